Background: an optimization exercise with open tools, aiming at small area, a short achievable clock period and few clock cycles per item. Do not read the settings as production practice. At most, simulation tests tie the RTL to the original design; equivalence was not proved. The runs stand in the order in which they began. Some may have run side by side, so a run need not build on the results above it, and the first need not be the original design. Some runs may be left out. An edit can pass the tests and still lose a function that they never use. Only the layout flow was run in runs 4, 9, 11, 12, 19 and 21; the RTL was not checked for function there. Power figures rest on the tool's default switching activity, not on a simulated workload.

$ cat flow/design.v
module mux8x3(i0, i1, i2, i3, i4, i5, i6, i7, key, out);
    input [15:0] i0, i1, i2, i3, i4, i5, i6, i7;
	input [2:0] key;
	output reg [15:0] out;
    always @* begin
        case (key)
            3'b000: out = i0;
            3'b001: out = i1;
            3'b010: out = i2;
            3'b011: out = i3;
            3'b100: out = i4;
            3'b101: out = i5;
            3'b110: out = i6;
            3'b111: out = i7;
        endcase
    end
endmodule
module mux4x2(i0, i1, i2, i3, key, out);
    input [15:0] i0, i1, i2, i3;
	input [1:0] key;
	output reg [15:0] out;
    always @* begin
        case (key)
            2'b00: out = i0;
            2'b01: out = i1;
            2'b10: out = i2;
            2'b11: out = i3;
        endcase
    end
endmodule
module registrador(in, enable, reset, out, clock);
	input [15:0] in;
	input enable, reset, clock;
	output reg [15:0] out;
	always @(posedge clock) begin
		if (reset == 1) out <= 16'b0000000000000000;
		else if (enable == 1) out <= in;
	end
endmodule
module bancoReg(in, out, key, w, reset, clock);
    input [15:0] in;
    input [2:0] key;
    input w, reset, clock;
    output [15:0] out;
    wire [15:0] outR0, outR1, outR2, outR3, outR4, outR5, outR6, outR7;
    reg r0e, r1e, r2e, r3e, r4e, r5e, r6e, r7e;
    mux8x3 mOut (.i0(outR0), .i1(outR1), .i2(outR2), .i3(outR3), .i4(outR4), .i5(outR5), .i6(outR6), .i7(outR7), .key(key), .out(out));
    registrador re0 (.in(in), .enable(r0e), .reset(reset), .out(outR0), .clock(clock));
    registrador re1 (.in(in), .enable(r1e), .reset(reset), .out(outR1), .clock(clock));
    registrador re2 (.in(in), .enable(r2e), .reset(reset), .out(outR2), .clock(clock));
    registrador re3 (.in(in), .enable(r3e), .reset(reset), .out(outR3), .clock(clock));
    registrador re4 (.in(in), .enable(r4e), .reset(reset), .out(outR4), .clock(clock));
    registrador re5 (.in(in), .enable(r5e), .reset(reset), .out(outR5), .clock(clock));
    registrador re6 (.in(in), .enable(r6e), .reset(reset), .out(outR6), .clock(clock));
    registrador re7 (.in(in), .enable(r7e), .reset(reset), .out(outR7), .clock(clock));
    always @* begin
        r0e = 0;
        r1e = 0;
        r2e = 0;
        r3e = 0;
        r4e = 0;
        r5e = 0;
        r6e = 0;
        r7e = 0;
        if (w == 1) begin
            case (key)
                3'b000: r0e = 1;
                3'b001: r1e = 1;
                3'b010: r2e = 1;
                3'b011: r3e = 1;
                3'b100: r4e = 1;
                3'b101: r5e = 1;
                3'b110: r6e = 1;
                3'b111: r7e = 1;
            endcase
        end
    end
endmodule
module extensor(in, out);
    input [15:0] in;
    output reg [15:0] out;
    always @* begin
        if (in[9] == 1)
            out = {6'b111111, in[9:0]};
        else out = {6'b000000, in[9:0]};
    end
endmodule
module ula (rA, b, opSelect, rG);
	input [15:0] rA, b;
	input [2:0] opSelect;
	output reg [15:0] rG;
	parameter REP = 3'b111;
	parameter LDI = 3'b101;
	parameter ADD = 3'b000;
	parameter SUB = 3'b001;
	parameter NAN = 3'b010;
	parameter OUT = 3'b100;
	always @* begin
		case (opSelect)
			ADD: rG = rA + b;
			SUB: rG = rA - b;
			NAN: rG = ~(rA & b);
			default: rG = rA;
		endcase
	end
endmodule
module counter (clock, clear, out);
	input clock, clear;
	output reg [1:0] out;
	always @(posedge clock) begin
		if(clear == 1)
			out <= 2'b00;
		else
			out <= out + 1'b1;
	end
endmodule
module pc(clock, reset, enable, jmp, pc);
    input clock, reset, enable;
    input [5:0] jmp;
    output reg [5:0] pc;
    always @(posedge clock) begin
        if (reset == 1) pc <= 6'd0;
        else if (enable == 1) begin
            if (jmp == 0) pc <= pc + 6'd1;
            else pc <= pc + jmp;
        end
    end
endmodule
module processor (clock, reset, instr, pc, bus, bus_valid, exit);
	input clock;
	input reset;             
	input [15:0] instr;      
	output [5:0] pc;         
	output reg [15:0] bus;
	output reg bus_valid;
	output reg exit;
	parameter ADD = 3'b000;  
	parameter SUB = 3'b001;  
	parameter NAN = 3'b010;  
	parameter HLT = 3'b011;  
	parameter OUT = 3'b100;  
	parameter LDI = 3'b101;  
	parameter BNE = 3'b110;  
	parameter REP = 3'b111;  
	wire [15:0] outMulti, outBReg, outRR, outRA, outUla, outEx;
	wire [1:0] outCont;
	wire [2:0] opcode = instr[15:13];
	wire run = ~exit;        
	wire taken = (opcode == BNE) && (outRR == 0);
	reg [5:0] jmp;
	reg [2:0] regSelect;
	reg [1:0] muxSelect;  
	reg w, rRe, rAe, pcE;
	wire clearCont = reset | exit | (outCont == 2'b11);
	bancoReg b1 (.in(outMulti), .out(outBReg), .key(regSelect), .w(w), .reset(reset), .clock(clock));
	extensor ex(.in(instr), .out(outEx));
	mux4x2 m1 (.i0(outBReg), .i1(outRR), .i2(outEx), .i3(16'b0000000000000000), .key(muxSelect), .out(outMulti));
	registrador rR(.in(outUla), .enable(rRe), .reset(1'b0), .out(outRR), .clock(clock));
	registrador rA(.in(outMulti), .enable(rAe), .reset(1'b0), .out(outRA), .clock(clock));
	ula u1 (.rA(outRA), .b(outMulti), .opSelect(opcode), .rG(outUla));
	counter c1 (.clock(clock), .clear(clearCont), .out(outCont));
	pc p1 (.clock(clock), .reset(reset), .enable(pcE), .jmp(jmp), .pc(pc));
	always @* begin
		jmp = 0;
		w = 0;
		rAe = 0;
		rRe = 0;
		pcE = 0;
		muxSelect = 0;
		regSelect = instr[12:10];  
		case (outCont)
			2'b00: begin
			end
			2'b01: begin
				rAe = run;
				if (opcode == REP) regSelect = instr[9:7];
				else if (opcode == LDI) muxSelect = 2'b10;
			end
			2'b10: begin
				rRe = run;
				if (opcode == ADD || opcode == SUB || opcode == NAN) regSelect = instr[9:7];
				else if (opcode == LDI) muxSelect = 2'b10;
			end
			2'b11: begin
				muxSelect = 2'b01;
				pcE = run;
				if (taken) begin
					muxSelect = 2'b10;
					jmp = outMulti[5:0];
				end
				else if (opcode == OUT || opcode == HLT) begin
				end
				else w = run;
			end
		endcase
	end
	always @(posedge clock) begin
		if (reset == 1) begin
			bus <= 16'b0000000000000000;
			bus_valid <= 0;
			exit <= 0;
		end
		else begin
			bus_valid <= 0;
			if (run && outCont == 2'b11 && !taken && opcode == OUT) begin
				bus <= outMulti;
				bus_valid <= 1;
			end
			if (run && outCont == 2'b11 && !taken && opcode == HLT) exit <= 1;
		end
	end
endmodule
$ cat flow/run.sh
#!/bin/bash
# synth_recipe.tcl (not shown) runs the flow's synth.tcl, then flattens the netlist and writes it again
# the make line also repeats each setting of config.mk as NAME=value (left out here)
make -C /OpenROAD-flow-scripts/flow DESIGN_CONFIG=/design/flow/config.mk WORK_HOME=/design/flow/orfs CLKGATE_MAP_FILE= SYNTH_SCRIPT=/design/flow/synth_recipe.tcl finish
$ cat flow/config.mk
export PLATFORM = sky130hd
export DESIGN_NAME = processor
export DESIGN_NICKNAME = processor
export VERILOG_FILES = /design/flow/design.v
export SDC_FILE = /design/flow/constraint.sdc
export NUM_CORES = 4
export LEC_CHECK = 0
export CAP_MARGIN = 20
export CORE_MARGIN = 2
export CORE_UTILIZATION = 40
export SLEW_MARGIN = 20
$ cat flow/constraint.sdc
create_clock -name core_clock -period 7.0 [get_ports {clock}]
set_input_delay 1.4000 -clock core_clock [delete_from_list [all_inputs] [get_ports {clock}]]
set_output_delay 1.4000 -clock core_clock [all_outputs]
set_load 0.01 [all_outputs]
==> impl_results.md, run 1 <==
- Status: finished clean
- DIE HEIGHT: 159 µm
- R2r setup slk: 1.04 ns
- P per Cell Area: 327 nW/µm²
- GR peak layer: met2
- Share of layout cells above drive strength 1: between 15 and 20%
- Worst Reg-to-Reg Cells: 22
- Pre-CTS setup slack: -0.0262 ns
- Initial antenna violation count: 0
- Hold_sp: b1.re3.out[12]$_SDFFE_PP0P_
- Hold Path Class: flop to flop
- Critical Path End Type: flop
- R2R Path End: rR.out[15]$_DFFE_PP_
- DR DRC count: 0
- Worst Tran Pin Value: 1.11 ns
- Placer Congestion: 0.931
- Most used cell, CP: and3_1
- DR iter-0 viols: 861
- Post-DP HPWL: 21400 µm
- DR vias: 8667
- Mean Syn Cell Area: 8.49 µm²
- Area growth syn-to-layout: 20.1%
- Largest net degree at the start of global routing: 101
- Met1 usage: between 30% and 40%
- Nets@finish: 1263
- Initial core utilization: about two fifths
- FF+latch count, synth: 186
- Syn Std Cell Area: 9590 µm²
- Postcts setup bufs: 0
- Clock Latency Late Sink: 0.44 ns
- Filler cells: 2286
- FF+latch area: around 4000 µm²
- Crit path max fanout: 4
- # resized after CTS: 0
- Sw Pwr: 1.40 mW
- Clock sink count: 186
- Max-slew headroom: 26.0%
- Final Hold Fails: 0
- Fin crit share: 94.2%
- Worst-path clk slew: 0.08 ns
- Global route overflow: 0
- TritonCTS clock tree: done
- Power share of the clock group: 25.2%
- N_diodes: 0
- Endpoints failing setup: 0
- Internal: 2.37 mW
- Leak: 4.13 nW
- Hold Path Stages: 2
- Arrival time worst endpoint: 6.77 ns
- Seq pwr share: 31.4%
- Final critical path time including I/O delays and setup: 6.59 ns
- Ys Warns: 9
- Most frequent cells in the layout: 158 x nand2_1, 154 x nor2_1, 154 x dfxtp_1
- Top-Level Pins: 42
- Hold Buf Count CTS: 0
- TritonCTS Buffers: 17
- Area occupied by multi-input gates: 5140 µm²
- Slowest stage delay, CP: 0.54 ns
- Register area share after synthesis: 42.2%
- Critical-path top delay cell: clkdlybuf4s50_1
- Max Clock Freq: approximately 150 MHz
- RSZ-0062 raised after global routing: no
- RR Startpoint: c1.out[0]$_SDFF_PP0_
- WL final: roughly 30000 µm
- Final Max Tran Viols: 0
- Routed Antenna Nets: 0
- 1st-pass router iterations: 5
- Switching share of total power: a little under two fifths
- Post-route setup slack: 0.406 ns
- Root Driver: clkbuf_16
- EDFF count, synth: 32
- Gate power share: 43.4%
- Setup CP Type: primary input to flop
- # rows: between 50 and 60
- M3 GR Usage: 4.08%
- Maximum vdd drop: 165 µV
- Hold Path Sink: b1.re3.out[12]$_SDFFE_PP0P_
- Met2 usage: 39.1%
- Worst Path Required: 7.18 ns
- Input/output buffers: 41
- Synth unique cells: 70
- Total GRT Usage: between 20% and 30%
- Core area: 23500 µm²
- Vias/cell: approximately 5.6
- Synthesized instance count: ~1100
- Ys flop type: dfxtp_1
- First-pass GRT wire length: 47700 µm
- Total power draw: 3.77 mW
- CP Launch Type: primary input
- Syn nets: roughly 1200
- Crit-path cells: clkdlybuf4s50_1, and3_2, mux2_2, nand3_2, buf_12, mux4_2, a22oi_1, o21a_1, and3_1, and4_1, a21oi_1, xnor2_1, ha_1, and3_1, nand3_1, nand2_1, a41oi_1, a211o_1, o21ai_0, xor3_1, or4_1, mux2i_1, a211oi_1
- Die ar.: 25200 µm²
- Post-synth ARST share: 0%
- Clk_skew: around 0.011 ns
- Die Wd: 159 µm
- Clock tree buffer depth: 2
- H-tree Lvls: 4
- Fin util: 49.0%
- Vias in the first global route: 8177
- Drt wl/cell: 19.6 µm
- Leading cell type in the layout, fill and taps excluded: nand2_1
- Max-cap violations: 0
synthesized netlist by cell type (all sizes together) (3+ instances only):
| library cell | count | area (µm²) |
|---|---|---|
| nor2 | 161 | 604 |
| o211ai | 9 | 67.6 |
| o211a | 4 | 40.0 |
| nor3 | 17 | 90.1 |
| nand2b | 5 | 31.3 |
| mux4 | 11 | 248 |
| o21a | 5 | 37.5 |
| edfxtp | 32 | 961 |
| o22a | 7 | 61.3 |
| clkbuf | 68 | 255 |
| inv | 27 | 101 |
| a32oi | 9 | 78.8 |
| and4 | 3 | 26.3 |
| buf | 20 | 108 |
| a21o | 8 | 60.1 |
| nor4 | 8 | 56.3 |
| o21ai | 32 | 160 |
| mux2i | 12 | 120 |
| nor2b | 10 | 62.6 |
| mux2 | 9 | 101 |
| and3 | 14 | 90.1 |
| and2 | 3 | 18.8 |
| a31oi | 10 | 62.6 |
| xor2 | 9 | 78.8 |
| ha | 27 | 338 |
| or3 | 4 | 25.0 |
| a221oi | 5 | 43.8 |
| nand4 | 9 | 56.3 |
| nand3 | 24 | 125 |
| xnor2 | 21 | 184 |
| a211oi | 93 | 698 |
| o21bai | 3 | 22.5 |
| o31ai | 3 | 36.3 |
| a21oi | 91 | 459 |
| o22ai | 5 | 31.3 |
| nand2 | 159 | 599 |
| a22oi | 8 | 60.1 |
| dfxtp | 154 | 3080 |
per-layer routing:
| metal | vias to the layer above | wire length [µm] |
|---|---|---|
| met5 | - | 0 |
| met4 | 0 | 573 |
| met3 | 40 | 1730 |
| met2 | 272 | 14200 |
| met1 | 4111 | 13800 |
| li1 | 4244 | - |
power groups by stage:
| stage | Sequential [mW] | Clock (mW) | Combinational (mW) |
|---|---|---|---|
| detailed placement | 1.21 | 0 | 1.61 |
| floorplan | 1.20 | 0 | 1.01 |
| global route | 1.19 | 1.01 | 1.78 |
| finish | 1.18 | 0.948 | 1.64 |
| CTS | 1.18 | 0.966 | 1.62 |
| global placement | 1.21 | 0 | 1.61 |
state kept, by name (all words and copies together) (netlist names), 2 cells and up:
| register | flops |
|---|---|
| b1.re0.out | 16 |
| b1.re1.out | 16 |
| b1.re2.out | 16 |
| b1.re3.out | 16 |
| b1.re4.out | 16 |
| b1.re5.out | 16 |
| b1.re6.out | 16 |
| b1.re7.out | 16 |
| bus | 16 |
| rA.out | 16 |
| rR.out | 16 |
| p1.pc | 6 |
| c1.out | 2 |
kinds of logic after synthesis:
logic type                 synth area share, %
AOI/OAI and AO/OA                         22.1
xor gates and xnor gates                  2.99
adders and majority gates                 3.94
buffers and inverters                     4.88
DFF                                       42.2
muxes                                     4.89
and+or+nand+nor                           19.0
stage by stage:
stage / hold slack, ns / area (µm²) / cells / setup TNS, ns
floorplan: 0.433 / 9590 / 1130 / 0
global placement: 0.441 / 11000 / 1516 / 0
detailed placement: 0.447 / 11000 / 1516 / -0.0262
CTS: 0.458 / 11500 / 1548 / 0
global route: 0.474 / 11500 / 1548 / 0
finish: 0.458 / 11500 / 1548 / 0
worst max-delay path by stage:
| stage | from | end | slack, ns |
|---|---|---|---|
| global placement | instr[13] | rR.out[15]$_DFFE_PP_ | 0.12 |
| detailed placement | instr[13] | rR.out[15]$_DFFE_PP_ | -0.03 |
| global route | instr[13] | rR.out[15]$_DFFE_PP_ | 0.03 |
| floorplan | instr[13] | rR.out[15]$_DFFE_PP_ | 0.62 |
| finish | instr[15] | rR.out[15]$_DFFE_PP_ | 0.41 |
| CTS | instr[13] | rR.out[15]$_DFFE_PP_ | 0.42 |
final cells by class:
cell class | count | area share [%]
clock inverters | 14 | 1.12
repair buffers | 155 | 11.1
flip-flops and latches | 186 | 35.1
multi-input cells | 828 | 44.6
well taps | 319 | 3.46
inverters | 28 | 0.912
clock buffers | 18 | 3.72
critical path, delay by kind of cell:
kind / cells / cell delay (ns)
compound gates: 7 / 1.16
mux: 3 / 1.09
simple gates: 8 / 1.72
xor+xnor: 2 / 0.40
fa+ha+maj: 1 / 0.30
buf+inv: 2 / 0.68
Testbench counts, summed over its fixed seeds: cycles 175,852, instructions 43,963.
==> run 2, diff against run 1 <==
==> flow/design.v (replaced) <==
module processor (clock, reset, instr, pc, bus, bus_valid, exit);
	input clock;
	input reset;             
	input [15:0] instr;      
	output reg [5:0] pc;     
	output [15:0] bus;
	output bus_valid;
	output exit;
	wire [2:0] op = instr[15:13];
	wire [2:0] a  = instr[12:10];
	wire [2:0] b  = instr[9:7];
	wire [15:0] imm = {{6{instr[9]}}, instr[9:0]};
	wire [5:0] off = instr[5:0];
	reg halted;              
	reg first;               
	wire hold = first & (op == 3'b100);
	wire run = ~halted & ~hold;
	reg [15:0] r0, r1, r2, r3, r4, r5, r6, r7;
	reg [15:0] ra, rb, res;
	always @* begin
		case (a)
			3'd0: ra = r0; 3'd1: ra = r1; 3'd2: ra = r2; 3'd3: ra = r3;
			3'd4: ra = r4; 3'd5: ra = r5; 3'd6: ra = r6; default: ra = r7;
		endcase
		case (b)
			3'd0: rb = r0; 3'd1: rb = r1; 3'd2: rb = r2; 3'd3: rb = r3;
			3'd4: rb = r4; 3'd5: rb = r5; 3'd6: rb = r6; default: rb = r7;
		endcase
		case (op)
			3'b000: res = ra + rb;
			3'b001: res = ra - rb;
			3'b010: res = ~(ra & rb);
			3'b101: res = imm;
			default: res = rb;       
		endcase
	end
	wire wr = run & (op == 3'b000 | op == 3'b001 | op == 3'b010 | op == 3'b101 | op == 3'b111);
	wire [15:0] wd = reset ? 16'd0 : res;
	wire [7:0] we = {8{reset}} | ({8{wr}} & (8'd1 << a));
	always @(posedge clock) begin
		if (we[0]) r0 <= wd;
		if (we[1]) r1 <= wd;
		if (we[2]) r2 <= wd;
		if (we[3]) r3 <= wd;
		if (we[4]) r4 <= wd;
		if (we[5]) r5 <= wd;
		if (we[6]) r6 <= wd;
		if (we[7]) r7 <= wd;
	end
	wire taken = (op == 3'b110) & (ra == 16'd0) & (off != 6'd0);
	always @(posedge clock) begin
		if (reset) begin
			pc <= 6'd0;
			halted <= 1'b0;
		end else if (run) begin
			pc <= pc + (taken ? off : 6'd1);
			if (op == 3'b011) halted <= 1'b1;
		end
	end
	always @(posedge clock) first <= reset;
	assign bus = ra;
	assign bus_valid = run & (op == 3'b100);
	assign exit = halted | (run & (op == 3'b011));
endmodule
==> run 2 against run 1 <==
  * Flip-flop and latch count shrank 50
  * Register-to-register slack gained 1.0 ns
  * Combinational power shrank 54%
  * Total power shrank 29%
  * Largest power group is now registers
==> impl_results.md, run 2 <==
- Status: finished clean
- Final Max Tran Viols: 0 (unchanged)
- Vias/cell: 6.31 (+13%)
- Leak: 3.69 nW (-11%)
- Most common cell in the netlist: edfxtp_1
- Simple-Gate Fraction of Synth Area: 13.7% (-5.3 points)
- DR DRC count: 0 (unchanged)
- Max Clock Freq: 163 MHz (+7.7%)
- Mean Syn Cell Area: 11.3 µm² (+33%)
- Post-route setup slack: 0.875 ns (+0.469 ns)
- Initial core utilization: 40.5% (-0.29 points)
- RSZ-0062 raised after global routing: no
- Drt wl/cell: 24.0 µm (+23%)
- Largest net degree at the start of global routing: 41 (-59%)
- Ys flop type: edfxtp_1
- Vias in the first global route: 6693 (-18%)
- Final critical path time including I/O delays and setup: 6.12 ns (-0.469 ns)
- Worst-path clk slew: 0.06 ns (-0.02 ns)
- TritonCTS Buffers: 17 (unchanged)
- Worst Reg-to-Reg Cells: 18 (-18%)
- CP Launch Type: primary input
- Share of layout cells above drive strength 1: 16.0% (+0.54 points)
- Input/output buffers: 41 (unchanged)
- Sum Neg Setup Slack: 0 ns (unchanged)
- 1st-pass router iterations: 5 (unchanged)
- Top-Level Pins: 42 (unchanged)
- Clock tree buffer depth: 2 (unchanged)
- Worst Path Required: 7.24 ns (+0.06 ns)
- R2r setup slk: 2.09 ns (+1.05 ns)
- DR vias: 6946 (-20%)
- Final Hold Fails: 0 (unchanged)
- Gate power share: 28.3% (-15 points)
- Ys Warns: 1 (-8)
- Placed Area: 9320 µm² (-15%)
- WL final: 26400 µm (-13%)
- Max-cap violations: 0 (unchanged)
- Synthesized instance count: 748 (-34%)
- Register area share after synthesis: 47.5% (+5.4 points)
- Sw Pwr: 0.844 mW (-40%)
- Postcts setup bufs: 0 (unchanged)
- # rows: 53 (-5.4%)
- Syn Std Cell Area: 8420 µm² (-12%)
- P per Cell Area: 269 nW/µm² (-18%)
- Post-synth ARST share: 0% (unchanged)
- Mux cell area share after synthesis: 10.6% (+5.7 points)
- # resized after CTS: 0 (unchanged)
- Clock sink count: 136 (-27%)
- Switching share of total power: 31.7% (-5.5 points)
- Seq pwr share: 40.3% (+8.9 points)
- Leading cell type in the layout, fill and taps excluded: edfxtp_1
- Max-slew headroom: 26.3% (+0.31 points)
- Slowest stage delay, CP: 0.68 ns (+0.14 ns)
- DIE HEIGHT: 149 µm (-6.1%)
- Die Wd: 149 µm (-6.1%)
- Maximum vdd drop: 164 µV (-0.52%)
- N_diodes: 0 (unchanged)
- Die ar.: 22200 µm² (-12%)
- Worst setup path endpoint: r2[15]$_DFFE_PP_
- Yosys top cell by area: edfxtp_1
- Routed Antenna Nets: 0 (unchanged)
- Synth unique cells: 83 (+19%)
- Fin crit share: 87.5% (-6.7 points)
- Crit path max fanout: 11 (+7)
- Hold Buf Count CTS: 0 (unchanged)
- Clock Latency Late Sink: 0.43 ns (about the same)
- Power share of the clock group: 31.4% (+6.2 points)
- Final Instance Area: 9880 µm² (-14%)
- Core area: 20800 µm² (-12%)
- Internal: 1.82 mW (-23%)
- EDFF count, synth: 128 (+300%)
- Endpoints failing setup: 0 (unchanged)
- Pre-CTS setup slack: 0.504 ns (+0.531 ns)
- Initial antenna violation count: 0 (unchanged)
- DR iter-0 viols: 825 (-4.2%)
- Arrival time worst endpoint: 6.36 ns (-0.41 ns)
- Critical-path top delay cell: clkdlybuf4s50_1
- Post-DP HPWL: 18900 µm (-12%)
- R2R Path End: r2[15]$_DFFE_PP_
- Crit-path cells: clkdlybuf4s50_1, buf_4, nor2_1, a221o_1, o211ai_1, ha_1, nand3_1, or2_1, o21ai_0, xnor2_1, ha_1, and4_1, o21ai_0, a31oi_1, o41ai_1, buf_4, o21ai_0, or4_1, and4_1, nand2_1
- Area growth syn-to-layout: 17.3%
- Setup CP Type: primary input to flop
- Total GRT Usage: 24.3% (+0.20 points)
- Global route overflow: 0 (unchanged)
- Most frequent cells in the layout: 128 x edfxtp_1, 51 x nor2_1, 46 x nand2_1
- Placer Congestion: 0.999 (+7.3%)
- Most used cell, CP: o21ai_0
- Clk_skew: 0.0133 ns (+0.00188 ns)
- Main area contributors after synthesis: edfxtp_1 46%, mux2i_1 4.3%, mux4_2 3.5%, ha_1 3.3%, nor2_1 2.3%
- Nets@finish: 854 (-32%)
- Root Driver: clkbuf_16
- TritonCTS clock tree: done
- First-pass GRT wire length: 40100 µm (-16%)
- Syn nets: 790 (-33%)
- FF+latch count, synth: 136 (-27%)
- Post-synthesis compound-gate area fraction: 17.5% (-4.7 points)
- Largest family of logic cells by synthesized area: compound AO/OA/AOI/OAI gates
- XOR/XNOR share of the synthesized area: 2.70% (-0.28 points)
- Synth top cells by count: 128 x edfxtp_1, 51 x nor2_1, 46 x nand2_1
- Worst Tran Pin Value: 1.10 ns (-0.00733 ns)
- Hold Path Class: flop to flop
- H-tree Lvls: 4 (unchanged)
- RR Startpoint: r6[1]$_DFFE_PP_
- Filler cells: 1896 (-17%)
- Critical Path End Type: flop
- Crit. Startpoint: instr[9]
- Synth top area share: 45.6% (+13 points)
- Post-synthesis adder-cell area fraction: 3.74% (-0.20 points)
run 2: cell types whose count changed after synthesis, sizes merged, moves of 24 or more:
cell and delta:
dfxtp -146, clkbuf -55, edfxtp +96, nand2 -113
a21oi -53, mux2i +24, nor2 -109, a211oi -82
run 2: power by group through the flow:
stage                     Combinational (mW)  Clock (mW)  Sequential [mW]
final                                  0.753       0.836             1.07
after global routing                   0.811       0.884             1.08
after CTS                              0.737       0.849             1.07
after detailed placement               0.731           0             1.09
after global placement                 0.722           0             1.08
after floorplan                        0.483           0             1.07
run 2: worst max-delay path, delay by kind of cell:
kind / cells / cell delay, ns
AND/OR/NAND/NOR: 7 / 1.60
XOR/XNOR: 1 / 0.15
buffers and inverters: 3 / 1.12
adder cells (fa/ha/maj): 2 / 0.55
AO/OA/AOI/OAI: 7 / 1.52
run 2: how the worst min path moves through the flow:
stage	start	endpoint	slack, ns	cells after the start
after floorplan	halted$_SDFFE_PP0P_	halted$_SDFFE_PP0P_	0.46	2
after global placement	pc[5]$_SDFFE_PP0P_	pc[5]$_SDFFE_PP0P_	0.46	2
after detailed placement	pc[5]$_SDFFE_PP0P_	pc[5]$_SDFFE_PP0P_	0.48	2
after CTS	pc[5]$_SDFFE_PP0P_	pc[5]$_SDFFE_PP0P_	0.49	2
after global routing	pc[5]$_SDFFE_PP0P_	pc[5]$_SDFFE_PP0P_	0.52	2
final	pc[5]$_SDFFE_PP0P_	pc[5]$_SDFFE_PP0P_	0.48	2
run 2: stage by stage:
stage / hold WS [ns] / util (%) / power, mW / cells
after global routing: 0.518 / 47.5 / 2.77 / 1100
final: 0.484 / 47.5 / 2.66 / 1100
after CTS: 0.486 / 47.4 / 2.66 / 1099
after global placement: 0.461 / 44.8 / 1.80 / 1067
after detailed placement: 0.478 / 44.8 / 1.82 / 1067
after floorplan: 0.460 / - / 1.55 / 748
run 2: per-layer routing:
metal,share of wire [%],track usage (%)
met4,3.2,8.38
met5,0,0
met2,45,36.9
met1,42,33.7
met3,10,6.42
run 2: cell type report:
type | count | area [µm²] | area share, %
multi-input combinational | 543 | 4110 | 41.6
sequential | 136 | 4000 | 40.5
timing repair buffer | 88 | 768 | 7.78
clock buffer | 17 | 425 | 4.31
tap | 275 | 344 | 3.48
clock inverter | 15 | 128 | 1.29
inverter | 26 | 97.6 | 0.988
run 2: cell families (layout without fill, tap and decap cells):
logic type,after synthesis,count (layout)
and+or+nand+nor,213,213
DFF,136,136
xor gates and xnor gates,26,26
AOI/OAI and AO/OA,210,210
muxes,70,70
buffers and inverters,69,146
adders and majority gates,24,24
Testbench counts for the RTL of run 2, summed over its fixed seeds: cycles 43,643, instructions 43,963.
==> run 3, diff against run 2 <==
==> flow/design.v (replaced) <==
module addpfx(input [15:0] x, input [15:0] y, input cin, output [15:0] s);
	wire [15:0] p0 = x ^ y;
	wire [15:0] g0 = (x & y) | {15'd0, p0[0] & cin};
	wire g1_1 = g0[1] | (p0[1] & g0[0]);
	wire p1_1 = p0[1] & p0[0];
	wire g1_2 = g0[2] | (p0[2] & g0[1]);
	wire p1_2 = p0[2] & p0[1];
	wire g1_3 = g0[3] | (p0[3] & g0[2]);
	wire p1_3 = p0[3] & p0[2];
	wire g1_4 = g0[4] | (p0[4] & g0[3]);
	wire p1_4 = p0[4] & p0[3];
	wire g1_5 = g0[5] | (p0[5] & g0[4]);
	wire p1_5 = p0[5] & p0[4];
	wire g1_6 = g0[6] | (p0[6] & g0[5]);
	wire p1_6 = p0[6] & p0[5];
	wire g1_7 = g0[7] | (p0[7] & g0[6]);
	wire p1_7 = p0[7] & p0[6];
	wire g1_8 = g0[8] | (p0[8] & g0[7]);
	wire p1_8 = p0[8] & p0[7];
	wire g1_9 = g0[9] | (p0[9] & g0[8]);
	wire p1_9 = p0[9] & p0[8];
	wire g1_10 = g0[10] | (p0[10] & g0[9]);
	wire p1_10 = p0[10] & p0[9];
	wire g1_11 = g0[11] | (p0[11] & g0[10]);
	wire p1_11 = p0[11] & p0[10];
	wire g1_12 = g0[12] | (p0[12] & g0[11]);
	wire p1_12 = p0[12] & p0[11];
	wire g1_13 = g0[13] | (p0[13] & g0[12]);
	wire p1_13 = p0[13] & p0[12];
	wire g1_14 = g0[14] | (p0[14] & g0[13]);
	wire p1_14 = p0[14] & p0[13];
	wire g1_15 = g0[15] | (p0[15] & g0[14]);
	wire p1_15 = p0[15] & p0[14];
	wire g2_2 = g1_2 | (p1_2 & g0[0]);
	wire p2_2 = p1_2 & p0[0];
	wire g2_3 = g1_3 | (p1_3 & g1_1);
	wire p2_3 = p1_3 & p1_1;
	wire g2_4 = g1_4 | (p1_4 & g1_2);
	wire p2_4 = p1_4 & p1_2;
	wire g2_5 = g1_5 | (p1_5 & g1_3);
	wire p2_5 = p1_5 & p1_3;
	wire g2_6 = g1_6 | (p1_6 & g1_4);
	wire p2_6 = p1_6 & p1_4;
	wire g2_7 = g1_7 | (p1_7 & g1_5);
	wire p2_7 = p1_7 & p1_5;
	wire g2_8 = g1_8 | (p1_8 & g1_6);
	wire p2_8 = p1_8 & p1_6;
	wire g2_9 = g1_9 | (p1_9 & g1_7);
	wire p2_9 = p1_9 & p1_7;
	wire g2_10 = g1_10 | (p1_10 & g1_8);
	wire p2_10 = p1_10 & p1_8;
	wire g2_11 = g1_11 | (p1_11 & g1_9);
	wire p2_11 = p1_11 & p1_9;
	wire g2_12 = g1_12 | (p1_12 & g1_10);
	wire p2_12 = p1_12 & p1_10;
	wire g2_13 = g1_13 | (p1_13 & g1_11);
	wire p2_13 = p1_13 & p1_11;
	wire g2_14 = g1_14 | (p1_14 & g1_12);
	wire p2_14 = p1_14 & p1_12;
	wire g2_15 = g1_15 | (p1_15 & g1_13);
	wire p2_15 = p1_15 & p1_13;
	wire g3_4 = g2_4 | (p2_4 & g0[0]);
	wire p3_4 = p2_4 & p0[0];
	wire g3_5 = g2_5 | (p2_5 & g1_1);
	wire p3_5 = p2_5 & p1_1;
	wire g3_6 = g2_6 | (p2_6 & g2_2);
	wire p3_6 = p2_6 & p2_2;
	wire g3_7 = g2_7 | (p2_7 & g2_3);
	wire p3_7 = p2_7 & p2_3;
	wire g3_8 = g2_8 | (p2_8 & g2_4);
	wire p3_8 = p2_8 & p2_4;
	wire g3_9 = g2_9 | (p2_9 & g2_5);
	wire p3_9 = p2_9 & p2_5;
	wire g3_10 = g2_10 | (p2_10 & g2_6);
	wire p3_10 = p2_10 & p2_6;
	wire g3_11 = g2_11 | (p2_11 & g2_7);
	wire p3_11 = p2_11 & p2_7;
	wire g3_12 = g2_12 | (p2_12 & g2_8);
	wire p3_12 = p2_12 & p2_8;
	wire g3_13 = g2_13 | (p2_13 & g2_9);
	wire p3_13 = p2_13 & p2_9;
	wire g3_14 = g2_14 | (p2_14 & g2_10);
	wire p3_14 = p2_14 & p2_10;
	wire g3_15 = g2_15 | (p2_15 & g2_11);
	wire p3_15 = p2_15 & p2_11;
	wire g4_8 = g3_8 | (p3_8 & g0[0]);
	wire p4_8 = p3_8 & p0[0];
	wire g4_9 = g3_9 | (p3_9 & g1_1);
	wire p4_9 = p3_9 & p1_1;
	wire g4_10 = g3_10 | (p3_10 & g2_2);
	wire p4_10 = p3_10 & p2_2;
	wire g4_11 = g3_11 | (p3_11 & g2_3);
	wire p4_11 = p3_11 & p2_3;
	wire g4_12 = g3_12 | (p3_12 & g3_4);
	wire p4_12 = p3_12 & p3_4;
	wire g4_13 = g3_13 | (p3_13 & g3_5);
	wire p4_13 = p3_13 & p3_5;
	wire g4_14 = g3_14 | (p3_14 & g3_6);
	wire p4_14 = p3_14 & p3_6;
	wire g4_15 = g3_15 | (p3_15 & g3_7);
	wire p4_15 = p3_15 & p3_7;
	wire [15:0] c = {g4_14, g4_13, g4_12, g4_11, g4_10, g4_9, g4_8, g3_7, g3_6, g3_5, g3_4, g2_3, g2_2, g1_1, g0[0], cin};
	assign s = p0 ^ c;
endmodule
module pcnext(pc, foff, seq, pred);
	input [5:0] pc;          
	input [5:0] foff;        
	output [5:0] seq;        
	output [5:0] pred;       
	assign seq = pc + 6'd1;
	assign pred = pc + foff;
endmodule
module processor (clock, reset, instr, pc, bus, bus_valid, exit);
	input clock;
	input reset;             
	input [15:0] instr;      
	output reg [5:0] pc;     
	output [15:0] bus;
	output bus_valid;
	output exit;
	reg [2:0] op;            
	reg [7:0] sa, sb;        
	reg [9:0] lo;            
	reg [5:0] alt;           
	reg valid;               
	reg halted;              
	wire [15:0] imm = {{6{lo[9]}}, lo};
	wire [5:0] off = lo[5:0];
	wire ex = valid & ~halted;
	reg [15:0] r0, r1, r2, r3, r4, r5, r6, r7;
	wire [15:0] ra = ({16{sa[0]}} & r0) | ({16{sa[1]}} & r1) | ({16{sa[2]}} & r2) | ({16{sa[3]}} & r3) |
	                 ({16{sa[4]}} & r4) | ({16{sa[5]}} & r5) | ({16{sa[6]}} & r6) | ({16{sa[7]}} & r7);
	wire [15:0] rb = ({16{sb[0]}} & r0) | ({16{sb[1]}} & r1) | ({16{sb[2]}} & r2) | ({16{sb[3]}} & r3) |
	                 ({16{sb[4]}} & r4) | ({16{sb[5]}} & r5) | ({16{sb[6]}} & r6) | ({16{sb[7]}} & r7);
	wire sub = (op == 3'b001);
	wire [15:0] sum;
	addpfx u_add (.x(ra), .y(rb ^ {16{sub}}), .cin(sub), .s(sum));
	wire s_sum = ~reset & (op == 3'b000 | op == 3'b001);
	wire s_nan = ~reset & (op == 3'b010);
	wire s_imm = ~reset & (op == 3'b101);
	wire s_rep = ~reset & (op == 3'b111);
	wire [15:0] wd = ({16{s_sum}} & sum) | ({16{s_nan}} & ~(ra & rb)) |
	                 ({16{s_imm}} & imm) | ({16{s_rep}} & rb);
	wire wr = ex & (op == 3'b000 | op == 3'b001 | op == 3'b010 | op == 3'b101 | op == 3'b111);
	wire [7:0] we = {8{reset}} | ({8{wr}} & sa);
	always @(posedge clock) begin
		if (we[0]) r0 <= wd;
		if (we[1]) r1 <= wd;
		if (we[2]) r2 <= wd;
		if (we[3]) r3 <= wd;
		if (we[4]) r4 <= wd;
		if (we[5]) r5 <= wd;
		if (we[6]) r6 <= wd;
		if (we[7]) r7 <= wd;
	end
	wire pred_ex = (op == 3'b110) & off[5];
	wire taken = (ra == 16'd0) & (off != 6'd0);
	wire redirect = ex & (op == 3'b110) & (taken != pred_ex);
	wire pred = (instr[15:13] == 3'b110) & instr[5];
	wire [5:0] pc_seq, pc_pred;
	pcnext u_pcnext (.pc(pc), .foff(instr[5:0]), .seq(pc_seq), .pred(pc_pred));
	always @(posedge clock) begin
		op <= instr[15:13];
		sa <= 8'd1 << instr[12:10];
		sb <= 8'd1 << instr[9:7];
		lo <= instr[9:0];
		alt <= pred ? pc_seq : pc_pred;
		if (reset) begin
			pc <= 6'd0;
			valid <= 1'b0;
			halted <= 1'b0;
		end else begin
			pc <= redirect ? alt : pred ? pc_pred : pc_seq;
			valid <= ~redirect;
			if (ex & (op == 3'b011)) halted <= 1'b1;
		end
	end
	assign bus = ra;
	assign bus_valid = ex & (op == 3'b100);
	assign exit = halted | (ex & (op == 3'b011));
endmodule
--- a/flow/config.mk
+++ b/flow/config.mk
@@ -7,5 +7,9 @@
 export LEC_CHECK = 0
 export CAP_MARGIN = 20
 export CORE_MARGIN = 2
-export CORE_UTILIZATION = 40
+export CORE_UTILIZATION = 55
+export CTS_BUF_LIST = sky130_fd_sc_hd__clkbuf_4 sky130_fd_sc_hd__clkbuf_8
+export SETUP_SLACK_MARGIN = 3.0
 export SLEW_MARGIN = 20
+export SYNTH_HIERARCHICAL = 1
+export SYNTH_MINIMUM_KEEP_SIZE = 0
==> run 3 against run 2 <==
  * Register-to-register slack better by 1.2 ns
  * Area after synthesis is 1.6% lower
  * Largest cell class is now sequential cells
  * Wire length is 7.8% lower
  * Still clean
  * Highest routed layer unchanged
==> impl_results.md, run 3 <==
- Status: finished clean
- H-tree Lvls: 4 (unchanged)
- DIE HEIGHT: 127 µm (-15%)
- Share of layout cells above drive strength 1: 12.0% (-4.0 points)
- DR iter-0 viols: 961 (+16%)
- Leak: 3.39 nW (-8.0%)
- Max-cap violations: 0 (unchanged)
- Clock Latency Late Sink: 0.47 ns (+0.04 ns)
- Sum Neg Setup Slack: 0 ns (unchanged)
- Global route overflow: 0 (unchanged)
- Post-synthesis compound-gate area fraction: 19.9% (+2.4 points)
- Simple-Gate Fraction of Synth Area: 10.1% (-3.6 points)
- Max-slew headroom: 24.0% (-2.4 points)
- # rows: 44 (-17%)
- TritonCTS Buffers: 17 (unchanged)
- Clk_skew: 0.0131 ns (-0.000169 ns)
- Die Wd: 127 µm (-15%)
- Largest net degree at the start of global routing: 20 (-51%)
- Mux cell area share after synthesis: 1.66% (-8.9 points)
- Synth unique cells: 56 (-33%)
- Setup CP Type: flop to flop
- Post-DP HPWL: 14900 µm (-21%)
- Root Driver: clkbuf_8
- DR DRC count: 0 (unchanged)
- Initial core utilization: 56.6% (+16 points)
- Max Clock Freq: 271 MHz (+66%)
- Initial antenna violation count: 0 (unchanged)
- Nets@finish: 738 (-14%)
- Largest family of logic cells by synthesized area: compound AO/OA/AOI/OAI gates
- Top-Level Pins: 42 (unchanged)
- Arrival time worst endpoint: 3.86 ns (-2.50 ns)
- Input/output buffers: 41 (unchanged)
- Total GRT Usage: 30.6% (+6.3 points)
- First-pass GRT wire length: 36400 µm (-9.3%)
- Maximum vdd drop: 147 µV (-10%)
- P per Cell Area: 276 nW/µm² (+2.3%)
- Worst-path clk slew: 0.09 ns (+0.03 ns)
- Synthesized instance count: 666 (-11%)
- Endpoints failing setup: 0 (unchanged)
- Area growth syn-to-layout: 10.6%
- EDFF count, synth: 128 (unchanged)
- Post-synth ARST share: 0% (unchanged)
- CP Launch Type: flop
- Most frequent cells in the layout: 128 x edfxtp_1, 123 x a22oi_1, 60 x nand2_1
- Post-synthesis adder-cell area fraction: 3.75% (about the same)
- Ys Warns: 7 (+6)
- N_diodes: 0 (unchanged)
- Routed Antenna Nets: 0 (unchanged)
- Leading cell type in the layout, fill and taps excluded: edfxtp_1
- Final Max Tran Viols: 0 (unchanged)
- Die ar.: 16100 µm² (-28%)
- XOR/XNOR share of the synthesized area: 3.91% (+1.2 points)
- FF+latch count, synth: 171 (+26%)
- Yosys top cell by area: edfxtp_1
- 1st-pass router iterations: 5 (unchanged)
- Vias in the first global route: 6330 (-5.4%)
- Synth top area share: 46.4% (+0.76 points)
- Main area contributors after synthesis: edfxtp_1 46%, a22oi_1 11%, dfxtp_1 10%, ha_1 3.0%, nand2_1 2.7%
- Syn Std Cell Area: 8290 µm² (-1.6%)
- DR vias: 6354 (-8.5%)
- Vias/cell: 7.11 (+13%)
- Clock tree buffer depth: 2 (unchanged)
- Placer Congestion: 0.864 (-14%)
- Crit. Startpoint: sb[3]$_SDFF_PP0_
- Worst Tran Pin Value: 1.14 ns (+0.0379 ns)
- Ys flop type: edfxtp_1
- Final Hold Fails: 0 (unchanged)
- Filler cells: 1177 (-38%)
- Hold_sp: alt[0]$_DFF_P_
- Fin util: 62.6% (+15 points)
- Crit path max fanout: 10 (-1)
- Core area: 14600 µm² (-30%)
- RR Startpoint: sb[3]$_SDFF_PP0_
- RSZ-0062 raised after global routing: no
- Clock sink count: 171 (+26%)
- Fin crit share: 52.7% (-35 points)
- TritonCTS clock tree: done
- Final critical path time including I/O delays and setup: 3.69 ns (-2.43 ns)
- Critical Path End Type: flop
- Synth top cells by count: 128 x edfxtp_1, 123 x a22oi_1, 60 x nand2_1
- Mean Syn Cell Area: 12.4 µm² (+10%)
- Worst Path Required: 7.17 ns (-0.07 ns)
- Register area share after synthesis: 56.8% (+9.3 points)
- Most common cell in the netlist: edfxtp_1
- Hold Path Class: flop to flop
- Syn nets: 707 (-11%)
- Drt wl/cell: 27.2 µm (+13%)
- Hold Buf Count CTS: 0 (unchanged)
- WL final: 24300 µm (-7.8%)
run 3: cell count changes after synthesis, moves of 17 or more:
cell      change
mux2i_1      -29
o22ai_1      -17
nor2_1       -38
a22oi_1     +116
o21ai_0      -31
nand4_1      +33
dfxtp_1      +35
a21oi_1      -20
nand2b_1     -23
run 3: Yosys stat by module (local to each module, per instance):
module     area (µm²)  times used  flops+latches
pcnext            259           1              0
processor        7250           1            171
addpfx            777           1              0
run 3: routing by layer:
layer	vias up	global-route usage (%)	share of wire, %
met5	-	0	0
met4	0	14.7	4.1
met3	91	8.86	11
met2	448	47.9	45
met1	3078	39.4	39
li1	2737	-	-
run 3: where the power goes:
group / internal [mW] / switching [mW]
Combinational: 0.211 / 0.327
Clock: 0.304 / 0.382
Sequential: 1.23 / 0.0756
run 3: cell type report:
class / count / area, µm² / area share (%)
flip-flops and latches: 171 / 4710 / 51.4
multi-input cells: 442 / 3280 / 35.7
repair buffers: 58 / 538 / 5.87
clock buffers: 19 / 255 / 2.78
well taps: 184 / 230 / 2.51
clock inverters: 13 / 129 / 1.41
inverters: 7 / 26.3 / 0.287
run 3: worst paths after layout:
check | to | slack [ns] | cells after the start
min reg2reg | pc[0]$_SDFF_PP0_ | 0.51 | 2
min | pc[0]$_SDFF_PP0_ | 0.51 | 2
max | r1[14]$_DFFE_PP_ | 3.31 | 14
max reg2reg | r1[14]$_DFFE_PP_ | 3.31 | 14
run 3: what timing repair did:
action	CTS	global route
setup endpoints to repair	0	50
resized for setup	0	5
setup buffers	0	0
run 3: cells by family (layout without fill, tap and decap cells):
kind of cell / Yosys count / after routing
flops: 171 / 171
xor+xnor: 37 / 37
mux: 13 / 13
compound gates: 210 / 210
fa+ha+maj: 23 / 23
buf+inv: 53 / 97
simple gates: 159 / 159
run 3: worst max-delay path: stages (launching register included):
cell	delay [ns]
dfxtp_2	0.54
buf_4	0.25
a22oi_1	0.10
nand4_1	0.15
xor2_1	0.22
fa_1	0.23
inv_1	0.06
fa_1	0.40
nor2b_1	0.20
o2111ai_2	0.18
a21oi_2	0.27
o31ai_1	0.12
xnor2_1	0.14
a221oi_1	0.30
nand2_1	0.22
run 3: metrics by stage:
stage / area [µm²] / hold WS, ns / total power, mW / std cells / worst slack (ns)
after floorplan: 8290 / 0.481 / 1.66 / 666 / 3.37
after global placement: 8770 / 0.491 / 1.84 / 862 / 3.20
after detailed placement: 8780 / 0.507 / 1.85 / 862 / 3.15
after CTS: 9160 / 0.515 / 2.52 / 894 / 3.01
after global routing: 9170 / 0.534 / 2.63 / 894 / 3.01
final: 9170 / 0.510 / 2.53 / 894 / 3.31
Testbench counts for the RTL of run 3, summed over its fixed seeds: cycles 45,298, instructions 43,963.
==> run 4, diff against run 3 <==
--- a/flow/design.v
+++ b/flow/design.v
@@ -120,6 +120,7 @@
 	output exit;
 	reg [2:0] op;            
 	reg [7:0] sa, sb;        
+	reg [7:0] sna, snb;      
 	reg [9:0] lo;            
 	reg [5:0] alt;           
 	reg valid;               
@@ -128,10 +129,16 @@
 	wire [5:0] off = lo[5:0];
 	wire ex = valid & ~halted;
 	reg [15:0] r0, r1, r2, r3, r4, r5, r6, r7;
-	wire [15:0] ra = ({16{sa[0]}} & r0) | ({16{sa[1]}} & r1) | ({16{sa[2]}} & r2) | ({16{sa[3]}} & r3) |
-	                 ({16{sa[4]}} & r4) | ({16{sa[5]}} & r5) | ({16{sa[6]}} & r6) | ({16{sa[7]}} & r7);
-	wire [15:0] rb = ({16{sb[0]}} & r0) | ({16{sb[1]}} & r1) | ({16{sb[2]}} & r2) | ({16{sb[3]}} & r3) |
-	                 ({16{sb[4]}} & r4) | ({16{sb[5]}} & r5) | ({16{sb[6]}} & r6) | ({16{sb[7]}} & r7);
+	wire [7:0] ra_lo = ({8{sa[0]}} & r0[7:0]) | ({8{sa[1]}} & r1[7:0]) | ({8{sa[2]}} & r2[7:0]) | ({8{sa[3]}} & r3[7:0]) |
+	                   ({8{sa[4]}} & r4[7:0]) | ({8{sa[5]}} & r5[7:0]) | ({8{sa[6]}} & r6[7:0]) | ({8{sa[7]}} & r7[7:0]);
+	wire [7:0] rb_lo = ({8{sb[0]}} & r0[7:0]) | ({8{sb[1]}} & r1[7:0]) | ({8{sb[2]}} & r2[7:0]) | ({8{sb[3]}} & r3[7:0]) |
+	                   ({8{sb[4]}} & r4[7:0]) | ({8{sb[5]}} & r5[7:0]) | ({8{sb[6]}} & r6[7:0]) | ({8{sb[7]}} & r7[7:0]);
+	wire [7:0] ra_hi = ({8{sna[0]}} | r0[15:8]) & ({8{sna[1]}} | r1[15:8]) & ({8{sna[2]}} | r2[15:8]) & ({8{sna[3]}} | r3[15:8]) &
+	                   ({8{sna[4]}} | r4[15:8]) & ({8{sna[5]}} | r5[15:8]) & ({8{sna[6]}} | r6[15:8]) & ({8{sna[7]}} | r7[15:8]);
+	wire [7:0] rb_hi = ({8{snb[0]}} | r0[15:8]) & ({8{snb[1]}} | r1[15:8]) & ({8{snb[2]}} | r2[15:8]) & ({8{snb[3]}} | r3[15:8]) &
+	                   ({8{snb[4]}} | r4[15:8]) & ({8{snb[5]}} | r5[15:8]) & ({8{snb[6]}} | r6[15:8]) & ({8{snb[7]}} | r7[15:8]);
+	wire [15:0] ra = {ra_hi, ra_lo};
+	wire [15:0] rb = {rb_hi, rb_lo};
 	wire sub = (op == 3'b001);
 	wire [15:0] sum;
 	addpfx u_add (.x(ra), .y(rb ^ {16{sub}}), .cin(sub), .s(sum));
@@ -163,6 +170,8 @@
 		op <= instr[15:13];
 		sa <= 8'd1 << instr[12:10];
 		sb <= 8'd1 << instr[9:7];
+		sna <= ~(8'd1 << instr[12:10]);
+		snb <= ~(8'd1 << instr[9:7]);
 		lo <= instr[9:0];
 		alt <= pred ? pc_seq : pc_pred;
 		if (reset) begin
==> run 4 against run 3 <==
  * Still clean on timing, DRC and antenna
  * Die area up 2.2%
  * Clock-buffer cell count down 1
  * Area after synthesis up 2.2%
  * Global-route usage decreased by 0.16 points
  * Flip-flop and latch count up 16
  * First-iteration DRC count down 31%
  * Core utilization shrank 0.35 points
  * Cell area up 2.9%
  * Worst setup slack got worse by 0.22 ns
  * Clock power is 6.3% higher
  * Synthesized cell count up 5.0%
  * Critical endpoint is now bus[13]
  * Largest cell class unchanged
==> impl_results.md, run 4 <==
- Maximum vdd drop: 177 µV (+20%)
- Top-Level Pins: 42 (unchanged)
- Seq pwr share: 52.5% (+0.9 points)
- Hold_sp: alt[1]$_DFF_P_
- DR iter-0 viols: 660 (-31%)
- Gate power share: 20.9% (-0.4 points)
- Die ar.: 16400 µm² (+2.2%)
- Sum Neg Setup Slack: 0 ns (unchanged)
- DIE HEIGHT: 128 µm (+1.1%)
- Die Wd: 128 µm (+1.1%)
- Total GRT Usage: 30.4% (-0.16 points)
- Final critical path time including I/O delays and setup: 3.91 ns (+0.222 ns)
- Most common cell in the netlist: edfxtp_1
- Fin util: 62.2% (-0.35 points)
- 1st-pass router iterations: 12 (+7)
- # rows: 45 (+2.3%)
- Synth top area share: 45.4% (-1.0 points)
- Clk_skew: 0.0121 ns (-0.000961 ns)
- Worst Reg-to-Reg Cells: 11 (-3)
- Endpoints failing setup: 0 (unchanged)
- Drt wl/cell: 26.4 µm (-3.1%)
- Syn nets: 740 (+4.7%)
- N_diodes: 0 (unchanged)
- Clock sink count: 187 (+9.4%)
- Root Driver: clkbuf_8
- H-tree Lvls: 4 (unchanged)
- Routed Antenna Nets: 0 (unchanged)
- # resized after CTS: 5 (+5)
- Leak: 3.60 nW (+6.2%)
- Switching share of total power: 30.3% (-0.69 points)
- Register area share after synthesis: 59.3% (+2.5 points)
- Max-cap violations: 0 (unchanged)
- Leading cell type in the layout, fill and taps excluded: edfxtp_1
- Crit. Startpoint: sna[2]$_DFF_P_
- DR vias: 6359 (+0.079%)
- Max-slew headroom: 26.3% (+2.3 points)
- Synthesized instance count: 699 (+5.0%)
- Mean Syn Cell Area: 12.1 µm² (-2.6%)
- Hold Path Stages: 2 (unchanged)
- Fin crit share: 55.9% (+3.2 points)
- Final Hold Fails: 0 (unchanged)
- Synth unique cells: 60 (+7.1%)
- Crit path max fanout: 8 (-2)
- Placer Congestion: 0.912 (+5.6%)
- RSZ-0062 raised after global routing: no
- Most frequent cells in the layout: 128 x edfxtp_1, 64 x o22ai_1, 63 x a22oi_1
- R2r setup slk: 3.13 ns (-0.18 ns)
- Yosys top cell by area: edfxtp_1
- Power share of the clock group: 26.6% (-0.5 points)
- Worst Path Required: 5.60 ns (-1.57 ns)
- Vias/cell: 6.91 (-2.7%)
- DR DRC count: 0 (unchanged)
- Vias in the first global route: 6207 (-1.9%)
- First-pass GRT wire length: 36300 µm (-0.34%)
- Input/output buffers: 41 (unchanged)
- Worst-path clk slew: 0.10 ns (about the same)
- Critical Path End Type: output pin
- Post-synth ARST share: 0% (unchanged)
- Ys flop type: edfxtp_1
- Global route overflow: 0 (unchanged)
- Setup CP Type: flop to output pin
- Hold Buf Count CTS: 0 (unchanged)
- Core area: 15100 µm² (+3.4%)
- FF+latch count, synth: 187 (+9.4%)
- Largest net degree at the start of global routing: 20 (unchanged)
- CP Launch Type: flop
- Postcts setup bufs: 0 (unchanged)
- Synth top cells by count: 128 x edfxtp_1, 64 x o22ai_1, 63 x a22oi_1
- Internal: 1.91 mW (+9.3%)
- R2R Path End: r2[15]$_DFFE_PP_
- RR Startpoint: snb[3]$_DFF_P_
- Worst Tran Pin Value: 1.11 ns (-0.0352 ns)
- WL final: 24300 µm (-0.29%)
- TritonCTS Buffers: 17 (unchanged)
- Main area contributors after synthesis: edfxtp_1 45%, dfxtp_1 14%, a22oi_1 5.6%, o22ai_1 4.7%, ha_1 3.0%
- Final Max Tran Viols: 0 (unchanged)
- Ys Warns: 7 (unchanged)
- Initial antenna violation count: 0 (unchanged)
- Hold Path Sink: pc[1]$_SDFF_PP0_
- Max Clock Freq: 256 MHz (-5.7%)
- Area growth syn-to-layout: 11.3%
- TritonCTS clock tree: done
- Status: finished clean
- Arrival time worst endpoint: 2.51 ns (-1.35 ns)
- Share of layout cells above drive strength 1: 10.2% (-1.7 points)
- Clock Latency Late Sink: 0.47 ns (about the same)
- Hold Path Class: flop to flop
- Nets@finish: 760 (+3.0%)
- Clock tree buffer depth: 2 (unchanged)
- EDFF count, synth: 128 (unchanged)
- Sw Pwr: 0.830 mW (+5.9%)
- Post-DP HPWL: 16100 µm (+7.8%)
- Syn Std Cell Area: 8470 µm² (+2.2%)
- Initial core utilization: 55.9% (-0.65 points)
- P per Cell Area: 290 nW/µm² (+5.3%)
==> run 4: kinds of logic (layout without fill, tap and decap cells) <==
group / Yosys count / after routing / synth area share [%]
adder cells (fa/ha/maj): 23 / 23 / 3.66
buffers and inverters: 69 / 102 / 3.65
flip-flops: 187 / 187 / 59.3
AO/OA/AOI/OAI: 210 / 210 / 18.2
AND/OR/NAND/NOR: 160 / 160 / 9.73
multiplexers: 13 / 13 / 1.62
XOR/XNOR: 37 / 37 / 3.83
==> run 4: layer usage <==
metal  global-route usage (%)  wire, µm  vias to the layer above
met5                    0.929         0                        -
met4                     16.9      1300                        0
met3                     6.55      2180                      130
met2                     50.3     11500                      404
met1                     37.3      9310                     3021
li1                         -         -                     2804
==> run 4: worst max-delay path by stage <==
| stage | cells past startpoint | to | slack, ns |
|---|---|---|---|
| 3_3_place_gp | 6 | r2[6]$_DFFE_PP_ | 3.21 |
| 4_1_cts | 3 | bus[8] | 3.03 |
| 3_5_place_dp | 6 | r2[9]$_DFFE_PP_ | 3.15 |
| 6_report | 3 | bus[13] | 3.09 |
| 5_1_grt | 11 | r3[15]$_DFFE_PP_ | 3.01 |
| 2_1_floorplan | 14 | r0[14]$_DFFE_PP_ | 3.39 |
==> run 4: power groups by stage <==
| stage | Clock [mW] | Sequential, mW | Combinational, mW |
|---|---|---|---|
| after floorplan | 0 | 1.40 | 0.410 |
| after global placement | 0 | 1.45 | 0.545 |
| after detailed placement | 0 | 1.45 | 0.556 |
| after CTS | 0.740 | 1.43 | 0.561 |
| after global routing | 0.783 | 1.44 | 0.628 |
| final | 0.728 | 1.43 | 0.572 |
==> run 4: final cells by class <==
class	count	area, µm²
Clock inverter	14	161
Multi-Input combinational cell	443	3220
Inverter	23	86.3
Timing Repair Buffer	47	455
Sequential cell	187	5020
Fill cell	1165	5720
Tap cell	188	235
Clock buffer	18	248
==> run 4: metrics by stage <==
step	worst slack (ns)	hold slack, ns	std cells	area, µm²	total power [mW]
after global routing	3.01	0.539	920	9430	2.85
after CTS	3.03	0.521	920	9400	2.73
after global placement	3.21	0.491	888	8950	2.00
after floorplan	3.39	0.483	699	8470	1.81
after detailed placement	3.15	0.508	888	8960	2.01
final	3.09	0.521	920	9430	2.74
==> run 4: worst max-delay path, cell delays in order, from the launching register on <==
cell	delay, ns
dfxtp_1	0.60
o22ai_1	0.18
nor4_2	0.61
clkdlybuf4s50_1	0.66
==> run 4: modules after synthesis, one instance, submodules excluded <==
module     cells  area, µm²  times used  flip-flops and latches
addpfx       101        777           1                       0
pcnext        29        259           1                       0
processor    569       7430           1                     187
==> run 5, diff against run 4 <==
--- a/flow/design.v
+++ b/flow/design.v
@@ -120,7 +120,6 @@
 	output exit;
 	reg [2:0] op;            
 	reg [7:0] sa, sb;        
-	reg [7:0] sna, snb;      
 	reg [9:0] lo;            
 	reg [5:0] alt;           
 	reg valid;               
@@ -129,16 +128,10 @@
 	wire [5:0] off = lo[5:0];
 	wire ex = valid & ~halted;
 	reg [15:0] r0, r1, r2, r3, r4, r5, r6, r7;
-	wire [7:0] ra_lo = ({8{sa[0]}} & r0[7:0]) | ({8{sa[1]}} & r1[7:0]) | ({8{sa[2]}} & r2[7:0]) | ({8{sa[3]}} & r3[7:0]) |
-	                   ({8{sa[4]}} & r4[7:0]) | ({8{sa[5]}} & r5[7:0]) | ({8{sa[6]}} & r6[7:0]) | ({8{sa[7]}} & r7[7:0]);
-	wire [7:0] rb_lo = ({8{sb[0]}} & r0[7:0]) | ({8{sb[1]}} & r1[7:0]) | ({8{sb[2]}} & r2[7:0]) | ({8{sb[3]}} & r3[7:0]) |
-	                   ({8{sb[4]}} & r4[7:0]) | ({8{sb[5]}} & r5[7:0]) | ({8{sb[6]}} & r6[7:0]) | ({8{sb[7]}} & r7[7:0]);
-	wire [7:0] ra_hi = ({8{sna[0]}} | r0[15:8]) & ({8{sna[1]}} | r1[15:8]) & ({8{sna[2]}} | r2[15:8]) & ({8{sna[3]}} | r3[15:8]) &
-	                   ({8{sna[4]}} | r4[15:8]) & ({8{sna[5]}} | r5[15:8]) & ({8{sna[6]}} | r6[15:8]) & ({8{sna[7]}} | r7[15:8]);
-	wire [7:0] rb_hi = ({8{snb[0]}} | r0[15:8]) & ({8{snb[1]}} | r1[15:8]) & ({8{snb[2]}} | r2[15:8]) & ({8{snb[3]}} | r3[15:8]) &
-	                   ({8{snb[4]}} | r4[15:8]) & ({8{snb[5]}} | r5[15:8]) & ({8{snb[6]}} | r6[15:8]) & ({8{snb[7]}} | r7[15:8]);
-	wire [15:0] ra = {ra_hi, ra_lo};
-	wire [15:0] rb = {rb_hi, rb_lo};
+	wire [15:0] ra = ({16{sa[0]}} & r0) | ({16{sa[1]}} & r1) | ({16{sa[2]}} & r2) | ({16{sa[3]}} & r3) |
+	                 ({16{sa[4]}} & r4) | ({16{sa[5]}} & r5) | ({16{sa[6]}} & r6) | ({16{sa[7]}} & r7);
+	wire [15:0] rb = ({16{sb[0]}} & r0) | ({16{sb[1]}} & r1) | ({16{sb[2]}} & r2) | ({16{sb[3]}} & r3) |
+	                 ({16{sb[4]}} & r4) | ({16{sb[5]}} & r5) | ({16{sb[6]}} & r6) | ({16{sb[7]}} & r7);
 	wire sub = (op == 3'b001);
 	wire [15:0] sum;
 	addpfx u_add (.x(ra), .y(rb ^ {16{sub}}), .cin(sub), .s(sum));
@@ -170,8 +163,6 @@
 		op <= instr[15:13];
 		sa <= 8'd1 << instr[12:10];
 		sb <= 8'd1 << instr[9:7];
-		sna <= ~(8'd1 << instr[12:10]);
-		snb <= ~(8'd1 << instr[9:7]);
 		lo <= instr[9:0];
 		alt <= pred ? pc_seq : pc_pred;
 		if (reset) begin
--- a/flow/config.mk
+++ b/flow/config.mk
@@ -7,7 +7,7 @@
 export LEC_CHECK = 0
 export CAP_MARGIN = 20
 export CORE_MARGIN = 2
-export CORE_UTILIZATION = 55
+export CORE_UTILIZATION = 70
 export CTS_BUF_LIST = sky130_fd_sc_hd__clkbuf_4 sky130_fd_sc_hd__clkbuf_8
 export SETUP_SLACK_MARGIN = 3.0
 export SLEW_MARGIN = 20
==> run 5 against run 4 <==
  * Critical path depth rose by 10
  * Via count rose by 1.6%
  * Worst hold slack got worse by 0.010 ns
  * Clock power fell by 8.8%
  * Wire length fell by 4.8%
  * Flip-flop and latch count fell by 16
  * Sequential power fell by 8%
  * Fmax rose by 2.9%
  * Final cell count fell by 8.2%
  * Clock skew rose by 0.0017 ns
  * Critical path type is now flop to flop
==> impl_results.md, run 5 <==
- XOR/XNOR share of the synthesized area: 3.91% (+0.086 points)
- Drt wl/cell: 27.3 µm (+3.6%)
- DIE HEIGHT: 113 µm (-12%)
- Clk_skew: 0.0139 ns (+0.00173 ns)
- Most frequent cells in the layout: 128 x edfxtp_1, 123 x a22oi_1, 60 x nand2_1
- Crit path max fanout: 16 (+8)
- Main area contributors after synthesis: edfxtp_1 46%, a22oi_1 11%, dfxtp_1 10%, ha_1 3.0%, nand2_1 2.7%
- Synth top cells by count: 128 x edfxtp_1, 123 x a22oi_1, 60 x nand2_1
- Mean Syn Cell Area: 12.4 µm² (+2.7%)
- R2r setup slk: 3.20 ns (+0.07 ns)
- Final Max Tran Viols: 0 (unchanged)
- Vias in the first global route: 6279 (+1.2%)
- Syn Std Cell Area: 8290 µm² (-2.2%)
- EDFF count, synth: 128 (unchanged)
- WL final: 23100 µm (-4.8%)
- Setup CP Type: flop to flop
- Ys Warns: 7 (unchanged)
- TritonCTS clock tree: done
- Routed Antenna Nets: 0 (unchanged)
- Total GRT Usage: 37.3% (+6.9 points)
- Largest family of logic cells by synthesized area: compound AO/OA/AOI/OAI gates
- Placer Congestion: 0.967 (+6.0%)
- DR iter-0 viols: 978 (+48%)
- Pre-CTS setup slack: 3.03 ns (-0.124 ns)
- Yosys top cell by area: edfxtp_1
- Synthesized instance count: 666 (-4.7%)
- FF+latch area: 4720 µm² (-6.1%)
- Hold Path Stages: 2 (unchanged)
- Vias/cell: 7.64 (+11%)
- Postcts setup bufs: 0 (unchanged)
- Post-synthesis adder-cell area fraction: 3.75% (+0.082 points)
- Synth top area share: 46.4% (+1.0 points)
- Clock tree buffer depth: 2 (unchanged)
- Placed Area: 8660 µm² (-3.4%)
- Mux cell area share after synthesis: 1.66% (+0.036 points)
- Ys flop type: edfxtp_1
- Critical Path End Type: flop
- Area growth syn-to-layout: 9.36%
- 1st-pass router iterations: 7 (-5)
- Worst Path Required: 7.18 ns (+1.58 ns)
- Core area: 11500 µm² (-24%)
- Leak: 3.35 nW (-6.9%)
- Register area share after synthesis: 56.8% (-2.5 points)
- N_diodes: 0 (unchanged)
- Hold Path Class: flop to flop
- Share of layout cells above drive strength 1: 11.7% (+1.4 points)
- Post-route setup slack: 3.20 ns (+0.111 ns)
- Endpoints failing setup: 0 (unchanged)
- Filler cells: 684 (-41%)
- Worst Tran Pin Value: 1.13 ns (+0.0212 ns)
- H-tree Lvls: 4 (unchanged)
- Root Driver: clkbuf_8
- CP Launch Type: flop
- Leading cell type in the layout, fill and taps excluded: edfxtp_1
- Initial antenna violation count: 0 (unchanged)
- Max Clock Freq: 263 MHz (+2.9%)
- P per Cell Area: 276 nW/µm² (-4.7%)
- First-pass GRT wire length: 35000 µm (-3.5%)
- Max-slew headroom: 24.9% (-1.4 points)
- Syn nets: 707 (-4.5%)
- Nets@finish: 730 (-3.9%)
- TritonCTS Buffers: 17 (unchanged)
- Post-synth ARST share: 0% (unchanged)
- # rows: 39 (-13%)
- Post-DP HPWL: 14000 µm (-13%)
- Die ar.: 12700 µm² (-22%)
- Input/output buffers: 41 (unchanged)
- Final Instance Area: 9060 µm² (-3.9%)
- Clock Latency Late Sink: 0.47 ns (about the same)
- Final Hold Fails: 0 (unchanged)
- Fin crit share: 54.3% (-1.6 points)
- Area occupied by multi-input gates: 3280 µm² (+1.9%)
- Final critical path time including I/O delays and setup: 3.80 ns (-0.111 ns)
- Synth unique cells: 56 (-6.7%)
- Largest net degree at the start of global routing: 20 (unchanged)
- Most common cell in the netlist: edfxtp_1
- WHS: 0.511 ns (-0.0100 ns)
- Post-synthesis compound-gate area fraction: 19.9% (+1.7 points)
- DR DRC count: 0 (unchanged)
- Simple-Gate Fraction of Synth Area: 10.1% (+0.37 points)
- DR vias: 6460 (+1.6%)
- Clock sink count: 171 (-8.6%)
- FF+latch count, synth: 171 (-8.6%)
- Worst-path clk slew: 0.09 ns (about the same)
- Worst Reg-to-Reg Cells: 13 (+2)
- Global route overflow: 0 (unchanged)
- Initial core utilization: 72.3% (+16 points)
- Arrival time worst endpoint: 3.98 ns (+1.47 ns)
- Max-cap violations: 0 (unchanged)
- Sum Neg Setup Slack: 0 ns (unchanged)
- Maximum vdd drop: 210 µV (+19%)
- RSZ-0062 raised after global routing: no
- Top-Level Pins: 42 (unchanged)
- Die Wd: 113 µm (-12%)
- Status: finished clean
run 5: cell count changes after synthesis, sizes merged, moves of 3 or more:
cell and delta:
nor3b +6, o22ai -64, nor4 -16, nand3b -4, a22oi +64, clkbuf -6
or3b -4, and3b +3, nand4 +16, dfxtp -16, inv -16, buf +6
run 5: worst max-delay path, cell delays in order, from the launching register on:
cell,delay [ns]
dfxtp_2,0.73
a22oi_1,0.14
nand4_1,0.19
xor2_1,0.22
fa_1,0.24
inv_1,0.06
fa_1,0.40
nor2b_1,0.24
o2111ai_2,0.19
a21oi_2,0.30
o31ai_1,0.14
xnor2_1,0.15
a221oi_1,0.27
nand2_1,0.20
run 5: where the power goes:
part           total, mW  switching, mW  internal [mW]
Clock              0.664          0.358          0.306
Sequential          1.32         0.0877           1.23
Combinational      0.524          0.315          0.209
run 5: cell type report:
cell class | count | area share, %
clock buffer | 20 | 2.97
clock inverter | 12 | 1.26
inverter | 7 | 0.290
multi-input combinational | 442 | 36.2
sequential | 171 | 52.1
tap | 143 | 1.97
timing repair buffer | 50 | 5.27
run 5: timing repair:
item                                    in CTS  in global routing
hold buffers                                 0                  0
resized for setup                            6                  5
endpoints found under the setup margin      25                 79
run 5: kinds of logic after synthesis:
kind of cell,after synthesis
XOR/XNOR,37
buffers and inverters,53
AO/OA/AOI/OAI,210
flip-flops,171
multiplexers,13
AND/OR/NAND/NOR,159
adder cells (fa/ha/maj),23
run 5: per-module statistics from Yosys (local to each module, per instance):
module | flops+latches | area [µm²] | copies in the design | cells inside
addpfx | 0 | 777 | 1 | 101
pcnext | 0 | 259 | 1 | 29
processor | 171 | 7250 | 1 | 536
run 5: worst paths after layout:
path / startpoint / to
worst max-delay path: sb[7]$_SDFF_PN0_ / r7[14]$_DFFE_PP_
worst min-delay path: alt[0]$_DFF_P_ / pc[0]$_SDFF_PP0_
worst max register to register: sb[7]$_SDFF_PN0_ / r7[14]$_DFFE_PP_
worst min register to register: alt[0]$_DFF_P_ / pc[0]$_SDFF_PP0_
run 5: metrics by stage:
step	utilization [%]	total power, mW	std cells
3_5_place_dp	75.5	1.84	813
3_3_place_gp	75.5	1.81	813
5_1_grt	79.0	2.60	845
2_1_floorplan	-	1.66	666
4_1_cts	78.9	2.49	845
6_report	79.0	2.50	845
run 5: layer usage:
layer / vias to the layer above / GRT usage (%) / share of wire (%)
li1: 2710 / - / -
met4: 0 / 20.4 / 5.0
met1: 3055 / 48.4 / 35
met3: 123 / 11.2 / 14
met2: 572 / 56.9 / 46
met5: - / 0 / 0
Testbench counts for the RTL of run 5, summed over its fixed seeds: cycles 45,298, instructions 43,963.
==> run 6, diff against run 5 <==
==> flow/design.v (replaced) <==
module addks(x, y, cin, s);
	input [15:0] x, y;
	input cin;
	output [15:0] s;
	wire p0_0, g0_0;
	ks_pgc u_pg0 (.x(x[0]), .y(y[0]), .c(cin), .p(p0_0), .g(g0_0));
	wire p0_1, g0_1;
	ks_pg u_pg1 (.x(x[1]), .y(y[1]), .p(p0_1), .g(g0_1));
	wire p0_2, g0_2;
	ks_pg u_pg2 (.x(x[2]), .y(y[2]), .p(p0_2), .g(g0_2));
	wire p0_3, g0_3;
	ks_pg u_pg3 (.x(x[3]), .y(y[3]), .p(p0_3), .g(g0_3));
	wire p0_4, g0_4;
	ks_pg u_pg4 (.x(x[4]), .y(y[4]), .p(p0_4), .g(g0_4));
	wire p0_5, g0_5;
	ks_pg u_pg5 (.x(x[5]), .y(y[5]), .p(p0_5), .g(g0_5));
	wire p0_6, g0_6;
	ks_pg u_pg6 (.x(x[6]), .y(y[6]), .p(p0_6), .g(g0_6));
	wire p0_7, g0_7;
	ks_pg u_pg7 (.x(x[7]), .y(y[7]), .p(p0_7), .g(g0_7));
	wire p0_8, g0_8;
	ks_pg u_pg8 (.x(x[8]), .y(y[8]), .p(p0_8), .g(g0_8));
	wire p0_9, g0_9;
	ks_pg u_pg9 (.x(x[9]), .y(y[9]), .p(p0_9), .g(g0_9));
	wire p0_10, g0_10;
	ks_pg u_pg10 (.x(x[10]), .y(y[10]), .p(p0_10), .g(g0_10));
	wire p0_11, g0_11;
	ks_pg u_pg11 (.x(x[11]), .y(y[11]), .p(p0_11), .g(g0_11));
	wire p0_12, g0_12;
	ks_pg u_pg12 (.x(x[12]), .y(y[12]), .p(p0_12), .g(g0_12));
	wire p0_13, g0_13;
	ks_pg u_pg13 (.x(x[13]), .y(y[13]), .p(p0_13), .g(g0_13));
	wire p0_14, g0_14;
	ks_pg u_pg14 (.x(x[14]), .y(y[14]), .p(p0_14), .g(g0_14));
	wire p0_15, g0_15;
	ks_pg u_pg15 (.x(x[15]), .y(y[15]), .p(p0_15), .g(g0_15));
	wire g1_1;
	ks_gcp u_1_1 (.gh(g0_1), .ph(p0_1), .gl(g0_0), .go(g1_1));
	wire g1_2, p1_2;
	ks_bcp u_1_2 (.gh(g0_2), .ph(p0_2), .gl(g0_1), .pl(p0_1), .go(g1_2), .po(p1_2));
	wire g1_3, p1_3;
	ks_bcp u_1_3 (.gh(g0_3), .ph(p0_3), .gl(g0_2), .pl(p0_2), .go(g1_3), .po(p1_3));
	wire g1_4, p1_4;
	ks_bcp u_1_4 (.gh(g0_4), .ph(p0_4), .gl(g0_3), .pl(p0_3), .go(g1_4), .po(p1_4));
	wire g1_5, p1_5;
	ks_bcp u_1_5 (.gh(g0_5), .ph(p0_5), .gl(g0_4), .pl(p0_4), .go(g1_5), .po(p1_5));
	wire g1_6, p1_6;
	ks_bcp u_1_6 (.gh(g0_6), .ph(p0_6), .gl(g0_5), .pl(p0_5), .go(g1_6), .po(p1_6));
	wire g1_7, p1_7;
	ks_bcp u_1_7 (.gh(g0_7), .ph(p0_7), .gl(g0_6), .pl(p0_6), .go(g1_7), .po(p1_7));
	wire g1_8, p1_8;
	ks_bcp u_1_8 (.gh(g0_8), .ph(p0_8), .gl(g0_7), .pl(p0_7), .go(g1_8), .po(p1_8));
	wire g1_9, p1_9;
	ks_bcp u_1_9 (.gh(g0_9), .ph(p0_9), .gl(g0_8), .pl(p0_8), .go(g1_9), .po(p1_9));
	wire g1_10, p1_10;
	ks_bcp u_1_10 (.gh(g0_10), .ph(p0_10), .gl(g0_9), .pl(p0_9), .go(g1_10), .po(p1_10));
	wire g1_11, p1_11;
	ks_bcp u_1_11 (.gh(g0_11), .ph(p0_11), .gl(g0_10), .pl(p0_10), .go(g1_11), .po(p1_11));
	wire g1_12, p1_12;
	ks_bcp u_1_12 (.gh(g0_12), .ph(p0_12), .gl(g0_11), .pl(p0_11), .go(g1_12), .po(p1_12));
	wire g1_13, p1_13;
	ks_bcp u_1_13 (.gh(g0_13), .ph(p0_13), .gl(g0_12), .pl(p0_12), .go(g1_13), .po(p1_13));
	wire g1_14, p1_14;
	ks_bcp u_1_14 (.gh(g0_14), .ph(p0_14), .gl(g0_13), .pl(p0_13), .go(g1_14), .po(p1_14));
	wire g1_15, p1_15;
	ks_bcp u_1_15 (.gh(g0_15), .ph(p0_15), .gl(g0_14), .pl(p0_14), .go(g1_15), .po(p1_15));
	wire inv1 = ~g0_0;
	wire g2_2;
	ks_gcn u_2_2 (.gh(g1_2), .ph(p1_2), .gl(inv1), .go(g2_2));
	wire g2_3;
	ks_gcn u_2_3 (.gh(g1_3), .ph(p1_3), .gl(g1_1), .go(g2_3));
	wire g2_4, p2_4;
	ks_bcn u_2_4 (.gh(g1_4), .ph(p1_4), .gl(g1_2), .pl(p1_2), .go(g2_4), .po(p2_4));
	wire g2_5, p2_5;
	ks_bcn u_2_5 (.gh(g1_5), .ph(p1_5), .gl(g1_3), .pl(p1_3), .go(g2_5), .po(p2_5));
	wire g2_6, p2_6;
	ks_bcn u_2_6 (.gh(g1_6), .ph(p1_6), .gl(g1_4), .pl(p1_4), .go(g2_6), .po(p2_6));
	wire g2_7, p2_7;
	ks_bcn u_2_7 (.gh(g1_7), .ph(p1_7), .gl(g1_5), .pl(p1_5), .go(g2_7), .po(p2_7));
	wire g2_8, p2_8;
	ks_bcn u_2_8 (.gh(g1_8), .ph(p1_8), .gl(g1_6), .pl(p1_6), .go(g2_8), .po(p2_8));
	wire g2_9, p2_9;
	ks_bcn u_2_9 (.gh(g1_9), .ph(p1_9), .gl(g1_7), .pl(p1_7), .go(g2_9), .po(p2_9));
	wire g2_10, p2_10;
	ks_bcn u_2_10 (.gh(g1_10), .ph(p1_10), .gl(g1_8), .pl(p1_8), .go(g2_10), .po(p2_10));
	wire g2_11, p2_11;
	ks_bcn u_2_11 (.gh(g1_11), .ph(p1_11), .gl(g1_9), .pl(p1_9), .go(g2_11), .po(p2_11));
	wire g2_12, p2_12;
	ks_bcn u_2_12 (.gh(g1_12), .ph(p1_12), .gl(g1_10), .pl(p1_10), .go(g2_12), .po(p2_12));
	wire g2_13, p2_13;
	ks_bcn u_2_13 (.gh(g1_13), .ph(p1_13), .gl(g1_11), .pl(p1_11), .go(g2_13), .po(p2_13));
	wire g2_14, p2_14;
	ks_bcn u_2_14 (.gh(g1_14), .ph(p1_14), .gl(g1_12), .pl(p1_12), .go(g2_14), .po(p2_14));
	wire g2_15, p2_15;
	ks_bcn u_2_15 (.gh(g1_15), .ph(p1_15), .gl(g1_13), .pl(p1_13), .go(g2_15), .po(p2_15));
	wire g3_4;
	ks_gcp u_3_4 (.gh(g2_4), .ph(p2_4), .gl(g0_0), .go(g3_4));
	wire inv2 = ~g1_1;
	wire g3_5;
	ks_gcp u_3_5 (.gh(g2_5), .ph(p2_5), .gl(inv2), .go(g3_5));
	wire g3_6;
	ks_gcp u_3_6 (.gh(g2_6), .ph(p2_6), .gl(g2_2), .go(g3_6));
	wire g3_7;
	ks_gcp u_3_7 (.gh(g2_7), .ph(p2_7), .gl(g2_3), .go(g3_7));
	wire g3_8, p3_8;
	ks_bcp u_3_8 (.gh(g2_8), .ph(p2_8), .gl(g2_4), .pl(p2_4), .go(g3_8), .po(p3_8));
	wire g3_9, p3_9;
	ks_bcp u_3_9 (.gh(g2_9), .ph(p2_9), .gl(g2_5), .pl(p2_5), .go(g3_9), .po(p3_9));
	wire g3_10, p3_10;
	ks_bcp u_3_10 (.gh(g2_10), .ph(p2_10), .gl(g2_6), .pl(p2_6), .go(g3_10), .po(p3_10));
	wire g3_11, p3_11;
	ks_bcp u_3_11 (.gh(g2_11), .ph(p2_11), .gl(g2_7), .pl(p2_7), .go(g3_11), .po(p3_11));
	wire g3_12, p3_12;
	ks_bcp u_3_12 (.gh(g2_12), .ph(p2_12), .gl(g2_8), .pl(p2_8), .go(g3_12), .po(p3_12));
	wire g3_13, p3_13;
	ks_bcp u_3_13 (.gh(g2_13), .ph(p2_13), .gl(g2_9), .pl(p2_9), .go(g3_13), .po(p3_13));
	wire g3_14, p3_14;
	ks_bcp u_3_14 (.gh(g2_14), .ph(p2_14), .gl(g2_10), .pl(p2_10), .go(g3_14), .po(p3_14));
	wire g3_15, p3_15;
	ks_bcp u_3_15 (.gh(g2_15), .ph(p2_15), .gl(g2_11), .pl(p2_11), .go(g3_15), .po(p3_15));
	wire inv3 = ~g0_0;
	wire g4_8;
	ks_gcn u_4_8 (.gh(g3_8), .ph(p3_8), .gl(inv3), .go(g4_8));
	wire g4_9;
	ks_gcn u_4_9 (.gh(g3_9), .ph(p3_9), .gl(g1_1), .go(g4_9));
	wire inv4 = ~g2_2;
	wire g4_10;
	ks_gcn u_4_10 (.gh(g3_10), .ph(p3_10), .gl(inv4), .go(g4_10));
	wire inv5 = ~g2_3;
	wire g4_11;
	ks_gcn u_4_11 (.gh(g3_11), .ph(p3_11), .gl(inv5), .go(g4_11));
	wire g4_12;
	ks_gcn u_4_12 (.gh(g3_12), .ph(p3_12), .gl(g3_4), .go(g4_12));
	wire g4_13;
	ks_gcn u_4_13 (.gh(g3_13), .ph(p3_13), .gl(g3_5), .go(g4_13));
	wire g4_14;
	ks_gcn u_4_14 (.gh(g3_14), .ph(p3_14), .gl(g3_6), .go(g4_14));
	wire g4_15;
	ks_gcn u_4_15 (.gh(g3_15), .ph(p3_15), .gl(g3_7), .go(g4_15));
	ks_sum u_s0 (.p(p0_0), .c(cin), .s(s[0]));
	ks_sum u_s1 (.p(p0_1), .c(g0_0), .s(s[1]));
	ks_sumn u_s2 (.p(p0_2), .c(g1_1), .s(s[2]));
	ks_sum u_s3 (.p(p0_3), .c(g2_2), .s(s[3]));
	ks_sum u_s4 (.p(p0_4), .c(g2_3), .s(s[4]));
	ks_sumn u_s5 (.p(p0_5), .c(g3_4), .s(s[5]));
	ks_sumn u_s6 (.p(p0_6), .c(g3_5), .s(s[6]));
	ks_sumn u_s7 (.p(p0_7), .c(g3_6), .s(s[7]));
	ks_sumn u_s8 (.p(p0_8), .c(g3_7), .s(s[8]));
	ks_sum u_s9 (.p(p0_9), .c(g4_8), .s(s[9]));
	ks_sum u_s10 (.p(p0_10), .c(g4_9), .s(s[10]));
	ks_sum u_s11 (.p(p0_11), .c(g4_10), .s(s[11]));
	ks_sum u_s12 (.p(p0_12), .c(g4_11), .s(s[12]));
	ks_sum u_s13 (.p(p0_13), .c(g4_12), .s(s[13]));
	ks_sum u_s14 (.p(p0_14), .c(g4_13), .s(s[14]));
	ks_sum u_s15 (.p(p0_15), .c(g4_14), .s(s[15]));
endmodule
module ks_pg(x, y, p, g);
	input x, y;
	output p, g;
	assign p = x ^ y;
	assign g = x & y;
endmodule
module ks_pgc(x, y, c, p, g);
	input x, y, c;
	output p, g;
	assign p = x ^ y;
	assign g = (x & y) | (p & c);
endmodule
module ks_bcp(gh, ph, gl, pl, go, po);
	input gh, ph, gl, pl;
	output go, po;
	assign go = ~(gh | (ph & gl));
	assign po = ~(ph & pl);
endmodule
module ks_bcn(gh, ph, gl, pl, go, po);
	input gh, ph, gl, pl;    
	output go, po;
	assign go = ~(gh & (ph | gl));
	assign po = ~(ph | pl);
endmodule
module ks_gcp(gh, ph, gl, go);
	input gh, ph, gl;
	output go;
	assign go = ~(gh | (ph & gl));
endmodule
module ks_gcn(gh, ph, gl, go);
	input gh, ph, gl;        
	output go;
	assign go = ~(gh & (ph | gl));
endmodule
module ks_sum(p, c, s);
	input p, c;
	output s;
	assign s = p ^ c;
endmodule
module ks_sumn(p, c, s);
	input p, c;              
	output s;
	assign s = ~(p ^ c);
endmodule
module pcnext(pc, foff, seq, pred);
	input [5:0] pc;          
	input [5:0] foff;        
	output [5:0] seq;        
	output [5:0] pred;       
	assign seq = pc + 6'd1;
	assign pred = pc + foff;
endmodule
module processor (clock, reset, instr, pc, bus, bus_valid, exit);
	input clock;
	input reset;             
	input [15:0] instr;      
	output reg [5:0] pc;     
	output [15:0] bus;
	output bus_valid;
	output exit;
	reg [2:0] op;            
	reg [7:0] sa, sb;        
	reg [9:0] lo;            
	reg [5:0] alt;           
	reg valid;               
	reg halted;              
	wire [15:0] imm = {{6{lo[9]}}, lo};
	wire [5:0] off = lo[5:0];
	wire ex = valid & ~halted;
	reg [15:0] r0, r1, r2, r3, r4, r5, r6, r7;
	wire [15:0] ra = ({16{sa[0]}} & r0) | ({16{sa[1]}} & r1) | ({16{sa[2]}} & r2) | ({16{sa[3]}} & r3) |
	                 ({16{sa[4]}} & r4) | ({16{sa[5]}} & r5) | ({16{sa[6]}} & r6) | ({16{sa[7]}} & r7);
	wire [15:0] rb = ({16{sb[0]}} & r0) | ({16{sb[1]}} & r1) | ({16{sb[2]}} & r2) | ({16{sb[3]}} & r3) |
	                 ({16{sb[4]}} & r4) | ({16{sb[5]}} & r5) | ({16{sb[6]}} & r6) | ({16{sb[7]}} & r7);
	wire sub = (op == 3'b001);
	wire [15:0] sum;
	addks u_add (.x(ra), .y(rb ^ {16{sub}}), .cin(sub), .s(sum));
	wire s_sum = ~reset & (op == 3'b000 | op == 3'b001);
	wire s_nan = ~reset & (op == 3'b010);
	wire s_imm = ~reset & (op == 3'b101);
	wire s_rep = ~reset & (op == 3'b111);
	wire [15:0] wd = ({16{s_sum}} & sum) | ({16{s_nan}} & ~(ra & rb)) |
	                 ({16{s_imm}} & imm) | ({16{s_rep}} & rb);
	wire wr = ex & (op == 3'b000 | op == 3'b001 | op == 3'b010 | op == 3'b101 | op == 3'b111);
	wire [7:0] we = {8{reset}} | ({8{wr}} & sa);
	always @(posedge clock) begin
		if (we[0]) r0 <= wd;
		if (we[1]) r1 <= wd;
		if (we[2]) r2 <= wd;
		if (we[3]) r3 <= wd;
		if (we[4]) r4 <= wd;
		if (we[5]) r5 <= wd;
		if (we[6]) r6 <= wd;
		if (we[7]) r7 <= wd;
	end
	wire pred_ex = (op == 3'b110) & off[5];
	wire taken = (ra == 16'd0) & (off != 6'd0);
	wire redirect = ex & (op == 3'b110) & (taken != pred_ex);
	wire pred = (instr[15:13] == 3'b110) & instr[5];
	wire [5:0] pc_seq, pc_pred;
	pcnext u_pcnext (.pc(pc), .foff(instr[5:0]), .seq(pc_seq), .pred(pc_pred));
	always @(posedge clock) begin
		op <= instr[15:13];
		sa <= 8'd1 << instr[12:10];
		sb <= 8'd1 << instr[9:7];
		lo <= instr[9:0];
		alt <= pred ? pc_seq : pc_pred;
		if (reset) begin
			pc <= 6'd0;
			valid <= 1'b0;
			halted <= 1'b0;
		end else begin
			pc <= redirect ? alt : pred ? pc_pred : pc_seq;
			valid <= ~redirect;
			if (ex & (op == 3'b011)) halted <= 1'b1;
		end
	end
	assign bus = ra;
	assign bus_valid = ex & (op == 3'b100);
	assign exit = halted | (ex & (op == 3'b011));
endmodule
--- a/flow/config.mk
+++ b/flow/config.mk
@@ -7,7 +7,7 @@
 export LEC_CHECK = 0
 export CAP_MARGIN = 20
 export CORE_MARGIN = 2
-export CORE_UTILIZATION = 70
+export CORE_UTILIZATION = 55
 export CTS_BUF_LIST = sky130_fd_sc_hd__clkbuf_4 sky130_fd_sc_hd__clkbuf_8
 export SETUP_SLACK_MARGIN = 3.0
 export SLEW_MARGIN = 20
==> run 6 against run 5 <==
  * Sequential share of layout area is 0.67 points lower
  * Die area is 27% higher
  * Critical path type is now flop to output pin
  * Clock power is 6.3% lower
  * Clock skew is 0.0085 ns higher
  * Global-route usage is 5.9 points lower
  * Core utilization is 18 points lower
  * Fmax is 1.6% higher
  * Clock-buffer cell count stayed put
  * Critical path depth is 10 lower
  * Sequential power hardly changed
  * Cell area is 1.3% higher
  * Still clean
  * Synthesized cell count is 1.8% higher
  * Highest routed layer unchanged
==> impl_results.md, run 6 <==
- Vias/cell: 7.05 (-7.8%)
- Hold Path Sink: pc[2]$_SDFF_PP0_
- Final Max Tran Viols: 0 (unchanged)
- Synth top cells by count: 128 x edfxtp_1, 123 x a22oi_1, 73 x nand2_1
- Endpoints failing setup: 0 (unchanged)
- Yosys top cell by area: edfxtp_1
- FF+latch count, synth: 171 (unchanged)
- Met2 usage: 48.6% (-8.3 points)
- Status: finished clean
- Filler cells: 1222 (+79%)
- N_diodes: 0 (unchanged)
- Sum Neg Setup Slack: 0 ns (unchanged)
- Initial antenna violation count: 0 (unchanged)
- Top-Level Pins: 42 (unchanged)
- Arrival time worst endpoint: 2.34 ns (-1.64 ns)
- Crit-path leading delay family: flip-flops
- R2r setup slk: 3.51 ns (+0.31 ns)
- Crit-path cells: a22oi_1, nand4_1, clkdlybuf4s50_1
- P per Cell Area: 272 nW/µm² (-1.4%)
- R2R Path End: r3[15]$_DFFE_PP_
- First-pass GRT wire length: 37300 µm (+6.6%)
- Final critical path time including I/O delays and setup: 3.74 ns (-0.0614 ns)
- Maximum vdd drop: 142 µV (-32%)
- Largest net degree at the start of global routing: 20 (unchanged)
- Root Driver: clkbuf_8
- Initial core utilization: 55.5% (-17 points)
- Clock sink count: 171 (unchanged)
- Share of layout cells above drive strength 1: 15.3% (+3.6 points)
- Post-synth ARST share: 0% (unchanged)
- Largest family of logic cells by synthesized area: compound AO/OA/AOI/OAI gates
- Worst Path Required: 5.60 ns (-1.58 ns)
- Mean Syn Cell Area: 12.3 µm² (-1.0%)
- Clock tree buffer depth: 2 (unchanged)
- DR DRC count: 0 (unchanged)
- Synth unique cells: 48 (-14%)
- DR vias: 6402 (-0.90%)
- Power share of the clock group: 24.9% (-1.6 points)
- Internal: 1.70 mW (-2.4%)
- Most frequent cells in the layout: 128 x edfxtp_1, 123 x a22oi_1, 73 x nand2_1
- Ys Warns: 7 (unchanged)
- Leak: 3.36 nW (+0.27%)
- Most common cell in the netlist: edfxtp_1
- Syn Std Cell Area: 8350 µm² (+0.76%)
- Placer Congestion: 0.979 (+1.3%)
- Global route overflow: 0 (unchanged)
- # rows: 45 (+15%)
- Leading cell type in the layout, fill and taps excluded: edfxtp_1
- Syn nets: 719 (+1.7%)
- Register area share after synthesis: 56.4% (-0.43 points)
- Die Wd: 127 µm (+13%)
- Gate power share: 22.5% (+1.6 points)
- Final Hold Fails: 0 (unchanged)
- Worst Reg-to-Reg Cells: 13 (unchanged)
- Hold Path Stages: 2 (unchanged)
- H-tree Lvls: 4 (unchanged)
- 1st-pass router iterations: 7 (unchanged)
- Slowest stage delay, CP: 0.75 ns (+0.02 ns)
- Routed Antenna Nets: 0 (unchanged)
- Area growth syn-to-layout: 9.91%
- Max-cap violations: 0 (unchanged)
- RSZ-0062 raised after global routing: no
- Post-DP HPWL: 15500 µm (+11%)
- Die ar.: 16200 µm² (+27%)
- DR iter-0 viols: 884 (-9.6%)
- TritonCTS clock tree: done
- Worst-path clk slew: 0.08 ns (about the same)
- Main area contributors after synthesis: edfxtp_1 46%, a22oi_1 11%, dfxtp_1 10%, ha_1 3.3%, nand2_1 3.3%
- Switching share of total power: 31.9% (+1.5 points)
- Input/output buffers: 41 (unchanged)
- Sw Pwr: 0.797 mW (+4.8%)
- Total GRT Usage: 31.5% (-5.9 points)
- Area occupied by multi-input gates: 3360 µm² (+2.5%)
- Worst Tran Pin Value: 1.16 ns (+0.0289 ns)
- GR peak layer: met2
- Simple-Gate Fraction of Synth Area: 9.79% (-0.32 points)
- EDFF count, synth: 128 (unchanged)
- Max Clock Freq: 267 MHz (+1.6%)
- DIE HEIGHT: 127 µm (+13%)
- Buf+Inv Stages, Crit Path: 1 (unchanged)
- WL final: 24900 µm (+8.0%)
- Setup CP Type: flop to output pin
- Mux cell area share after synthesis: 1.53% (-0.13 points)
- WHS: 0.516 ns (+0.00510 ns)
- Synthesized instance count: 678 (+1.8%)
- Max-slew headroom: 23.0% (-1.9 points)
- Hold_sp: alt[2]$_DFF_P_
- Nets@finish: 748 (+2.5%)
- FF+latch area: 4720 µm² (about the same)
- Post-synthesis adder-cell area fraction: 3.54% (-0.21 points)
- M3 GR Usage: 9.34% (-1.9 points)
- Synth top area share: 46.0% (-0.35 points)
- Crit path max fanout: 17 (+1)
- Clock Latency Late Sink: 0.48 ns (about the same)
- Core area: 15000 µm² (+31%)
- TritonCTS Buffers: 17 (unchanged)
- Critical-path top delay cell: dfxtp_2
- Critical Path End Type: output pin
- Clk_skew: 0.0224 ns (+0.00849 ns)
- Met1 usage: 41.0% (-7.4 points)
- CP Launch Type: flop
- Hold Path Class: flop to flop
- RR Startpoint: sb[3]$_SDFF_PP0_
- Seq pwr share: 52.6% (about the same)
- Vias in the first global route: 6347 (+1.1%)
- XOR/XNOR share of the synthesized area: 4.30% (+0.39 points)
- Fin crit share: 53.4% (-0.88 points)
- Ys flop type: edfxtp_1
- Post-synthesis compound-gate area fraction: 20.8% (+0.96 points)
- Drt wl/cell: 27.5 µm (+0.50%)
run 6: changes by cell type in the layout (fill, tap and decap cells not counted), sizes merged, moves of 3 or more:
cell,delta
a21oi,+12
buf,+3
clkinv,-3
nand2,+13
nand3,-7
nand4,-3
nor2,+4
o21ai,+16
xnor2,-4
xor2,+8
run 6: routing by layer:
metal	share of wire, %	wire length, µm
met5	0	0
met4	4.6	1140
met3	11	2710
met2	46	11400
met1	39	9640
run 6: per-module statistics from Yosys, one instance, submodules excluded, excerpt:
module | flip-flops and latches | times used | cells
addks | 0 | 1 | 4
ks_sum | 0 | 11 | 1
ks_sumn | 0 | 5 | 1
ks_bcn | 0 | 11 | 2
ks_pgc | 0 | 1 | 2
pcnext | 0 | 1 | 29
run 6: final cells by class:
type / count / area share, %
flip-flops and latches: 171 / 51.4
multi-input cells: 459 / 36.6
inverters: 5 / 0.205
clock inverters: 12 / 0.968
well taps: 188 / 2.56
clock buffers: 20 / 2.80
repair buffers: 53 / 5.45
run 6: metrics by stage:
stage	worst slack, ns	power, mW	instance area, µm²	cells	util (%)
floorplan	3.68	1.69	8350	678	-
global placement	3.20	1.88	8810	876	58.6
detailed placement	3.13	1.88	8810	876	58.6
CTS	3.23	2.50	9170	908	61.0
global route	3.19	2.60	9180	908	61.0
finish	3.26	2.50	9180	908	61.0
run 6: timing repair:
item,in CTS,in global routing
hold buffers,0,0
buffers inserted,0,0
resized for setup,8,1
endpoints found under the setup margin,12,8
gates cloned,0,0
run 6: worst min-delay path, cell delays in order (launching register included):
cell and delay, ns:
dfxtp_1 0.30, a21oi_1 0.11, a211oi_1 0.06
run 6: worst max path at each step:
stage | end | cells after the start | slack, ns | startpoint
final | bus[15] | 3 | 3.26 | sa[3]$_SDFF_PP0_
after detailed placement | r3[15]$_DFFE_PP_ | 6 | 3.13 | reset
after global placement | r0[15]$_DFFE_PP_ | 6 | 3.20 | reset
after global routing | bus[6] | 3 | 3.19 | sa[2]$_SDFF_PP0_
after floorplan | r0[15]$_DFFE_PP_ | 13 | 3.68 | op[1]$_DFF_P_
after CTS | r2[15]$_DFFE_PP_ | 12 | 3.23 | sb[4]$_SDFF_PN0_
run 6: logic make-up after synthesis:
| family | count (synthesis) |
|---|---|
| buf+inv | 48 |
| xor+xnor | 41 |
| mux | 12 |
| compound gates | 222 |
| fa+ha+maj | 23 |
| flops | 171 |
| simple gates | 161 |
run 6: power by group through the flow:
stage | clock network [mW] | logic [mW] | registers [mW]
finish | 0.622 | 0.563 | 1.31
global placement | 0 | 0.547 | 1.33
global route | 0.669 | 0.610 | 1.32
detailed placement | 0 | 0.552 | 1.33
floorplan | 0 | 0.399 | 1.29
CTS | 0.632 | 0.555 | 1.31
Testbench counts for the RTL of run 6, summed over its fixed seeds: cycles 45,298, instructions 43,963.
==> run 7, diff against run 6 <==
--- a/flow/config.mk
+++ b/flow/config.mk
@@ -9,7 +9,7 @@
 export CORE_MARGIN = 2
 export CORE_UTILIZATION = 55
 export CTS_BUF_LIST = sky130_fd_sc_hd__clkbuf_4 sky130_fd_sc_hd__clkbuf_8
-export SETUP_SLACK_MARGIN = 3.0
+export SETUP_SLACK_MARGIN = 3.5
 export SLEW_MARGIN = 20
 export SYNTH_HIERARCHICAL = 1
 export SYNTH_MINIMUM_KEEP_SIZE = 0
==> run 7 against run 6 <==
  * Fmax is 6.1% higher
  * Combinational power increased by 2%
  * Die area unchanged
  * Area after synthesis unchanged
  * Still clean
  * Clock power about the same
  * Flip-flop and latch count is the same
  * Register-to-register slack better by 0.18 ns
==> impl_results.md, run 7 <==
- DR DRC count: 0 (unchanged)
- Setup CP Type: flop to output pin
- Area occupied by multi-input gates: 3390 µm² (+1.0%)
- Syn nets: 719 (unchanged)
- Most common cell in the netlist: edfxtp_1
- Crit-path leading delay family: buffers and inverters
- Arrival time worst endpoint: 2.12 ns (-0.22 ns)
- Ys Warns: 7 (unchanged)
- FF+latch area: 4740 µm² (+0.45%)
- Mean Syn Cell Area: 12.3 µm² (unchanged)
- DIE HEIGHT: 127 µm (unchanged)
- Post-synth ARST share: 0% (unchanged)
- H-tree Lvls: 4 (unchanged)
- Dpl cells: 876 (unchanged)
- Slowest stage delay, CP: 0.61 ns (-0.14 ns)
- Initial antenna violation count: 0 (unchanged)
- Input/output buffers: 41 (unchanged)
- Post-DP HPWL: 15500 µm (unchanged)
- TritonCTS clock tree: done
- Crit-path cells: a22oi_1, nand4_1, clkdlybuf4s50_1
- Final Instance Area: 9280 µm² (+1.1%)
- WHS: 0.515 ns (-0.000697 ns)
- Post-route setup slack: 3.48 ns (+0.216 ns)
- Max-slew headroom: 19.8% (-3.1 points)
- Max-cap violations: 0 (unchanged)
- Final Hold Fails: 0 (unchanged)
- Routed Antenna Nets: 0 (unchanged)
- Worst Path Required: 5.60 ns (about the same)
- Share of layout cells above drive strength 1: 17.2% (+1.9 points)
- First-pass GRT wire length: 37400 µm (+0.18%)
- Vias in the first global route: 6316 (-0.49%)
- Core area: 15000 µm² (unchanged)
- Syn Std Cell Area: 8350 µm² (unchanged)
- Placed Area: 8810 µm² (unchanged)
- Final Max Tran Viols: 0 (unchanged)
- WL final: 25000 µm (+0.11%)
- Ys flop type: edfxtp_1
- Leak: 3.40 nW (+1.2%)
- Vias/cell: 7.02 (-0.39%)
- Drt wl/cell: 27.3 µm (-0.54%)
- Synthesized instance count: 678 (unchanged)
- Yosys top cell by area: edfxtp_1
- Die Wd: 127 µm (unchanged)
- Buf+Inv Stages, Crit Path: 1 (unchanged)
- CP Launch Type: flop
- R2r setup slk: 3.69 ns (+0.18 ns)
- Clock tree buffer depth: 2 (unchanged)
- Die ar.: 16200 µm² (unchanged)
- N_diodes: 0 (unchanged)
- Hold Buf Count CTS: 0 (unchanged)
- Initial core utilization: 55.5% (unchanged)
- Synth top cells by count: 128 x edfxtp_1, 123 x a22oi_1, 73 x nand2_1
- Clk_skew: 0.0145 ns (-0.00787 ns)
- Top-Level Pins: 42 (unchanged)
- Worst-path clk slew: 0.09 ns (about the same)
- Synth top area share: 46.0% (unchanged)
- Placer Congestion: 0.979 (unchanged)
- Pre-CTS setup slack: 3.13 ns (unchanged)
- TritonCTS Buffers: 17 (unchanged)
- Critical-path top delay cell: clkdlybuf4s50_1
- Register area share after synthesis: 56.4% (unchanged)
- Maximum vdd drop: 143 µV (+0.50%)
- 1st-pass router iterations: 8 (+1)
- Filler cells: 1218 (-0.33%)
- EDFF count, synth: 128 (unchanged)
- Fin crit share: 50.3% (-3.1 points)
- Clock sink count: 171 (unchanged)
- Critical Path End Type: output pin
- DR vias: 6419 (+0.27%)
- Most frequent cells in the layout: 128 x edfxtp_1, 123 x a22oi_1, 70 x nand2_1
- DR iter-0 viols: 963 (+8.9%)
- Non-filler cells, final: 914 (+0.66%)
- RSZ-0062 raised after global routing: yes
- Root Driver: clkbuf_8
- Final critical path time including I/O delays and setup: 3.52 ns (-0.216 ns)
- FF+latch count, synth: 171 (unchanged)
- Nets@finish: 754 (+0.80%)
- Synth unique cells: 48 (unchanged)
- Clock Latency Late Sink: 0.47 ns (about the same)
- # rows: 45 (unchanged)
- Main area contributors after synthesis: edfxtp_1 46%, a22oi_1 11%, dfxtp_1 10%, ha_1 3.3%, nand2_1 3.3%
- Area growth syn-to-layout: 11.1%
- Worst Tran Pin Value: 1.20 ns (+0.0472 ns)
- Status: finished clean
- Leading cell type in the layout, fill and taps excluded: edfxtp_1
- Global route overflow: 0 (unchanged)
- Crit path max fanout: 17 (unchanged)
- Hold Path Class: flop to flop
- Endpoints failing setup: 0 (unchanged)
- Largest net degree at the start of global routing: 20 (unchanged)
- P per Cell Area: 271 nW/µm² (-0.61%)
- Total GRT Usage: 31.5% (about the same)
- Sum Neg Setup Slack: 0 ns (unchanged)
- Max Clock Freq: 284 MHz (+6.1%)
## run 7: cell count changes in the layout (fill, tap and decap cells not counted), moves of 2 or more
cell,before,now
a221oi_2,0,2
dfxtp_2,9,2
nand2_1,73,70
a221oi_1,7,5
nand2_2,0,3
dfxtp_4,0,8
buf_4,12,18
## run 7: modules after synthesis, one instance, submodules excluded
module / flops+latches / times used / area [µm²] / cells
ks_gcn: 0 / 9 / 5.00 / 1
ks_gcp: 0 / 5 / 8.76 / 1
ks_pgc: 0 / 1 / 20.0 / 2
pcnext: 0 / 1 / 259 / 29
addks: 0 / 1 / 15.0 / 4
ks_sum: 0 / 11 / 8.76 / 1
ks_bcn: 0 / 11 / 12.5 / 2
ks_bcp: 0 / 20 / 12.5 / 2
ks_pg: 0 / 15 / 12.5 / 1
processor: 171 / 1 / 7250 / 536
ks_sumn: 0 / 5 / 8.76 / 1
## run 7: tightest hold or removal path, stage by stage (launching register included)
cell	delay, ns
dfxtp_1	0.30
a21oi_1	0.11
a211oi_1	0.06
## run 7: final timing paths
kind | startpoint | end | cells after the start
hold reg to reg | alt[2]$_DFF_P_ | pc[2]$_SDFF_PP0_ | 2
setup reg to reg | sb[3]$_SDFF_PP0_ | r1[13]$_DFFE_PP_ | 12
hold / removal | alt[2]$_DFF_P_ | pc[2]$_SDFF_PP0_ | 2
setup / recovery | sa[2]$_SDFF_PP0_ | bus[3] | 3
## run 7: repair_timing
| action | 4_1_cts | 5_1_grt |
|---|---|---|
| setup endpoints to repair | 75 | 45 |
| setup buffers | 1 | 5 |
| gates resized for setup | 18 | 9 |
| pin swaps | 2 | 2 |
## run 7: area by class of cell
cell class	count	share of cell area [%]
inverters	5	0.202
clock inverters	12	0.958
multi-input cells	459	36.6
repair buffers	59	5.88
flip-flops and latches	171	51.1
well taps	188	2.54
clock buffers	20	2.77
## run 7: power breakdown
part / total (mW) / switching (mW) / internal [mW]
registers: 1.31 / 0.0838 / 1.23
clock network: 0.622 / 0.362 / 0.260
logic: 0.577 / 0.357 / 0.221
total: 2.51 / 0.802 / 1.71
## run 7: cell families (layout without fill, tap and decap cells)
| logic type | count (synthesis) | count (layout) | share of synthesized area (%) |
|---|---|---|---|
| buffers and inverters | 48 | 96 | 3.66 |
| and+or+nand+nor | 161 | 161 | 9.79 |
| xor gates and xnor gates | 41 | 41 | 4.30 |
| adders and majority gates | 23 | 23 | 3.54 |
| DFF | 171 | 171 | 56.4 |
| muxes | 12 | 12 | 1.53 |
| AOI/OAI and AO/OA | 222 | 222 | 20.8 |
## run 7: stage by stage
stage	total power, mW	utilization (%)
2_1_floorplan	1.69	-
4_1_cts	2.50	61.2
5_1_grt	2.62	61.7
3_3_place_gp	1.88	58.6
3_5_place_dp	1.88	58.6
6_report	2.51	61.7
## run 7: layer usage
metal | vias up | part of all wire, % | GRT usage (%)
met5 | - | 0 | 0
met4 | 0 | 3.9 | 14.9
met3 | 91 | 11 | 7.91
met2 | 448 | 46 | 49.2
met1 | 3117 | 39 | 41.6
li1 | 2763 | - | -
==> run 8, diff against run 7 <==
--- a/flow/config.mk
+++ b/flow/config.mk
@@ -9,7 +9,7 @@
 export CORE_MARGIN = 2
 export CORE_UTILIZATION = 55
 export CTS_BUF_LIST = sky130_fd_sc_hd__clkbuf_4 sky130_fd_sc_hd__clkbuf_8
-export SETUP_SLACK_MARGIN = 3.5
+export SETUP_SLACK_MARGIN = 4.0
 export SLEW_MARGIN = 20
 export SYNTH_HIERARCHICAL = 1
 export SYNTH_MINIMUM_KEEP_SIZE = 0
==> run 8 against run 7 <==
  * Area after synthesis unchanged
  * Critical path type is now flop to flop
  * Synthesized cell count unchanged
  * Highest routed layer unchanged
  * Non-clock buffer count increased by 126
  * Die area unchanged
==> impl_results.md, run 8 <==
- Die ar.: 16200 µm² (unchanged)
- First-pass GRT wire length: 40700 µm (+8.9%)
- DR vias: 7314 (+14%)
- Area growth syn-to-layout: 37.8%
- Largest net degree at the start of global routing: 20 (unchanged)
- Leading cell type in the layout, fill and taps excluded: edfxtp_1
- Slowest stage delay, CP: 0.44 ns (-0.17 ns)
- Largest family of logic cells by synthesized area: compound AO/OA/AOI/OAI gates
- # rows: 45 (unchanged)
- Most frequent cells in the layout: 128 x edfxtp_1, 93 x buf_4, 73 x a22oi_1
- Register area share after synthesis: 56.4% (unchanged)
- Fin crit share: 47.3% (-3.0 points)
- Worst-path clk slew: 0.10 ns (about the same)
- Synth top cells by count: 128 x edfxtp_1, 123 x a22oi_1, 73 x nand2_1
- Pre-CTS setup slack: 3.29 ns (+0.158 ns)
- DR DRC count: 0 (unchanged)
- Clock sink count: 171 (unchanged)
- Hold Buf Count CTS: 0 (unchanged)
- Crit. Startpoint: sb[0]$_SDFF_PP0_
- Yosys top cell by area: edfxtp_1
- Post-synth ARST share: 0% (unchanged)
- Post-route setup slack: 3.69 ns (+0.211 ns)
- Synth unique cells: 48 (unchanged)
- Synth top area share: 46.0% (unchanged)
- Most used cell, CP: nand2_2
- Ys Warns: 7 (unchanged)
- Main area contributors after synthesis: edfxtp_1 46%, a22oi_1 11%, dfxtp_1 10%, ha_1 3.3%, nand2_1 3.3%
- Drt wl/cell: 29.3 µm (+7.3%)
- Share of layout cells above drive strength 1: 48.0% (+31 points)
- Worst Path Required: 7.20 ns (+1.60 ns)
- Sum Neg Setup Slack: 0 ns (unchanged)
- Endpoints failing setup: 0 (unchanged)
- RSZ-0062 raised after global routing: yes
- Synthesized instance count: 678 (unchanged)
- Syn nets: 719 (unchanged)
- R2R Path End: r2[9]$_DFFE_PP_
- WL final: 30500 µm (+22%)
- Hold Path Class: flop to flop
- Clock tree buffer depth: 2 (unchanged)
- Worst setup path endpoint: r2[9]$_DFFE_PP_
- Max Clock Freq: 302 MHz (+6.4%)
- Clock Latency Late Sink: 0.48 ns (about the same)
- TritonCTS clock tree: done
- Mean Syn Cell Area: 12.3 µm² (unchanged)
- Crit path max fanout: 8 (-9)
- Worst Tran Pin Value: 1.25 ns (+0.0510 ns)
- Max-cap violations: 0 (unchanged)
- Clk_skew: 0.0163 ns (+0.00182 ns)
- Global route overflow: 0 (unchanged)
- Initial core utilization: 55.5% (unchanged)
- Vias/cell: 7.03 (about the same)
- Nets@finish: 880 (+17%)
- Initial antenna violation count: 0 (unchanged)
- Post-synthesis compound-gate area fraction: 20.8% (unchanged)
- Maximum vdd drop: 176 µV (+23%)
- Worst Reg-to-Reg Cells: 12 (unchanged)
- Setup CP Type: flop to flop
- Mux cell area share after synthesis: 1.53% (unchanged)
- Leak: 4.33 nW (+27%)
- FF+latch count, synth: 171 (unchanged)
- Most common cell in the netlist: edfxtp_1
- EDFF count, synth: 128 (unchanged)
- P per Cell Area: 267 nW/µm² (-1.6%)
- Placer Congestion: 0.902 (-7.9%)
- Routed Antenna Nets: 0 (unchanged)
- Post-synthesis adder-cell area fraction: 3.54% (unchanged)
- Arrival time worst endpoint: 3.51 ns (+1.39 ns)
- Max-slew headroom: 16.4% (-3.4 points)
- 1st-pass router iterations: 6 (-2)
- Status: finished clean
- DR iter-0 viols: 1052 (+9.2%)
- Crit-path cells: buf_12, a22oi_2, nand4_1, xor2_2, ha_4, nand2_8, nor2_4, nand2_2, o21ai_2, xor2_1, a221oi_2, nand2_2
- R2r setup slk: 3.69 ns (about the same)
- RR Startpoint: sb[0]$_SDFF_PP0_
- Final Max Tran Viols: 0 (unchanged)
- Critical Path End Type: flop
- Top-Level Pins: 42 (unchanged)
- Vias in the first global route: 6907 (+9.4%)
- Total GRT Usage: 34.1% (+2.7 points)
- Post-DP HPWL: 15100 µm (-2.7%)
- DIE HEIGHT: 127 µm (unchanged)
- Input/output buffers: 41 (unchanged)
- XOR/XNOR share of the synthesized area: 4.30% (unchanged)
- CP Launch Type: flop
- H-tree Lvls: 4 (unchanged)
- Final critical path time including I/O delays and setup: 3.31 ns (-0.211 ns)
- Critical-path top delay cell: nand4_1
- Die Wd: 127 µm (unchanged)
- Simple-Gate Fraction of Synth Area: 9.79% (unchanged)
- Final Hold Fails: 0 (unchanged)
- Core area: 15000 µm² (unchanged)
- Ys flop type: edfxtp_1
- Syn Std Cell Area: 8350 µm² (unchanged)
- Root Driver: clkbuf_8
- TritonCTS Buffers: 17 (unchanged)
-- run 8: cell counts after synthesis --
Identical to the previous run, type by type.
-- run 8: power by group --
part / switching [mW] / internal [mW] / total, mW
sequential: 0.0939 / 1.23 / 1.32
combinational: 0.529 / 0.425 / 0.954
clock: 0.385 / 0.404 / 0.788
-- run 8: layout make-up --
cell class / instances / area, µm²
tap: 188 / 235
clock inverter: 14 / 208
timing repair buffer: 185 / 1740
antenna: 1 / 2.50
sequential: 171 / 4760
inverter: 5 / 18.8
multi-input combinational: 459 / 4290
fill: 899 / 3530
clock buffer: 18 / 241
-- run 8: layer usage --
metal | vias to the layer above | routed length, µm | GRT usage (%) | share of wire [%]
met3 | 180 | 3850 | 10.1 | 13
met1 | 3541 | 10500 | 43.4 | 34
met5 | - | 0 | 0 | 0
met2 | 580 | 14000 | 52.3 | 46
li1 | 3013 | - | - | -
met4 | 0 | 2160 | 19.9 | 7.1
-- run 8: worst min path at each step --
stage                         startpoint               end  slack [ns]  cells past startpoint
final                     alt[4]$_DFF_P_  pc[4]$_SDFF_PP0_        0.51                      2
after global routing      alt[2]$_DFF_P_  pc[2]$_SDFF_PP0_        0.54                      2
after CTS                 alt[5]$_DFF_P_  pc[5]$_SDFF_PP0_        0.51                      2
after detailed placement  alt[5]$_DFF_P_  pc[5]$_SDFF_PP0_        0.50                      2
after global placement    alt[1]$_DFF_P_  pc[1]$_SDFF_PP0_        0.49                      2
after floorplan           alt[0]$_DFF_P_  pc[0]$_SDFF_PP0_        0.48                      2
-- run 8: logic make-up after synthesis --
logic type,count (synthesis)
and+or+nand+nor,161
xor gates and xnor gates,41
adders and majority gates,23
DFF,171
AOI/OAI and AO/OA,222
muxes,12
buffers and inverters,48
-- run 8: metrics by stage --
| stage | hold slack [ns] | total power [mW] | cells | cell area [µm²] | util, % |
|---|---|---|---|---|---|
| after global placement | 0.488 | 1.87 | 874 | 8790 | 58.5 |
| after CTS | 0.511 | 2.78 | 996 | 10300 | 68.4 |
| after global routing | 0.544 | 3.16 | 1040 | 11500 | 76.5 |
| after detailed placement | 0.500 | 1.88 | 874 | 8790 | 58.5 |
| final | 0.512 | 3.07 | 1041 | 11500 | 76.5 |
| after floorplan | 0.481 | 1.69 | 678 | 8360 | - |
-- run 8: critical path, delay by kind of cell (launching register included) --
kind                     cells  cell delay (ns)
AND/OR/NAND/NOR              5             0.94
buffers and inverters        1             0.15
flip-flops                   1             0.38
XOR/XNOR                     2             0.44
AO/OA/AOI/OAI                3             0.71
adder cells (fa/ha/maj)      1             0.38
-- run 8: per-module statistics from Yosys (local to each module, per instance) --
module / area (µm²) / cells inside
addks: 15.0 / 4
ks_bcn: 12.5 / 2
ks_bcp: 12.5 / 2
ks_gcn: 5.00 / 1
ks_gcp: 8.76 / 1
ks_pg: 12.5 / 1
ks_pgc: 20.0 / 2
ks_sum: 8.76 / 1
ks_sumn: 8.76 / 1
pcnext: 259 / 29
processor: 7250 / 536
-- run 8: repair_timing --
item                                    in CTS  in global routing
gates cloned                                 0                  1
endpoints found under the setup margin     280                145
resized for setup                          164                175
setup buffers                               90                 43
pin swaps                                   50                 81
==> run 9, diff against run 8 <==
--- a/flow/design.v
+++ b/flow/design.v
@@ -1,7 +1,9 @@
-module addks(x, y, cin, s);
+module addks(x, y, cin, sel, other, o);
 	input [15:0] x, y;
 	input cin;
-	output [15:0] s;
+	input sel;
+	input [15:0] other;
+	output [15:0] o;
 	wire p0_0, g0_0;
 	ks_pgc u_pg0 (.x(x[0]), .y(y[0]), .c(cin), .p(p0_0), .g(g0_0));
 	wire p0_1, g0_1;
@@ -137,22 +139,54 @@
 	ks_gcn u_4_14 (.gh(g3_14), .ph(p3_14), .gl(g3_6), .go(g4_14));
 	wire g4_15;
 	ks_gcn u_4_15 (.gh(g3_15), .ph(p3_15), .gl(g3_7), .go(g4_15));
-	ks_sum u_s0 (.p(p0_0), .c(cin), .s(s[0]));
-	ks_sum u_s1 (.p(p0_1), .c(g0_0), .s(s[1]));
-	ks_sumn u_s2 (.p(p0_2), .c(g1_1), .s(s[2]));
-	ks_sum u_s3 (.p(p0_3), .c(g2_2), .s(s[3]));
-	ks_sum u_s4 (.p(p0_4), .c(g2_3), .s(s[4]));
-	ks_sumn u_s5 (.p(p0_5), .c(g3_4), .s(s[5]));
-	ks_sumn u_s6 (.p(p0_6), .c(g3_5), .s(s[6]));
-	ks_sumn u_s7 (.p(p0_7), .c(g3_6), .s(s[7]));
-	ks_sumn u_s8 (.p(p0_8), .c(g3_7), .s(s[8]));
-	ks_sum u_s9 (.p(p0_9), .c(g4_8), .s(s[9]));
-	ks_sum u_s10 (.p(p0_10), .c(g4_9), .s(s[10]));
-	ks_sum u_s11 (.p(p0_11), .c(g4_10), .s(s[11]));
-	ks_sum u_s12 (.p(p0_12), .c(g4_11), .s(s[12]));
-	ks_sum u_s13 (.p(p0_13), .c(g4_12), .s(s[13]));
-	ks_sum u_s14 (.p(p0_14), .c(g4_13), .s(s[14]));
-	ks_sum u_s15 (.p(p0_15), .c(g4_14), .s(s[15]));
+	wire x0_0, x1_0;
+	ks_pre u_pre0 (.p(p0_0), .sel(sel), .other(other[0]), .x0(x0_0), .x1(x1_0));
+	ks_mux u_o0 (.c(cin), .x0(x0_0), .x1(x1_0), .o(o[0]));
+	wire x0_1, x1_1;
+	ks_pre u_pre1 (.p(p0_1), .sel(sel), .other(other[1]), .x0(x0_1), .x1(x1_1));
+	ks_mux u_o1 (.c(g0_0), .x0(x0_1), .x1(x1_1), .o(o[1]));
+	wire x0_2, x1_2;
+	ks_pre u_pre2 (.p(p0_2), .sel(sel), .other(other[2]), .x0(x0_2), .x1(x1_2));
+	ks_muxn u_o2 (.c(g1_1), .x0(x0_2), .x1(x1_2), .o(o[2]));
+	wire x0_3, x1_3;
+	ks_pre u_pre3 (.p(p0_3), .sel(sel), .other(other[3]), .x0(x0_3), .x1(x1_3));
+	ks_mux u_o3 (.c(g2_2), .x0(x0_3), .x1(x1_3), .o(o[3]));
+	wire x0_4, x1_4;
+	ks_pre u_pre4 (.p(p0_4), .sel(sel), .other(other[4]), .x0(x0_4), .x1(x1_4));
+	ks_mux u_o4 (.c(g2_3), .x0(x0_4), .x1(x1_4), .o(o[4]));
+	wire x0_5, x1_5;
+	ks_pre u_pre5 (.p(p0_5), .sel(sel), .other(other[5]), .x0(x0_5), .x1(x1_5));
+	ks_muxn u_o5 (.c(g3_4), .x0(x0_5), .x1(x1_5), .o(o[5]));
+	wire x0_6, x1_6;
+	ks_pre u_pre6 (.p(p0_6), .sel(sel), .other(other[6]), .x0(x0_6), .x1(x1_6));
+	ks_muxn u_o6 (.c(g3_5), .x0(x0_6), .x1(x1_6), .o(o[6]));
+	wire x0_7, x1_7;
+	ks_pre u_pre7 (.p(p0_7), .sel(sel), .other(other[7]), .x0(x0_7), .x1(x1_7));
+	ks_muxn u_o7 (.c(g3_6), .x0(x0_7), .x1(x1_7), .o(o[7]));
+	wire x0_8, x1_8;
+	ks_pre u_pre8 (.p(p0_8), .sel(sel), .other(other[8]), .x0(x0_8), .x1(x1_8));
+	ks_muxn u_o8 (.c(g3_7), .x0(x0_8), .x1(x1_8), .o(o[8]));
+	wire x0_9, x1_9;
+	ks_pre u_pre9 (.p(p0_9), .sel(sel), .other(other[9]), .x0(x0_9), .x1(x1_9));
+	ks_mux u_o9 (.c(g4_8), .x0(x0_9), .x1(x1_9), .o(o[9]));
+	wire x0_10, x1_10;
+	ks_pre u_pre10 (.p(p0_10), .sel(sel), .other(other[10]), .x0(x0_10), .x1(x1_10));
+	ks_mux u_o10 (.c(g4_9), .x0(x0_10), .x1(x1_10), .o(o[10]));
+	wire x0_11, x1_11;
+	ks_pre u_pre11 (.p(p0_11), .sel(sel), .other(other[11]), .x0(x0_11), .x1(x1_11));
+	ks_mux u_o11 (.c(g4_10), .x0(x0_11), .x1(x1_11), .o(o[11]));
+	wire x0_12, x1_12;
+	ks_pre u_pre12 (.p(p0_12), .sel(sel), .other(other[12]), .x0(x0_12), .x1(x1_12));
+	ks_mux u_o12 (.c(g4_11), .x0(x0_12), .x1(x1_12), .o(o[12]));
+	wire x0_13, x1_13;
+	ks_pre u_pre13 (.p(p0_13), .sel(sel), .other(other[13]), .x0(x0_13), .x1(x1_13));
+	ks_mux u_o13 (.c(g4_12), .x0(x0_13), .x1(x1_13), .o(o[13]));
+	wire x0_14, x1_14;
+	ks_pre u_pre14 (.p(p0_14), .sel(sel), .other(other[14]), .x0(x0_14), .x1(x1_14));
+	ks_mux u_o14 (.c(g4_13), .x0(x0_14), .x1(x1_14), .o(o[14]));
+	wire x0_15, x1_15;
+	ks_pre u_pre15 (.p(p0_15), .sel(sel), .other(other[15]), .x0(x0_15), .x1(x1_15));
+	ks_mux u_o15 (.c(g4_14), .x0(x0_15), .x1(x1_15), .o(o[15]));
 endmodule
 module ks_pg(x, y, p, g);
 	input x, y;
@@ -188,15 +222,22 @@
 	output go;
 	assign go = ~(gh & (ph | gl));
 endmodule
-module ks_sum(p, c, s);
-	input p, c;
-	output s;
-	assign s = p ^ c;
-endmodule
-module ks_sumn(p, c, s);
-	input p, c;              
-	output s;
-	assign s = ~(p ^ c);
+module ks_pre(p, sel, other, x0, x1);
+	input p, sel, other;
+	output x0, x1;
+	assign x0 = sel ? p : other;
+	assign x1 = x0 ^ sel;
+endmodule
+module ks_mux(c, x0, x1, o);
+	input c, x0, x1;
+	output o;
+	assign o = c ? x1 : x0;
+endmodule
+module ks_muxn(c, x0, x1, o);
+	input c;                 
+	input x0, x1;
+	output o;
+	assign o = c ? x0 : x1;
 endmodule
 module pcnext(pc, foff, seq, pred);
 	input [5:0] pc;          
@@ -229,14 +270,13 @@
 	wire [15:0] rb = ({16{sb[0]}} & r0) | ({16{sb[1]}} & r1) | ({16{sb[2]}} & r2) | ({16{sb[3]}} & r3) |
 	                 ({16{sb[4]}} & r4) | ({16{sb[5]}} & r5) | ({16{sb[6]}} & r6) | ({16{sb[7]}} & r7);
 	wire sub = (op == 3'b001);
-	wire [15:0] sum;
-	addks u_add (.x(ra), .y(rb ^ {16{sub}}), .cin(sub), .s(sum));
 	wire s_sum = ~reset & (op == 3'b000 | op == 3'b001);
 	wire s_nan = ~reset & (op == 3'b010);
 	wire s_imm = ~reset & (op == 3'b101);
 	wire s_rep = ~reset & (op == 3'b111);
-	wire [15:0] wd = ({16{s_sum}} & sum) | ({16{s_nan}} & ~(ra & rb)) |
-	                 ({16{s_imm}} & imm) | ({16{s_rep}} & rb);
+	wire [15:0] other = ({16{s_nan}} & ~(ra & rb)) | ({16{s_imm}} & imm) | ({16{s_rep}} & rb);
+	wire [15:0] wd;
+	addks u_add (.x(ra), .y(rb ^ {16{sub}}), .cin(sub), .sel(s_sum), .other(other), .o(wd));
 	wire wr = ex & (op == 3'b000 | op == 3'b001 | op == 3'b010 | op == 3'b101 | op == 3'b111);
 	wire [7:0] we = {8{reset}} | ({8{wr}} & sa);
 	always @(posedge clock) begin
==> flow/flow/run.sh (new file) <==
#!/bin/bash
# Standard layout (standard.sh, unchanged synthesis and steps), with
# one change: the buffers placed on the ports are sky130_fd_sc_hd__buf_1
# instead of the default cell the port-buffering step picks.
# The make output goes to standard.log; each ORFS step keeps its own log
# under orfs/logs/.
set -euo pipefail
export BUFFER_PORTS_ARGS="-buffer_cell sky130_fd_sc_hd__buf_1"
bash standard.sh > standard.log 2>&1
==> flow/standard.sh (new file) <==
#!/bin/bash
# synth_recipe.tcl (not shown) runs the flow's synth.tcl, then flattens the netlist and writes it again
# the make line also repeats each setting of config.mk as NAME=value (left out here)
make -C /OpenROAD-flow-scripts/flow DESIGN_CONFIG=/design/flow/config.mk WORK_HOME=/design/flow/orfs CLKGATE_MAP_FILE= SYNTH_SCRIPT=/design/flow/synth_recipe.tcl "${@:-finish}"
--- a/flow/config.mk
+++ b/flow/config.mk
@@ -9,7 +9,7 @@
 export CORE_MARGIN = 2
 export CORE_UTILIZATION = 55
 export CTS_BUF_LIST = sky130_fd_sc_hd__clkbuf_4 sky130_fd_sc_hd__clkbuf_8
-export SETUP_SLACK_MARGIN = 4.0
+export SETUP_SLACK_MARGIN = 3.8
 export SLEW_MARGIN = 20
 export SYNTH_HIERARCHICAL = 1
 export SYNTH_MINIMUM_KEEP_SIZE = 0
removed: flow/run.sh
==> run 9 against run 8 <==
  * Still clean on timing, DRC and antenna
  * Cell area shrank 17%
  * Worst setup slack improved by 0.19 ns
  * Synthesized cell count increased by 2.2%
  * Critical path depth is 8 lower
  * Clock skew is 0.0040 ns lower
  * Worst hold slack about the same
  * First-iteration DRC count shrank 28%
  * Non-clock buffer count decreased by 125
  * Clock power shrank 18%
  * Area after synthesis is 4.9% higher
  * Critical endpoint is now bus[2]
  * Highest routed layer unchanged
==> impl_results.md, run 9 <==
- Status: finished clean
- Initial core utilization: 55.7% (+0.19 points)
- Ys Warns: 7 (unchanged)
- DIE HEIGHT: 130 µm (+2.3%)
- Syn nets: 734 (+2.1%)
- Root Driver: clkbuf_8
- P per Cell Area: 278 nW/µm² (+4.3%)
- FF+latch area: 4740 µm² (-0.39%)
- Slowest stage delay, CP: 0.31 ns (-0.13 ns)
- Fin crit share: 44.7% (-2.7 points)
- Initial antenna violation count: 0 (unchanged)
- Die ar.: 16900 µm² (+4.7%)
- RR Startpoint: sb[7]$_SDFF_PN0_
- R2R Path End: r4[14]$_DFFE_PP_
- Final Max Tran Viols: 0 (unchanged)
- Area growth syn-to-layout: 8.80%
- Critical-path top delay cell: dfxtp_1
- Maximum vdd drop: 125 µV (-29%)
- EDFF count, synth: 128 (unchanged)
- WL final: 25500 µm (-16%)
- Crit-path leading delay family: buffers and inverters
- Clock Latency Late Sink: 0.48 ns (about the same)
- Leading cell type in the layout, fill and taps excluded: edfxtp_1
- Max-cap violations: 0 (unchanged)
- Clock sink count: 171 (unchanged)
- N_diodes: 0 (-1)
- Mean Syn Cell Area: 12.6 µm² (+2.6%)
- Ys flop type: edfxtp_1
- Post-route setup slack: 3.87 ns (+0.186 ns)
- Global route overflow: 0 (unchanged)
- 1st-pass router iterations: 5 (-1)
- Filler cells: 1292 (+44%)
- Vias/cell: 6.83 (-2.8%)
- Routed Antenna Nets: 0 (unchanged)
- Syn Std Cell Area: 8760 µm² (+4.9%)
- Final critical path time including I/O delays and setup: 3.13 ns (-0.186 ns)
- Clk_skew: 0.0123 ns (-0.00404 ns)
- Share of layout cells above drive strength 1: 22.1% (-26 points)
- CP Launch Type: flop
- Largest net degree at the start of global routing: 25 (+25%)
- Hold Path Stages: 2 (unchanged)
- WHS: 0.512 ns (-0.0000550 ns)
- Largest family of logic cells by synthesized area: compound AO/OA/AOI/OAI gates
- RSZ-0062 raised after global routing: no
- Setup CP Type: flop to output pin
- DR iter-0 viols: 754 (-28%)
- Synth top cells by count: 128 x edfxtp_1, 123 x a22oi_1, 43 x dfxtp_1
- Placer Congestion: 0.863 (-4.3%)
- Worst Tran Pin Value: 1.13 ns (-0.123 ns)
- Top-Level Pins: 42 (unchanged)
- R2r setup slk: 3.91 ns (+0.22 ns)
- Post-DP HPWL: 15800 µm (+4.3%)
- Area occupied by multi-input gates: 3820 µm² (-11%)
- Mux cell area share after synthesis: 6.94% (+5.4 points)
- Core area: 15700 µm² (+4.5%)
- XOR/XNOR share of the synthesized area: 2.50% (-1.8 points)
- Final Hold Fails: 0 (unchanged)
- Most common cell in the netlist: edfxtp_1
- TritonCTS Buffers: 17 (unchanged)
- First-pass GRT wire length: 37600 µm (-7.8%)
- Worst-path clk slew: 0.09 ns (about the same)
- Synthesized instance count: 693 (+2.2%)
- H-tree Lvls: 4 (unchanged)
- Post-synthesis compound-gate area fraction: 21.7% (+0.86 points)
- Register area share after synthesis: 53.7% (-2.6 points)
- Drt wl/cell: 26.6 µm (-9.2%)
- Post-synthesis adder-cell area fraction: 3.37% (-0.16 points)
- Pre-CTS setup slack: 2.84 ns (-0.447 ns)
- Input/output buffers: 41 (unchanged)
- Max Clock Freq: 320 MHz (+5.9%)
- Simple-Gate Fraction of Synth Area: 8.27% (-1.5 points)
- Worst Path Required: 5.60 ns (-1.60 ns)
- Nets@finish: 771 (-12%)
- Synth unique cells: 49 (+2.1%)
- Total GRT Usage: 31.0% (-3.1 points)
- DR DRC count: 0 (unchanged)
- Sum Neg Setup Slack: 0 ns (unchanged)
- TritonCTS clock tree: done
- Crit-path cells: buf_4, a22oi_1, nand4_1, buf_1
- FF+latch count, synth: 171 (unchanged)
- Clock tree buffer depth: 2 (unchanged)
- Most frequent cells in the layout: 128 x edfxtp_1, 123 x a22oi_1, 41 x a21oi_1
- Arrival time worst endpoint: 1.73 ns (-1.78 ns)
- Critical Path End Type: output pin
- Endpoints failing setup: 0 (unchanged)
- Max-slew headroom: 24.6% (+8.2 points)
- Worst Reg-to-Reg Cells: 10 (-2)
- Vias in the first global route: 6320 (-8.5%)
- Main area contributors after synthesis: edfxtp_1 44%, a22oi_1 11%, dfxtp_1 9.8%, mux2_4 5.5%, ha_1 3.1%
- Hold Path Class: flop to flop
- Synth top area share: 43.9% (-2.1 points)
- Hold Path Sink: pc[1]$_SDFF_PP0_
- Crit path max fanout: 17 (+9)
- Hold_sp: alt[1]$_DFF_P_
- # rows: 46 (+2.2%)
- Die Wd: 130 µm (+2.3%)
- Yosys top cell by area: edfxtp_1
- Post-synth ARST share: 0% (unchanged)
- DR vias: 6550 (-10%)
- Leak: 3.53 nW (-18%)
- Buf+Inv Stages, Crit Path: 2 (+1)
[run 9: cell types whose count changed in the layout (fill, tap and decap cells not counted), moves of 22 or more]
cell     delta
a22oi_2    -50
nand2_1    -22
a22oi_1    +50
buf_6      -32
buf_1      +40
a21oi_1    +32
buf_4      -76
nor2_1     +25
mux2_4     +32
[run 9: final cells by class]
| cell class | instances | area share, % |
|---|---|---|
| repair buffers | 60 | 3.20 |
| flip-flops and latches | 171 | 49.8 |
| clock inverters | 15 | 1.35 |
| inverters | 5 | 0.197 |
| well taps | 216 | 2.84 |
| clock buffers | 17 | 2.46 |
| multi-input cells | 475 | 40.1 |
[run 9: worst max-delay path by stage]
stage	from	end	slack (ns)	depth (start not counted)
after floorplan	reset	r0[10]$_DFFE_PP_	3.17	5
after global placement	reset	r2[4]$_DFFE_PP_	2.92	5
after detailed placement	reset	r0[10]$_DFFE_PP_	2.84	5
after CTS	sa[1]$_SDFF_PP0_	bus[15]	3.73	4
after global routing	sb[4]$_SDFF_PN0_	r4[14]$_DFFE_PP_	3.79	11
final	sa[5]$_SDFF_PN0_	bus[2]	3.87	4
[run 9: modules after synthesis (local to each module, per instance), a selection]
module	cell area (µm²)	flip-flops and latches
ks_pre	23.8	0
ks_bcn	12.5	0
ks_gcn	5.00	0
ks_pg	12.5	0
ks_muxn	15.0	0
addks	15.0	0
pcnext	259	0
ks_bcp	12.5	0
processor	7180	171
ks_mux	15.0	0
[run 9: metrics by stage]
stage	util, %	instance area (µm²)	total power [mW]	instances
2_1_floorplan	-	8800	1.81	693
3_3_place_gp	57.2	8980	1.97	917
3_5_place_dp	57.2	8980	1.99	917
4_1_cts	60.0	9430	2.63	953
5_1_grt	60.6	9530	2.77	959
6_report	60.6	9530	2.65	959
[run 9: cells by family (layout without fill, tap and decap cells)]
kind of cell / after synthesis / count (layout)
and+or+nand+nor: 128 / 129
DFF: 171 / 171
AOI/OAI and AO/OA: 254 / 254
buffers and inverters: 48 / 97
xor gates and xnor gates: 25 / 25
muxes: 44 / 44
adders and majority gates: 23 / 23
[run 9: power by group]
part,switching [mW],total (mW),leakage [nW],internal [mW]
clock network,0.387,0.644,0.187,0.258
registers,0.0990,1.37,1.69,1.27
logic,0.398,0.638,1.65,0.240
total,0.884,2.65,3.53,1.77
[run 9: timing repair]
action / CTS / global route
cloned: 1 / 0
gates resized for setup: 23 / 15
hold buffers: 0 / 0
setup buffers: 3 / 6
setup endpoints to repair: 144 / 106
pin swaps: 4 / 5
[run 9: routing by layer]
metal | share of wire [%] | vias to the layer above | global-route usage, %
li1 | - | 2860 | -
met1 | 41 | 3233 | 41.7
met2 | 47 | 375 | 49.0
met3 | 8.9 | 82 | 7.05
met4 | 3.3 | 0 | 12.8
met5 | 0 | - | 0
[run 9: worst register-to-register path, cell delays in order, from the launching register on]
cell and delay [ns]:
dfxtp_2 0.69, a22oi_1 0.14, nand4_1 0.19, xor2_1 0.20, ha_1 0.29, a21o_2 0.26, a21oi_4 0.22, inv_1 0.11
a21oi_4 0.19, o21ai_1 0.16, mux2_4 0.37
==> run 10, diff against run 9 <==
==> flow/design.v: back to that of run 6 <==
--- a/flow/config.mk
+++ b/flow/config.mk
@@ -9,7 +9,7 @@
 export CORE_MARGIN = 2
 export CORE_UTILIZATION = 55
 export CTS_BUF_LIST = sky130_fd_sc_hd__clkbuf_4 sky130_fd_sc_hd__clkbuf_8
-export SETUP_SLACK_MARGIN = 3.8
+export SETUP_SLACK_MARGIN = 3.5
 export SLEW_MARGIN = 20
 export SYNTH_HIERARCHICAL = 1
 export SYNTH_MINIMUM_KEEP_SIZE = 0
==> run 10 against run 9 <==
  * Final cell count decreased by 5.5%
  * Fmax down 7.0%
  * Sequential share of layout area is 2.4 points higher
  * Core utilization down 0.45 points
  * Critical endpoint is now bus[14]
  * Flip-flop and latch count is the same
  * Clock-buffer cell count is the same
  * Clock power rose by 13%
  * Worst hold slack about the same
  * Largest cell class unchanged
==> impl_results.md, run 10 <==
- Buf+Inv Stages, Crit Path: 1 (-1)
- Largest family of logic cells by synthesized area: compound AO/OA/AOI/OAI gates
- Area growth syn-to-layout: 8.38%
- Synth unique cells: 48 (-2.0%)
- Max-slew headroom: 27.5% (+2.9 points)
- Endpoints failing setup: 0 (unchanged)
- Synth top area share: 46.0% (+2.1 points)
- Final Max Tran Viols: 0 (unchanged)
- Core area: 15000 µm² (-4.3%)
- First-pass GRT wire length: 36500 µm (-2.9%)
- CP Launch Type: flop
- Crit-path cells: a22oi_1, nand4_1, buf_1
- Leading cell type in the layout, fill and taps excluded: edfxtp_1
- Critical Path End Type: output pin
- Die ar.: 16200 µm² (-4.5%)
- XOR/XNOR share of the synthesized area: 4.30% (+1.8 points)
- Pre-CTS setup slack: 3.19 ns (+0.346 ns)
- DR vias: 6366 (-2.8%)
- DIE HEIGHT: 127 µm (-2.3%)
- Post-synthesis adder-cell area fraction: 3.54% (+0.16 points)
- P per Cell Area: 288 nW/µm² (+3.5%)
- Post-synth ARST share: 0% (unchanged)
- Arrival time worst endpoint: 1.96 ns (+0.23 ns)
- Post-DP HPWL: 15700 µm (-0.54%)
- Non-filler cells, final: 906 (-5.5%)
- Vias in the first global route: 6359 (+0.62%)
- Main area contributors after synthesis: edfxtp_1 46%, a22oi_1 11%, dfxtp_1 10%, ha_1 3.3%, nand2_1 3.3%
- Nets@finish: 746 (-3.2%)
- Crit path max fanout: 17 (unchanged)
- Worst-path clk slew: 0.09 ns (about the same)
- Final Hold Fails: 0 (unchanged)
- DR iter-0 viols: 799 (+6.0%)
- Initial core utilization: 55.5% (-0.19 points)
- Hold Path Class: flop to flop
- Filler cells: 1203 (-6.9%)
- Drt wl/cell: 26.9 µm (+1.2%)
- Max-cap violations: 0 (unchanged)
- Sum Neg Setup Slack: 0 ns (unchanged)
- Synthesized instance count: 678 (-2.2%)
- Synth top cells by count: 128 x edfxtp_1, 123 x a22oi_1, 73 x nand2_1
- Total GRT Usage: 30.7% (-0.35 points)
- Register area share after synthesis: 56.4% (+2.6 points)
- TritonCTS clock tree: done
- # rows: 45 (-2.2%)
- Most common cell in the netlist: edfxtp_1
- Leak: 3.29 nW (-6.9%)
- Worst Tran Pin Value: 1.09 ns (-0.0428 ns)
- Critical-path top delay cell: dfxtp_2
- 1st-pass router iterations: 6 (+1)
- EDFF count, synth: 128 (unchanged)
- Slowest stage delay, CP: 0.71 ns (+0.40 ns)
- Input/output buffers: 41 (unchanged)
- Initial antenna violation count: 0 (unchanged)
- Worst Path Required: 5.60 ns (about the same)
- Mux cell area share after synthesis: 1.53% (-5.4 points)
- Maximum vdd drop: 149 µV (+19%)
- Fin crit share: 48.0% (+3.4 points)
- Mean Syn Cell Area: 12.3 µm² (-2.5%)
- N_diodes: 0 (unchanged)
- Share of layout cells above drive strength 1: 17.4% (-4.7 points)
- Clock tree buffer depth: 2 (unchanged)
- Most frequent cells in the layout: 128 x edfxtp_1, 123 x a22oi_1, 66 x nand2_1
- Ys flop type: edfxtp_1
- Post-route setup slack: 3.64 ns (-0.236 ns)
- Die Wd: 127 µm (-2.3%)
- Top-Level Pins: 42 (unchanged)
- DR DRC count: 0 (unchanged)
- Dpl cells: 872 (-4.9%)
- Root Driver: clkbuf_8
- Status: finished clean
- Largest net degree at the start of global routing: 20 (-20%)
- Routed Antenna Nets: 0 (unchanged)
- FF+latch count, synth: 171 (unchanged)
- Placer Congestion: 0.983 (+14%)
- RSZ-0062 raised after global routing: yes
- Simple-Gate Fraction of Synth Area: 9.79% (+1.5 points)
- Ys Warns: 7 (unchanged)
- Post-synthesis compound-gate area fraction: 20.8% (-0.86 points)
- Total power draw: 2.60 mW (-1.7%)
- H-tree Lvls: 4 (unchanged)
- Clock Latency Late Sink: 0.47 ns (about the same)
- Yosys top cell by area: edfxtp_1
- Clock sink count: 171 (unchanged)
- Setup CP Type: flop to output pin
- Crit-path leading delay family: flip-flops
- WL final: 24400 µm (-4.4%)
- Max Clock Freq: 297 MHz (-7.0%)
- Clk_skew: 0.0124 ns (+0.000172 ns)
- Global route overflow: 0 (unchanged)
- Vias/cell: 7.03 (+2.9%)
- TritonCTS Buffers: 17 (unchanged)
- Final critical path time including I/O delays and setup: 3.36 ns (+0.236 ns)
- Syn nets: 719 (-2.0%)
- Syn Std Cell Area: 8350 µm² (-4.7%)
==> run 10: path summary, 6_finish.rpt <==
kind | start | endpoint | slack [ns] | depth (start not counted)
setup / recovery | sa[3]$_SDFF_PP0_ | bus[14] | 3.64 | 3
hold / removal | alt[2]$_DFF_P_ | pc[2]$_SDFF_PP0_ | 0.51 | 2
setup reg to reg | sb[2]$_SDFF_PP0_ | r1[11]$_DFFE_PP_ | 3.65 | 12
hold reg to reg | alt[2]$_DFF_P_ | pc[2]$_SDFF_PP0_ | 0.51 | 2
==> run 10: cell type report <==
class | count | area (µm²) | area share [%]
well taps | 188 | 235 | 2.60
clock inverters | 15 | 178 | 1.96
inverters | 5 | 18.8 | 0.207
repair buffers | 51 | 229 | 2.53
clock buffers | 17 | 234 | 2.59
flip-flops and latches | 171 | 4720 | 52.2
multi-input cells | 459 | 3430 | 37.9
==> run 10: per-stage QoR <==
step / utilization (%) / cell area (µm²) / hold WS (ns)
6_report: 60.2 / 9050 / 0.512
5_1_grt: 60.2 / 9050 / 0.542
4_1_cts: 59.8 / 8990 / 0.510
3_5_place_dp: 56.8 / 8530 / 0.499
3_3_place_gp: 56.7 / 8530 / 0.490
2_1_floorplan: - / 8350 / 0.481
==> run 10: cells by family after synthesis <==
| family | Yosys count |
|---|---|
| compound gates | 222 |
| flops | 171 |
| simple gates | 161 |
| buf+inv | 48 |
| xor+xnor | 41 |
| fa+ha+maj | 23 |
| mux | 12 |
==> run 10: where the power goes <==
group / total [mW] / switching, mW / internal, mW
logic: 0.561 / 0.372 / 0.189
clock network: 0.726 / 0.395 / 0.330
registers: 1.32 / 0.0860 / 1.23
total: 2.60 / 0.854 / 1.75
==> run 10: worst reg2reg max path, stage by stage (launching register included) <==
cell and delay [ns]:
dfxtp_1 0.33, buf_4 0.21, a22oi_1 0.23, nand4_1 0.32, xor2_1 0.26, ha_1 0.41, nand2_1 0.13, nor2_1 0.23
nand2_1 0.08, o21ai_1 0.19, xor2_1 0.11, a221oi_1 0.39, nand2_2 0.18
==> run 10: metal layers <==
metal	part of all wire, %	GRT usage [%]
met2	47	48.5
met5	0	0
met4	5.4	20.4
met1	38	38.4
met3	9.2	6.28
==> run 10: timing repair <==
| action | CTS | global route |
|---|---|---|
| setup endpoints to repair | 80 | 64 |
| resized for setup | 14 | 14 |
| hold buffers | 0 | 0 |
| setup buffers | 2 | 0 |
| pin swaps | 1 | 1 |
==> run 10: per-module statistics from Yosys (local to each module, per instance), a selection <==
module,flops+latches,cells
addks,0,4
ks_sum,0,1
ks_sumn,0,1
ks_bcn,0,2
ks_bcp,0,2
ks_gcp,0,1
ks_pgc,0,2
Testbench counts for the RTL of run 10, summed over its fixed seeds: cycles 45,298, instructions 43,963.
==> run 11, diff against run 10 <==
==> flow/design.v: back to that of run 9 <==
--- a/flow/config.mk
+++ b/flow/config.mk
@@ -9,7 +9,9 @@
 export CORE_MARGIN = 2
 export CORE_UTILIZATION = 55
 export CTS_BUF_LIST = sky130_fd_sc_hd__clkbuf_4 sky130_fd_sc_hd__clkbuf_8
-export SETUP_SLACK_MARGIN = 3.5
+export CTS_CLUSTER_DIAMETER = 100
+export CTS_CLUSTER_SIZE = 40
+export SETUP_SLACK_MARGIN = 3.8
 export SLEW_MARGIN = 20
 export SYNTH_HIERARCHICAL = 1
 export SYNTH_MINIMUM_KEEP_SIZE = 0
==> run 11 against run 10 <==
  * Combinational power grew 14%
  * Non-clock buffer count grew 9
  * Clock power shrank 11%
  * Total power grew 1.8%
  * Area after synthesis grew 4.9%
  * Highest routed layer unchanged
  * Global-route usage grew 0.35 points
  * Wire length grew 4.6%
  * Fmax grew 7.6%
  * Final cell count grew 5.8%
  * Critical endpoint is now bus[2]
  * Sequential power grew 4%
  * Largest cell class unchanged
==> impl_results.md, run 11 <==
- Most frequent cells in the layout: 128 x edfxtp_1, 123 x a22oi_1, 41 x a21oi_1
- # rows: 46 (+2.2%)
- Max Clock Freq: 320 MHz (+7.6%)
- Post-route setup slack: 3.87 ns (+0.236 ns)
- Critical Path End Type: output pin
- Final critical path time including I/O delays and setup: 3.13 ns (-0.236 ns)
- Sum Neg Setup Slack: 0 ns (unchanged)
- Root Driver: clkbuf_8
- Most common cell in the netlist: edfxtp_1
- Initial core utilization: 55.7% (+0.19 points)
- EDFF count, synth: 128 (unchanged)
- Routed Antenna Nets: 0 (unchanged)
- Drt wl/cell: 26.6 µm (-1.2%)
- Worst-path clk slew: 0.09 ns (about the same)
- Total GRT Usage: 31.0% (+0.35 points)
- DIE HEIGHT: 130 µm (+2.3%)
- Clock sink count: 171 (unchanged)
- Clock Latency Late Sink: 0.48 ns (about the same)
- Main area contributors after synthesis: edfxtp_1 44%, a22oi_1 11%, dfxtp_1 9.8%, mux2_4 5.5%, ha_1 3.1%
- Worst Path Required: 5.60 ns (about the same)
- RR Startpoint: sb[7]$_SDFF_PN0_
- Max-cap violations: 0 (unchanged)
- Seq pwr share: 51.6% (+1.0 points)
- Initial antenna violation count: 0 (unchanged)
- Status: finished clean
- Input/output buffers: 41 (unchanged)
- First-pass GRT wire length: 37600 µm (+3.0%)
- Synth top cells by count: 128 x edfxtp_1, 123 x a22oi_1, 43 x dfxtp_1
- Pre-CTS setup slack: 2.84 ns (-0.346 ns)
- Crit path max fanout: 17 (unchanged)
- Nets@finish: 771 (+3.4%)
- Hold Path Class: flop to flop
- Share of layout cells above drive strength 1: 22.1% (+4.7 points)
- Hold Path Stages: 2 (unchanged)
- FF+latch count, synth: 171 (unchanged)
- Arrival time worst endpoint: 1.73 ns (-0.23 ns)
- P per Cell Area: 278 nW/µm² (-3.3%)
- Syn Std Cell Area: 8760 µm² (+4.9%)
- Synth top area share: 43.9% (-2.1 points)
- Die ar.: 16900 µm² (+4.7%)
- TritonCTS clock tree: done
- Final Max Tran Viols: 0 (unchanged)
- Vias/cell: 6.83 (-2.8%)
- Die Wd: 130 µm (+2.3%)
- Sw Pwr: 0.884 mW (+3.6%)
- Worst Tran Pin Value: 1.13 ns (+0.0428 ns)
- Power share of the clock group: 24.3% (-3.6 points)
- Mean Syn Cell Area: 12.6 µm² (+2.6%)
- Clk_skew: 0.0123 ns (-0.000172 ns)
- DR vias: 6550 (+2.9%)
- Core area: 15700 µm² (+4.5%)
- Top-Level Pins: 42 (unchanged)
- RSZ-0062 raised after global routing: no
- Placer Congestion: 0.863 (-12%)
- Fin util: 60.6% (+0.45 points)
- Setup CP Type: flop to output pin
- Global route overflow: 0 (unchanged)
- Maximum vdd drop: 125 µV (-16%)
- Post-synth ARST share: 0% (unchanged)
- R2R Path End: r4[14]$_DFFE_PP_
- Leak: 3.53 nW (+7.4%)
- Hold Path Sink: pc[1]$_SDFF_PP0_
- Switching share of total power: 33.4% (+0.57 points)
- DR iter-0 viols: 754 (-5.6%)
- Worst Reg-to-Reg Cells: 10 (-2)
- Register area share after synthesis: 53.7% (-2.6 points)
- Gate power share: 24.1% (+2.6 points)
- Synthesized instance count: 693 (+2.2%)
- 1st-pass router iterations: 5 (-1)
- CP Launch Type: flop
- Max-slew headroom: 24.6% (-2.9 points)
- R2r setup slk: 3.91 ns (+0.26 ns)
- WHS: 0.512 ns (+0.0000450 ns)
- Vias in the first global route: 6320 (-0.61%)
- Leading cell type in the layout, fill and taps excluded: edfxtp_1
- Area growth syn-to-layout: 8.80%
- Ys Warns: 7 (unchanged)
- Largest net degree at the start of global routing: 25 (+25%)
- Ys flop type: edfxtp_1
- Synth unique cells: 49 (+2.1%)
- WL final: 25500 µm (+4.6%)
- Clock tree buffer depth: 2 (unchanged)
- DR DRC count: 0 (unchanged)
- Hold_sp: alt[1]$_DFF_P_
- Yosys top cell by area: edfxtp_1
- Final Hold Fails: 0 (unchanged)
- Syn nets: 734 (+2.1%)
- Total power draw: 2.65 mW (+1.8%)
- H-tree Lvls: 4 (unchanged)
- Fin crit share: 44.7% (-3.4 points)
- N_diodes: 0 (unchanged)
- Post-DP HPWL: 15800 µm (+0.54%)
- Endpoints failing setup: 0 (unchanged)
- Internal: 1.77 mW (+0.90%)
- TritonCTS Buffers: 17 (unchanged)
## run 11: cell count changes after synthesis, sizes merged, moves of 11 or more
cell / change
nand2: -49
a21oi: +32
mux2: +32
nor2: +15
xor2: -11
## run 11: modules after synthesis (local to each module, per instance)
module,flip-flops and latches,area (µm²),cells inside,copies in the design
processor,171,7180,503,1
pcnext,0,259,29,1
ks_pre,0,23.8,3,16
ks_pgc,0,20.0,2,1
addks,0,15.0,4,1
ks_mux,0,15.0,1,11
ks_muxn,0,15.0,1,5
ks_bcn,0,12.5,2,11
ks_bcp,0,12.5,2,20
ks_pg,0,12.5,1,15
ks_gcp,0,8.76,1,5
ks_gcn,0,5.00,1,9
## run 11: how the worst max path moves through the flow
stage	startpoint	end	slack (ns)	cells past startpoint
2_1_floorplan	reset	r0[10]$_DFFE_PP_	3.17	5
3_3_place_gp	reset	r2[4]$_DFFE_PP_	2.92	5
3_5_place_dp	reset	r0[10]$_DFFE_PP_	2.84	5
4_1_cts	sa[1]$_SDFF_PP0_	bus[15]	3.73	4
5_1_grt	sb[4]$_SDFF_PN0_	r4[14]$_DFFE_PP_	3.79	11
6_report	sa[5]$_SDFF_PN0_	bus[2]	3.87	4
## run 11: cell families (layout without fill, tap and decap cells)
family,Yosys count,in the layout,share of synthesized area (%)
muxes,44,44,6.94
xor gates and xnor gates,25,25,2.50
buffers and inverters,48,97,3.49
and+or+nand+nor,128,129,8.27
adders and majority gates,23,23,3.37
DFF,171,171,53.7
AOI/OAI and AO/OA,254,254,21.7
## run 11: layout make-up
class	instances	area (µm²)
inverter	5	18.8
timing repair buffer	60	305
fill	1292	6190
multi-input combinational	475	3820
clock inverter	15	129
sequential	171	4740
tap	216	270
clock buffer	17	234
## run 11: timing repair
item	4_1_cts	5_1_grt
resized for setup	23	15
hold buffers	0	0
buffers inserted	3	6
setup endpoints to repair	144	106
cloned	1	0
pin swaps	4	5
## run 11: critical path, cell delays in order, from the launching register on
cell and delay, ns:
dfxtp_1 0.31, buf_4 0.23, a22oi_1 0.20, nand4_1 0.28, buf_1 0.22
## run 11: routing by layer
layer	vias to the layer above	wire length (µm)	track usage [%]
met5	-	0	0
met4	0	847	12.8
met3	82	2290	7.05
met2	375	12000	49.0
met1	3233	10400	41.7
li1	2860	-	-
## run 11: stage by stage
step	instance area, µm²	std cells
global placement	8980	917
finish	9530	959
CTS	9430	953
floorplan	8800	693
global route	9530	959
detailed placement	8980	917
## run 11: power groups by stage
| stage | Combinational [mW] | Clock [mW] | Sequential, mW |
|---|---|---|---|
| 2_1_floorplan | 0.464 | 0 | 1.34 |
| 3_3_place_gp | 0.591 | 0 | 1.38 |
| 3_5_place_dp | 0.604 | 0 | 1.39 |
| 4_1_cts | 0.611 | 0.655 | 1.36 |
| 5_1_grt | 0.688 | 0.702 | 1.38 |
| 6_report | 0.638 | 0.644 | 1.37 |
==> run 12, diff against run 11 <==
--- a/flow/design.v
+++ b/flow/design.v
@@ -252,11 +252,12 @@
 	input reset;             
 	input [15:0] instr;      
 	output reg [5:0] pc;     
-	output [15:0] bus;
-	output bus_valid;
+	output reg [15:0] bus;
+	output reg bus_valid;
 	output exit;
 	reg [2:0] op;            
 	reg [7:0] sa, sb;        
+	reg [7:0] sna, snb;      
 	reg [9:0] lo;            
 	reg [5:0] alt;           
 	reg valid;               
@@ -265,10 +266,16 @@
 	wire [5:0] off = lo[5:0];
 	wire ex = valid & ~halted;
 	reg [15:0] r0, r1, r2, r3, r4, r5, r6, r7;
-	wire [15:0] ra = ({16{sa[0]}} & r0) | ({16{sa[1]}} & r1) | ({16{sa[2]}} & r2) | ({16{sa[3]}} & r3) |
-	                 ({16{sa[4]}} & r4) | ({16{sa[5]}} & r5) | ({16{sa[6]}} & r6) | ({16{sa[7]}} & r7);
-	wire [15:0] rb = ({16{sb[0]}} & r0) | ({16{sb[1]}} & r1) | ({16{sb[2]}} & r2) | ({16{sb[3]}} & r3) |
-	                 ({16{sb[4]}} & r4) | ({16{sb[5]}} & r5) | ({16{sb[6]}} & r6) | ({16{sb[7]}} & r7);
+	wire [7:0] ra_lo = ({8{sa[0]}} & r0[7:0]) | ({8{sa[1]}} & r1[7:0]) | ({8{sa[2]}} & r2[7:0]) | ({8{sa[3]}} & r3[7:0]) |
+	                   ({8{sa[4]}} & r4[7:0]) | ({8{sa[5]}} & r5[7:0]) | ({8{sa[6]}} & r6[7:0]) | ({8{sa[7]}} & r7[7:0]);
+	wire [7:0] rb_lo = ({8{sb[0]}} & r0[7:0]) | ({8{sb[1]}} & r1[7:0]) | ({8{sb[2]}} & r2[7:0]) | ({8{sb[3]}} & r3[7:0]) |
+	                   ({8{sb[4]}} & r4[7:0]) | ({8{sb[5]}} & r5[7:0]) | ({8{sb[6]}} & r6[7:0]) | ({8{sb[7]}} & r7[7:0]);
+	wire [7:0] ra_hi = ({8{sna[0]}} | r0[15:8]) & ({8{sna[1]}} | r1[15:8]) & ({8{sna[2]}} | r2[15:8]) & ({8{sna[3]}} | r3[15:8]) &
+	                   ({8{sna[4]}} | r4[15:8]) & ({8{sna[5]}} | r5[15:8]) & ({8{sna[6]}} | r6[15:8]) & ({8{sna[7]}} | r7[15:8]);
+	wire [7:0] rb_hi = ({8{snb[0]}} | r0[15:8]) & ({8{snb[1]}} | r1[15:8]) & ({8{snb[2]}} | r2[15:8]) & ({8{snb[3]}} | r3[15:8]) &
+	                   ({8{snb[4]}} | r4[15:8]) & ({8{snb[5]}} | r5[15:8]) & ({8{snb[6]}} | r6[15:8]) & ({8{snb[7]}} | r7[15:8]);
+	wire [15:0] ra = {ra_hi, ra_lo};
+	wire [15:0] rb = {rb_hi, rb_lo};
 	wire sub = (op == 3'b001);
 	wire s_sum = ~reset & (op == 3'b000 | op == 3'b001);
 	wire s_nan = ~reset & (op == 3'b010);
@@ -299,6 +306,8 @@
 		op <= instr[15:13];
 		sa <= 8'd1 << instr[12:10];
 		sb <= 8'd1 << instr[9:7];
+		sna <= ~(8'd1 << instr[12:10]);
+		snb <= ~(8'd1 << instr[9:7]);
 		lo <= instr[9:0];
 		alt <= pred ? pc_seq : pc_pred;
 		if (reset) begin
@@ -311,7 +320,9 @@
 			if (ex & (op == 3'b011)) halted <= 1'b1;
 		end
 	end
-	assign bus = ra;
-	assign bus_valid = ex & (op == 3'b100);
+	always @(posedge clock) begin
+		bus <= ra;
+		bus_valid <= ~reset & ex & (op == 3'b100);
+	end
 	assign exit = halted | (ex & (op == 3'b011));
 endmodule
--- a/flow/config.mk
+++ b/flow/config.mk
@@ -9,9 +9,7 @@
 export CORE_MARGIN = 2
 export CORE_UTILIZATION = 55
 export CTS_BUF_LIST = sky130_fd_sc_hd__clkbuf_4 sky130_fd_sc_hd__clkbuf_8
-export CTS_CLUSTER_DIAMETER = 100
-export CTS_CLUSTER_SIZE = 40
-export SETUP_SLACK_MARGIN = 3.8
+export SETUP_SLACK_MARGIN = 4.0
 export SLEW_MARGIN = 20
 export SYNTH_HIERARCHICAL = 1
 export SYNTH_MINIMUM_KEEP_SIZE = 0
==> run 12 against run 11 <==
  * Still clean
  * First-iteration DRC count is 2.4% higher
  * Sequential share of layout area up 1.1 points
  * Final cell count rose by 9.0%
  * Critical endpoint is now r1[9]$_DFFE_PP_
  * Highest routed layer unchanged
==> impl_results.md, run 12 <==
- Main area contributors after synthesis: edfxtp_1 41%, dfxtp_1 16%, mux2_4 5.2%, a22oi_1 4.9%, o22ai_1 4.3%
- Filler cells: 1264 (-2.2%)
- Mean Syn Cell Area: 12.5 µm² (-1.1%)
- Area growth syn-to-layout: 14.2%
- Crit path max fanout: 21 (+4)
- Final critical path time including I/O delays and setup: 2.96 ns (-0.163 ns)
- Sum Neg Setup Slack: 0 ns (unchanged)
- Drt wl/cell: 26.3 µm (-1.4%)
- First-pass GRT wire length: 40000 µm (+6.4%)
- TritonCTS clock tree: done
- Maximum vdd drop: 188 µV (+50%)
- Input/output buffers: 41 (unchanged)
- Hold_sp: alt[1]$_DFF_P_
- Most frequent cells in the layout: 128 x edfxtp_1, 64 x o22ai_1, 61 x a22oi_1
- WL final: 27400 µm (+7.5%)
- TritonCTS Buffers: 31 (+14)
- DR iter-0 viols: 772 (+2.4%)
- Yosys top cell by area: edfxtp_1
- N_diodes: 0 (unchanged)
- Post-DP HPWL: 17200 µm (+9.4%)
- Routed Antenna Nets: 0 (unchanged)
- Synth unique cells: 53 (+8.2%)
- Die Wd: 134 µm (+3.0%)
- EDFF count, synth: 128 (unchanged)
- Hold Buf Count CTS: 0 (unchanged)
- Clock Latency Late Sink: 0.57 ns (+0.09 ns)
- Final Max Tran Viols: 0 (unchanged)
- Final Hold Fails: 0 (unchanged)
- DR DRC count: 0 (unchanged)
- Fin crit share: 42.3% (-2.3 points)
- RSZ-0062 raised after global routing: yes
- Critical Path End Type: flop
- Ys flop type: edfxtp_1
- Largest net degree at the start of global routing: 28 (+12%)
- Arrival time worst endpoint: 3.25 ns (+1.52 ns)
- Root Driver: clkbuf_8
- Max-cap violations: 0 (unchanged)
- Syn Std Cell Area: 9300 µm² (+6.2%)
- Vias in the first global route: 6726 (+6.4%)
- Initial antenna violation count: 0 (unchanged)
- DIE HEIGHT: 134 µm (+3.0%)
- CP Launch Type: primary input
- Global route overflow: 0 (unchanged)
- Placer Congestion: 0.830 (-3.9%)
- Worst-path clk slew: 0.06 ns (-0.03 ns)
- Vias/cell: 6.64 (-2.8%)
- P per Cell Area: 315 nW/µm² (+13%)
- Syn nets: 785 (+6.9%)
- Top-Level Pins: 42 (unchanged)
- Max Clock Freq: 337 MHz (+5.5%)
- Status: finished clean
- Hold Path Class: flop to flop
- Synth top area share: 41.3% (-2.6 points)
- Die ar.: 18000 µm² (+6.0%)
- RR Startpoint: sa[2]$_DFF_P_
- # rows: 47 (+2.2%)
- Register area share after synthesis: 57.7% (+4.0 points)
- Post-synth ARST share: 0% (unchanged)
- Total power draw: 3.34 mW (+26%)
- Ys Warns: 7 (unchanged)
- Total GRT Usage: 29.9% (-1.1 points)
- Worst Path Required: 7.29 ns (+1.69 ns)
- 1st-pass router iterations: 7 (+2)
- Setup CP Type: primary input to flop
- Synth top cells by count: 128 x edfxtp_1, 76 x dfxtp_1, 64 x o22ai_1
- Crit. Startpoint: reset
- Clk_skew: 0.0198 ns (+0.00749 ns)
- Most common cell in the netlist: edfxtp_1
- Area occupied by multi-input gates: 3870 µm² (+1.1%)
- Leak: 4.11 nW (+16%)
- Max-slew headroom: 24.0% (-0.65 points)
- DR vias: 6941 (+6.0%)
- Share of layout cells above drive strength 1: 27.0% (+5.0 points)
- Nets@finish: 841 (+9.1%)
- Worst Tran Pin Value: 1.14 ns (+0.00972 ns)
- Synthesized instance count: 744 (+7.4%)
- Endpoints failing setup: 0 (unchanged)
- Clock tree buffer depth: 3 (+1)
- Leading cell type in the layout, fill and taps excluded: edfxtp_1
- FF+latch area: 5410 µm² (+14%)
- Clock sink count: 204 (+19%)
- H-tree Lvls: 1 (-3)
- FF+latch count, synth: 204 (+19%)
- Initial core utilization: 56.1% (+0.36 points)
- Core area: 16600 µm² (+5.5%)
run 12: cell count changes after synthesis, sizes merged, moves of 5 or more:
cell / delta
o22ai: +64
nand4: -16
nor4: +16
a22oi: -64
nor3b: -5
dfxtp: +33
inv: +16
run 12: cell type report:
cell class	count	area share [%]
Sequential cell	204	50.9
Timing Repair Buffer	65	3.22
Multi-Input combinational cell	477	36.4
Inverter	21	0.742
Tap cell	220	2.59
Clock inverter	7	0.342
Clock buffer	51	5.78
run 12: Yosys stat by module (local to each module, per instance):
module	cells inside	flops+latches	area, µm²
addks	4	0	15.0
ks_bcn	2	0	12.5
ks_bcp	2	0	12.5
ks_gcn	1	0	5.00
ks_gcp	1	0	8.76
ks_mux	1	0	15.0
ks_muxn	1	0	15.0
ks_pg	1	0	12.5
ks_pgc	2	0	20.0
ks_pre	3	0	23.8
pcnext	29	0	259
processor	554	204	7720
run 12: kinds of logic after synthesis:
kind of cell / Yosys count / synth area share [%]
AOI/OAI and AO/OA: 254 / 19.5
xor gates and xnor gates: 25 / 2.35
muxes: 44 / 6.54
DFF: 204 / 57.7
adders and majority gates: 23 / 3.17
and+or+nand+nor: 130 / 7.45
buffers and inverters: 64 / 3.34
run 12: path summary, 6_finish.rpt:
check / end / slack, ns / cells past startpoint
worst min register to register: pc[1]$_SDFF_PP0_ / 0.51 / 2
worst min-delay path: pc[1]$_SDFF_PP0_ / 0.51 / 2
worst max register to register: r2[15]$_DFFE_PP_ / 4.05 / 9
worst max-delay path: r1[9]$_DFFE_PP_ / 4.04 / 7
run 12: power breakdown:
part           switching, mW  internal (mW)
sequential             0.123           1.50
clock                  0.431          0.552
combinational          0.442          0.294
run 12: per-stage QoR:
step           area [µm²]  std cells  setup slack, ns  utilization, %  hold slack (ns)
3_3_place_gp         9580        971             2.83            57.8            0.494
5_1_grt             10600       1045             3.96            64.0            0.530
4_1_cts             10300       1031             3.84            62.3            0.506
3_5_place_dp         9580        971             2.78            57.8            0.501
6_report            10600       1045             4.04            64.0            0.506
2_1_floorplan        9340        744             3.20               -            0.478
run 12: timing repair:
action,in CTS,in global routing
setup endpoints to repair,257,133
buffers inserted,1,14
cloned,1,0
resized for setup,26,47
pin swaps,1,8
run 12: layer usage:
metal | track usage (%) | vias up | routed length (µm)
li1 | - | 3057 | -
met1 | 38.7 | 3348 | 10700
met2 | 49.8 | 430 | 12800
met3 | 4.76 | 106 | 2590
met4 | 13.9 | 0 | 1400
met5 | 0 | - | 0
run 12: critical path, cell delays in order:
cell and delay [ns]:
clkbuf_4 0.29, nor3_1 0.09, buf_4 0.21, and2_0 0.35, a211o_1 0.32, mux2_4 0.27, mux2_4 0.31
==> run 13, diff against run 12 <==
--- a/flow/design.v
+++ b/flow/design.v
@@ -257,7 +257,6 @@
 	output exit;
 	reg [2:0] op;            
 	reg [7:0] sa, sb;        
-	reg [7:0] sna, snb;      
 	reg [9:0] lo;            
 	reg [5:0] alt;           
 	reg valid;               
@@ -266,16 +265,10 @@
 	wire [5:0] off = lo[5:0];
 	wire ex = valid & ~halted;
 	reg [15:0] r0, r1, r2, r3, r4, r5, r6, r7;
-	wire [7:0] ra_lo = ({8{sa[0]}} & r0[7:0]) | ({8{sa[1]}} & r1[7:0]) | ({8{sa[2]}} & r2[7:0]) | ({8{sa[3]}} & r3[7:0]) |
-	                   ({8{sa[4]}} & r4[7:0]) | ({8{sa[5]}} & r5[7:0]) | ({8{sa[6]}} & r6[7:0]) | ({8{sa[7]}} & r7[7:0]);
-	wire [7:0] rb_lo = ({8{sb[0]}} & r0[7:0]) | ({8{sb[1]}} & r1[7:0]) | ({8{sb[2]}} & r2[7:0]) | ({8{sb[3]}} & r3[7:0]) |
-	                   ({8{sb[4]}} & r4[7:0]) | ({8{sb[5]}} & r5[7:0]) | ({8{sb[6]}} & r6[7:0]) | ({8{sb[7]}} & r7[7:0]);
-	wire [7:0] ra_hi = ({8{sna[0]}} | r0[15:8]) & ({8{sna[1]}} | r1[15:8]) & ({8{sna[2]}} | r2[15:8]) & ({8{sna[3]}} | r3[15:8]) &
-	                   ({8{sna[4]}} | r4[15:8]) & ({8{sna[5]}} | r5[15:8]) & ({8{sna[6]}} | r6[15:8]) & ({8{sna[7]}} | r7[15:8]);
-	wire [7:0] rb_hi = ({8{snb[0]}} | r0[15:8]) & ({8{snb[1]}} | r1[15:8]) & ({8{snb[2]}} | r2[15:8]) & ({8{snb[3]}} | r3[15:8]) &
-	                   ({8{snb[4]}} | r4[15:8]) & ({8{snb[5]}} | r5[15:8]) & ({8{snb[6]}} | r6[15:8]) & ({8{snb[7]}} | r7[15:8]);
-	wire [15:0] ra = {ra_hi, ra_lo};
-	wire [15:0] rb = {rb_hi, rb_lo};
+	wire [15:0] ra = ({16{sa[0]}} & r0) | ({16{sa[1]}} & r1) | ({16{sa[2]}} & r2) | ({16{sa[3]}} & r3) |
+	                 ({16{sa[4]}} & r4) | ({16{sa[5]}} & r5) | ({16{sa[6]}} & r6) | ({16{sa[7]}} & r7);
+	wire [15:0] rb = ({16{sb[0]}} & r0) | ({16{sb[1]}} & r1) | ({16{sb[2]}} & r2) | ({16{sb[3]}} & r3) |
+	                 ({16{sb[4]}} & r4) | ({16{sb[5]}} & r5) | ({16{sb[6]}} & r6) | ({16{sb[7]}} & r7);
 	wire sub = (op == 3'b001);
 	wire s_sum = ~reset & (op == 3'b000 | op == 3'b001);
 	wire s_nan = ~reset & (op == 3'b010);
@@ -306,8 +299,6 @@
 		op <= instr[15:13];
 		sa <= 8'd1 << instr[12:10];
 		sb <= 8'd1 << instr[9:7];
-		sna <= ~(8'd1 << instr[12:10]);
-		snb <= ~(8'd1 << instr[9:7]);
 		lo <= instr[9:0];
 		alt <= pred ? pc_seq : pc_pred;
 		if (reset) begin
==> run 13 against run 12 <==
  * Still clean on timing, DRC and antenna
  * Wire length shrank 3.5%
  * Core utilization decreased by 1.8 points
  * Die area decreased by 2.3%
  * Worst hold slack barely moved
  * Critical path type is now flop to flop
  * Critical endpoint is now r1[14]$_DFFE_PP_
==> impl_results.md, run 13 <==
- Hold Buf Count CTS: 0 (unchanged)
- Mux cell area share after synthesis: 6.70% (+0.16 points)
- Max Clock Freq: 337 MHz (-0.23%)
- Worst-path clk slew: 0.10 ns (+0.04 ns)
- Worst Path Required: 7.21 ns (-0.08 ns)
- Endpoints failing setup: 0 (unchanged)
- Worst Reg-to-Reg Cells: 9 (unchanged)
- Share of layout cells above drive strength 1: 22.2% (-4.9 points)
- Clock sink count: 188 (-7.8%)
- Non-filler cells, final: 974 (-6.8%)
- Nets@finish: 786 (-6.5%)
- Mean Syn Cell Area: 12.8 µm² (+2.3%)
- Synth top cells by count: 128 x edfxtp_1, 124 x a22oi_1, 60 x dfxtp_1
- Clock Latency Late Sink: 0.47 ns (-0.10 ns)
- P per Cell Area: 291 nW/µm² (-7.4%)
- Status: finished clean
- RSZ-0062 raised after global routing: yes
- Initial core utilization: 56.8% (+0.68 points)
- Main area contributors after synthesis: edfxtp_1 42%, dfxtp_1 13%, a22oi_1 10%, mux2_4 5.3%, ha_1 3.0%
- Most common cell in the netlist: edfxtp_1
- TritonCTS clock tree: done
- Leak: 3.68 nW (-11%)
- Vias in the first global route: 6466 (-3.9%)
- DR iter-0 viols: 709 (-8.2%)
- Setup CP Type: flop to flop
- TritonCTS Buffers: 17 (-45%)
- Post-synthesis adder-cell area fraction: 3.25% (+0.076 points)
- Synth unique cells: 48 (-9.4%)
- Dpl cells: 937 (-3.5%)
- Post-synthesis compound-gate area fraction: 20.9% (+1.4 points)
- Worst Tran Pin Value: 1.12 ns (-0.0250 ns)
- Global route overflow: 0 (unchanged)
- # rows: 46 (-2.1%)
- Final Hold Fails: 0 (unchanged)
- Total GRT Usage: 30.1% (+0.23 points)
- Total power draw: 2.90 mW (-13%)
- Ys Warns: 7 (unchanged)
- Hold Path Class: flop to flop
- N_diodes: 0 (unchanged)
- Area growth syn-to-layout: 9.60%
- Fin crit share: 42.4% (+0.099 points)
- Final critical path time including I/O delays and setup: 2.97 ns (+0.00692 ns)
- WL final: 26500 µm (-3.5%)
- FF+latch count, synth: 188 (-7.8%)
- Crit. Startpoint: sa[7]$_SDFF_PN0_
- Clock tree buffer depth: 2 (-1)
- R2R Path End: r1[14]$_DFFE_PP_
- Post-synth ARST share: 0% (unchanged)
- First-pass GRT wire length: 39000 µm (-2.5%)
- Core area: 16000 µm² (-3.5%)
- Critical Path End Type: flop
- Leading cell type in the layout, fill and taps excluded: edfxtp_1
- DR DRC count: 0 (unchanged)
- EDFF count, synth: 128 (unchanged)
- XOR/XNOR share of the synthesized area: 2.41% (+0.056 points)
- Root Driver: clkbuf_8
- Worst setup path endpoint: r1[14]$_DFFE_PP_
- CP Launch Type: flop
- Register area share after synthesis: 55.5% (-2.1 points)
- Die Wd: 133 µm (-1.1%)
- Max-slew headroom: 25.6% (+1.7 points)
- Synth top area share: 42.3% (+0.99 points)
- Routed Antenna Nets: 0 (unchanged)
- Fin util: 62.2% (-1.8 points)
- Syn nets: 751 (-4.3%)
- H-tree Lvls: 4 (+3)
- Final Max Tran Viols: 0 (unchanged)
- Syn Std Cell Area: 9080 µm² (-2.3%)
- Most frequent cells in the layout: 128 x edfxtp_1, 124 x a22oi_1, 53 x dfxtp_1
- DR vias: 6672 (-3.9%)
- Yosys top cell by area: edfxtp_1
- FF+latch area: 5060 µm² (-6.4%)
- Largest family of logic cells by synthesized area: compound AO/OA/AOI/OAI gates
- Filler cells: 1290 (+2.1%)
- Crit path max fanout: 17 (-19%)
- Drt wl/cell: 27.2 µm (+3.5%)
- Top-Level Pins: 42 (unchanged)
- Clk_skew: 0.0155 ns (-0.00429 ns)
- Placer Congestion: 0.877 (+5.6%)
- 1st-pass router iterations: 5 (-2)
- Die ar.: 17600 µm² (-2.3%)
- Largest net degree at the start of global routing: 49 (+75%)
- Maximum vdd drop: 131 µV (-30%)
- Vias/cell: 6.85 (+3.1%)
- Ys flop type: edfxtp_1
- Simple-Gate Fraction of Synth Area: 7.92% (+0.47 points)
- Initial antenna violation count: 0 (unchanged)
- Post-DP HPWL: 15900 µm (-7.7%)
- DIE HEIGHT: 133 µm (-1.1%)
- RR Startpoint: sa[7]$_SDFF_PN0_
- Input/output buffers: 41 (unchanged)
- Sum Neg Setup Slack: 0 ns (unchanged)
- Arrival time worst endpoint: 3.18 ns (-0.07 ns)
- Synthesized instance count: 710 (-4.6%)
- R2r setup slk: 4.03 ns (-0.02 ns)
- Max-cap violations: 0 (unchanged)
- Area occupied by multi-input gates: 3870 µm² (about the same)
-- run 13: cell types whose count changed after synthesis, moves of 6 or more --
cell / before / now
a22oi_1: 61 / 124
o22ai_1: 64 / 0
clkbuf_1: 18 / 24
nor4_1: 21 / 3
inv_1: 21 / 5
dfxtp_1: 76 / 60
nand4_1: 16 / 29
buf_6: 6 / 16
buf_2: 11 / 1
nor3b_1: 2 / 8
-- run 13: worst min path at each step --
stage                        start               end  slack, ns  depth (start not counted)
floorplan           alt[0]$_DFF_P_  pc[0]$_SDFF_PP0_       0.48                          2
global placement    alt[5]$_DFF_P_  pc[5]$_SDFF_PP0_       0.50                          2
detailed placement  alt[4]$_DFF_P_  pc[4]$_SDFF_PP0_       0.50                          2
CTS                 alt[1]$_DFF_P_  pc[1]$_SDFF_PP0_       0.51                          2
global route        alt[4]$_DFF_P_  pc[4]$_SDFF_PP0_       0.53                          2
finish              alt[1]$_DFF_P_  pc[1]$_SDFF_PP0_       0.51                          2
-- run 13: critical path, cell delays in order (launching register included) --
cell and delay (ns):
dfxtp_2 0.74, a22oi_1 0.20, nand4_2 0.23, ha_1 0.30, a21o_4 0.25, a21oi_4 0.23
inv_1 0.10, a21oi_4 0.20, o21ai_2 0.12, mux2_4 0.34
-- run 13: logic make-up (layout without fill, tap and decap cells) --
| family | after synthesis | in the layout |
|---|---|---|
| xor gates and xnor gates | 25 | 25 |
| buffers and inverters | 48 | 96 |
| muxes | 44 | 44 |
| AOI/OAI and AO/OA | 254 | 254 |
| DFF | 188 | 188 |
| and+or+nand+nor | 128 | 128 |
| adders and majority gates | 23 | 23 |
-- run 13: what timing repair did --
item	4_1_cts	5_1_grt
gates resized for setup	26	22
gates cloned	0	0
setup endpoints to repair	176	130
pin swaps	1	6
setup buffers	0	5
-- run 13: metrics by stage --
stage,hold slack (ns),worst slack (ns),instance area [µm²]
2_1_floorplan,0.479,3.17,9130
3_3_place_gp,0.498,2.91,9340
3_5_place_dp,0.504,2.82,9340
4_1_cts,0.514,4.00,9830
5_1_grt,0.531,3.98,9950
6_report,0.505,4.03,9950
-- run 13: cell type report --
type / count / area share, %
clock buffers: 20 / 2.64
inverters: 5 / 0.189
flip-flops and latches: 188 / 50.8
multi-input cells: 474 / 38.9
clock inverters: 12 / 1.58
repair buffers: 59 / 3.17
well taps: 216 / 2.71
-- run 13: per-layer routing --
layer	track usage, %	part of all wire, %	vias to the layer above
li1	-	-	2908
met1	39.3	39	3299
met2	48.0	47	386
met3	6.74	9.8	79
met4	14.4	3.6	0
met5	0	0	-
-- run 13: power breakdown --
| group | internal, mW | leakage, nW | switching (mW) | total (mW) |
|---|---|---|---|---|
| Clock | 0.374 | 0.211 | 0.386 | 0.760 |
| Sequential | 1.38 | 1.82 | 0.0976 | 1.48 |
| Combinational | 0.247 | 1.64 | 0.413 | 0.661 |
| Total | 2.00 | 3.68 | 0.896 | 2.90 |
-- run 13: modules after synthesis, one instance, submodules excluded --
| module | flip-flops and latches | times used |
|---|---|---|
| addks | 0 | 1 |
| ks_muxn | 0 | 5 |
| ks_bcp | 0 | 20 |
| ks_pre | 0 | 16 |
| ks_gcn | 0 | 9 |
| pcnext | 0 | 1 |
| ks_gcp | 0 | 5 |
| ks_mux | 0 | 11 |
| ks_pg | 0 | 15 |
| ks_bcn | 0 | 11 |
| processor | 188 | 1 |
| ks_pgc | 0 | 1 |
Testbench counts for the RTL of run 13, summed over its fixed seeds: cycles 45,298, instructions 43,963.
==> run 14, diff against run 13 <==
==> flow/flow/run.sh (replaced) <==
#!/bin/bash
set -euo pipefail
export BUFFER_PORTS_ARGS="-buffer_cell sky130_fd_sc_hd__buf_1"
export CTS_ARGS="-sink_clustering_enable -repair_clock_nets -buf_list {sky130_fd_sc_hd__clkbuf_4 sky130_fd_sc_hd__clkbuf_8} -dont_use_dummy_load"
bash standard.sh > standard.log 2>&1
==> run 14 against run 13 <==
  * Total power is 7.8% lower
  * Non-clock buffer count is 1 higher
  * Sequential share of layout area is 0.95 points higher
  * Critical endpoint is now r7[9]$_DFFE_PP_
  * Largest cell class unchanged
  * Largest power group unchanged
==> impl_results.md, run 14 <==
- TritonCTS clock tree: done
- Syn Std Cell Area: 9080 µm² (unchanged)
- Total GRT Usage: 29.8% (-0.36 points)
- Mean Syn Cell Area: 12.8 µm² (unchanged)
- Most common cell in the netlist: edfxtp_1
- Vias/cell: 6.81 (-0.52%)
- Max Clock Freq: 341 MHz (+1.2%)
- Yosys top cell by area: edfxtp_1
- DR DRC count: 0 (unchanged)
- Fin crit share: 41.9% (-0.49 points)
- Worst-path clk slew: 0.09 ns (about the same)
- Critical Path End Type: flop
- Syn nets: 751 (unchanged)
- Placer Congestion: 0.877 (unchanged)
- Synth top cells by count: 128 x edfxtp_1, 124 x a22oi_1, 60 x dfxtp_1
- Top-Level Pins: 42 (unchanged)
- Seq pwr share: 55.4% (+4.4 points)
- DR vias: 6542 (-1.9%)
- Clock tree buffer depth: 2 (unchanged)
- Global route overflow: 0 (unchanged)
- Max-slew headroom: 30.5% (+4.8 points)
- Synth top area share: 42.3% (unchanged)
- Clock sink count: 188 (unchanged)
- TritonCTS Buffers: 17 (unchanged)
- RSZ-0062 raised after global routing: yes
- Setup CP Type: flop to flop
- Final critical path time including I/O delays and setup: 2.94 ns (-0.0345 ns)
- Post-synth ARST share: 0% (unchanged)
- Synthesized instance count: 710 (unchanged)
- Placed Area: 9340 µm² (unchanged)
- Vias in the first global route: 6404 (-0.96%)
- Worst Tran Pin Value: 1.04 ns (-0.0725 ns)
- Input/output buffers: 41 (unchanged)
- Met2 WL post-DR: 12400 µm (-0.89%)
- Post-route setup slack: 4.06 ns (+0.0345 ns)
- # rows: 46 (unchanged)
- Ys flop type: edfxtp_1
- WL final: 26200 µm (-1.2%)
- Initial core utilization: 56.8% (unchanged)
- WHS: 0.497 ns (-0.00846 ns)
- Most frequent cells in the layout: 128 x edfxtp_1, 123 x a22oi_1, 53 x dfxtp_1
- EDFF count, synth: 128 (unchanged)
- DIE HEIGHT: 133 µm (unchanged)
- P per Cell Area: 274 nW/µm² (-6.0%)
- Crit path max fanout: 17 (unchanged)
- Die Wd: 133 µm (unchanged)
- Clock Latency Late Sink: 0.46 ns (about the same)
- Highest routed layer: met4
- Max-cap violations: 0 (unchanged)
- Gate power share: 24.5% (+1.7 points)
- Final Instance Area: 9770 µm² (-1.9%)
- Switching share of total power: 31.0% (+0.14 points)
- Area growth syn-to-layout: 7.54%
- Maximum vdd drop: 132 µV (+1.1%)
- Fin util: 61.0% (-1.2 points)
- Hold Buf Count CTS: 0 (unchanged)
- WL met1: 10400 µm (-0.15%)
- Dpl cells: 937 (unchanged)
- Internal: 1.84 mW (-8.0%)
- Endpoints failing setup: 0 (unchanged)
- Initial antenna violation count: 0 (unchanged)
- Synth unique cells: 48 (unchanged)
- 1st-pass router iterations: 5 (unchanged)
- Main area contributors after synthesis: edfxtp_1 42%, dfxtp_1 13%, a22oi_1 10%, mux2_4 5.3%, ha_1 3.0%
- Hold Path Class: flop to flop
- Die ar.: 17600 µm² (unchanged)
- Ys Warns: 7 (unchanged)
- WL met3: 2510 µm (-3.0%)
- Non-filler cells, final: 960 (-1.4%)
- Worst Path Required: 7.18 ns (-0.03 ns)
- Clk_skew: 0.0323 ns (+0.0168 ns)
- Largest net degree at the start of global routing: 49 (unchanged)
- Pre-CTS setup slack: 2.82 ns (unchanged)
- Arrival time worst endpoint: 3.12 ns (-0.06 ns)
- Post-DP HPWL: 15900 µm (unchanged)
- Leak: 3.59 nW (-2.3%)
- Root Driver: clkbuf_8
- Sum Neg Setup Slack: 0 ns (unchanged)
- Status: finished clean
- First-pass GRT wire length: 38500 µm (-1.2%)
- Routed Antenna Nets: 0 (unchanged)
- Final Max Tran Viols: 0 (unchanged)
- Leading cell type in the layout, fill and taps excluded: edfxtp_1
- Share of layout cells above drive strength 1: 21.5% (-0.66 points)
- Nets@finish: 787 (+0.13%)
- Drt wl/cell: 27.3 µm (+0.27%)
- Register area share after synthesis: 55.5% (unchanged)
- CP Launch Type: flop
- Sw Pwr: 0.830 mW (-7.4%)
- H-tree Lvls: 4 (unchanged)
- Filler cells: 1309 (+1.5%)
- Core area: 16000 µm² (unchanged)
- FF+latch count, synth: 188 (unchanged)
- Total power draw: 2.67 mW (-7.8%)
- DR iter-0 viols: 763 (+7.6%)
- N_diodes: 0 (unchanged)
- Final Hold Fails: 0 (unchanged)
- Power share of the clock group: 20.2% (-6.0 points)
-- run 14: cell counts after synthesis --
Identical to the previous run, type by type.
-- run 14: final cells by class --
class / count / area [µm²] / area share [%]
Clock buffer: 17 / 234 / 2.40
Inverter: 5 / 18.8 / 0.192
Multi-Input combinational cell: 474 / 3860 / 39.5
Sequential cell: 188 / 5060 / 51.8
Tap cell: 216 / 270 / 2.77
Timing Repair Buffer: 60 / 323 / 3.31
-- run 14: cells by family after synthesis --
logic type               after synthesis  synth area share, %
AO/OA/AOI/OAI                        254                 20.9
XOR/XNOR                              25                 2.41
adder cells (fa/ha/maj)               23                 3.25
buffers and inverters                 48                 3.32
flip-flops                           188                 55.5
multiplexers                          44                 6.70
AND/OR/NAND/NOR                      128                 7.92
-- run 14: per-layer routing --
layer | vias to the layer above | GRT usage (%)
li1 | 2890 | -
met4 | 0 | 13.9
met5 | - | 0
met2 | 369 | 47.2
met3 | 73 | 6.44
met1 | 3210 | 39.3
-- run 14: worst paths after layout --
check	startpoint	end	slack, ns	cells past startpoint
setup / recovery	sa[6]$_SDFF_PN0_	r7[9]$_DFFE_PP_	4.06	8
hold / removal	alt[1]$_DFF_P_	pc[1]$_SDFF_PP0_	0.50	2
setup reg to reg	sa[6]$_SDFF_PN0_	r7[9]$_DFFE_PP_	4.06	8
hold reg to reg	alt[1]$_DFF_P_	pc[1]$_SDFF_PP0_	0.50	2
-- run 14: critical path, stage by stage, from the launching register on --
cell	delay, ns
dfxtp_2	0.52
a22oi_1	0.27
nand4_1	0.32
ha_1	0.50
nand2_1	0.17
nor2_2	0.20
nand2_1	0.07
o21ai_1	0.23
mux2_4	0.37
-- run 14: power groups by stage --
stage	combinational [mW]	clock (mW)	sequential, mW
finish	0.655	0.539	1.48
global route	0.709	0.586	1.49
CTS	0.626	0.542	1.48
detailed placement	0.610	0	1.50
global placement	0.595	0	1.49
floorplan	0.452	0	1.47
-- run 14: what timing repair did --
| item | 4_1_cts | 5_1_grt |
|---|---|---|
| setup endpoints to repair | 191 | 130 |
| setup buffers | 1 | 5 |
| pin swaps | 2 | 8 |
| resized for setup | 28 | 21 |
-- run 14: per-module statistics from Yosys, one instance, submodules excluded, excerpt --
module     cell area (µm²)  flops+latches  copies in the design
addks                 15.0              0                     1
ks_bcn                12.5              0                    11
ks_bcp                12.5              0                    20
ks_gcn                5.00              0                     9
ks_gcp                8.76              0                     5
ks_mux                15.0              0                    11
ks_muxn               15.0              0                     5
ks_pg                 12.5              0                    15
ks_pgc                20.0              0                     1
pcnext                 259              0                     1
processor             7500            188                     1
==> run 15, diff against run 14 <==
--- a/flow/design.v
+++ b/flow/design.v
@@ -5,7 +5,8 @@
 	input [15:0] other;
 	output [15:0] o;
 	wire p0_0, g0_0;
-	ks_pgc u_pg0 (.x(x[0]), .y(y[0]), .c(cin), .p(p0_0), .g(g0_0));
+	ks_p u_pg0 (.x(x[0]), .y(y[0]), .p(p0_0));
+	ks_maj u_g0 (.x(x[0]), .y(y[0]), .c(cin), .g(g0_0));
 	wire p0_1, g0_1;
 	ks_pg u_pg1 (.x(x[1]), .y(y[1]), .p(p0_1), .g(g0_1));
 	wire p0_2, g0_2;
@@ -194,11 +195,15 @@
 	assign p = x ^ y;
 	assign g = x & y;
 endmodule
-module ks_pgc(x, y, c, p, g);
-	input x, y, c;
-	output p, g;
+module ks_p(x, y, p);
+	input x, y;
+	output p;
 	assign p = x ^ y;
-	assign g = (x & y) | (p & c);
+endmodule
+module ks_maj(x, y, c, g);
+	input x, y, c;
+	output g;
+	assign g = (x & y) | (x & c) | (y & c);
 endmodule
 module ks_bcp(gh, ph, gl, pl, go, po);
 	input gh, ph, gl, pl;
--- a/flow/config.mk
+++ b/flow/config.mk
@@ -9,7 +9,7 @@
 export CORE_MARGIN = 2
 export CORE_UTILIZATION = 55
 export CTS_BUF_LIST = sky130_fd_sc_hd__clkbuf_4 sky130_fd_sc_hd__clkbuf_8
-export SETUP_SLACK_MARGIN = 4.0
+export SETUP_SLACK_MARGIN = 4.2
 export SLEW_MARGIN = 20
 export SYNTH_HIERARCHICAL = 1
 export SYNTH_MINIMUM_KEEP_SIZE = 0
==> run 15 against run 14 <==
  * Synthesized cell count unchanged
  * Combinational power rose by 31%
  * Total power increased by 7.5%
  * Largest cell class unchanged
  * Global-route usage increased by 0.52 points
  * Flip-flop and latch count unchanged
  * Still clean on timing, DRC and antenna
  * Critical path depth grew 1
  * Clock skew rose by 0.0061 ns
  * Area after synthesis is the same
  * Critical path type unchanged
  * Highest routed layer unchanged
  * Die area unchanged
==> impl_results.md, run 15 <==
- Status: finished clean
- Worst Tran Pin Value: 0.778 ns (-0.265 ns)
- Clock sink count: 188 (unchanged)
- Most frequent cells in the layout: 128 x edfxtp_1, 114 x a22oi_1, 49 x dfxtp_1, 49 x buf_4
- Yosys top cell by area: edfxtp_1
- DR iter-0 viols: 712 (-6.7%)
- Crit path max fanout: 17 (unchanged)
- Syn nets: 750 (-0.13%)
- Met1 usage: 37.6% (-1.6 points)
- Initial core utilization: 56.8% (unchanged)
- Area growth syn-to-layout: 16.4%
- Input/output buffers: 41 (unchanged)
- EDFF count, synth: 128 (unchanged)
- Clk_skew: 0.0383 ns (+0.00605 ns)
- CP Launch Type: flop
- Sum Neg Setup Slack: 0 ns (unchanged)
- Hold Path Stages: 1 (-1)
- WL final: 27800 µm (+6.1%)
- Worst-path clk slew: 0.10 ns (about the same)
- Endpoints failing setup: 0 (unchanged)
- Vias in the first global route: 6595 (+3.0%)
- Leak: 3.85 nW (+7.0%)
- Global route overflow: 0 (unchanged)
- Vias/cell: 6.87 (+0.87%)
- Final critical path time including I/O delays and setup: 2.79 ns (-0.146 ns)
- Setup CP Type: flop to flop
- Placer Congestion: 0.870 (-0.80%)
- Total GRT Usage: 30.3% (+0.52 points)
- Total power draw: 2.88 mW (+7.5%)
- M3 GR Usage: 8.35% (+1.9 points)
- First-pass GRT wire length: 39200 µm (+1.8%)
- Ys Warns: 7 (unchanged)
- Largest net degree at the start of global routing: 25 (-49%)
- Maximum vdd drop: 146 µV (+10%)
- Placed Area: 9340 µm² (about the same)
- Synth top area share: 42.3% (unchanged)
- Die Wd: 133 µm (unchanged)
- Hold Buf Count CTS: 0 (unchanged)
- H-tree Lvls: 4 (unchanged)
- Die ar.: 17600 µm² (unchanged)
- Fin crit share: 39.9% (-2.1 points)
- Top-Level Pins: 42 (unchanged)
- Ys flop type: edfxtp_1
- Synth unique cells: 49 (+2.1%)
- Syn Std Cell Area: 9080 µm² (unchanged)
- # rows: 46 (unchanged)
- RSZ-0062 raised after global routing: yes
- Root Driver: clkbuf_8
- Post-DP HPWL: 15800 µm (-0.96%)
- Final Hold Fails: 0 (unchanged)
- Worst Reg-to-Reg Cells: 9 (+1)
- Drt wl/cell: 27.8 µm (+1.9%)
- Arrival time worst endpoint: 2.97 ns (-0.15 ns)
- DR vias: 6874 (+5.1%)
- DR DRC count: 0 (unchanged)
- GR peak layer: met2
- Nets@finish: 825 (+4.8%)
- Clock tree buffer depth: 2 (unchanged)
- P per Cell Area: 272 nW/µm² (-0.67%)
- Core area: 16000 µm² (unchanged)
- Leading cell type in the layout, fill and taps excluded: edfxtp_1
- TritonCTS clock tree: done
- Max Clock Freq: 358 MHz (+5.2%)
- Clock Latency Late Sink: 0.47 ns (about the same)
- Most common cell in the netlist: edfxtp_1
- Max-cap violations: 0 (unchanged)
- TritonCTS Buffers: 17 (unchanged)
- 1st-pass router iterations: 6 (+1)
- Post-synth ARST share: 0% (unchanged)
- Final Instance Area: 10600 µm² (+8.2%)
- Synthesized instance count: 710 (unchanged)
- Critical Path End Type: flop
- Share of layout cells above drive strength 1: 32.8% (+11 points)
- Worst Path Required: 7.18 ns (about the same)
- FF+latch count, synth: 188 (unchanged)
- DIE HEIGHT: 133 µm (unchanged)
- Routed Antenna Nets: 0 (unchanged)
- Hold Path Class: flop to flop
- Register area share after synthesis: 55.5% (unchanged)
- Max-slew headroom: 47.8% (+17 points)
- Final Max Tran Viols: 0 (unchanged)
- Filler cells: 1207 (-7.8%)
- Synth top cells by count: 128 x edfxtp_1, 124 x a22oi_1, 60 x dfxtp_1
- Main area contributors after synthesis: edfxtp_1 42%, dfxtp_1 13%, a22oi_1 10%, mux2_4 5.3%, ha_1 2.9%
- Initial antenna violation count: 1 (+1)
- Mean Syn Cell Area: 12.8 µm² (unchanged)
- Met2 usage: 49.2% (+2.0 points)
run 15: changes by cell type in the layout (fill, tap and decap cells not counted), moves of 8 or more:
cell,delta
a22oi_1,-9
ha_1,-10
nand2_1,-10
buf_4,+36
nor2_4,+8
ha_4,+10
a22oi_2,+9
dfxtp_4,+8
xor2_2,+8
run 15: path summary, 6_finish.rpt:
| kind | start | to | slack (ns) |
|---|---|---|---|
| hold reg to reg | op[1]$_DFF_P_ | bus_valid$_DFF_P_ | 0.45 |
| hold / removal | op[1]$_DFF_P_ | bus_valid$_DFF_P_ | 0.45 |
| setup reg to reg | sa[5]$_SDFF_PN0_ | r2[12]$_DFFE_PP_ | 4.21 |
| setup / recovery | sa[5]$_SDFF_PN0_ | r2[12]$_DFFE_PP_ | 4.21 |
run 15: logic make-up (layout without fill, tap and decap cells):
group	after synthesis	after routing	share of synthesized area [%]
AOI/OAI and AO/OA	253	253	20.8
DFF	188	188	55.5
and+or+nand+nor	128	130	7.92
buffers and inverters	48	119	3.32
muxes	44	44	6.70
xor gates and xnor gates	26	26	2.51
adders and majority gates	23	23	3.24
other	0	1	0
run 15: final cells by class:
cell class	instances	area, µm²	share of cell area (%)
Timing Repair Buffer	97	651	6.16
Multi-Input combinational cell	476	4310	40.8
Tap cell	216	270	2.56
Clock buffer	17	234	2.21
Sequential cell	188	5080	48.1
Inverter	5	18.8	0.178
Antenna cell	1	2.50	0.0237
run 15: what timing repair did:
item / 4_1_cts / 5_1_grt
gates cloned: 1 / 1
pin swaps: 8 / 47
setup buffers: 15 / 29
setup endpoints to repair: 259 / 121
gates resized for setup: 59 / 81
endpoints found under the hold margin: 0 / 0
run 15: report_power, final:
group          internal [mW]  switching [mW]  leakage [nW]
clock                  0.215           0.320         0.122
sequential              1.38          0.0984          1.83
combinational          0.358           0.502          1.90
total                   1.95           0.920          3.85
run 15: modules after synthesis (local to each module, per instance), excerpt:
module | area [µm²] | cells | copies in the design | flip-flops and latches
ks_pre | 23.8 | 3 | 16 | 0
ks_mux | 15.0 | 1 | 11 | 0
ks_gcn | 5.00 | 1 | 9 | 0
ks_muxn | 15.0 | 1 | 5 | 0
processor | 7500 | 520 | 1 | 188
ks_bcn | 12.5 | 2 | 11 | 0
ks_bcp | 12.5 | 2 | 20 | 0
addks | 15.0 | 4 | 1 | 0
run 15: critical path: stages (launching register included):
cell and delay, ns:
dfxtp_1 0.31, buf_4 0.23, a22oi_1 0.22, nand4_1 0.31
ha_4 0.44, nand2_2 0.11, o21ai_4 0.23, inv_1 0.08
o21ai_2 0.19, mux2_4 0.36
run 15: metrics by stage:
stage	instances	hold WS [ns]	worst slack (ns)	util, %
after floorplan	710	0.479	3.17	-
after global placement	936	0.490	2.88	58.4
after detailed placement	936	0.501	2.78	58.4
after CTS	969	0.502	4.17	61.9
after global routing	999	0.468	4.14	66.0
final	1000	0.447	4.21	66.1
run 15: layer usage:
metal / wire length, µm / up-vias
met5: 0 / -
met3: 2630 / 106
met1: 10600 / 3364
li1: - / 2972
met2: 13200 / 432
met4: 1270 / 0
Testbench counts for the RTL of run 15, summed over its fixed seeds: cycles 45,298, instructions 43,963.
==> run 16, diff against run 15 <==
--- a/flow/config.mk
+++ b/flow/config.mk
@@ -9,7 +9,7 @@
 export CORE_MARGIN = 2
 export CORE_UTILIZATION = 55
 export CTS_BUF_LIST = sky130_fd_sc_hd__clkbuf_4 sky130_fd_sc_hd__clkbuf_8
-export SETUP_SLACK_MARGIN = 4.2
+export SETUP_SLACK_MARGIN = 4.0
 export SLEW_MARGIN = 20
 export SYNTH_HIERARCHICAL = 1
 export SYNTH_MINIMUM_KEEP_SIZE = 0
==> run 16 against run 15 <==
  * Still clean on timing, DRC and antenna
  * Via count down 4.3%
  * Combinational power down 26%
  * Largest cell class unchanged
  * First-iteration DRC count down 8.3%
  * Largest power group unchanged
  * Critical path depth up 1
==> impl_results.md, run 16 <==
- Crit-path cells: buf_6, a22oi_1, nand4_1, xor2_1, ha_2, nand2_1, nor2_2, nand2_1, o21ai_2, mux2_4
- Vias in the first global route: 6479 (-1.8%)
- Core area: 16000 µm² (unchanged)
- Die Wd: 133 µm (unchanged)
- Placer Congestion: 0.894 (+2.8%)
- Most common cell in the netlist: edfxtp_1
- WL final: 26200 µm (-5.6%)
- Critical-path top delay cell: dfxtp_4
- Ys flop type: edfxtp_1
- Initial core utilization: 56.8% (unchanged)
- Hold Path Class: flop to flop
- Max Clock Freq: 340 MHz (-5.1%)
- TritonCTS clock tree: done
- Mux cell area share after synthesis: 6.70% (unchanged)
- Syn Std Cell Area: 9080 µm² (unchanged)
- Global route overflow: 0 (unchanged)
- Most frequent cells in the layout: 128 x edfxtp_1, 124 x a22oi_1, 43 x dfxtp_1
- Yosys top cell by area: edfxtp_1
- Status: finished clean
- Stages on the worst setup path: 10 (+1)
- Post-DP HPWL: 15700 µm (-0.18%)
- Share of layout cells above drive strength 1: 22.3% (-10 points)
- First-pass GRT wire length: 38600 µm (-1.5%)
- Crit path max fanout: 9 (-8)
- Initial antenna violation count: 0 (-1)
- Hold Path Stages: 2 (+1)
- Synth unique cells: 49 (unchanged)
- EDFF count, synth: 128 (unchanged)
- RSZ-0062 raised after global routing: yes
- Crit-path leading delay family: simple AND/OR/NAND/NOR gates
- Clk_skew: 0.0370 ns (-0.00132 ns)
- Hold Buf Count CTS: 0 (unchanged)
- FF+latch count, synth: 188 (unchanged)
- Worst Path Required: 7.19 ns (about the same)
- Leading cell type in the layout, fill and taps excluded: edfxtp_1
- Area growth syn-to-layout: 6.96%
- # rows: 46 (unchanged)
- DIE HEIGHT: 133 µm (unchanged)
- Total GRT Usage: 29.7% (-0.58 points)
- Vias/cell: 6.88 (+0.16%)
- Arrival time worst endpoint: 3.13 ns (+0.16 ns)
- Routed Antenna Nets: 0 (unchanged)
- P per Cell Area: 275 nW/µm² (+1.1%)
- Sum Neg Setup Slack: 0 ns (unchanged)
- WHS: 0.508 ns (+0.0611 ns)
- Fin crit share: 42.0% (+2.2 points)
- Clock tree buffer depth: 2 (unchanged)
- Worst-path clk slew: 0.10 ns (about the same)
- Simple-Gate Fraction of Synth Area: 7.92% (unchanged)
- Most used cell, CP: nand2_1
- Input/output buffers: 41 (unchanged)
- Post-synthesis adder-cell area fraction: 3.24% (unchanged)
- TritonCTS Buffers: 17 (unchanged)
- N_diodes: 0 (-1)
- Post-synth ARST share: 0% (unchanged)
- Synth top cells by count: 128 x edfxtp_1, 124 x a22oi_1, 60 x dfxtp_1
- Mean Syn Cell Area: 12.8 µm² (unchanged)
- DR iter-0 viols: 653 (-8.3%)
- Fin util: 60.7% (-5.3 points)
- Final critical path time including I/O delays and setup: 2.94 ns (+0.151 ns)
- DR vias: 6575 (-4.3%)
- Final Hold Fails: 0 (unchanged)
- DR DRC count: 0 (unchanged)
- Maximum vdd drop: 139 µV (-4.4%)
- Leak: 3.55 nW (-7.8%)
- Largest net degree at the start of global routing: 49 (+96%)
- Post-synthesis compound-gate area fraction: 20.8% (unchanged)
- Filler cells: 1308 (+8.4%)
- Setup CP Type: flop to flop
- Largest family of logic cells by synthesized area: compound AO/OA/AOI/OAI gates
- XOR/XNOR share of the synthesized area: 2.51% (unchanged)
- H-tree Lvls: 4 (unchanged)
- Nets@finish: 781 (-5.3%)
- Endpoints failing setup: 0 (unchanged)
- 1st-pass router iterations: 5 (-1)
- FF+latch area: 5090 µm² (about the same)
- Synth top area share: 42.3% (unchanged)
- Synthesized instance count: 710 (unchanged)
- Slowest stage delay, CP: 0.44 ns (about the same)
- Critical Path End Type: flop
- Buf+Inv Stages, Crit Path: 1 (-1)
- Drt wl/cell: 27.4 µm (-1.2%)
- Worst Reg-to-Reg Cells: 10 (+1)
- CP Launch Type: flop
- Main area contributors after synthesis: edfxtp_1 42%, dfxtp_1 13%, a22oi_1 10%, mux2_4 5.3%, ha_1 2.9%
- Worst Tran Pin Value: 0.725 ns (-0.0534 ns)
- Die ar.: 17600 µm² (unchanged)
- Clock Latency Late Sink: 0.46 ns (about the same)
- Area occupied by multi-input gates: 3830 µm² (-11%)
- Ys Warns: 7 (unchanged)
- Register area share after synthesis: 55.5% (unchanged)
- Max-slew headroom: 51.4% (+3.6 points)
- Total power draw: 2.67 mW (-7.1%)
- Max-cap violations: 0 (unchanged)
- Top-Level Pins: 42 (unchanged)
- Final Max Tran Viols: 0 (unchanged)
- Syn nets: 750 (unchanged)
- Root Driver: clkbuf_8
- Clock sink count: 188 (unchanged)
[run 16: cell counts after synthesis]
Identical to the previous run, type by type.
[run 16: tightest hold or removal path: stages, from the launching register on]
cell      delay, ns
dfxtp_1        0.31
a21oi_1        0.10
a211oi_1       0.06
[run 16: logic make-up after synthesis]
family                     after synthesis
adders and majority gates               23
AOI/OAI and AO/OA                      253
buffers and inverters                   48
and+or+nand+nor                        128
xor gates and xnor gates                26
DFF                                    188
muxes                                   44
[run 16: final timing paths]
kind / start / end / slack (ns)
worst max-delay path: sb[0]$_SDFF_PP0_ / r7[11]$_DFFE_PP_ / 4.06
worst min-delay path: alt[1]$_DFF_P_ / pc[1]$_SDFF_PP0_ / 0.51
worst max register to register: sb[0]$_SDFF_PP0_ / r7[11]$_DFFE_PP_ / 4.06
worst min register to register: alt[1]$_DFF_P_ / pc[1]$_SDFF_PP0_ / 0.51
[run 16: final cells by class]
cell class,count,share of cell area [%]
multi-input combinational,474,39.5
sequential,188,52.4
timing repair buffer,55,2.78
tap,216,2.78
inverter,5,0.193
clock buffer,17,2.41
[run 16: metrics by stage]
step / cells / worst slack, ns / instance area [µm²]
detailed placement: 928 / 2.83 / 9270
CTS: 946 / 4.00 / 9590
finish: 955 / 4.06 / 9710
floorplan: 710 / 3.17 / 9130
global placement: 928 / 2.92 / 9270
global route: 955 / 3.96 / 9710
[run 16: modules after synthesis, one instance, submodules excluded, a selection]
module,cell area (µm²),copies in the design
processor,7500,1
ks_mux,15.0,11
ks_pre,23.8,16
ks_maj,11.3,1
addks,15.0,1
ks_bcp,12.5,20
ks_gcn,5.00,9
[run 16: per-layer routing]
metal / GRT usage (%) / up-vias / part of all wire [%]
met5: 0 / - / 0
met4: 14.1 / 0 / 4.1
met2: 48.7 / 358 / 48
li1: - / 2889 / -
met3: 6.32 / 87 / 8.6
met1: 37.8 / 3241 / 40
[run 16: what timing repair did]
item                       CTS  global route
pin swaps                    0             6
gates resized for setup     42            15
setup endpoints to repair  259           116
setup buffers                1             9
[run 16: power breakdown]
group	switching, mW	internal (mW)
Combinational	0.389	0.246
Clock	0.324	0.215
Sequential	0.114	1.38
Total	0.827	1.84
==> run 17, diff against run 16 <==
--- a/flow/config.mk
+++ b/flow/config.mk
@@ -7,7 +7,7 @@
 export LEC_CHECK = 0
 export CAP_MARGIN = 20
 export CORE_MARGIN = 2
-export CORE_UTILIZATION = 55
+export CORE_UTILIZATION = 45
 export CTS_BUF_LIST = sky130_fd_sc_hd__clkbuf_4 sky130_fd_sc_hd__clkbuf_8
 export SETUP_SLACK_MARGIN = 4.0
 export SLEW_MARGIN = 20
==> run 17 against run 16 <==
  * Cell area fell by 0.32%
  * Sequential power about the same
  * Die area grew 22%
  * Still clean on timing, DRC and antenna
  * Total power shrank 0.85%
  * Worst hold slack worse by 0.012 ns
  * Highest routed layer unchanged
  * Clock-buffer cell count unchanged
  * Non-clock buffer count down 8
==> impl_results.md, run 17 <==
- Status: finished clean
- Initial antenna violation count: 0 (unchanged)
- # rows: 51 (+11%)
- Syn Std Cell Area: 9080 µm² (unchanged)
- Arrival time worst endpoint: 3.20 ns (+0.07 ns)
- TritonCTS Buffers: 17 (unchanged)
- RSZ-0062 raised after global routing: yes
- Worst Path Required: 7.18 ns (about the same)
- Setup CP Type: primary input to flop
- Max-cap violations: 0 (unchanged)
- Main area contributors after synthesis: edfxtp_1 42%, dfxtp_1 13%, a22oi_1 10%, mux2_4 5.3%, ha_1 2.9%
- P per Cell Area: 273 nW/µm² (-0.53%)
- Nets@finish: 774 (-0.90%)
- DIE HEIGHT: 146 µm (+10%)
- Leading cell type in the layout, fill and taps excluded: edfxtp_1
- Die ar.: 21300 µm² (+22%)
- Final critical path time including I/O delays and setup: 3.02 ns (+0.0817 ns)
- Top-Level Pins: 42 (unchanged)
- DR iter-0 viols: 704 (+7.8%)
- Most used cell, CP: mux2_4
- Post-DP HPWL: 16100 µm (+2.5%)
- Post-synth ARST share: 0% (unchanged)
- Register area share after synthesis: 55.5% (unchanged)
- Clock sink count: 188 (unchanged)
- Drt wl/cell: 26.0 µm (-5.1%)
- DR DRC count: 0 (unchanged)
- Ys flop type: edfxtp_1
- WL final: 26000 µm (-0.89%)
- Worst-path clk slew: 0.10 ns (about the same)
- Final Max Tran Viols: 0 (unchanged)
- Clk_skew: 0.0379 ns (+0.000849 ns)
- Crit-path cells: clkbuf_4, nand2b_1, or3_4, a21oi_1, a211o_1, mux2_4, mux2_4
- Max Clock Freq: 331 MHz (-2.7%)
- Crit path max fanout: 21 (+12)
- Root Driver: clkbuf_8
- FF+latch count, synth: 188 (unchanged)
- Fin util: 49.3% (-11 points)
- Hold Path Class: flop to flop
- Fin crit share: 43.2% (+1.2 points)
- Max-slew headroom: 22.0% (-29 points)
- Ys Warns: 7 (unchanged)
- Placer Congestion: 0.851 (-4.9%)
- Worst Tran Pin Value: 1.15 ns (+0.429 ns)
- Critical Path End Type: flop
- Clock Latency Late Sink: 0.47 ns (about the same)
- Routed Antenna Nets: 0 (unchanged)
- Input/output buffers: 41 (unchanged)
- N_diodes: 0 (unchanged)
- Area growth syn-to-layout: 6.61%
- Most common cell in the netlist: edfxtp_1
- Maximum vdd drop: 116 µV (-17%)
- DR vias: 6495 (-1.2%)
- Global route overflow: 0 (unchanged)
- 1st-pass router iterations: 5 (unchanged)
- Total GRT Usage: 24.3% (-5.4 points)
- Filler cells: 1760 (+35%)
- Synth top cells by count: 128 x edfxtp_1, 124 x a22oi_1, 60 x dfxtp_1
- Clock tree buffer depth: 2 (unchanged)
- Largest net degree at the start of global routing: 25 (-49%)
- Leak: 3.51 nW (-0.98%)
- Most frequent cells in the layout: 128 x edfxtp_1, 124 x a22oi_1, 42 x dfxtp_1
- Synth unique cells: 49 (unchanged)
- Synth top area share: 42.3% (unchanged)
- Core area: 19700 µm² (+23%)
- Synthesized instance count: 710 (unchanged)
- Vias in the first global route: 6545 (+1.0%)
- Final Hold Fails: 0 (unchanged)
- H-tree Lvls: 4 (unchanged)
- Share of layout cells above drive strength 1: 20.1% (-2.2 points)
- Yosys top cell by area: edfxtp_1
- Sum Neg Setup Slack: 0 ns (unchanged)
- Die Wd: 146 µm (+10%)
- First-pass GRT wire length: 38900 µm (+0.62%)
- Slowest stage delay, CP: 0.31 ns (-0.13 ns)
- CP Launch Type: primary input
- Mean Syn Cell Area: 12.8 µm² (unchanged)
- Initial core utilization: 46.2% (-11 points)
- TritonCTS clock tree: done
- Vias/cell: 6.51 (-5.4%)
- Critical-path top delay cell: or3_4
- EDFF count, synth: 128 (unchanged)
- Endpoints failing setup: 0 (unchanged)
- Syn nets: 750 (unchanged)
## run 17: cell count changes in the layout (fill, tap and decap cells not counted), sizes merged
cell  change
buf       -8
nor3      +1
## run 17: power by group
part | total, mW | internal, mW | switching, mW
clock | 0.545 | 0.215 | 0.330
sequential | 1.50 | 1.38 | 0.115
combinational | 0.605 | 0.228 | 0.378
total | 2.65 | 1.83 | 0.822
## run 17: logic make-up after synthesis
group | after synthesis | share of synthesized area, %
xor+xnor | 26 | 2.51
buf+inv | 48 | 3.32
simple gates | 128 | 7.92
flops | 188 | 55.5
compound gates | 253 | 20.8
fa+ha+maj | 23 | 3.24
mux | 44 | 6.70
## run 17: metal layers
layer	vias up	wire [µm]	share of wire (%)	global-route usage (%)
li1	2873	-	-	-
met1	3187	10200	39	30.8
met2	355	12600	48	40.5
met3	80	2290	8.8	5.13
met4	0	962	3.7	10.6
met5	-	0	0	0
## run 17: layout make-up
class                   count  area, µm²  share of cell area [%]
clock buffers              17        234                    2.42
inverters                   5       18.8                   0.194
multi-input cells         475       3800                    39.3
flip-flops and latches    188       5090                    52.5
well taps                 265        332                    3.42
repair buffers             47        206                    2.13
## run 17: worst paths after layout
kind | to | slack (ns) | cells past startpoint | start
max reg2reg | r1[12]$_DFFE_PP_ | 4.01 | 3 | op[2]$_DFF_P_
min | pc[1]$_SDFF_PP0_ | 0.50 | 2 | alt[1]$_DFF_P_
max | r4[14]$_DFFE_PP_ | 3.98 | 7 | reset
min reg2reg | pc[1]$_SDFF_PP0_ | 0.50 | 2 | alt[1]$_DFF_P_
## run 17: stage by stage
stage / setup WS (ns) / instance area [µm²] / power (mW) / instances / hold WS (ns)
after floorplan: 3.17 / 9130 / 1.92 / 710 / 0.479
after global placement: 2.91 / 9330 / 2.08 / 976 / 0.494
after detailed placement: 2.82 / 9330 / 2.11 / 976 / 0.505
after CTS: 3.91 / 9630 / 2.64 / 996 / 0.490
after global routing: 3.93 / 9680 / 2.76 / 997 / 0.516
final: 3.98 / 9680 / 2.65 / 997 / 0.496
## run 17: what timing repair did
item / 4_1_cts / 5_1_grt
setup buffers: 2 / 1
endpoints found under the hold margin: 0 / 0
pin swaps: 2 / 1
cloned: 1 / 0
hold buffers: 0 / 0
endpoints found under the setup margin: 176 / 211
resized for setup: 28 / 18
## run 17: worst max-delay path, delay by kind of cell
family / cells / cell delay (ns)
AOI/OAI and AO/OA: 2 / 0.39
buffers and inverters: 1 / 0.28
and+or+nand+nor: 2 / 0.54
muxes: 2 / 0.58
## run 17: Yosys stat by module (local to each module, per instance), a selection
| module | times used | cells |
|---|---|---|
| ks_bcp | 20 | 2 |
| ks_gcn | 9 | 1 |
| ks_gcp | 5 | 1 |
| ks_maj | 1 | 1 |
| ks_mux | 11 | 1 |
| ks_muxn | 5 | 1 |
| ks_pre | 16 | 3 |
| processor | 1 | 520 |
==> run 18, diff against run 17 <==
--- a/flow/config.mk
+++ b/flow/config.mk
@@ -7,7 +7,7 @@
 export LEC_CHECK = 0
 export CAP_MARGIN = 20
 export CORE_MARGIN = 2
-export CORE_UTILIZATION = 45
+export CORE_UTILIZATION = 65
 export CTS_BUF_LIST = sky130_fd_sc_hd__clkbuf_4 sky130_fd_sc_hd__clkbuf_8
 export SETUP_SLACK_MARGIN = 4.0
 export SLEW_MARGIN = 20
==> run 18 against run 17 <==
  * Sequential share of layout area increased by 0.37 points
  * Critical endpoint is now r7[14]$_DFFE_PP_
  * Clock-buffer cell count unchanged
  * Non-clock buffer count grew 4
  * Critical path type is now flop to flop
  * Synthesized cell count did not move
  * Worst hold slack improved by 0.0072 ns
  * Global-route usage is 11 points higher
  * Wire length shrank 1.2%
  * Die area is 30% lower
  * Combinational power rose by 3%
  * Final cell count fell by 8.1%
==> impl_results.md, run 18 <==
- Status: finished clean
- WL final: 25600 µm (-1.2%)
- Register area share after synthesis: 55.5% (unchanged)
- Vias/cell: 7.28 (+12%)
- Filler cells: 990 (-44%)
- Die Wd: 122 µm (-16%)
- Area growth syn-to-layout: 5.90%
- Input/output buffers: 41 (unchanged)
- Buf+Inv Stages, Crit Path: 1 (unchanged)
- EDFF count, synth: 128 (unchanged)
- Synth top cells by count: 128 x edfxtp_1, 124 x a22oi_1, 60 x dfxtp_1
- R2R Path End: r7[14]$_DFFE_PP_
- Power share of the clock group: 20.5% (about the same)
- TritonCTS Buffers: 17 (unchanged)
- R2r setup slk: 4.06 ns (+0.05 ns)
- Synthesized instance count: 710 (unchanged)
- Dpl cells: 892 (-8.6%)
- Worst Path Required: 7.20 ns (+0.02 ns)
- Drt wl/cell: 28.0 µm (+7.5%)
- Yosys top cell by area: edfxtp_1
- Synth unique cells: 49 (unchanged)
- Max-slew headroom: 26.5% (+4.5 points)
- Syn Std Cell Area: 9080 µm² (unchanged)
- Initial antenna violation count: 0 (unchanged)
- Share of layout cells above drive strength 1: 20.4% (+0.33 points)
- Clock sink count: 188 (unchanged)
- Non-filler cells, final: 916 (-8.1%)
- Nets@finish: 777 (+0.39%)
- Post-DP HPWL: 15300 µm (-4.9%)
- Max Clock Freq: 340 MHz (+2.9%)
- Main area contributors after synthesis: edfxtp_1 42%, dfxtp_1 13%, a22oi_1 10%, mux2_4 5.3%, ha_1 2.9%
- Hold Path Sink: pc[0]$_SDFF_PP0_
- Placer Congestion: 0.895 (+5.2%)
- Sw Pwr: 0.830 mW (+0.97%)
- RR Startpoint: sa[2]$_SDFF_PP0_
- Hold_sp: alt[0]$_DFF_P_
- H-tree Lvls: 4 (unchanged)
- Mean Syn Cell Area: 12.8 µm² (unchanged)
- 1st-pass router iterations: 5 (unchanged)
- Crit-path leading delay family: compound AO/OA/AOI/OAI gates
- Slowest stage delay, CP: 0.75 ns (+0.44 ns)
- Crit-path cells: a22oi_1, nand4_2, ha_1, a21oi_4, inv_1, a21oi_2, o21ai_1, mux2_4
- Endpoints failing setup: 0 (unchanged)
- Vias in the first global route: 6412 (-2.0%)
- DR iter-0 viols: 895 (+27%)
- Initial core utilization: 65.9% (+20 points)
- Gate power share: 23.3% (+0.4 points)
- Core area: 13800 µm² (-30%)
- Largest net degree at the start of global routing: 49 (+96%)
- Maximum vdd drop: 166 µV (+43%)
- DR vias: 6665 (+2.6%)
- Root Driver: clkbuf_8
- Top-Level Pins: 42 (unchanged)
- Fin crit share: 42.0% (-1.2 points)
- Leading cell type in the layout, fill and taps excluded: edfxtp_1
- Switching share of total power: 31.1% (+0.077 points)
- Syn nets: 750 (unchanged)
- DR DRC count: 0 (unchanged)
- Die ar.: 14900 µm² (-30%)
- DIE HEIGHT: 122 µm (-16%)
- RSZ-0062 raised after global routing: no
- Total GRT Usage: 35.0% (+11 points)
- Final Max Tran Viols: 0 (unchanged)
- Clk_skew: 0.0312 ns (-0.00672 ns)
- Crit path max fanout: 17 (-19%)
- Setup CP Type: flop to flop
- Critical-path top delay cell: dfxtp_2
- FF+latch count, synth: 188 (unchanged)
- Leak: 3.53 nW (+0.58%)
- Final critical path time including I/O delays and setup: 2.94 ns (-0.0858 ns)
- Hold Path Stages: 2 (unchanged)
- Ys flop type: edfxtp_1
- Most frequent cells in the layout: 128 x edfxtp_1, 124 x a22oi_1, 43 x dfxtp_1
- TritonCTS clock tree: done
- Worst Reg-to-Reg Cells: 8 (+5)
- Routed Antenna Nets: 0 (unchanged)
- Seq pwr share: 56.2% (-0.3 points)
- Most common cell in the netlist: edfxtp_1
- Ys Warns: 7 (unchanged)
- First-pass GRT wire length: 37300 µm (-3.9%)
- Internal: 1.84 mW (+0.61%)
- Worst-path clk slew: 0.10 ns (about the same)
- Synth top area share: 42.3% (unchanged)
- CP Launch Type: flop
- Placed Area: 9230 µm² (-1.1%)
- Clock Latency Late Sink: 0.49 ns (+0.02 ns)
- # rows: 43 (-16%)
- Final Hold Fails: 0 (unchanged)
- Critical Path End Type: flop
- Final Instance Area: 9620 µm² (-0.67%)
- Max-cap violations: 0 (unchanged)
- Clock tree buffer depth: 2 (unchanged)
- Worst Tran Pin Value: 1.10 ns (-0.0515 ns)
- P per Cell Area: 277 nW/µm² (+1.4%)
- Global route overflow: 0 (unchanged)
- Hold Path Class: flop to flop
- Post-synth ARST share: 0% (unchanged)
- Arrival time worst endpoint: 3.14 ns (-0.06 ns)
- Sum Neg Setup Slack: 0 ns (unchanged)
## run 18: cell counts after synthesis
Identical to the previous run, type by type.
## run 18: layout make-up
| cell class | count | area (µm²) | share of cell area, % |
|---|---|---|---|
| Inverter | 5 | 18.8 | 0.195 |
| Antenna cell | 1 | 2.50 | 0.0260 |
| Timing Repair Buffer | 51 | 236 | 2.46 |
| Sequential cell | 188 | 5090 | 52.9 |
| Clock buffer | 17 | 234 | 2.43 |
| Tap cell | 180 | 225 | 2.34 |
| Multi-Input combinational cell | 474 | 3810 | 39.6 |
## run 18: cell families (layout without fill, tap and decap cells)
group,count (synthesis),count (layout),synth area share (%)
AO/OA/AOI/OAI,253,253,20.8
multiplexers,44,44,6.70
adder cells (fa/ha/maj),23,23,3.24
buffers and inverters,48,73,3.32
flip-flops,188,188,55.5
other,0,1,0
AND/OR/NAND/NOR,128,128,7.92
XOR/XNOR,26,26,2.51
## run 18: worst max-delay path by stage
stage | end | slack (ns) | cells past startpoint | from
after floorplan | r0[10]$_DFFE_PP_ | 3.17 | 5 | reset
after global placement | r0[13]$_DFFE_PP_ | 2.96 | 7 | reset
after detailed placement | r1[1]$_DFFE_PP_ | 2.88 | 7 | reset
after CTS | r4[15]$_DFFE_PP_ | 4.00 | 3 | op[2]$_DFF_P_
after global routing | r7[14]$_DFFE_PP_ | 4.00 | 8 | sa[6]$_SDFF_PN0_
final | r7[14]$_DFFE_PP_ | 4.06 | 8 | sa[2]$_SDFF_PP0_
## run 18: Yosys stat by module, one instance, submodules excluded, excerpt
module | flops+latches | cells
ks_bcp | 0 | 2
ks_gcn | 0 | 1
ks_maj | 0 | 1
ks_muxn | 0 | 1
ks_p | 0 | 1
pcnext | 0 | 29
## run 18: per-layer routing
layer | part of all wire, % | global-route usage [%] | vias up
li1 | - | - | 2881
met1 | 39 | 45.6 | 3268
met2 | 48 | 55.4 | 417
met3 | 10 | 8.71 | 99
met4 | 3.5 | 16.0 | 0
met5 | 0 | 0 | -
## run 18: tightest hold or removal path, delay by kind of cell, from the launching register on
| kind | cells | cell delay, ns |
|---|---|---|
| compound gates | 2 | 0.16 |
| flops | 1 | 0.30 |
## run 18: power groups by stage
stage	registers, mW	clock network [mW]	logic (mW)
4_1_cts	1.49	0.547	0.586
5_1_grt	1.51	0.588	0.670
6_report	1.50	0.545	0.622
3_5_place_dp	1.52	0	0.584
3_3_place_gp	1.51	0	0.566
2_1_floorplan	1.47	0	0.452
## run 18: metrics by stage
step	worst slack [ns]	util, %	total power [mW]	hold WS [ns]
finish	4.06	69.8	2.67	0.503
global route	4.00	69.8	2.77	0.561
CTS	4.00	69.0	2.63	0.502
detailed placement	2.88	67.0	2.10	0.496
global placement	2.96	67.0	2.08	0.487
floorplan	3.17	-	1.92	0.479
## run 18: timing repair
item / CTS / global route
endpoints found under the setup margin: 145 / 69
setup buffers: 0 / 6
resized for setup: 28 / 18
hold buffers: 0 / 0
pin swaps: 0 / 5
==> run 19, diff against run 18 <==
--- a/flow/design.v
+++ b/flow/design.v
@@ -257,33 +257,38 @@
 	input reset;             
 	input [15:0] instr;      
 	output reg [5:0] pc;     
-	output reg [15:0] bus;
-	output reg bus_valid;
+	output [15:0] bus;
+	output bus_valid;
 	output exit;
-	reg [2:0] op;            
-	reg [7:0] sa, sb;        
-	reg [9:0] lo;            
-	reg [5:0] alt;           
-	reg valid;               
-	reg halted;              
-	wire [15:0] imm = {{6{lo[9]}}, lo};
-	wire [5:0] off = lo[5:0];
-	wire ex = valid & ~halted;
+	parameter ADD = 3'b000, SUB = 3'b001, NAN = 3'b010, HLT = 3'b011,
+	          OUT = 3'b100, LDI = 3'b101, BNE = 3'b110, REP = 3'b111;
 	reg [15:0] r0, r1, r2, r3, r4, r5, r6, r7;
-	wire [15:0] ra = ({16{sa[0]}} & r0) | ({16{sa[1]}} & r1) | ({16{sa[2]}} & r2) | ({16{sa[3]}} & r3) |
-	                 ({16{sa[4]}} & r4) | ({16{sa[5]}} & r5) | ({16{sa[6]}} & r6) | ({16{sa[7]}} & r7);
-	wire [15:0] rb = ({16{sb[0]}} & r0) | ({16{sb[1]}} & r1) | ({16{sb[2]}} & r2) | ({16{sb[3]}} & r3) |
-	                 ({16{sb[4]}} & r4) | ({16{sb[5]}} & r5) | ({16{sb[6]}} & r6) | ({16{sb[7]}} & r7);
-	wire sub = (op == 3'b001);
-	wire s_sum = ~reset & (op == 3'b000 | op == 3'b001);
-	wire s_nan = ~reset & (op == 3'b010);
-	wire s_imm = ~reset & (op == 3'b101);
-	wire s_rep = ~reset & (op == 3'b111);
-	wire [15:0] other = ({16{s_nan}} & ~(ra & rb)) | ({16{s_imm}} & imm) | ({16{s_rep}} & rb);
+	reg [2:0] op_r;
+	reg [7:0] sa_r, sb_r;
+	reg [9:0] lo_r;
+	reg [5:0] alt_r;
+	reg valid_r;
+	reg [2:0] op_x;
+	reg [7:0] sa_x;          
+	reg [9:0] lo_x;
+	reg [5:0] alt_x;
+	reg valid_x;
+	reg [15:0] A;            
+	reg [15:0] B;            
+	reg halted;              
+	wire ex = valid_x & ~halted;
+	wire [15:0] imm = {{6{lo_x[9]}}, lo_x};
+	wire [5:0] off = lo_x[5:0];
+	wire sub = (op_x == SUB);
+	wire s_sum = ~reset & (op_x == ADD | op_x == SUB);
+	wire s_nan = ~reset & (op_x == NAN);
+	wire s_imm = ~reset & (op_x == LDI);
+	wire s_rep = ~reset & (op_x == REP);
+	wire [15:0] other = ({16{s_nan}} & ~(A & B)) | ({16{s_imm}} & imm) | ({16{s_rep}} & B);
 	wire [15:0] wd;
-	addks u_add (.x(ra), .y(rb ^ {16{sub}}), .cin(sub), .sel(s_sum), .other(other), .o(wd));
-	wire wr = ex & (op == 3'b000 | op == 3'b001 | op == 3'b010 | op == 3'b101 | op == 3'b111);
-	wire [7:0] we = {8{reset}} | ({8{wr}} & sa);
+	addks u_add (.x(A), .y(B ^ {16{sub}}), .cin(sub), .sel(s_sum), .other(other), .o(wd));
+	wire wr = ex & (op_x == ADD | op_x == SUB | op_x == NAN | op_x == LDI | op_x == REP);
+	wire [7:0] we = {8{reset}} | ({8{wr}} & sa_x);
 	always @(posedge clock) begin
 		if (we[0]) r0 <= wd;
 		if (we[1]) r1 <= wd;
@@ -294,31 +299,43 @@
 		if (we[6]) r6 <= wd;
 		if (we[7]) r7 <= wd;
 	end
-	wire pred_ex = (op == 3'b110) & off[5];
-	wire taken = (ra == 16'd0) & (off != 6'd0);
-	wire redirect = ex & (op == 3'b110) & (taken != pred_ex);
-	wire pred = (instr[15:13] == 3'b110) & instr[5];
+	wire pred_x = (op_x == BNE) & off[5];
+	wire taken = (A == 16'd0) & (off != 6'd0);
+	wire redirect = ex & (op_x == BNE) & (taken != pred_x);
+	wire [15:0] ra = ({16{sa_r[0]}} & r0) | ({16{sa_r[1]}} & r1) | ({16{sa_r[2]}} & r2) | ({16{sa_r[3]}} & r3) |
+	                 ({16{sa_r[4]}} & r4) | ({16{sa_r[5]}} & r5) | ({16{sa_r[6]}} & r6) | ({16{sa_r[7]}} & r7);
+	wire [15:0] rb = ({16{sb_r[0]}} & r0) | ({16{sb_r[1]}} & r1) | ({16{sb_r[2]}} & r2) | ({16{sb_r[3]}} & r3) |
+	                 ({16{sb_r[4]}} & r4) | ({16{sb_r[5]}} & r5) | ({16{sb_r[6]}} & r6) | ({16{sb_r[7]}} & r7);
+	wire fwa = wr & |(sa_x & sa_r);      
+	wire fwb = wr & |(sa_x & sb_r);
+	wire pred = (instr[15:13] == BNE) & instr[5];
 	wire [5:0] pc_seq, pc_pred;
 	pcnext u_pcnext (.pc(pc), .foff(instr[5:0]), .seq(pc_seq), .pred(pc_pred));
 	always @(posedge clock) begin
-		op <= instr[15:13];
-		sa <= 8'd1 << instr[12:10];
-		sb <= 8'd1 << instr[9:7];
-		lo <= instr[9:0];
-		alt <= pred ? pc_seq : pc_pred;
+		op_r <= instr[15:13];
+		sa_r <= 8'd1 << instr[12:10];
+		sb_r <= 8'd1 << instr[9:7];
+		lo_r <= instr[9:0];
+		alt_r <= pred ? pc_seq : pc_pred;
+		op_x <= op_r;
+		sa_x <= sa_r;
+		lo_x <= lo_r;
+		alt_x <= alt_r;
+		A <= fwa ? wd : ra;
+		B <= fwb ? wd : rb;
 		if (reset) begin
 			pc <= 6'd0;
-			valid <= 1'b0;
+			valid_r <= 1'b0;
+			valid_x <= 1'b0;
 			halted <= 1'b0;
 		end else begin
-			pc <= redirect ? alt : pred ? pc_pred : pc_seq;
-			valid <= ~redirect;
-			if (ex & (op == 3'b011)) halted <= 1'b1;
+			pc <= redirect ? alt_x : pred ? pc_pred : pc_seq;
+			valid_r <= ~redirect;
+			valid_x <= valid_r & ~redirect;
+			if (ex & (op_x == HLT)) halted <= 1'b1;
 		end
 	end
-	always @(posedge clock) begin
-		bus <= ra;
-		bus_valid <= ~reset & ex & (op == 3'b100);
-	end
-	assign exit = halted | (ex & (op == 3'b011));
+	assign bus = A;
+	assign bus_valid = ex & (op_x == OUT);
+	assign exit = halted | (ex & (op_x == HLT));
 endmodule
--- a/flow/config.mk
+++ b/flow/config.mk
@@ -7,9 +7,9 @@
 export LEC_CHECK = 0
 export CAP_MARGIN = 20
 export CORE_MARGIN = 2
-export CORE_UTILIZATION = 65
+export CORE_UTILIZATION = 55
 export CTS_BUF_LIST = sky130_fd_sc_hd__clkbuf_4 sky130_fd_sc_hd__clkbuf_8
-export SETUP_SLACK_MARGIN = 4.0
+export SETUP_SLACK_MARGIN = 4.6
 export SLEW_MARGIN = 20
 export SYNTH_HIERARCHICAL = 1
 export SYNTH_MINIMUM_KEEP_SIZE = 0
==> run 19 against run 18 <==
  * Wire length up 36%
  * Fmax up 3.5%
  * Still clean
  * First-iteration DRC count down 2.2%
  * Clock power up 77%
  * Sequential share of layout area down 8.2 points
  * Clock skew down 0.0023 ns
  * Cell area up 39%
  * Global-route usage down 4.4 points
  * Worst hold slack worse by 0.18 ns
==> impl_results.md, run 19 <==
- Clock tree buffer depth: 3 (+1)
- Input/output buffers: 41 (unchanged)
- Top-Level Pins: 42 (unchanged)
- Yosys top cell by area: edfxtp_1
- WL met3: 3900 µm (+52%)
- Endpoints failing setup: 0 (unchanged)
- Post-synth ARST share: 0% (unchanged)
- Placer Congestion: 0.864 (-3.4%)
- EDFF count, synth: 128 (unchanged)
- DR DRC count: 0 (unchanged)
- FF+latch count, synth: 231 (+23%)
- RR Startpoint: op_x[0]$_DFF_P_
- Global route overflow: 0 (unchanged)
- DR vias: 8361 (+25%)
- Most common cell in the netlist: edfxtp_1
- Status: finished clean
- # rows: 49 (+14%)
- Filler cells: 1124 (+14%)
- Final Hold Fails: 0 (unchanged)
- Drt wl/cell: 29.5 µm (+5.5%)
- P per Cell Area: 300 nW/µm² (+8.1%)
- DIE HEIGHT: 140 µm (+15%)
- Synth top cells by count: 128 x edfxtp_1, 103 x dfxtp_1, 65 x nor2_1
- Vias/cell: 7.07 (-2.8%)
- Routed Antenna Nets: 0 (unchanged)
- Clock sink count: 231 (+23%)
- Fin crit share: 40.6% (-1.4 points)
- Synth unique cells: 49 (unchanged)
- Syn Std Cell Area: 10200 µm² (+13%)
- Final critical path time including I/O delays and setup: 2.84 ns (-0.0985 ns)
- Area growth syn-to-layout: 31.1%
- CP Launch Type: flop
- Crit-path leading delay family: flip-flops
- Root Driver: clkbuf_8
- Die ar.: 19700 µm² (+32%)
- Worst Path Required: 5.60 ns (-1.60 ns)
- Met2 WL post-DR: 16300 µm (+33%)
- WL met1: 12400 µm (+25%)
- Setup CP Type: flop to output pin
- Nets@finish: 995 (+28%)
- Mean Syn Cell Area: 12.6 µm² (-1.2%)
- Worst-path clk slew: 0.06 ns (-0.04 ns)
- Register area share after synthesis: 57.8% (+2.2 points)
- RSZ-0062 raised after global routing: yes
- WL final: 34900 µm (+36%)
- Syn nets: 849 (+13%)
- Maximum vdd drop: 181 µV (+9.0%)
- Highest routed layer: met4
- Slowest stage delay, CP: 0.36 ns (-0.39 ns)
- Ys flop type: edfxtp_1
- Main area contributors after synthesis: edfxtp_1 38%, dfxtp_1 20%, a221oi_1 5.5%, a22o_1 5.5%, mux2_4 4.7%
- Post-route setup slack: 4.16 ns (+0.0985 ns)
- Crit path max fanout: 5 (-12)
- Most frequent cells in the layout: 128 x edfxtp_1, 77 x dfxtp_1, 72 x buf_4
- Largest net degree at the start of global routing: 49 (unchanged)
- Share of layout cells above drive strength 1: 46.3% (+26 points)
- Initial core utilization: 56.5% (-9.4 points)
- Clk_skew: 0.0289 ns (-0.00230 ns)
- Ys Warns: 7 (unchanged)
- Leak: 5.07 nW (+43%)
- Critical-path top delay cell: dfxtp_4
- DR iter-0 viols: 875 (-2.2%)
- First-pass GRT wire length: 44900 µm (+20%)
- Crit-path cells: and3b_4, a21o_1, buf_2
- Max Clock Freq: 352 MHz (+3.5%)
- Total GRT Usage: 30.6% (-4.4 points)
- Sum Neg Setup Slack: 0 ns (unchanged)
- Max-cap violations: 0 (unchanged)
- Worst Tran Pin Value: 1.28 ns (+0.174 ns)
- Crit. Startpoint: op_x[2]$_DFF_P_
- Core area: 18100 µm² (+31%)
- Critical Path End Type: output pin
- Post-DP HPWL: 17900 µm (+17%)
- Leading cell type in the layout, fill and taps excluded: edfxtp_1
- Clock Latency Late Sink: 0.54 ns (+0.05 ns)
- Hold_sp: op_r[2]$_DFF_P_
- Synth top area share: 37.6% (-4.7 points)
- TritonCTS Buffers: 39 (+22)
- Total power draw: 4.02 mW (+51%)
- Synthesized instance count: 809 (+14%)
- 1st-pass router iterations: 5 (unchanged)
- Die Wd: 140 µm (+15%)
- Arrival time worst endpoint: 1.44 ns (-1.70 ns)
- Vias in the first global route: 7711 (+20%)
- TritonCTS clock tree: done
- Final Max Tran Viols: 0 (unchanged)
- Max-slew headroom: 14.8% (-12 points)
- Initial antenna violation count: 0 (unchanged)
- N_diodes: 0 (-1)
- Buf+Inv Stages, Crit Path: 1 (unchanged)
- Pre-CTS setup slack: 2.85 ns (-0.0387 ns)
- H-tree Lvls: 2 (-2)
- Hold Path Class: flop to flop
## run 19: changes by cell type in the layout (fill, tap and decap cells not counted), moves of 25 or more
cell,delta
dfxtp_1,+34
a31oi_1,+31
buf_6,+39
buf_4,+63
nand4_1,-25
a21oi_1,-25
nor2_2,+26
buf_1,-26
a22oi_1,-116
a221oi_1,+64
a22o_1,+64
## run 19: modules after synthesis, one instance, submodules excluded, a selection
module | copies in the design | flops+latches | area [µm²]
processor | 1 | 231 | 8640
ks_pre | 16 | 0 | 23.8
ks_pg | 15 | 0 | 12.5
ks_bcn | 11 | 0 | 12.5
ks_gcn | 9 | 0 | 5.00
ks_maj | 1 | 0 | 11.3
addks | 1 | 0 | 15.0
ks_bcp | 20 | 0 | 12.5
ks_mux | 11 | 0 | 15.0
## run 19: worst register-to-register path: stages (launching register included)
cell	delay, ns
dfxtp_4	0.37
nor3b_4	0.23
buf_6	0.18
buf_6	0.12
xor2_4	0.06
maj3_2	0.38
inv_1	0.21
o21ai_4	0.10
a21oi_4	0.32
o21ai_4	0.14
mux2_4	0.38
nor2_2	0.12
a31oi_1	0.06
## run 19: layer usage
metal / track usage, % / vias to the layer above
met5: 0 / -
met4: 13.2 / 0
met3: 5.95 / 161
met2: 48.9 / 611
met1: 40.9 / 4088
li1: - / 3501
## run 19: cells by family after synthesis
logic type	share of synthesized area, %
xor+xnor	2.23
flops	57.8
buf+inv	2.53
simple gates	6.77
compound gates	21.9
fa+ha+maj	2.88
mux	5.95
## run 19: final timing paths
path	endpoint	slack, ns	cells past startpoint
worst max-delay path	exit	4.16	3
worst min-delay path	op_x[2]$_DFF_P_	0.32	0
worst max register to register	A[15]$_DFF_P_	4.18	12
worst min register to register	op_x[2]$_DFF_P_	0.32	0
## run 19: layout make-up
class                   instances  area (µm²)  share of cell area [%]
multi-input cells             536        5300                    39.6
clock buffers                  39         537                    4.01
inverters                       5        18.8                   0.140
repair buffers                142        1270                    9.45
flip-flops and latches        231        5990                    44.7
well taps                     229         287                    2.14
## run 19: through the flow
stage,utilization (%),instance area [µm²],hold WS (ns),std cells
after floorplan,-,10300,0.310,809
after global placement,58.6,10600,0.310,1043
after detailed placement,58.6,10600,0.312,1043
after CTS,65.0,11700,0.324,1118
after global routing,74.1,13400,0.331,1182
final,74.1,13400,0.323,1182
## run 19: repair_timing
item / in CTS / in global routing
setup buffers: 35 / 50
setup endpoints to repair: 312 / 252
gates resized for setup: 123 / 235
pin swaps: 4 / 77
hold buffers: 0 / 0
gates cloned: 1 / 14
## run 19: power breakdown
| group | internal [mW] | total [mW] | switching [mW] |
|---|---|---|---|
| sequential | 1.68 | 1.84 | 0.162 |
| combinational | 0.554 | 1.21 | 0.660 |
| clock | 0.491 | 0.963 | 0.472 |
| total | 2.72 | 4.02 | 1.29 |
==> run 20, diff against run 19 <==
==> flow/design.v: back to that of run 15 <==
==> flow/flow/run.sh (replaced) <==
#!/bin/bash
# Standard layout (standard.sh, unchanged synthesis and steps), with
# one change: the buffers placed on the ports are sky130_fd_sc_hd__buf_1
# instead of the default cell the port-buffering step picks.
# The make output goes to standard.log; each ORFS step keeps its own log
# under orfs/logs/.
set -euo pipefail
export BUFFER_PORTS_ARGS="-buffer_cell sky130_fd_sc_hd__buf_1"
bash standard.sh > standard.log 2>&1
--- a/flow/config.mk
+++ b/flow/config.mk
@@ -9,7 +9,7 @@
 export CORE_MARGIN = 2
 export CORE_UTILIZATION = 55
 export CTS_BUF_LIST = sky130_fd_sc_hd__clkbuf_4 sky130_fd_sc_hd__clkbuf_8
-export SETUP_SLACK_MARGIN = 4.6
+export SETUP_SLACK_MARGIN = 4.0
 export SLEW_MARGIN = 20
 export SYNTH_HIERARCHICAL = 1
 export SYNTH_MINIMUM_KEEP_SIZE = 0
==> run 20 against run 19 <==
  * Final cell count decreased by 18%
  * Wire length down 25%
  * Register-to-register slack lost 0.09 ns
  * Clock-buffer cell count is 21 lower
  * Cell area is 27% lower
  * Total power decreased by 29%
  * Synthesized cell count shrank 12%
  * First-iteration DRC count shrank 32%
  * Critical endpoint is now r0[14]$_DFFE_PP_
  * Largest cell class unchanged
  * Largest power group unchanged
  * Highest routed layer unchanged
==> impl_results.md, run 20 <==
- Endpoints failing setup: 0 (unchanged)
- Placed Area: 9270 µm² (-13%)
- GR peak layer: met2
- Final Max Tran Viols: 0 (unchanged)
- Ys Warns: 7 (unchanged)
- Worst Path Required: 7.22 ns (+1.62 ns)
- Slowest stage delay, CP: 0.75 ns (+0.39 ns)
- DR vias: 6586 (-21%)
- Most common cell in the netlist: edfxtp_1
- Total GRT Usage: 29.8% (-0.79 points)
- Ys flop type: edfxtp_1
- RSZ-0062 raised after global routing: no
- Register area share after synthesis: 55.5% (-2.2 points)
- Setup CP Type: flop to flop
- Crit-path cells: a22oi_1, nand4_2, ha_1, a21oi_4, inv_1, a21oi_2, o21ai_1, mux2_4
- Area growth syn-to-layout: 8.22%
- Critical Path End Type: flop
- Most frequent cells in the layout: 128 x edfxtp_1, 124 x a22oi_1, 42 x dfxtp_1
- H-tree Lvls: 4 (+2)
- Max-cap violations: 0 (unchanged)
- Hold Path Class: flop to flop
- Max Clock Freq: 344 MHz (-2.3%)
- Clock sink count: 188 (-19%)
- Clk_skew: 0.0216 ns (-0.00722 ns)
- Input/output buffers: 41 (unchanged)
- # rows: 46 (-6.1%)
- First-pass GRT wire length: 38800 µm (-14%)
- EDFF count, synth: 128 (unchanged)
- R2r setup slk: 4.09 ns (-0.09 ns)
- Die Wd: 133 µm (-5.6%)
- Hold Path Stages: 2 (+2)
- Synth top cells by count: 128 x edfxtp_1, 124 x a22oi_1, 60 x dfxtp_1
- Status: finished clean
- Post-synth ARST share: 0% (unchanged)
- Nets@finish: 777 (-22%)
- Worst Tran Pin Value: 1.06 ns (-0.217 ns)
- Leak: 3.61 nW (-29%)
- Met2 usage: 48.2% (-0.70 points)
- Final Hold Fails: 0 (unchanged)
- Post-DP HPWL: 15700 µm (-12%)
- Top-Level Pins: 42 (unchanged)
- FF+latch area: 5090 µm² (-15%)
- Final critical path time including I/O delays and setup: 2.91 ns (+0.0673 ns)
- Initial core utilization: 56.8% (+0.24 points)
- Global route overflow: 0 (unchanged)
- Final Instance Area: 9830 µm² (-27%)
- Root Driver: clkbuf_8
- Mean Syn Cell Area: 12.8 µm² (+1.2%)
- Synth unique cells: 49 (unchanged)
- Syn Std Cell Area: 9080 µm² (-11%)
- Placer Congestion: 0.894 (+3.5%)
- P per Cell Area: 289 nW/µm² (-3.7%)
- Non-filler cells, final: 966 (-18%)
- Dpl cells: 928 (-11%)
- Area occupied by multi-input gates: 3820 µm² (-28%)
- Worst Reg-to-Reg Cells: 8 (-4)
- Core area: 16000 µm² (-12%)
- Sum Neg Setup Slack: 0 ns (unchanged)
- Max-slew headroom: 29.4% (+15 points)
- Filler cells: 1294 (+15%)
- Crit path max fanout: 17 (+12)
- Vias/cell: 6.82 (-3.6%)
- Main area contributors after synthesis: edfxtp_1 42%, dfxtp_1 13%, a22oi_1 10%, mux2_4 5.3%, ha_1 2.9%
- Met1 usage: 37.9% (-3.0 points)
- Largest net degree at the start of global routing: 49 (unchanged)
- Clock tree buffer depth: 2 (-1)
- DIE HEIGHT: 133 µm (-5.6%)
- Vias in the first global route: 6509 (-16%)
- Synthesized instance count: 710 (-12%)
- Synth top area share: 42.3% (+4.7 points)
- Clock Latency Late Sink: 0.47 ns (-0.07 ns)
- WHS: 0.514 ns (+0.191 ns)
- TritonCTS clock tree: done
- Die ar.: 17600 µm² (-11%)
- Share of layout cells above drive strength 1: 23.1% (-23 points)
- Fin crit share: 41.5% (+0.96 points)
- TritonCTS Buffers: 17 (-56%)
- Total power draw: 2.84 mW (-29%)
- 1st-pass router iterations: 5 (unchanged)
- DR iter-0 viols: 599 (-32%)
- Arrival time worst endpoint: 3.12 ns (+1.68 ns)
- Initial antenna violation count: 0 (unchanged)
- DR DRC count: 0 (unchanged)
- Routed Antenna Nets: 0 (unchanged)
- M3 GR Usage: 6.55% (+0.60 points)
- Drt wl/cell: 27.0 µm (-8.6%)
- Leading cell type in the layout, fill and taps excluded: edfxtp_1
- Yosys top cell by area: edfxtp_1
- CP Launch Type: flop
- Maximum vdd drop: 145 µV (-20%)
- Worst-path clk slew: 0.10 ns (+0.04 ns)
- Hold Buf Count CTS: 0 (unchanged)
- WL final: 26100 µm (-25%)
- Syn nets: 750 (-12%)
- Critical-path top delay cell: dfxtp_2
- N_diodes: 0 (unchanged)
- FF+latch count, synth: 188 (-19%)
run 20: final cells by class:
class                           count  share of cell area [%]
Clock buffer                       18                    2.46
Timing Repair Buffer               51                    2.41
Inverter                            5                   0.191
Tap cell                          216                    2.75
Multi-Input combinational cell    474                    38.9
Sequential cell                   188                    51.8
Clock inverter                     14                    1.53
run 20: metrics by stage:
step	setup WS, ns	utilization (%)
final	4.09	61.4
after global placement	2.92	57.9
after global routing	4.00	61.4
after floorplan	3.17	-
after detailed placement	2.83	57.9
after CTS	4.00	60.8
run 20: critical path, delay by kind of cell (launching register included):
family | cells | cell delay, ns
buffers and inverters | 1 | 0.08
AO/OA/AOI/OAI | 4 | 0.89
AND/OR/NAND/NOR | 1 | 0.23
flip-flops | 1 | 0.75
multiplexers | 1 | 0.36
adder cells (fa/ha/maj) | 1 | 0.34
run 20: worst paths after layout:
kind / start / endpoint
hold reg to reg: alt[2]$_DFF_P_ / pc[2]$_SDFF_PP0_
setup / recovery: sa[2]$_SDFF_PP0_ / r0[14]$_DFFE_PP_
setup reg to reg: sa[2]$_SDFF_PP0_ / r0[14]$_DFFE_PP_
hold / removal: alt[2]$_DFF_P_ / pc[2]$_SDFF_PP0_
run 20: report_power, final:
group | total [mW] | internal, mW | leakage, nW | switching [mW]
registers | 1.50 | 1.38 | 1.83 | 0.115
logic | 0.624 | 0.240 | 1.58 | 0.384
clock network | 0.717 | 0.301 | 0.205 | 0.416
run 20: logic make-up after synthesis:
group,count (synthesis),share of synthesized area [%]
AO/OA/AOI/OAI,253,20.8
XOR/XNOR,26,2.51
adder cells (fa/ha/maj),23,3.24
buffers and inverters,48,3.32
flip-flops,188,55.5
multiplexers,44,6.70
AND/OR/NAND/NOR,128,7.92
run 20: routing by layer:
layer	share of wire [%]	wire length, µm
met5	0	0
met4	4.3	1130
met3	8.8	2280
met2	47	12300
met1	40	10400
run 20: timing repair:
action                                  4_1_cts  5_1_grt
pin swaps                                     0        3
gates resized for setup                      38       16
setup buffers                                 0        6
endpoints found under the setup margin      246       86
cloned                                        0        0
run 20: per-module statistics from Yosys, one instance, submodules excluded, a selection:
module     cell area, µm²  times used  cells inside  flops+latches
ks_bcn               12.5          11             2              0
ks_muxn              15.0           5             1              0
addks                15.0           1             4              0
ks_mux               15.0          11             1              0
ks_pg                12.5          15             1              0
ks_gcn               5.00           9             1              0
ks_maj               11.3           1             1              0
ks_bcp               12.5          20             2              0
ks_gcp               8.76           5             1              0
pcnext                259           1            29              0
ks_p                 8.76           1             1              0
processor            7500           1           520            188
Testbench counts for the RTL of run 20, summed over its fixed seeds: cycles 45,298, instructions 43,963.
==> run 21, diff against run 20 <==
--- a/flow/design.v
+++ b/flow/design.v
@@ -257,33 +257,38 @@
 	input reset;             
 	input [15:0] instr;      
 	output reg [5:0] pc;     
-	output reg [15:0] bus;
-	output reg bus_valid;
+	output [15:0] bus;
+	output bus_valid;
 	output exit;
-	reg [2:0] op;            
-	reg [7:0] sa, sb;        
-	reg [9:0] lo;            
-	reg [5:0] alt;           
-	reg valid;               
-	reg halted;              
-	wire [15:0] imm = {{6{lo[9]}}, lo};
-	wire [5:0] off = lo[5:0];
-	wire ex = valid & ~halted;
+	parameter ADD = 3'b000, SUB = 3'b001, NAN = 3'b010, HLT = 3'b011,
+	          OUT = 3'b100, LDI = 3'b101, BNE = 3'b110, REP = 3'b111;
 	reg [15:0] r0, r1, r2, r3, r4, r5, r6, r7;
-	wire [15:0] ra = ({16{sa[0]}} & r0) | ({16{sa[1]}} & r1) | ({16{sa[2]}} & r2) | ({16{sa[3]}} & r3) |
-	                 ({16{sa[4]}} & r4) | ({16{sa[5]}} & r5) | ({16{sa[6]}} & r6) | ({16{sa[7]}} & r7);
-	wire [15:0] rb = ({16{sb[0]}} & r0) | ({16{sb[1]}} & r1) | ({16{sb[2]}} & r2) | ({16{sb[3]}} & r3) |
-	                 ({16{sb[4]}} & r4) | ({16{sb[5]}} & r5) | ({16{sb[6]}} & r6) | ({16{sb[7]}} & r7);
-	wire sub = (op == 3'b001);
-	wire s_sum = ~reset & (op == 3'b000 | op == 3'b001);
-	wire s_nan = ~reset & (op == 3'b010);
-	wire s_imm = ~reset & (op == 3'b101);
-	wire s_rep = ~reset & (op == 3'b111);
-	wire [15:0] other = ({16{s_nan}} & ~(ra & rb)) | ({16{s_imm}} & imm) | ({16{s_rep}} & rb);
+	reg [2:0] op_r;
+	reg [7:0] sa_r, sb_r;
+	reg [9:0] lo_r;
+	reg [5:0] alt_r;
+	reg valid_r;
+	reg [2:0] op_x;
+	reg [7:0] sa_x;          
+	reg [9:0] lo_x;
+	reg [5:0] alt_x;
+	reg valid_x;
+	reg [15:0] A;            
+	reg [15:0] B;            
+	reg halted;              
+	reg sub, k_sum, k_nan, k_imm, k_rep;     
+	wire ex = valid_x & ~halted;
+	wire [15:0] imm = {{6{lo_x[9]}}, lo_x};
+	wire [5:0] off = lo_x[5:0];
+	wire s_sum = ~reset & k_sum;
+	wire s_nan = ~reset & k_nan;
+	wire s_imm = ~reset & k_imm;
+	wire s_rep = ~reset & k_rep;
+	wire [15:0] other = ({16{s_nan}} & ~(A & B)) | ({16{s_imm}} & imm) | ({16{s_rep}} & B);
 	wire [15:0] wd;
-	addks u_add (.x(ra), .y(rb ^ {16{sub}}), .cin(sub), .sel(s_sum), .other(other), .o(wd));
-	wire wr = ex & (op == 3'b000 | op == 3'b001 | op == 3'b010 | op == 3'b101 | op == 3'b111);
-	wire [7:0] we = {8{reset}} | ({8{wr}} & sa);
+	addks u_add (.x(A), .y(B ^ {16{sub}}), .cin(sub), .sel(s_sum), .other(other), .o(wd));
+	wire wr = ex & (op_x == ADD | op_x == SUB | op_x == NAN | op_x == LDI | op_x == REP);
+	wire [7:0] we = {8{reset}} | ({8{wr}} & sa_x);
 	always @(posedge clock) begin
 		if (we[0]) r0 <= wd;
 		if (we[1]) r1 <= wd;
@@ -294,31 +299,48 @@
 		if (we[6]) r6 <= wd;
 		if (we[7]) r7 <= wd;
 	end
-	wire pred_ex = (op == 3'b110) & off[5];
-	wire taken = (ra == 16'd0) & (off != 6'd0);
-	wire redirect = ex & (op == 3'b110) & (taken != pred_ex);
-	wire pred = (instr[15:13] == 3'b110) & instr[5];
+	wire pred_x = (op_x == BNE) & off[5];
+	wire taken = (A == 16'd0) & (off != 6'd0);
+	wire redirect = ex & (op_x == BNE) & (taken != pred_x);
+	wire [15:0] ra = ({16{sa_r[0]}} & r0) | ({16{sa_r[1]}} & r1) | ({16{sa_r[2]}} & r2) | ({16{sa_r[3]}} & r3) |
+	                 ({16{sa_r[4]}} & r4) | ({16{sa_r[5]}} & r5) | ({16{sa_r[6]}} & r6) | ({16{sa_r[7]}} & r7);
+	wire [15:0] rb = ({16{sb_r[0]}} & r0) | ({16{sb_r[1]}} & r1) | ({16{sb_r[2]}} & r2) | ({16{sb_r[3]}} & r3) |
+	                 ({16{sb_r[4]}} & r4) | ({16{sb_r[5]}} & r5) | ({16{sb_r[6]}} & r6) | ({16{sb_r[7]}} & r7);
+	wire fwa = wr & |(sa_x & sa_r);      
+	wire fwb = wr & |(sa_x & sb_r);
+	wire pred = (instr[15:13] == BNE) & instr[5];
 	wire [5:0] pc_seq, pc_pred;
 	pcnext u_pcnext (.pc(pc), .foff(instr[5:0]), .seq(pc_seq), .pred(pc_pred));
 	always @(posedge clock) begin
-		op <= instr[15:13];
-		sa <= 8'd1 << instr[12:10];
-		sb <= 8'd1 << instr[9:7];
-		lo <= instr[9:0];
-		alt <= pred ? pc_seq : pc_pred;
+		op_r <= instr[15:13];
+		sa_r <= 8'd1 << instr[12:10];
+		sb_r <= 8'd1 << instr[9:7];
+		lo_r <= instr[9:0];
+		alt_r <= pred ? pc_seq : pc_pred;
+		op_x <= op_r;
+		sub <= (op_r == SUB);
+		k_sum <= (op_r == ADD | op_r == SUB);
+		k_nan <= (op_r == NAN);
+		k_imm <= (op_r == LDI);
+		k_rep <= (op_r == REP);
+		sa_x <= sa_r;
+		lo_x <= lo_r;
+		alt_x <= alt_r;
+		A <= fwa ? wd : ra;
+		B <= fwb ? wd : rb;
 		if (reset) begin
 			pc <= 6'd0;
-			valid <= 1'b0;
+			valid_r <= 1'b0;
+			valid_x <= 1'b0;
 			halted <= 1'b0;
 		end else begin
-			pc <= redirect ? alt : pred ? pc_pred : pc_seq;
-			valid <= ~redirect;
-			if (ex & (op == 3'b011)) halted <= 1'b1;
+			pc <= redirect ? alt_x : pred ? pc_pred : pc_seq;
+			valid_r <= ~redirect;
+			valid_x <= valid_r & ~redirect;
+			if (ex & (op_x == HLT)) halted <= 1'b1;
 		end
 	end
-	always @(posedge clock) begin
-		bus <= ra;
-		bus_valid <= ~reset & ex & (op == 3'b100);
-	end
-	assign exit = halted | (ex & (op == 3'b011));
+	assign bus = A;
+	assign bus_valid = ex & (op_x == OUT);
+	assign exit = halted | (ex & (op_x == HLT));
 endmodule
--- a/flow/config.mk
+++ b/flow/config.mk
@@ -9,7 +9,7 @@
 export CORE_MARGIN = 2
 export CORE_UTILIZATION = 55
 export CTS_BUF_LIST = sky130_fd_sc_hd__clkbuf_4 sky130_fd_sc_hd__clkbuf_8
-export SETUP_SLACK_MARGIN = 4.0
+export SETUP_SLACK_MARGIN = 4.5
 export SLEW_MARGIN = 20
 export SYNTH_HIERARCHICAL = 1
 export SYNTH_MINIMUM_KEEP_SIZE = 0
==> run 21 against run 20 <==
  * Core utilization up 11 points
  * Worst setup slack better by 0.057 ns
  * Combinational power rose by 76%
  * First-iteration DRC count increased by 43%
  * Flip-flop and latch count rose by 48
  * Global-route usage is 3.9 points higher
  * Critical endpoint is now bus_valid
  * Largest cell class unchanged
==> impl_results.md, run 21 <==
- 1st-pass router iterations: 5 (unchanged)
- Initial core utilization: 55.8% (-0.92 points)
- Crit-path cells: and4bb_2, and2b_2, buf_6
- Global route overflow: 0 (unchanged)
- Most frequent cells in the layout: 136 x a22oi_1, 128 x edfxtp_1, 79 x dfxtp_1
- Placer Congestion: 0.842 (-5.9%)
- Die ar.: 20000 µm² (+14%)
- WL final: 35700 µm (+37%)
- Most common cell in the netlist: a22oi_1
- Drt wl/cell: 29.5 µm (+9.2%)
- Arrival time worst endpoint: 1.45 ns (-1.67 ns)
- DIE HEIGHT: 141 µm (+6.7%)
- FF+latch count, synth: 236 (+26%)
- DR DRC count: 0 (unchanged)
- Buf+Inv Stages, Crit Path: 1 (unchanged)
- Mean Syn Cell Area: 12.7 µm² (-0.35%)
- Ys Warns: 7 (unchanged)
- Vias/cell: 6.92 (+1.4%)
- Status: finished clean
- Routed Antenna Nets: 0 (unchanged)
- Slowest stage delay, CP: 0.34 ns (-0.41 ns)
- Die Wd: 141 µm (+6.7%)
- Worst Path Required: 5.60 ns (-1.62 ns)
- Final Max Tran Viols: 0 (unchanged)
- Fin util: 72.4% (+11 points)
- DR vias: 8389 (+27%)
- Filler cells: 1252 (-3.2%)
- TritonCTS clock tree: done
- Vias in the first global route: 8176 (+26%)
- Root Driver: clkbuf_8
- Synthesized instance count: 814 (+15%)
- Worst-path clk slew: 0.06 ns (-0.04 ns)
- Worst Tran Pin Value: 1.15 ns (+0.0957 ns)
- Post-DP HPWL: 18500 µm (+17%)
- Register area share after synthesis: 57.9% (+2.3 points)
- Final critical path time including I/O delays and setup: 2.85 ns (-0.0566 ns)
- Max-cap violations: 0 (unchanged)
- DR iter-0 viols: 858 (+43%)
- Ys flop type: edfxtp_1
- H-tree Lvls: 2 (-2)
- Sum Neg Setup Slack: 0 ns (unchanged)
- Max Clock Freq: 351 MHz (+2.0%)
- Post-synth ARST share: 0% (unchanged)
- CP Launch Type: flop
- RSZ-0062 raised after global routing: yes
- Clk_skew: 0.0417 ns (+0.0201 ns)
- Clock sink count: 236 (+26%)
- # rows: 50 (+8.7%)
- Main area contributors after synthesis: edfxtp_1 37%, dfxtp_1 21%, a22oi_1 9.8%, mux2_4 4.6%, mux2_2 4.1%
- Critical-path top delay cell: dfxtp_2
- Core area: 18600 µm² (+16%)
- Synth top area share: 37.0% (-5.3 points)
- Dpl cells: 1053 (+13%)
- Top-Level Pins: 42 (unchanged)
- First-pass GRT wire length: 49400 µm (+27%)
- Setup CP Type: flop to output pin
- Critical Path End Type: output pin
- Total GRT Usage: 33.7% (+3.9 points)
- EDFF count, synth: 128 (unchanged)
- Endpoints failing setup: 0 (unchanged)
- Hold Path Class: flop to flop
- Maximum vdd drop: 197 µV (+36%)
- Non-filler cells, final: 1213 (+26%)
- Clock tree buffer depth: 3 (+1)
- Leak: 5.21 nW (+44%)
- Initial antenna violation count: 0 (unchanged)
- Share of layout cells above drive strength 1: 43.9% (+21 points)
- Largest net degree at the start of global routing: 25 (-49%)
- Final Hold Fails: 0 (unchanged)
- Max-slew headroom: 22.9% (-6.5 points)
- Yosys top cell by area: edfxtp_1
- Synth unique cells: 46 (-6.1%)
- Synth top cells by count: 136 x a22oi_1, 128 x edfxtp_1, 108 x dfxtp_1
- Crit path max fanout: 2 (-15)
- Fin crit share: 40.7% (-0.81 points)
- TritonCTS Buffers: 39 (+22)
- Syn Std Cell Area: 10400 µm² (+14%)
- Area growth syn-to-layout: 29.6%
- Crit-path leading delay family: simple AND/OR/NAND/NOR gates
- N_diodes: 0 (unchanged)
- Input/output buffers: 41 (unchanged)
- P per Cell Area: 317 nW/µm² (+9.6%)
- Syn nets: 854 (+14%)
- Nets@finish: 990 (+27%)
- Leading cell type in the layout, fill and taps excluded: a22oi_1
- Clock Latency Late Sink: 0.56 ns (+0.09 ns)
-- run 21: cell types whose count changed after synthesis, moves of 7 or more --
cell / previous run / this run
a21o_1: 10 / 1
clkbuf_1: 24 / 41
mux2_2: 6 / 38
a21o_2: 1 / 10
dfxtp_1: 60 / 108
buf_6: 16 / 2
nand4_1: 29 / 36
a22oi_1: 124 / 136
a211o_1: 7 / 0
nand2_1: 24 / 34
-- run 21: report_power, final --
group / internal (mW) / switching (mW) / leakage [nW]
logic: 0.509 / 0.592 / 2.53
clock network: 0.741 / 0.542 / 0.441
registers: 1.70 / 0.170 / 2.23
-- run 21: per-stage QoR --
stage	area (µm²)	hold slack (ns)	worst slack, ns	total power [mW]
floorplan	10500	0.310	3.68	2.28
CTS	12600	0.323	4.16	3.98
global placement	10800	0.310	3.34	2.50
finish	13400	0.326	4.15	4.25
detailed placement	10800	0.313	3.30	2.52
global route	13400	0.327	4.11	4.39
-- run 21: path summary, 6_finish.rpt --
path | slack [ns] | from | endpoint | cells after the start
setup / recovery | 4.15 | op_x[0]$_DFF_P_ | bus_valid | 3
hold / removal | 0.33 | lo_r[9]$_DFF_P_ | lo_x[9]$_DFF_P_ | 0
setup reg to reg | 4.41 | sub$_DFF_P_ | r3[12]$_DFFE_PP_ | 11
hold reg to reg | 0.33 | lo_r[9]$_DFF_P_ | lo_x[9]$_DFF_P_ | 0
-- run 21: cell type report --
class / count / area (µm²) / share of cell area [%]
well taps: 234 / 293 / 2.18
repair buffers: 128 / 1200 / 8.92
multi-input cells: 540 / 5010 / 37.3
clock inverters: 10 / 104 / 0.773
clock buffers: 60 / 732 / 5.44
inverters: 5 / 18.8 / 0.140
flip-flops and latches: 236 / 6080 / 45.3
-- run 21: per-layer routing --
layer / global-route usage, % / wire length (µm)
met5: 0 / 0
met4: 16.5 / 2190
met3: 7.90 / 3720
met2: 53.9 / 16400
met1: 43.4 / 13400
-- run 21: logic make-up after synthesis --
kind of cell / share of synthesized area, %
AOI/OAI and AO/OA: 18.2
DFF: 57.9
and+or+nand+nor: 7.55
muxes: 9.33
buffers and inverters: 2.01
xor gates and xnor gates: 2.19
adders and majority gates: 2.83
-- run 21: per-module statistics from Yosys, one instance, submodules excluded, excerpt --
module     cells  flops+latches  area, µm²  copies in the design
processor    624            236       8800                     1
pcnext        29              0        259                     1
ks_muxn        1              0       15.0                     5
ks_pg          1              0       12.5                    15
ks_bcp         2              0       12.5                    20
ks_bcn         2              0       12.5                    11
ks_p           1              0       8.76                     1
ks_gcp         1              0       8.76                     5
ks_gcn         1              0       5.00                     9
-- run 21: repair_timing --
item / CTS / global route
setup endpoints to repair: 184 / 144
hold buffers: 0 / 0
buffers inserted: 37 / 36
pin swaps: 17 / 40
resized for setup: 132 / 104
cloned: 11 / 6
==> run 22, diff against run 21 <==
==> flow/design.v: back to that of run 15 <==
--- a/flow/config.mk
+++ b/flow/config.mk
@@ -9,7 +9,7 @@
 export CORE_MARGIN = 2
 export CORE_UTILIZATION = 55
 export CTS_BUF_LIST = sky130_fd_sc_hd__clkbuf_4 sky130_fd_sc_hd__clkbuf_8
-export SETUP_SLACK_MARGIN = 4.5
+export SETUP_SLACK_MARGIN = 4.1
 export SLEW_MARGIN = 20
 export SYNTH_HIERARCHICAL = 1
 export SYNTH_MINIMUM_KEEP_SIZE = 0
==> run 22 against run 21 <==
  * Highest routed layer unchanged
  * Sequential power is about 20% lower
  * Wire length decreased by 24%
  * Total power is 31% lower
  * Non-clock buffer count decreased by 54
  * Largest cell class unchanged
  * Area after synthesis fell by 12%
  * Die area is 12% lower
==> impl_results.md, run 22 <==
- Internal: 1.97 mW (-33%)
- Vias in the first global route: 6523 (-20%)
- Mean Syn Cell Area: 12.8 µm² (+0.35%)
- Power share of the clock group: 24.5% (-5.7 points)
- Syn nets: 750 (-12%)
- Leak: 3.75 nW (-28%)
- First-pass GRT wire length: 38900 µm (-21%)
- DR DRC count: 0 (unchanged)
- Core area: 16000 µm² (-14%)
- Initial antenna violation count: 0 (unchanged)
- Gate power share: 24.5% (-1.4 points)
- WL final: 27100 µm (-24%)
- Status: finished clean
- 1st-pass router iterations: 5 (unchanged)
- Switching share of total power: 32.7% (+2.0 points)
- Most common cell in the netlist: edfxtp_1
- N_diodes: 0 (unchanged)
- Slowest stage delay, CP: 0.31 ns (-0.03 ns)
- Placed Area: 9270 µm² (-14%)
- Area growth syn-to-layout: 12.4%
- Worst Path Required: 7.22 ns (+1.62 ns)
- Critical Path End Type: flop
- Top-Level Pins: 42 (unchanged)
- P per Cell Area: 287 nW/µm² (-9.4%)
- Initial core utilization: 56.8% (+0.92 points)
- H-tree Lvls: 4 (+2)
- Die Wd: 133 µm (-6.3%)
- Seq pwr share: 51.0% (+7.0 points)
- Yosys top cell by area: edfxtp_1
- Clock Latency Late Sink: 0.47 ns (-0.09 ns)
- Routed Antenna Nets: 0 (unchanged)
- Largest net degree at the start of global routing: 49 (+96%)
- Ys Warns: 7 (unchanged)
- Synth unique cells: 49 (+6.5%)
- Drt wl/cell: 27.4 µm (-6.9%)
- Final critical path time including I/O delays and setup: 2.85 ns (+0.00550 ns)
- Final Hold Fails: 0 (unchanged)
- Root Driver: clkbuf_8
- Final Instance Area: 10200 µm² (-24%)
- Arrival time worst endpoint: 3.07 ns (+1.62 ns)
- Vias/cell: 6.82 (-1.4%)
- Worst-path clk slew: 0.10 ns (+0.04 ns)
- Register area share after synthesis: 55.5% (-2.3 points)
- Fin util: 63.8% (-8.5 points)
- Ys flop type: edfxtp_1
- Max-slew headroom: 51.8% (+29 points)
- Main area contributors after synthesis: edfxtp_1 42%, dfxtp_1 13%, a22oi_1 10%, mux2_4 5.3%, ha_1 2.9%
- DR vias: 6744 (-20%)
- Global route overflow: 0 (unchanged)
- DR iter-0 viols: 752 (-12%)
- Area occupied by multi-input gates: 4000 µm² (-20%)
- Total GRT Usage: 29.8% (-3.8 points)
- TritonCTS clock tree: done
- Filler cells: 1293 (+3.3%)
- WHS: 0.508 ns (+0.181 ns)
- EDFF count, synth: 128 (unchanged)
- Worst Tran Pin Value: 0.718 ns (-0.436 ns)
- Crit-path cells: buf_4, nor3_1, buf_4, and2_1, a211o_1, mux2_4, mux2_4
- Hold Path Class: flop to flop
- Most frequent cells in the layout: 128 x edfxtp_1, 124 x a22oi_1, 42 x dfxtp_1
- Clock tree buffer depth: 2 (-1)
- Post-DP HPWL: 15700 µm (-15%)
- Synthesized instance count: 710 (-13%)
- Clock sink count: 188 (-20%)
- CP Launch Type: primary input
- Fin crit share: 40.8% (+0.079 points)
- Die ar.: 17600 µm² (-12%)
- Sw Pwr: 0.957 mW (-27%)
- Placer Congestion: 0.894 (+6.2%)
- Final Max Tran Viols: 0 (unchanged)
- Nets@finish: 800 (-19%)
- Syn Std Cell Area: 9080 µm² (-12%)
- TritonCTS Buffers: 17 (-56%)
- # rows: 46 (-8.0%)
- Max-cap violations: 0 (unchanged)
- Post-synth ARST share: 0% (unchanged)
- Clk_skew: 0.0227 ns (-0.0190 ns)
- Crit path max fanout: 20 (+18)
- DIE HEIGHT: 133 µm (-6.3%)
- Setup CP Type: primary input to flop
- Endpoints failing setup: 0 (unchanged)
- Max Clock Freq: 350 MHz (-0.19%)
- Share of layout cells above drive strength 1: 28.6% (-15 points)
- Critical-path top delay cell: mux2_4
- Maximum vdd drop: 145 µV (-27%)
- FF+latch count, synth: 188 (-20%)
- FF+latch area: 5100 µm² (-16%)
- Input/output buffers: 41 (unchanged)
- Synth top cells by count: 128 x edfxtp_1, 124 x a22oi_1, 60 x dfxtp_1
- Sum Neg Setup Slack: 0 ns (unchanged)
- RSZ-0062 raised after global routing: yes
- Synth top area share: 42.3% (+5.3 points)
- Leading cell type in the layout, fill and taps excluded: edfxtp_1
==> run 22: layout make-up <==
class                      instances  area share, %
multi-input combinational        474           39.1
inverter                           5          0.184
sequential                       188           50.0
clock inverter                    14           1.47
clock buffer                      18           2.37
timing repair buffer              74           4.20
tap                              216           2.65
==> run 22: layer usage <==
| metal | GRT usage (%) | share of wire (%) |
|---|---|---|
| met5 | 0 | 0 |
| met3 | 6.36 | 9.6 |
| met2 | 48.3 | 48 |
| met1 | 38.1 | 39 |
| met4 | 15.3 | 4.0 |
==> run 22: what timing repair did <==
action | in CTS | in global routing
setup buffers | 1 | 28
resized for setup | 50 | 47
hold buffers | 0 | 0
setup endpoints to repair | 263 | 63
pin swaps | 0 | 25
==> run 22: critical path: cells and delay by family <==
family / cells / cell delay, ns
simple gates: 2 / 0.36
compound gates: 1 / 0.29
buf+inv: 2 / 0.42
mux: 2 / 0.59
==> run 22: kinds of logic after synthesis <==
kind of cell	count (synthesis)	synth area share (%)
AOI/OAI and AO/OA	253	20.8
DFF	188	55.5
xor gates and xnor gates	26	2.51
muxes	44	6.70
adders and majority gates	23	3.24
and+or+nand+nor	128	7.92
buffers and inverters	48	3.32
==> run 22: modules after synthesis, one instance, submodules excluded <==
module,times used,flip-flops and latches
ks_pg,15,0
addks,1,0
processor,1,188
ks_mux,11,0
ks_muxn,5,0
ks_gcn,9,0
ks_bcn,11,0
ks_gcp,5,0
ks_pre,16,0
ks_p,1,0
ks_bcp,20,0
pcnext,1,0
ks_maj,1,0
==> run 22: worst paths after layout <==
path                                  startpoint               end  cells after the start  slack, ns
worst max-delay path                       reset  r6[12]$_DFFE_PP_                      7       4.15
worst min-delay path              alt[1]$_DFF_P_  pc[1]$_SDFF_PP0_                      2       0.51
worst max register to register  sb[5]$_SDFF_PN0_  r1[11]$_DFFE_PP_                      9       4.16
worst min register to register    alt[1]$_DFF_P_  pc[1]$_SDFF_PP0_                      2       0.51
==> run 22: per-stage QoR <==
step | power (mW) | cells | setup slack, ns
floorplan | 1.92 | 710 | 3.17
global placement | 2.08 | 928 | 2.92
detailed placement | 2.11 | 928 | 2.83
CTS | 2.82 | 961 | 4.10
global route | 3.04 | 989 | 4.08
finish | 2.93 | 989 | 4.15
==> run 22: power groups by stage <==
| stage | sequential, mW | clock, mW | combinational, mW |
|---|---|---|---|
| floorplan | 1.47 | 0 | 0.452 |
| global placement | 1.51 | 0 | 0.573 |
| detailed placement | 1.52 | 0 | 0.588 |
| CTS | 1.49 | 0.725 | 0.605 |
| global route | 1.51 | 0.769 | 0.769 |
| finish | 1.49 | 0.717 | 0.719 |
Testbench counts for the RTL of run 22, summed over its fixed seeds: cycles 45,298, instructions 43,963.
==> run 23, diff against run 22 <==
--- a/flow/config.mk
+++ b/flow/config.mk
@@ -9,7 +9,8 @@
 export CORE_MARGIN = 2
 export CORE_UTILIZATION = 55
 export CTS_BUF_LIST = sky130_fd_sc_hd__clkbuf_4 sky130_fd_sc_hd__clkbuf_8
-export SETUP_SLACK_MARGIN = 4.1
+export PLACE_DENSITY = 0.75
+export SETUP_SLACK_MARGIN = 4.0
 export SLEW_MARGIN = 20
 export SYNTH_HIERARCHICAL = 1
 export SYNTH_MINIMUM_KEEP_SIZE = 0
==> run 23 against run 22 <==
  * Still clean
  * Clock skew shrank 0.0067 ns
  * Cell area is 3.6% lower
  * Global-route usage fell by 1.2 points
  * Via count increased by 0.13%
  * Sequential share of layout area up 1.8 points
  * Non-clock buffer count decreased by 22
  * Core utilization down 2.3 points
  * Total power decreased by 4.1%
  * Largest power group unchanged
==> impl_results.md, run 23 <==
- # rows: 46 (unchanged)
- Total power draw: 2.81 mW (-4.1%)
- Sum Neg Setup Slack: 0 ns (unchanged)
- Ys Warns: 7 (unchanged)
- Max Clock Freq: 339 MHz (-3.4%)
- Final Hold Fails: 0 (unchanged)
- Global route overflow: 0 (unchanged)
- Root Driver: clkbuf_8
- P per Cell Area: 285 nW/µm² (-0.49%)
- Largest net degree at the start of global routing: 49 (unchanged)
- Slowest stage delay, CP: 0.53 ns (+0.22 ns)
- Maximum vdd drop: 142 µV (-2.1%)
- Final Max Tran Viols: 0 (unchanged)
- Placed Area: 9280 µm² (about the same)
- Hold Buf Count CTS: 0 (unchanged)
- Most frequent cells in the layout: 128 x edfxtp_1, 124 x a22oi_1, 43 x dfxtp_1
- Top-Level Pins: 42 (unchanged)
- Final Instance Area: 9840 µm² (-3.6%)
- EDFF count, synth: 128 (unchanged)
- Vias in the first global route: 6465 (-0.89%)
- RSZ-0062 raised after global routing: yes
- Setup CP Type: flop to flop
- Synthesized instance count: 710 (unchanged)
- Filler cells: 1239 (-4.2%)
- H-tree Lvls: 4 (unchanged)
- DR DRC count: 0 (unchanged)
- Mean Syn Cell Area: 12.8 µm² (unchanged)
- TritonCTS Buffers: 17 (unchanged)
- Worst Path Required: 7.21 ns (about the same)
- Synth unique cells: 49 (unchanged)
- DIE HEIGHT: 133 µm (unchanged)
- Arrival time worst endpoint: 3.16 ns (+0.09 ns)
- TritonCTS clock tree: done
- Leading cell type in the layout, fill and taps excluded: edfxtp_1
- Drt wl/cell: 26.1 µm (-4.8%)
- Routed Antenna Nets: 0 (unchanged)
- Critical Path End Type: flop
- Nets@finish: 778 (-2.8%)
- Clock Latency Late Sink: 0.47 ns (about the same)
- First-pass GRT wire length: 37600 µm (-3.2%)
- Core area: 16000 µm² (unchanged)
- Most common cell in the netlist: edfxtp_1
- Status: finished clean
- Total GRT Usage: 28.7% (-1.2 points)
- Buf+Inv Stages, Crit Path: 0 (-2)
- Hold Path Class: flop to flop
- Crit-path leading delay family: simple AND/OR/NAND/NOR gates
- Synth top cells by count: 128 x edfxtp_1, 124 x a22oi_1, 60 x dfxtp_1
- Clock tree buffer depth: 2 (unchanged)
- Crit path max fanout: 17 (-15%)
- Post-synth ARST share: 0% (unchanged)
- Synth top area share: 42.3% (unchanged)
- Initial core utilization: 56.8% (unchanged)
- Pre-CTS setup slack: 2.87 ns (+0.0366 ns)
- Input/output buffers: 41 (unchanged)
- Post-route setup slack: 4.05 ns (-0.0990 ns)
- Ys flop type: edfxtp_1
- Placer Congestion: 0.919 (+2.8%)
- Share of layout cells above drive strength 1: 22.2% (-6.4 points)
- WL final: 25300 µm (-6.9%)
- Initial antenna violation count: 0 (unchanged)
- DR iter-0 viols: 891 (+18%)
- Die Wd: 133 µm (unchanged)
- Max-slew headroom: 26.5% (-25 points)
- Leak: 3.63 nW (-3.1%)
- Endpoints failing setup: 0 (unchanged)
- Fin crit share: 42.2% (+1.4 points)
- Post-DP HPWL: 15300 µm (-3.0%)
- Yosys top cell by area: edfxtp_1
- Register area share after synthesis: 55.5% (unchanged)
- Crit-path cells: a22oi_1, nand4_1, ha_4, nand2_1, nor2_1, a21oi_2, o21ai_1, mux2_4
- Syn nets: 750 (unchanged)
- FF+latch count, synth: 188 (unchanged)
- Final critical path time including I/O delays and setup: 2.95 ns (+0.0990 ns)
- Worst-path clk slew: 0.10 ns (about the same)
- DR vias: 6753 (+0.13%)
- Vias/cell: 6.98 (+2.4%)
- Die ar.: 17600 µm² (unchanged)
- Area growth syn-to-layout: 8.35%
- Worst Tran Pin Value: 1.10 ns (+0.384 ns)
- N_diodes: 0 (unchanged)
- Fin util: 61.5% (-2.3 points)
- Clk_skew: 0.0159 ns (-0.00674 ns)
- Main area contributors after synthesis: edfxtp_1 42%, dfxtp_1 13%, a22oi_1 10%, mux2_4 5.3%, ha_1 2.9%
- 1st-pass router iterations: 6 (+1)
- Clock sink count: 188 (unchanged)
- CP Launch Type: flop
- Critical-path top delay cell: dfxtp_2
- Syn Std Cell Area: 9080 µm² (unchanged)
- Max-cap violations: 0 (unchanged)
## run 23: changes by cell type in the layout (fill, tap and decap cells not counted), moves of 5 or more
cell    before  now
a21o_2       9    1
buf_4       30    9
nor2_1      21   31
ha_1        10   15
nor2_2       8    1
a21o_1       2   10
## run 23: logic make-up (layout without fill, tap and decap cells)
kind of cell / Yosys count / in the layout / synth area share (%)
mux: 44 / 44 / 6.70
fa+ha+maj: 23 / 23 / 3.24
compound gates: 253 / 253 / 20.8
flops: 188 / 188 / 55.5
buf+inv: 48 / 89 / 3.32
simple gates: 128 / 128 / 7.92
xor+xnor: 26 / 26 / 2.51
## run 23: power by group
part	internal (mW)	switching, mW	leakage [nW]
clock	0.308	0.382	0.203
sequential	1.38	0.113	1.83
combinational	0.238	0.386	1.59
total	1.93	0.880	3.63
## run 23: what timing repair did
| action | 4_1_cts | 5_1_grt |
|---|---|---|
| pin swaps | 0 | 3 |
| gates resized for setup | 27 | 23 |
| hold endpoints to repair | 0 | 0 |
| endpoints found under the setup margin | 134 | 132 |
| buffers inserted | 0 | 7 |
## run 23: layout make-up
cell class / instances / area, µm² / area share [%]
flip-flops and latches: 188 / 5100 / 51.8
repair buffers: 52 / 256 / 2.61
well taps: 216 / 270 / 2.75
clock inverters: 12 / 108 / 1.09
inverters: 5 / 18.8 / 0.191
multi-input cells: 474 / 3820 / 38.8
clock buffers: 20 / 269 / 2.73
## run 23: metal layers
metal | track usage, % | up-vias | routed length [µm]
met3 | 5.21 | 111 | 2220
met5 | 0 | - | 0
met4 | 13.4 | 0 | 1190
met2 | 47.7 | 451 | 12200
li1 | - | 2904 | -
met1 | 36.5 | 3287 | 9650
## run 23: worst min-delay path, cell delays in order, from the launching register on
cell,delay (ns)
dfxtp_1,0.31
a21oi_1,0.10
a211oi_1,0.06
## run 23: path summary, 6_finish.rpt
kind,start,end,slack (ns),cells after the start
worst max-delay path,sa[0]$_SDFF_PP0_,r0[13]$_DFFE_PP_,4.05,8
worst min-delay path,alt[3]$_DFF_P_,pc[3]$_SDFF_PP0_,0.51,2
worst max register to register,sa[0]$_SDFF_PP0_,r0[13]$_DFFE_PP_,4.05,8
worst min register to register,alt[3]$_DFF_P_,pc[3]$_SDFF_PP0_,0.51,2
## run 23: per-stage QoR
stage | cells | hold slack (ns)
after floorplan | 710 | 0.479
after global placement | 928 | 0.489
after detailed placement | 928 | 0.500
after CTS | 960 | 0.512
after global routing | 967 | 0.528
final | 967 | 0.508
## run 23: modules after synthesis, one instance, submodules excluded
module	area, µm²	flops+latches	cells
ks_bcn	12.5	0	2
processor	7500	188	520
ks_gcn	5.00	0	1
ks_maj	11.3	0	1
ks_pg	12.5	0	1
ks_mux	15.0	0	1
ks_bcp	12.5	0	2
ks_muxn	15.0	0	1
ks_pre	23.8	0	3
ks_p	8.76	0	1
ks_gcp	8.76	0	1
addks	15.0	0	4
pcnext	259	0	29
==> run 24, diff against run 23 <==
--- a/flow/config.mk
+++ b/flow/config.mk
@@ -9,7 +9,7 @@
 export CORE_MARGIN = 2
 export CORE_UTILIZATION = 55
 export CTS_BUF_LIST = sky130_fd_sc_hd__clkbuf_4 sky130_fd_sc_hd__clkbuf_8
-export PLACE_DENSITY = 0.75
+export GPL_ROUTABILITY_DRIVEN = 0
 export SETUP_SLACK_MARGIN = 4.0
 export SLEW_MARGIN = 20
 export SYNTH_HIERARCHICAL = 1
==> run 24 against run 23 <==
  * Still clean on timing, DRC and antenna
  * Total power is 1.1% higher
  * Cell area is 0.11% lower
  * Clock-buffer cell count is 2 lower
  * Clock power is 3.9% higher
  * Fmax is 1.7% higher
  * Core utilization is 0.070 points lower
  * Combinational power hardly changed
  * Worst hold slack better by 0.0060 ns
  * Largest power group unchanged
==> impl_results.md, run 24 <==
- N_diodes: 0 (unchanged)
- Clock sink count: 188 (unchanged)
- First-pass GRT wire length: 38800 µm (+3.0%)
- Root Driver: clkbuf_8
- Vias/cell: 6.82 (-2.4%)
- Ys Warns: 7 (unchanged)
- Drt wl/cell: 27.0 µm (+3.3%)
- RSZ-0062 raised after global routing: no
- Area growth syn-to-layout: 8.22%
- Fin util: 61.4% (-0.070 points)
- Final Instance Area: 9830 µm² (-0.11%)
- Nets@finish: 777 (-0.13%)
- Vias in the first global route: 6509 (+0.68%)
- CP Launch Type: flop
- Total GRT Usage: 29.8% (+1.1 points)
- Routed Antenna Nets: 0 (unchanged)
- DR iter-0 viols: 599 (-33%)
- Max Clock Freq: 344 MHz (+1.7%)
- Worst Tran Pin Value: 1.06 ns (-0.0431 ns)
- Placed Area: 9270 µm² (about the same)
- Clock Latency Late Sink: 0.47 ns (about the same)
- Arrival time worst endpoint: 3.12 ns (-0.04 ns)
- Worst Path Required: 7.22 ns (about the same)
- Pre-CTS setup slack: 2.83 ns (-0.0366 ns)
- Yosys top cell by area: edfxtp_1
- Final Max Tran Viols: 0 (unchanged)
- TritonCTS clock tree: done
- TritonCTS Buffers: 17 (unchanged)
- Share of layout cells above drive strength 1: 23.1% (+0.83 points)
- Ys flop type: edfxtp_1
- Clock tree buffer depth: 2 (unchanged)
- Top-Level Pins: 42 (unchanged)
- Register area share after synthesis: 55.5% (unchanged)
- Initial core utilization: 56.8% (unchanged)
- Crit path max fanout: 17 (unchanged)
- Synth top area share: 42.3% (unchanged)
- Leading cell type in the layout, fill and taps excluded: edfxtp_1
- Clk_skew: 0.0216 ns (+0.00571 ns)
- H-tree Lvls: 4 (unchanged)
- Fin crit share: 41.5% (-0.69 points)
- DR DRC count: 0 (unchanged)
- Setup CP Type: flop to flop
- Filler cells: 1294 (+4.4%)
- WL final: 26100 µm (+3.2%)
- Synthesized instance count: 710 (unchanged)
- FF+latch count, synth: 188 (unchanged)
- EDFF count, synth: 128 (unchanged)
- Synth unique cells: 49 (unchanged)
- Die Wd: 133 µm (unchanged)
- Maximum vdd drop: 145 µV (+2.1%)
- Input/output buffers: 41 (unchanged)
- Status: finished clean
- Post-synth ARST share: 0% (unchanged)
- Post-route setup slack: 4.09 ns (+0.0480 ns)
- 1st-pass router iterations: 5 (-1)
- Die ar.: 17600 µm² (unchanged)
- Main area contributors after synthesis: edfxtp_1 42%, dfxtp_1 13%, a22oi_1 10%, mux2_4 5.3%, ha_1 2.9%
- Syn nets: 750 (unchanged)
- Hold Buf Count CTS: 0 (unchanged)
- Final Hold Fails: 0 (unchanged)
- Final critical path time including I/O delays and setup: 2.91 ns (-0.0480 ns)
- Syn Std Cell Area: 9080 µm² (unchanged)
- Max-cap violations: 0 (unchanged)
- Global route overflow: 0 (unchanged)
- Post-DP HPWL: 15700 µm (+3.1%)
- DIE HEIGHT: 133 µm (unchanged)
- Most frequent cells in the layout: 128 x edfxtp_1, 124 x a22oi_1, 42 x dfxtp_1
- Most common cell in the netlist: edfxtp_1
- Synth top cells by count: 128 x edfxtp_1, 124 x a22oi_1, 60 x dfxtp_1
- Worst Reg-to-Reg Cells: 8 (unchanged)
- P per Cell Area: 289 nW/µm² (+1.2%)
- Hold Path Class: flop to flop
- # rows: 46 (unchanged)
- Leak: 3.61 nW (-0.48%)
- Worst-path clk slew: 0.10 ns (about the same)
- Critical Path End Type: flop
- Core area: 16000 µm² (unchanged)
- Sum Neg Setup Slack: 0 ns (unchanged)
- Hold Path Stages: 2 (unchanged)
- WHS: 0.514 ns (+0.00600 ns)
- Endpoints failing setup: 0 (unchanged)
- Max-slew headroom: 29.4% (+2.9 points)
- Mean Syn Cell Area: 12.8 µm² (unchanged)
- Initial antenna violation count: 0 (unchanged)
- DR vias: 6586 (-2.5%)
- Largest net degree at the start of global routing: 49 (unchanged)
run 24: cell counts after synthesis:
No cell type changed its count.
run 24: cells by family (layout without fill, tap and decap cells):
logic type,count (synthesis),after routing,share of synthesized area (%)
AOI/OAI and AO/OA,253,253,20.8
xor gates and xnor gates,26,26,2.51
adders and majority gates,23,23,3.24
buffers and inverters,48,88,3.32
DFF,188,188,55.5
muxes,44,44,6.70
and+or+nand+nor,128,128,7.92
run 24: metal layers:
metal	wire length (µm)	global-route usage [%]	up-vias
met4	1130	15.0	0
met5	0	0	-
li1	-	-	2902
met2	12300	48.2	357
met3	2280	6.55	94
met1	10400	37.9	3233
run 24: final timing paths:
path	slack (ns)	start	end
setup / recovery	4.09	sa[2]$_SDFF_PP0_	r0[14]$_DFFE_PP_
hold / removal	0.51	alt[2]$_DFF_P_	pc[2]$_SDFF_PP0_
setup reg to reg	4.09	sa[2]$_SDFF_PP0_	r0[14]$_DFFE_PP_
hold reg to reg	0.51	alt[2]$_DFF_P_	pc[2]$_SDFF_PP0_
run 24: Yosys stat by module (local to each module, per instance), a selection:
module / flops+latches / cell area, µm² / cells inside
addks: 0 / 15.0 / 4
ks_muxn: 0 / 15.0 / 1
pcnext: 0 / 259 / 29
ks_mux: 0 / 15.0 / 1
ks_bcn: 0 / 12.5 / 2
ks_gcp: 0 / 8.76 / 1
run 24: repair_timing:
| item | in CTS | in global routing |
|---|---|---|
| resized for setup | 38 | 16 |
| setup endpoints to repair | 246 | 86 |
| setup buffers | 0 | 6 |
| gates cloned | 0 | 0 |
| pin swaps | 0 | 3 |
run 24: final cells by class:
cell class              count  area, µm²  share of cell area [%]
flip-flops and latches    188       5090                    51.8
inverters                   5       18.8                   0.191
repair buffers             51        236                    2.41
multi-input cells         474       3820                    38.9
clock buffers              18        241                    2.46
clock inverters            14        150                    1.53
well taps                 216        270                    2.75
run 24: power breakdown:
| part | internal, mW | total (mW) | leakage, nW | switching (mW) |
|---|---|---|---|---|
| Combinational | 0.240 | 0.624 | 1.58 | 0.384 |
| Clock | 0.301 | 0.717 | 0.205 | 0.416 |
| Sequential | 1.38 | 1.50 | 1.83 | 0.115 |
run 24: worst max-delay path, stage by stage (launching register included):
cell	delay [ns]
dfxtp_2	0.75
a22oi_1	0.24
nand4_2	0.23
ha_1	0.34
a21oi_4	0.27
inv_1	0.08
a21oi_2	0.22
o21ai_1	0.16
mux2_4	0.36
run 24: through the flow:
stage / std cells / total power, mW
after floorplan: 710 / 1.92
final: 966 / 2.84
after global routing: 966 / 2.96
after CTS: 960 / 2.81
after global placement: 928 / 2.08
after detailed placement: 928 / 2.11

port drivers added, routing unchanged:
The results above use ideal ports. As a check the final layouts listed here were re-extracted and re-timed, cells and wires unchanged.
Step 1 sets driving cells, clkbuf_16 on the clock port and buf_2 on the other inputs (assumed; they add their load-dependent delay and slew).
Step 2, shift: input delay + t, output delay - t, t = (earliest + latest rising clock arrival at the registers) / 2. This alone moves slack from input paths to output paths.
a / b / c = ideal / step 1 / step 2; a / b = the first two.
run | t, ns | setup WS [ns] | hold slack, ns
run 1 | 0.483 | 0.406 / 0.429 / -0.054 | 0.458 / 0.458 / 0.458
run 2 | 0.467 | 0.875 / 0.893 / 0.426 | 0.484 / 0.484 / 0.484
run 3 | 0.502 | 3.310 / 3.274 / 3.113 | 0.510 / 0.510 / 0.510
run 4 | 0.502 | 3.088 / 3.049 / 3.129 | 0.521 / 0.521 / 0.521
run 5 | 0.503 | 3.199 / 3.199 / 3.067 | 0.511 / 0.511 / 0.511
run 6 | 0.504 | 3.260 / 3.221 / 3.137 | 0.516 / 0.516 / 0.516
run 7 | 0.504 | 3.477 / 3.438 / 3.174 | 0.515 / 0.515 / 0.515
run 8 | 0.508 | 3.687 / 3.687 / 3.667 | 0.512 / 0.512 / 0.512
run 9 | 0.515 | 3.873 / 3.833 / 3.434 | 0.512 / 0.512 / 0.512
run 10 | 0.506 | 3.637 / 3.597 / 3.471 | 0.512 / 0.512 / 0.512
run 11 | 0.515 | 3.873 / 3.833 / 3.434 | 0.512 / 0.512 / 0.512
run 12 | 0.595 | 4.036 / 4.047 / 3.452 | 0.506 / 0.506 / 0.506
run 13 | 0.503 | 4.029 / 4.029 / 3.603 | 0.505 / 0.505 / 0.505
run 14 | 0.488 | 4.064 / 4.064 / 3.592 | 0.497 / 0.497 / 0.497
run 15 | 0.494 | 4.209 / 4.209 / 3.736 | 0.447 / 0.447 / 0.447
run 16 | 0.485 | 4.059 / 4.059 / 3.600 | 0.508 / 0.508 / 0.508
run 17 | 0.499 | 3.977 / 3.994 / 3.495 | 0.496 / 0.496 / 0.496
run 18 | 0.514 | 4.063 / 4.053 / 3.626 | 0.503 / 0.503 / 0.503
run 19 | 0.560 | 4.161 / 4.122 / 3.586 | 0.323 / 0.323 / 0.323
run 20 | 0.497 | 4.094 / 4.087 / 3.612 | 0.514 / 0.514 / 0.514
run 21 | 0.575 | 4.151 / 4.110 / 3.752 | 0.326 / 0.326 / 0.326
run 22 | 0.502 | 4.145 / 4.149 / 3.649 | 0.508 / 0.508 / 0.508
run 23 | 0.509 | 4.046 / 4.033 / 3.611 | 0.508 / 0.508 / 0.508
run 24 | 0.497 | 4.094 / 4.087 / 3.612 | 0.514 / 0.514 / 0.514
With both steps, setup timing fails in run 1, where it was met with ideal ports. The setup slack of run 12, which loses most, moves by +0.011 ns with the drivers and by -0.584 ns with both steps.
